What follows belongs to an exercise in optimizing a design on an open flow for small area; a production flow would make more cautious choices. The RTL was checked by simulation tests, not by an equivalence proof against the original design. Order is by start time. A run may have started before the one above it ended, and the first run may already hold edits. Not every run is shown, and edits may drop behaviour that the tests do not exercise.

File: design/flow/config.mk
export PLATFORM = sky130hd
export DESIGN_NAME = cpu
export DESIGN_NICKNAME = cpu
export VERILOG_FILES = /design/flow/design.v
export SDC_FILE = /design/flow/constraint.sdc
export NUM_CORES = 4
export LEC_CHECK = 0
export CAP_MARGIN = 20
export CORE_MARGIN = 2
export CORE_UTILIZATION = 40
export SLEW_MARGIN = 20
File: design/flow/constraint.sdc
create_clock -name core_clock -period 12.0 [get_ports {clk}]
set_input_delay 2.4000 -clock core_clock [delete_from_list [all_inputs] [get_ports {clk}]]
set_output_delay 2.4000 -clock core_clock [all_outputs]
set_load 0.01 [all_outputs]
File: design/flow/design.v
module uart_tx (
    input  wire        clk,             
    input  wire        resetn,          
    output wire        uart_txd,        
    output wire        uart_tx_busy,    
    input  wire        uart_tx_en,      
    input  wire [ 7:0] uart_tx_data,    
    input  wire [15:0] CYCLES_PER_BIT
);
  parameter STOP_BITS = 1;
  localparam COUNT_REG_LEN = 16;
  reg txd_reg;
  reg [7:0] data_to_send;
  reg [COUNT_REG_LEN-1:0] cycle_counter;
  reg [3:0] bit_counter;
  reg [2:0] fsm_state;
  reg [2:0] n_fsm_state;
  localparam FSM_IDLE = 0;
  localparam FSM_START = 1;
  localparam FSM_SEND = 2;
  localparam FSM_STOP = 3;
  assign uart_tx_busy = fsm_state != FSM_IDLE;
  assign uart_txd     = txd_reg;
  wire next_bit = cycle_counter == CYCLES_PER_BIT;
  wire payload_done = bit_counter == 8;
  wire stop_done = bit_counter == STOP_BITS && fsm_state == FSM_STOP;
  always @(*) begin : p_n_fsm_state
    case (fsm_state)
      FSM_IDLE:  n_fsm_state = uart_tx_en ? FSM_START : FSM_IDLE;
      FSM_START: n_fsm_state = next_bit ? FSM_SEND : FSM_START;
      FSM_SEND:  n_fsm_state = payload_done ? FSM_STOP : FSM_SEND;
      FSM_STOP:  n_fsm_state = stop_done ? FSM_IDLE : FSM_STOP;
      default:   n_fsm_state = FSM_IDLE;
    endcase
  end
  integer i;
  always @(posedge clk) begin : p_data_to_send
    if (!resetn) begin
      data_to_send <= 8'b0;
      i <= 0;
    end else if (fsm_state == FSM_IDLE && uart_tx_en) begin
      data_to_send <= uart_tx_data;
    end else if (fsm_state == FSM_SEND && next_bit) begin
      data_to_send[0] <= data_to_send[1];
      data_to_send[1] <= data_to_send[2];
      data_to_send[2] <= data_to_send[3];
      data_to_send[3] <= data_to_send[4];
      data_to_send[4] <= data_to_send[5];
      data_to_send[5] <= data_to_send[6];
      data_to_send[6] <= data_to_send[7];
    end
  end
  /*verilator lint_off WIDTHTRUNC*/
  always @(posedge clk) begin : p_bit_counter
    if (!resetn) begin
      bit_counter <= 4'b0;
    end else if (fsm_state != FSM_SEND && fsm_state != FSM_STOP) begin
      bit_counter <= {COUNT_REG_LEN{1'b0}};
    end else if (fsm_state == FSM_SEND && n_fsm_state == FSM_STOP) begin
      bit_counter <= {COUNT_REG_LEN{1'b0}};
    end else if (fsm_state == FSM_STOP && next_bit) begin
      bit_counter <= bit_counter + 1'b1;
    end else if (fsm_state == FSM_SEND && next_bit) begin
      bit_counter <= bit_counter + 1'b1;
    end
  end
  /*verilator lint_on WIDTHTRUNC*/
  always @(posedge clk) begin : p_cycle_counter
    if (!resetn) begin
      cycle_counter <= {COUNT_REG_LEN{1'b0}};
    end else if (next_bit) begin
      cycle_counter <= {COUNT_REG_LEN{1'b0}};
    end else if (fsm_state == FSM_START || fsm_state == FSM_SEND || fsm_state == FSM_STOP) begin
      cycle_counter <= cycle_counter + 1'b1;
    end
  end
  always @(posedge clk) begin : p_fsm_state
    if (!resetn) begin
      fsm_state <= FSM_IDLE;
    end else begin
      fsm_state <= n_fsm_state;
    end
  end
  always @(posedge clk) begin : p_txd_reg
    if (!resetn) begin
      txd_reg <= 1'b1;
    end else if (fsm_state == FSM_IDLE) begin
      txd_reg <= 1'b1;
    end else if (fsm_state == FSM_START) begin
      txd_reg <= 1'b0;
    end else if (fsm_state == FSM_SEND) begin
      txd_reg <= data_to_send[0];
    end else if (fsm_state == FSM_STOP) begin
      txd_reg <= 1'b1;
    end
  end
endmodule
module uart_rx (
    input  wire        clk,             
    input  wire        resetn,          
    input  wire        uart_rxd,        
    input  wire        uart_rx_en,      
    output wire        uart_rx_break,   
    output wire        uart_rx_valid,   
    output reg  [ 7:0] uart_rx_data,    
    input  wire [15:0] CYCLES_PER_BIT
);
  localparam COUNT_REG_LEN = 16;
  reg rxd_reg;
  reg rxd_reg_0;
  reg [7:0] recieved_data;
  reg [COUNT_REG_LEN-1:0] cycle_counter;
  reg [3:0] bit_counter;
  reg bit_sample;
  reg [2:0] fsm_state;
  reg [2:0] n_fsm_state;
  localparam FSM_IDLE = 0;
  localparam FSM_START = 1;
  localparam FSM_RECV = 2;
  localparam FSM_STOP = 3;
  assign uart_rx_break = uart_rx_valid && ~|recieved_data;
  assign uart_rx_valid = fsm_state == FSM_STOP && n_fsm_state == FSM_IDLE;
  always @(posedge clk) begin
    if (!resetn) begin
      uart_rx_data <= 8'b0;
    end else if (fsm_state == FSM_STOP) begin
      uart_rx_data <= recieved_data;
    end
  end
  wire next_bit     = cycle_counter == CYCLES_PER_BIT ||
                        fsm_state       == FSM_STOP &&
                        cycle_counter   == {1'b0, CYCLES_PER_BIT[14:0]};
  wire payload_done = bit_counter == 8;
  always @(*) begin : p_n_fsm_state
    case (fsm_state)
      FSM_IDLE:  n_fsm_state = rxd_reg ? FSM_IDLE : FSM_START;
      FSM_START: n_fsm_state = next_bit ? FSM_RECV : FSM_START;
      FSM_RECV:  n_fsm_state = payload_done ? FSM_STOP : FSM_RECV;
      FSM_STOP:  n_fsm_state = next_bit ? FSM_IDLE : FSM_STOP;
      default:   n_fsm_state = FSM_IDLE;
    endcase
  end
  always @(posedge clk) begin : p_recieved_data
    if (!resetn) begin
      recieved_data <= 8'b0;
    end else if (fsm_state == FSM_IDLE) begin
      recieved_data <= 8'b0;
    end else if (fsm_state == FSM_RECV && next_bit) begin
      recieved_data[7] <= bit_sample;
      recieved_data[0] <= recieved_data[1];
      recieved_data[1] <= recieved_data[2];
      recieved_data[2] <= recieved_data[3];
      recieved_data[3] <= recieved_data[4];
      recieved_data[4] <= recieved_data[5];
      recieved_data[5] <= recieved_data[6];
      recieved_data[6] <= recieved_data[7];
    end
  end
  /*verilator lint_off WIDTHTRUNC*/
  always @(posedge clk) begin : p_bit_counter
    if (!resetn) begin
      bit_counter <= 4'b0;
    end else if (fsm_state != FSM_RECV) begin
      bit_counter <= {COUNT_REG_LEN{1'b0}};
    end else if (fsm_state == FSM_RECV && next_bit) begin
      bit_counter <= bit_counter + 1'b1;
    end
  end
  /*verilator lint_on WIDTHTRUNC*/
  always @(posedge clk) begin : p_bit_sample
    if (!resetn) begin
      bit_sample <= 1'b0;
    end else if (cycle_counter == {1'b0, CYCLES_PER_BIT[14:0]}) begin
      bit_sample <= rxd_reg;
    end
  end
  always @(posedge clk) begin : p_cycle_counter
    if (!resetn) begin
      cycle_counter <= {COUNT_REG_LEN{1'b0}};
    end else if (next_bit) begin
      cycle_counter <= {COUNT_REG_LEN{1'b0}};
    end else if (fsm_state == FSM_START || fsm_state == FSM_RECV || fsm_state == FSM_STOP) begin
      cycle_counter <= cycle_counter + 1'b1;
    end
  end
  always @(posedge clk) begin : p_fsm_state
    if (!resetn) begin
      fsm_state <= FSM_IDLE;
    end else begin
      fsm_state <= n_fsm_state;
    end
  end
  always @(posedge clk) begin : p_rxd_reg
    if (!resetn) begin
      rxd_reg   <= 1'b1;
      rxd_reg_0 <= 1'b1;
    end else if (uart_rx_en) begin
      rxd_reg   <= rxd_reg_0;
      rxd_reg_0 <= uart_rxd;
    end
  end
endmodule
module i2c_master (
    input logic clk,
    input logic reset,
    input logic req,
    input logic [15:0] scl_ratio,
    input  logic sda_i,
    output logic sda_o,
    output logic sda_oe,
    output logic scl,
    input  logic [ 3:0] mask,
    input  logic [ 6:0] device_addr,
    input  logic [31:0] data_in,
    output logic [31:0] data_out,
    input logic write,
    output logic busy,
    output logic valid,
    output logic [4:0] acks
);
  typedef enum {
    RESET,
    START,
    SEND_ADDR,
    SEND_CMD,
    RECV_CMD_ACK,
    RECV_FRAME,
    SEND_FRAME_ACK,
    SEND_FRAME,
    RECV_FRAME_ACK,
    STOP,
    END
  } states_t;
  states_t        state;
  logic           scl_reg;
  logic           scl_trigger;
  logic           data_trigger;
  logic           command_trigger;
  logic    [15:0] scl_counter;
  logic    [ 1:0] frame_index;
  logic    [ 1:0] next_frame_index;
  logic           has_next_index;
  logic    [ 7:0] frame;
  logic           sda_i_sync0;
  logic           sda_i_sync1;
  logic    [ 2:0] index;
  always_ff @(posedge clk) begin : scl_trigger_gen
    sda_i_sync0 <= sda_i;
    sda_i_sync1 <= sda_i_sync0;
    if (scl_trigger) begin
      scl_counter <= 0;
    end else scl_counter <= scl_counter + 1;
    if (reset == 0 || req == 1) begin
      scl_counter <= 0;
    end
  end
  logic is_sending;
  assign is_sending = (state == START || state == SEND_ADDR || state == SEND_CMD || state == RECV_CMD_ACK || state == RECV_FRAME
                        || state == SEND_FRAME_ACK || state == SEND_FRAME || state == RECV_FRAME_ACK);
  assign scl = scl_reg;
  assign scl_trigger = (scl_counter == scl_ratio);
  assign data_trigger = (is_sending && scl_counter == {1'b0, scl_ratio[15:1]} && scl_reg == 0);
  assign command_trigger = (scl_counter == {1'b0, scl_ratio[15:1]} && scl_reg == 1);
  always_ff @(posedge clk) begin
    if (scl_trigger) begin
      scl_reg <= ~scl_reg;
    end
    if (command_trigger) begin
      case (state)
        RESET: state <= START;
        RECV_FRAME: data_out[frame_index*8+index] <= sda_i_sync1;
        STOP: state <= END;
        END: state <= END;
      endcase
    end
    if (data_trigger) begin
      case (state)
        START: begin
          state <= SEND_ADDR;
          index <= 6;
          data_out <= 32'b0;
        end
        SEND_ADDR: begin
          if (index == 0) begin
            state <= SEND_CMD;
            index <= 7;
            if (mask[3] == 1) frame_index <= 3;
            else if (mask[2] == 1) frame_index <= 2;
            else if (mask[1] == 1) frame_index <= 1;
            else frame_index <= 0;
          end else index <= index - 1;
        end
        SEND_CMD: state <= RECV_CMD_ACK;
        RECV_CMD_ACK: begin
          if (write) state <= SEND_FRAME;
          else state <= RECV_FRAME;
        end
        RECV_FRAME: begin
          if (index == 0) begin
            state <= SEND_FRAME_ACK;
            index <= 7;
          end else index <= index - 1;
        end
        SEND_FRAME_ACK: begin
          state <= STOP;
          if (has_next_index) begin
            frame_index <= next_frame_index;
            state <= RECV_FRAME;
          end
        end
        SEND_FRAME: begin
          if (index == 0) begin
            state <= RECV_FRAME_ACK;
            index <= 7;
          end else index <= index - 1;
        end
        RECV_FRAME_ACK: begin
          state <= STOP;
          if (has_next_index) begin
            frame_index <= next_frame_index;
            state <= SEND_FRAME;
          end
        end
      endcase
    end
    if (reset == 0) begin
      state <= RESET;
      scl_reg <= 1;
      frame_index <= 3;
      index <= 6;
      data_out <= 32'b0;
    end else if (req == 1) begin
      state   <= RESET;
      scl_reg <= 1;
      index   <= 6;
    end
  end
  logic cmd_ack;
  logic [3:0] frame_acks;
  always_ff @(posedge clk) begin
    if (command_trigger) begin
      case (state)
        START: begin
          frame_acks <= 4'b1111;
          cmd_ack <= 1'b1;
        end
        RECV_CMD_ACK:   cmd_ack <= sda_i_sync1;
        RECV_FRAME_ACK: frame_acks[frame_index] <= sda_i_sync1;
      endcase
    end
    if (reset == 0) begin
      frame_acks <= 4'b1111;
      cmd_ack <= 1;
    end
  end
  assign acks = {cmd_ack, frame_acks};
  always_comb begin
    has_next_index   = 0;
    next_frame_index = 3;
    case (frame_index)
      3: begin
        if (mask[2] == 1) begin
          next_frame_index = 2;
          has_next_index   = 1;
        end else if (mask[1] == 1) begin
          next_frame_index = 1;
          has_next_index   = 1;
        end else if (mask[0] == 1) begin
          next_frame_index = 0;
          has_next_index   = 1;
        end
      end
      2: begin
        if (mask[1] == 1) begin
          next_frame_index = 1;
          has_next_index   = 1;
        end else if (mask[0] == 1) begin
          next_frame_index = 0;
          has_next_index   = 1;
        end
      end
      1: begin
        if (mask[0] == 1) begin
          next_frame_index = 0;
          has_next_index   = 1;
        end
      end
    endcase
  end
  always_comb begin
    sda_oe = 1;
    sda_o  = 1;
    busy   = 1;
    valid  = 0;
    frame  = data_in[frame_index*8+:8];
    case (state)
      START: begin
        sda_o = 0;
      end
      SEND_ADDR: sda_o = device_addr[index];
      SEND_CMD:  sda_o = ~write;   
      RECV_CMD_ACK: begin
        sda_oe = 0;
      end
      RECV_FRAME: begin
        sda_oe = 0;
      end
      SEND_FRAME_ACK: sda_o = 0;
      SEND_FRAME: sda_o = frame[index];
      RECV_FRAME_ACK: begin
        sda_oe = 0;
      end
      STOP: begin
        sda_o = 0;
      end
      RESET, END: begin
        busy = 0;
      end
    endcase
  end
endmodule
module spi_master (
    input logic clk,
    input logic reset,      
    input logic req,
    input logic slow_mode,  
    input  logic so,
    output logic si,
    output logic sclk,   
    output logic ce,     
    input  logic [22:0] addr,        
    input  logic [31:0] data_in,     
    input  logic [ 1:0] byte_mask,   
    output logic [31:0] data_out,    
    input  logic write,
    output logic busy,
    output logic valid
);
  typedef enum logic [2:0] {
    RESET,
    SEND_COMMAND,
    SEND_ADDR,
    WAITING,
    RECV_DATA,
    SEND_DATA,
    VALID
  } states_t;
  states_t state;
  logic       write_reg;
  logic [4:0] index;
  logic [4:0] end_index;
  logic [1:0] clk_counter;
  logic posedge_trigger;
  logic negedge_trigger;
  logic [31:0] data_sw;
  assign data_sw = {data_in[7:0], data_in[15:8], data_in[23:16], data_in[31:24]};
  always_ff @(posedge clk) begin : clock_generator
    clk_counter <= clk_counter + 1;
    posedge_trigger <= 1'b0;
    negedge_trigger <= 1'b0;
    if (slow_mode) begin
      if (clk_counter == 0) posedge_trigger <= 1;
      else if (clk_counter == 2) negedge_trigger <= 1;
    end else begin
      if (clk_counter[0] == 0) posedge_trigger <= 1;
      else negedge_trigger <= 1;
    end
    if (reset == 0) begin
      clk_counter <= 0;
    end
  end
  always_ff @(posedge clk) begin
    if (posedge_trigger) begin
      sclk <= 1;
      case (state)
        SEND_COMMAND: begin
          if (index == 0) begin
            state <= SEND_ADDR;
            index <= 23;
          end else index <= index - 1;
        end
        SEND_ADDR: begin
          if (index == 0) begin
            if (write_reg == 1'b1) state <= SEND_DATA;
            else state <= WAITING;
            index <= 31;
          end else index <= index - 1;
        end
        WAITING: state <= RECV_DATA;
        RECV_DATA, SEND_DATA: begin
          if (index == end_index) begin
            state <= VALID;
          end else index <= index - 1;
        end
        VALID: ;
        default: state <= RESET;
      endcase
    end else if (negedge_trigger) begin
      sclk <= 0;
      case (state)
        RESET: begin
          write_reg <= write;
          state <= SEND_COMMAND;
          index <= 7;
          ce <= 1'b1;
        end
        SEND_COMMAND: si <= (index[2:1] == 2'b00) && (index[0] || ~write_reg);
        RECV_DATA: data_out <= {data_out[30:0], so};
        SEND_ADDR: si <= (index == 5'd23) ? 1'b0 : addr[index];
        SEND_DATA: si <= data_sw[index];
        VALID: ce <= 1'b0;
        default: ;
      endcase
    end
    if (req == 1) begin   
      state <= RESET;
      ce <= 1'b0;
      si <= 1'b0;
    end
    if (reset == 0) begin
      write_reg <= 0;
      state <= RESET;
      ce <= 1'b0;
      index <= 7;
    end
  end
  always_comb begin
    busy  = (state != RESET) && (state != VALID);
    valid = (state == VALID);
    case (byte_mask)
      2'b00: end_index = 24;
      2'b01: end_index = 16;
      default: end_index = 0;
    endcase
  end
endmodule   
`default_nettype none
module dsmod (
	input  wire			i_rst_n,
	input  wire			i_clk,
	input  wire			i_ena_mod,
	input  wire			i_load_pre,		 
	input  wire [29:0]	i_data,
	input  wire			i_mode,			 
	input  wire [1:0]	i_osr,			 
	output wire			o_ds
);
	reg  [29:0] data_pre_r;
	reg  [37:0] data_interp_r;
	reg  [41:0] accu2_r;
	reg  [41:0] accu3_r;
	assign o_ds = i_mode ? ~accu3_r[41] : ~accu2_r[39];
	wire [29:0] diff_w = i_data - data_pre_r;
	reg  [37:0] data_step_w;
	always @(*) begin
		case (i_osr)
			2'd0:    data_step_w = {{5{diff_w[29]}}, diff_w, 3'b0};
			2'd1:    data_step_w = {{6{diff_w[29]}}, diff_w, 2'b0};
			2'd2:    data_step_w = {{7{diff_w[29]}}, diff_w, 1'b0};
			default: data_step_w = {{8{diff_w[29]}}, diff_w};
		endcase
	end
	wire [41:0] fb_w        = {o_ds ? 5'b11111 : 5'b00001, 37'b0};
	wire [41:0] accu2_nxt_w = accu2_r + {{4{data_interp_r[37]}}, data_interp_r} + fb_w;
	wire [41:0] accu3_nxt_w = accu3_r + accu2_nxt_w + fb_w;
	always @(posedge i_clk) begin
		if (!i_rst_n) begin
			accu2_r <= 42'b0;
			accu3_r <= 42'b0;
			data_pre_r <= 30'b0;
			data_interp_r <= 38'b0;
		end else if (i_ena_mod) begin
			accu2_r <= accu2_nxt_w;
			accu3_r <= accu3_nxt_w;
			if (i_load_pre) data_pre_r <= i_data;
			data_interp_r <= data_interp_r + data_step_w;
		end
	end
endmodule  
`default_nettype wire
module cordic_iterative (
    input  wire        clk_i,
    input  wire        rstn_i,
    input  wire        strb_data_valid_i,
    input  wire [29:0] Z_i,
    output wire [29:0] X_o,
    output wire [29:0] Y_o,
    output wire        strb_data_valid_o
);
  localparam [29:0] K_INIT = 30'b010011011011101001011110001101;
  reg  [29:0] x_r, y_r, z_r;
  reg  [ 4:0] shift_value;
  reg  [29:0] angle;
  always @(*) begin
    case (shift_value)
      5'd0:  angle = 30'b001000000000000000000000000000;
      5'd1:  angle = 30'b000100101110010000000101000111;
      5'd2:  angle = 30'b000010011111101100111000010111;
      5'd3:  angle = 30'b000001010001000100010001110101;
      5'd4:  angle = 30'b000000101000101100001101010001;
      5'd5:  angle = 30'b000000010100010111010111111000;
      5'd6:  angle = 30'b000000001010001011110110001000;
      5'd7:  angle = 30'b000000000101000101111100010101;
      5'd8:  angle = 30'b000000000010100010111110010101;
      5'd9:  angle = 30'b000000000001010001011111001100;
      5'd10: angle = 30'b000000000000101000101111100110;
      5'd11: angle = 30'b000000000000010100010111110011;
      5'd12: angle = 30'b000000000000001010001011111010;
      5'd13: angle = 30'b000000000000000101000101111101;
      5'd14: angle = 30'b000000000000000010100010111110;
      5'd15: angle = 30'b000000000000000001010001011111;
      5'd16: angle = 30'b000000000000000000101000110000;
      5'd17: angle = 30'b000000000000000000010100011000;
      5'd18: angle = 30'b000000000000000000001010001100;
      5'd19: angle = 30'b000000000000000000000101000110;
      5'd20: angle = 30'b000000000000000000000010100011;
      5'd21: angle = 30'b000000000000000000000001010001;
      5'd22: angle = 30'b000000000000000000000000101001;
      5'd23: angle = 30'b000000000000000000000000010100;
      5'd24: angle = 30'b000000000000000000000000001010;
      5'd25: angle = 30'b000000000000000000000000000101;
      5'd26: angle = 30'b000000000000000000000000000011;
      5'd27: angle = 30'b000000000000000000000000000001;
      5'd28: angle = 30'b000000000000000000000000000001;
      default: angle = 30'b0;
    endcase
  end
  wire        dir_up = ~z_r[29];
  wire [29:0] y_shr = $signed(y_r) >>> shift_value;
  wire [29:0] x_shr = $signed(x_r) >>> shift_value;
  wire [30:0] sum_x = {x_r[29], x_r} + {y_shr[29] ^ dir_up, y_shr ^ {30{dir_up}}} + {30'b0, dir_up};
  wire [30:0] sum_y = {y_r[29], y_r} + {x_shr[29] ^ ~dir_up, x_shr ^ {30{~dir_up}}} + {30'b0, ~dir_up};
  wire [29:0] dx = (sum_x[30] ^ sum_x[29]) ? {sum_x[30], {29{~sum_x[30]}}} : sum_x[29:0];
  wire [29:0] dy = (sum_y[30] ^ sum_y[29]) ? {sum_y[30], {29{~sum_y[30]}}} : sum_y[29:0];
  wire [29:0] dz = z_r + ((angle ^ {30{dir_up}}) + {29'b0, dir_up});
  wire z_hi = (Z_i[29:28] == 2'b01) && (Z_i[27:0] != 28'd0);   
  wire z_lo = (Z_i[29:28] == 2'b10);                            
  always @(posedge clk_i) begin
    if (!rstn_i) begin
      x_r <= 30'd0;
      y_r <= 30'd0;
      z_r <= 30'd0;
    end else if (strb_data_valid_i) begin
      x_r <= (z_hi || z_lo) ? 30'd0 : K_INIT;
      y_r <= z_hi ? K_INIT : (z_lo ? -K_INIT : 30'd0);
      z_r <= {z_hi ? 2'b00 : (z_lo ? 2'b11 : Z_i[29:28]), Z_i[27:0]};
    end else begin
      x_r <= dx;
      y_r <= dy;
      z_r <= dz;
    end
  end
  always @(posedge clk_i) begin
    if (!rstn_i || strb_data_valid_i) shift_value <= 5'd0;
    else if (shift_value != 5'd31) shift_value <= shift_value + 5'd1;
  end
  assign strb_data_valid_o = (shift_value == 5'd30);
  assign X_o = x_r;
  assign Y_o = y_r;
endmodule
`default_nettype none
module lo_gen (
	input				i_rst_n,		 
	input				i_clk,
	input				i_enable,		 
	input 		[2:0]	i_div_sel,		 
	output reg			o_lo_i,
	output reg			o_lo_q,
	output reg			o_lo_ix,
	output reg			o_lo_qx
);
	reg					lo_i_r, lo_q_r;
	reg			[3:0]	lo_ctr_r;
	wire				lo1_i_w, lo1_q_w, lo1_ix_w, lo1_qx_w;	
	localparam	[2:0]	DIV1  = 3'b000;  
	localparam	[2:0]	DIV2  = 3'b001;  
	localparam	[2:0]	DIV4  = 3'b010;  
	localparam	[2:0]	DIV8  = 3'b011;  
	localparam	[2:0]	DBG1  = 3'b100;  
	localparam	[2:0]	DBG2  = 3'b101;  
	localparam	[2:0]	DBG3  = 3'b110;  
	localparam	[2:0]	DBG4  = 3'b111;  
	always @(*) begin
		case (i_div_sel)
			DIV1: begin
				o_lo_i  = lo1_i_w;
				o_lo_q  = lo1_q_w;
				o_lo_ix = lo1_ix_w;
				o_lo_qx = lo1_qx_w;
			end
			DIV2: begin
				o_lo_i  = lo_ctr_r[1:0] == 2'b00;
				o_lo_q  = lo_ctr_r[1:0] == 2'b01; 
				o_lo_ix = lo_ctr_r[1:0] == 2'b10;
				o_lo_qx = lo_ctr_r[1:0] == 2'b11; 
			end
			DIV4: begin
				o_lo_i  = lo_ctr_r[2:1] == 2'b00;
				o_lo_q  = lo_ctr_r[2:1] == 2'b01; 
				o_lo_ix = lo_ctr_r[2:1] == 2'b10;
				o_lo_qx = lo_ctr_r[2:1] == 2'b11; 
			end
			DIV8: begin
				o_lo_i  = lo_ctr_r[3:2] == 2'b00;
				o_lo_q  = lo_ctr_r[3:2] == 2'b01; 
				o_lo_ix = lo_ctr_r[3:2] == 2'b10;
				o_lo_qx = lo_ctr_r[3:2] == 2'b11; 
			end
			DBG1: begin
				o_lo_i  = 1'b1;
				o_lo_q  = 1'b0;
				o_lo_ix = 1'b0;
				o_lo_qx = 1'b0;
			end	
			DBG2: begin
				o_lo_i  = 1'b0;
				o_lo_q  = 1'b1;
				o_lo_ix = 1'b0;
				o_lo_qx = 1'b0;
			end	
			DBG3: begin
				o_lo_i  = 1'b0;
				o_lo_q  = 1'b0;
				o_lo_ix = 1'b1;
				o_lo_qx = 1'b0;
			end	
			DBG4: begin
				o_lo_i  = 1'b0;
				o_lo_q  = 1'b0;
				o_lo_ix = 1'b0;
				o_lo_qx = 1'b1;
			end	
			default: begin
				o_lo_i  = 1'b0;
				o_lo_q  = 1'b0;
				o_lo_ix = 1'b0; 
				o_lo_qx = 1'b0;
			end
		endcase
	end
  	always @(posedge i_clk) begin
		if (!i_rst_n) begin
			lo_i_r <= 1'b0;
			lo_ctr_r <= 4'b0;
		end else begin
			if (i_enable) begin
				lo_i_r <= ~lo_i_r;
				lo_ctr_r <= lo_ctr_r + 1'b1;
			end
		end	
	end
	always @(negedge i_clk) begin
		if (!i_rst_n) begin
			lo_q_r <= 1'b0;
		end else begin
			if (i_enable) begin
				lo_q_r <= lo_i_r;
			end
		end	
	end	
  	assign lo1_i_w  =  lo_i_r & ~lo_q_r;
	assign lo1_q_w  =  lo_i_r &  lo_q_r;
	assign lo1_ix_w = ~lo_i_r &  lo_q_r;
	assign lo1_qx_w = ~lo_i_r & ~lo_q_r;
endmodule  
`default_nettype wire
module freq_generator (
    input logic        clk,
    input logic        reset_n,
    input logic [29:0] f_c,
    input logic [ 1:0] osr_level,    
    input logic [ 2:0] lo_div_sel,
    input logic        ds_mode,
    input logic        ds_invert,
    input logic start,
    output logic active,
    output logic cos_ds,
    output logic cos_ds_n,
    output logic sin_ds,
    output logic sin_ds_n,
    output logic lo_i,
    output logic lo_q,
    output logic lo_ix,
    output logic lo_qx
);
  localparam logic [7:0] CORDIC_START = 31;
  logic [ 7:0] OSR;
  logic [29:0] theta;
  logic [29:0] cosine;
  logic [29:0] sine;
  logic [29:0] X_o;
  logic [29:0] Y_o;
  logic        cordic_strb_i;
  logic        cordic_strb_o;
  logic        transmission_reset_n;
  cordic_iterative cordic (
      .clk_i(clk),
      .rstn_i(transmission_reset_n),
      .strb_data_valid_i(cordic_strb_i),
      .Z_i(theta),
      .X_o(X_o),
      .Y_o(Y_o),
      .strb_data_valid_o(cordic_strb_o)
  );
  logic       mod_ena;
  logic [7:0] fetch_ctr;
  always_ff @(posedge clk) begin
    if (!transmission_reset_n) fetch_ctr <= 8'd0;
    else if (mod_ena) fetch_ctr <= (fetch_ctr == 8'd0) ? OSR : fetch_ctr - 8'd1;
  end
  logic load_pre;
  assign load_pre = (fetch_ctr == 8'd1);
  logic cos_o_ds;
  dsmod dsmod_cos (
      .i_rst_n(transmission_reset_n),
      .i_clk(clk),
      .i_ena_mod(mod_ena),
      .i_load_pre(load_pre),
      .i_data(cosine),
      .i_mode(ds_mode),
      .i_osr(osr_level),
      .o_ds(cos_o_ds)
  );
  assign cos_ds   = cos_o_ds ^ ds_invert;
  assign cos_ds_n = ~cos_ds;
  logic sin_o_ds;
  dsmod dsmod_sin (
      .i_rst_n(transmission_reset_n),
      .i_clk(clk),
      .i_ena_mod(mod_ena),
      .i_load_pre(load_pre),
      .i_data(sine),
      .i_mode(ds_mode),
      .i_osr(osr_level),
      .o_ds(sin_o_ds)
  );
  assign sin_ds   = sin_o_ds ^ ds_invert;
  assign sin_ds_n = ~sin_ds;
  lo_gen lo_gen (
      .i_rst_n(transmission_reset_n),
      .i_clk(clk),
      .i_enable(mod_ena),
      .i_div_sel(lo_div_sel),
      .o_lo_i(lo_i),
      .o_lo_q(lo_q),
      .o_lo_ix(lo_ix),
      .o_lo_qx(lo_qx)
  );
  typedef enum logic [1:0] {
    IDLE,
    CORDIC_ONLY,   
    DSMOD_ONLY,    
    DSMOD_CORDIC   
  } transmit_state_t;
  transmit_state_t transmit_state;
  logic [7:0] transmit_counter;
  always_ff @(posedge clk) begin
    transmission_reset_n <= 1;
    if (cordic_strb_o) begin
      theta  <= theta + f_c;
      cosine <= X_o;
      sine   <= Y_o;
    end
    case (transmit_state)
      IDLE: begin
        if (start) begin
          transmit_state <= CORDIC_ONLY;
          cordic_strb_i <= 1;
          theta <= 0;
        end
      end
      CORDIC_ONLY: begin
        cordic_strb_i <= 0;
        if (cordic_strb_o) begin
          transmit_state <= DSMOD_ONLY;
          transmit_counter <= OSR;
          mod_ena <= 1;
        end
      end
      DSMOD_ONLY: begin
        transmit_counter <= transmit_counter - 1;
        if (transmit_counter <= CORDIC_START) begin
          transmit_state <= DSMOD_CORDIC;
          cordic_strb_i  <= 1;
        end
      end
      DSMOD_CORDIC: begin
        cordic_strb_i <= 0;
        if (transmit_counter == 0) begin
          transmit_counter <= OSR;
          transmit_state   <= DSMOD_ONLY;
        end else transmit_counter <= transmit_counter - 1;
      end
    endcase
    if (reset_n == 0) begin
      transmission_reset_n <= 0;
      cordic_strb_i <= 0;
      theta <= 0;
      mod_ena <= 0;
      cosine <= 30'd0;
      sine <= 30'd0;
      transmit_counter <= 255;
      transmit_state <= IDLE;
    end
  end
  always_comb begin
    case (osr_level)
      2'b00: OSR = 8'd31;
      2'b01: OSR = 8'd63;
      2'b10: OSR = 8'd127;
      default: OSR = 8'd255;
    endcase
  end
  assign active = (transmit_state == IDLE) ? 0 : 1;
endmodule
module memory #(
    parameter int CLK_FREQ,
    parameter int BAUD
) (
    input logic clk,
    input logic reset,
    input logic ce,      
    input logic spi_slow_mode,
    input logic [ 2:0] funct3,
    input logic [31:0] addr,
    input logic [31:0] datain,
    input logic        memwrite,
    output logic [31:0] dataout,
    output logic        busy,
    output logic        valid,
    input  logic so,
    output logic si,
    output logic sclk,
    output logic sram_ce,
    output logic scl,
    input  logic sda_i,
    output logic sda_o,
    output logic sda_oe,
    input  logic rx,
    output logic tx,
    output logic uart_rx_valid,
    input  logic [2:0] gpio_in,
    output logic [3:0] gpio_out,
    output logic cos_ds,
    output logic cos_ds_n,
    output logic sin_ds,
    output logic sin_ds_n,
    output logic lo_i,
    output logic lo_q,
    output logic lo_ix,
    output logic lo_qx,
    output logic intr_timer,
    output logic load_access_fault
);
localparam logic [6:0] OP_RTYPE = 7'b0110011;
localparam logic [6:0] OP_ITYPE = 7'b0010011;
localparam logic [6:0] OP_LUI = 7'b0110111;
localparam logic [6:0] OP_AUIPC = 7'b0010111;
localparam logic [6:0] OP_LW = 7'b0000011;
localparam logic [6:0] OP_SW = 7'b0100011;
localparam logic [6:0] OP_JALR = 7'b1100111;
localparam logic [6:0] OP_JAL = 7'b1101111;
localparam logic [6:0] OP_BRANCH = 7'b1100011;
localparam logic [6:0] OP_MRET = 7'b1110011;
localparam logic [6:0] OP_CSR = 7'b1110011;
localparam logic [6:0] FUNCT7_ADD = 7'b0000000;
localparam logic [2:0] FUNCT3_ADD = 3'b000;
localparam logic [6:0] FUNCT7_SUB = 7'b0100000;
localparam logic [2:0] FUNCT3_SUB = 3'b000;
localparam logic [6:0] FUNCT7_AND = 7'b0000000;
localparam logic [2:0] FUNCT3_AND = 3'b111;
localparam logic [6:0] FUNCT7_OR = 7'b0000000;
localparam logic [2:0] FUNCT3_OR = 3'b110;
localparam logic [6:0] FUNCT7_XOR = 7'b0000000;
localparam logic [2:0] FUNCT3_XOR = 3'b100;
localparam logic [6:0] FUNCT7_SLT = 7'b0000000;
localparam logic [2:0] FUNCT3_SLT = 3'b010;
localparam logic [6:0] FUNCT7_SLTU = 7'b0000000;
localparam logic [2:0] FUNCT3_SLTU = 3'b011;
localparam logic [6:0] FUNCT7_SRA = 7'b0100000;
localparam logic [2:0] FUNCT3_SRA = 3'b101;
localparam logic [6:0] FUNCT7_SRL = 7'b0000000;
localparam logic [2:0] FUNCT3_SRL = 3'b101;
localparam logic [6:0] FUNCT7_SLL = 7'b0000000;
localparam logic [2:0] FUNCT3_SLL = 3'b001;
localparam logic [2:0] FUNCT3_ADDI = 3'b000;
localparam logic [2:0] FUNCT3_ANDI = 3'b111;
localparam logic [2:0] FUNCT3_ORI = 3'b110;
localparam logic [2:0] FUNCT3_XORI = 3'b100;
localparam logic [2:0] FUNCT3_SLTI = 3'b010;
localparam logic [2:0] FUNCT3_SLTIU = 3'b011;
localparam logic [6:0] FUNCT7_SRAI = 7'b0100000;
localparam logic [2:0] FUNCT3_SRAI = 3'b101;
localparam logic [6:0] FUNCT7_SRLI = 7'b0000000;
localparam logic [2:0] FUNCT3_SRLI = 3'b101;
localparam logic [6:0] FUNCT7_SLLI = 7'b0000000;
localparam logic [2:0] FUNCT3_SLLI = 3'b001;
localparam logic [2:0] FUNCT3_MEM_B = 3'b000;
localparam logic [2:0] FUNCT3_MEM_H = 3'b001;
localparam logic [2:0] FUNCT3_MEM_W = 3'b010;
localparam logic [2:0] FUNCT3_LBU = 3'b100;
localparam logic [2:0] FUNCT3_LHU = 3'b101;
localparam logic [2:0] FUNCT3_BEQ = 3'b000;
localparam logic [2:0] FUNCT3_BNE = 3'b001;
localparam logic [2:0] FUNCT3_BLT = 3'b100;
localparam logic [2:0] FUNCT3_BGE = 3'b101;
localparam logic [2:0] FUNCT3_BLTU = 3'b110;
localparam logic [2:0] FUNCT3_BGEU = 3'b111;
localparam logic [6:0] FUNCT7_MRET = 7'b0011000;
localparam logic [2:0] FUNCT3_MRET = 3'b000;
localparam logic [2:0] FUNCT3_CSRW = 3'b001;
localparam logic [2:0] FUNCT3_CSRR = 3'b010;
  localparam logic [5:0] I2C_DEVICE_LO   = 6'h03;
  localparam logic [5:0] I2C_MASK_LO     = 6'h05;
  localparam logic [5:0] I2C_ACK_LO      = 6'h06;
  localparam logic [5:0] MTIME_LO        = 6'h08;
  localparam logic [5:0] MTIMEH_LO       = 6'h0C;
  localparam logic [5:0] MTIMECMP_LO     = 6'h10;
  localparam logic [5:0] MTIMECMPH_LO    = 6'h14;
  localparam logic [5:0] FREQ_STATUS_LO  = 6'h18;
  localparam logic [5:0] FREQ_OSR_FC_LO  = 6'h1C;
  localparam logic [5:0] FREQ_LO_DIV_LO  = 6'h20;
  localparam logic [5:0] UART_RX_STATUS_LO = 6'h21;
  localparam logic [5:0] UART_RX_DATA_LO = 6'h22;
  localparam logic [5:0] UART_RX_CPB_LO  = 6'h24;
  localparam logic [5:0] UART_TX_CPB_LO  = 6'h28;
  localparam logic [5:0] SCL_RATIO_LO    = 6'h2C;
  typedef enum logic [2:0] {
    IDLE,
    WRITING,
    READING,
    GPIO_WAIT,
    CONTROL_REG,
    VALID,
    FINISH,
    FAULT
  } states_t;
  states_t        state;
  logic    [63:0] mtime;
  logic    [63:0] mtimecmp;
  logic master_busy;
  logic sram_busy, sram_valid;
  logic i2c_req, i2c_busy, i2c_valid;
  logic [6:0] i2c_addr;
  logic [3:0] i2c_mask;
  logic [31:0] sram_dataout, i2c_dataout;
  logic [2:0] gpio_in_sync;
  logic sclk_flag;
  logic is_sram, is_periph, is_gpio_out, is_gpio_in, is_uart_tx, is_i2c_dev, is_i2c_data, is_ctrl;
  assign is_sram     = (addr[31:23] == 9'd0);
  assign is_periph   = (addr[31:6] == 26'h0020000);   
  assign is_gpio_out = is_periph && addr[5:0] == 6'h00;
  assign is_gpio_in  = is_periph && addr[5:0] == 6'h01;
  assign is_uart_tx  = is_periph && addr[5:0] == 6'h02;
  assign is_i2c_dev  = is_periph && addr[5:0] == 6'h03;
  assign is_i2c_data = is_periph && addr[5:0] == 6'h04;
  assign is_ctrl     = is_periph && addr[5:0] >= 6'h05 && addr[5:0] <= 6'h2C;
  logic tgt_sram, tgt_i2c, tgt_uart;
  assign tgt_sram = is_sram;
  assign tgt_i2c  = is_i2c_data;
  assign tgt_uart = is_uart_tx;
  logic sram_req;
  spi_master sram_master (
      .clk(clk),
      .reset(reset),
      .req(sram_req),
      .slow_mode(spi_slow_mode),
      .si(si),
      .so(so),
      .sclk(sclk),
      .ce(sram_ce),
      .addr(addr[22:0]),
      .byte_mask(funct3[1:0]),
      .data_in(datain),
      .data_out(sram_dataout),
      .write(memwrite),
      .busy(sram_busy),
      .valid(sram_valid)
  );
  logic [4:0] i2c_acks;
  localparam TARGET = 100_000;   
  localparam SCL_RATIO_DEFAULT = (CLK_FREQ / TARGET) / 2;
  logic [15:0] scl_ratio;
  i2c_master i2c_master (
      .clk(clk),
      .reset(reset),
      .req(i2c_req),
      .scl_ratio(scl_ratio),
      .sda_i(sda_i),
      .sda_o(sda_o),
      .sda_oe(sda_oe),
      .scl(scl),
      .device_addr(i2c_addr),
      .mask(i2c_mask),
      .data_in(datain),
      .data_out(i2c_dataout),
      .write(memwrite),
      .busy(i2c_busy),
      .valid(i2c_valid),
      .acks(i2c_acks)
  );
  localparam BIT_P = 1_000_000_000 * 1 / BAUD;   
  localparam CLK_P = 1_000_000_000 * 1 / CLK_FREQ;   
  localparam [15:0] CYCLES_PER_BIT_DEFAULT = 16'(BIT_P / CLK_P);
  logic uart_tx_busy;
  logic uart_tx_en;
  logic [15:0] uart_tx_cpb;
  uart_tx uart_transmitter (
      .clk(clk),
      .resetn(reset),
      .uart_txd(tx),
      .uart_tx_busy(uart_tx_busy),
      .uart_tx_en(uart_tx_en),
      .uart_tx_data(datain[7:0]),
      .CYCLES_PER_BIT(uart_tx_cpb)
  );
  logic [ 2:0] uart_rx_status;
  logic [ 7:0] uart_rx_data;
  logic [15:0] uart_rx_cpb;
  assign uart_rx_valid = uart_rx_status[2];
  uart_rx uart_receiver (
      .clk(clk),
      .resetn(reset),
      .uart_rxd(rx),
      .uart_rx_en(uart_rx_status[0]),
      .uart_rx_break(uart_rx_status[1]),
      .uart_rx_valid(uart_rx_status[2]),
      .uart_rx_data(uart_rx_data),
      .CYCLES_PER_BIT(uart_rx_cpb)
  );
  logic [ 2:0] freq_status;
  logic [31:0] osr_fc_reg;
  logic [ 4:0] ds_lo_conf;
  freq_generator freq_inst (
      .clk(clk),
      .reset_n(freq_status[0]),
      .f_c(osr_fc_reg[29:0]),
      .osr_level(osr_fc_reg[31:30]),
      .lo_div_sel(ds_lo_conf[2:0]),
      .ds_mode(ds_lo_conf[3]),
      .ds_invert(ds_lo_conf[4]),
      .start(freq_status[1]),
      .active(freq_status[2]),
      .cos_ds(cos_ds),
      .cos_ds_n(cos_ds_n),
      .sin_ds(sin_ds),
      .sin_ds_n(sin_ds_n),
      .lo_i(lo_i),
      .lo_q(lo_q),
      .lo_ix(lo_ix),
      .lo_qx(lo_qx)
  );
  always_ff @(posedge clk) begin
    mtime <= mtime + 1;
    gpio_in_sync <= gpio_in;
    if (reset == 0) begin
      state <= IDLE;
      uart_tx_en <= 0;
      mtime <= 0;
      mtimecmp <= 0;
      freq_status[1:0] <= 2'b00;
      gpio_out <= 4'd0;
      gpio_in_sync <= 3'd0;
      uart_rx_status[0] <= 1'b0;
      osr_fc_reg <= {2'b11, 30'b000001100111110101011101010101};
      uart_tx_cpb <= CYCLES_PER_BIT_DEFAULT;
      uart_rx_cpb <= CYCLES_PER_BIT_DEFAULT;
      scl_ratio <= SCL_RATIO_DEFAULT[15:0];
      sclk_flag <= 0;
      i2c_mask <= 4'b1111;
      i2c_addr <= 7'b0;
      ds_lo_conf <= 5'b00100;
    end else if (ce) begin
      state <= IDLE;
      uart_tx_en <= 0;
    end else begin
      case (state)
        IDLE: begin
          sclk_flag <= 0;
          if (is_sram) begin
            state <= memwrite ? WRITING : READING;
          end else if (is_gpio_out) begin
            if (memwrite) begin
              gpio_out <= datain[3:0];
              state <= GPIO_WAIT;
            end else begin
              dataout <= 0;
              state   <= FAULT;
            end
          end else if (is_gpio_in) begin
            if (~memwrite) begin
              dataout <= {29'b0, gpio_in_sync};
              state <= GPIO_WAIT;
            end else state <= FAULT;
          end else if (is_uart_tx) begin
            if (memwrite) begin
              uart_tx_en <= 1;
              state <= WRITING;
            end else state <= FAULT;
          end else if (is_i2c_dev || is_ctrl) begin
            state <= CONTROL_REG;
          end else if (is_i2c_data) begin
            state <= memwrite ? WRITING : READING;
          end else state <= FAULT;
        end
        READING: begin
          if (master_busy) sclk_flag <= 1;
          if (sclk_flag && ~master_busy) begin
            state <= VALID;
            if (tgt_sram) begin
              case (funct3)
                FUNCT3_MEM_B: dataout <= {24'b0, sram_dataout[7:0]};
                FUNCT3_LBU:   dataout <= {{24{sram_dataout[7]}}, sram_dataout[7:0]};
                FUNCT3_MEM_H: dataout <= {16'b0, sram_dataout[7:0], sram_dataout[15:8]};
                FUNCT3_LHU:   dataout <= {{16{sram_dataout[7]}}, sram_dataout[7:0], sram_dataout[15:8]};
                default:
                dataout <= {sram_dataout[7:0], sram_dataout[15:8], sram_dataout[23:16], sram_dataout[31:24]};
              endcase
            end else dataout <= i2c_dataout;
          end
        end
        WRITING: begin
          if (master_busy) begin
            sclk_flag <= 1;
            if (tgt_uart) uart_tx_en <= 0;
          end
          if (sclk_flag && ~master_busy) state <= FINISH;
        end
        GPIO_WAIT: state <= FINISH;
        CONTROL_REG: begin
          state <= FINISH;
          if (memwrite) begin
            case (addr[5:0])
              I2C_DEVICE_LO:     i2c_addr <= datain[6:0];
              I2C_MASK_LO:       i2c_mask <= datain[3:0];
              MTIME_LO:          mtime[31:0] <= datain;
              MTIMEH_LO:         mtime[63:32] <= datain;
              MTIMECMP_LO:       mtimecmp[31:0] <= datain;
              MTIMECMPH_LO:      mtimecmp[63:32] <= datain;
              FREQ_STATUS_LO:    freq_status[1:0] <= datain[1:0];
              FREQ_OSR_FC_LO:    osr_fc_reg <= datain;
              FREQ_LO_DIV_LO:    ds_lo_conf <= datain[4:0];
              UART_RX_STATUS_LO: uart_rx_status[0] <= datain[0];
              UART_RX_CPB_LO:    uart_rx_cpb <= datain[15:0];
              UART_TX_CPB_LO:    uart_tx_cpb <= datain[15:0];
              SCL_RATIO_LO:      scl_ratio <= datain[15:0];
              default: ;
            endcase
          end else begin
            case (addr[5:0])
              I2C_DEVICE_LO:     dataout <= {25'b0, i2c_addr};
              I2C_MASK_LO:       dataout <= {28'b0, i2c_mask};
              I2C_ACK_LO:        dataout <= {27'b0, i2c_acks};
              MTIME_LO:          dataout <= mtime[31:0];
              MTIMEH_LO:         dataout <= mtime[63:32];
              MTIMECMP_LO:       dataout <= mtimecmp[31:0];
              MTIMECMPH_LO:      dataout <= mtimecmp[63:32];
              FREQ_STATUS_LO:    dataout <= {29'b0, freq_status};
              FREQ_OSR_FC_LO:    dataout <= osr_fc_reg;
              FREQ_LO_DIV_LO:    dataout <= {27'b0, ds_lo_conf};
              UART_RX_STATUS_LO: dataout <= {29'b0, uart_rx_status};
              UART_RX_DATA_LO:   dataout <= {24'b0, uart_rx_data};
              UART_RX_CPB_LO:    dataout <= {16'b0, uart_rx_cpb};
              UART_TX_CPB_LO:    dataout <= {16'b0, uart_tx_cpb};
              SCL_RATIO_LO:      dataout <= {16'b0, scl_ratio};
              default: ;
            endcase
          end
        end
        default: ;   
      endcase
    end
  end
  logic reading_or_writing;
  assign reading_or_writing = (state == READING || state == WRITING);
  always_comb begin
    master_busy = sram_busy;
    if (tgt_i2c) master_busy = i2c_busy;
    else if (tgt_uart) master_busy = uart_tx_busy;
  end
  assign busy = (state == READING || state == WRITING || state == GPIO_WAIT || state == CONTROL_REG) ? 1'b1 : 1'b0;
  assign valid = (state == VALID) ? 1'b1 : 1'b0;
  assign i2c_req  = ~(tgt_i2c && reading_or_writing);
  assign sram_req = ~(tgt_sram && reading_or_writing);
  assign intr_timer = ($unsigned(mtime) >= $unsigned(mtimecmp)) ? 1 : 0;
  assign load_access_fault = (state == FAULT) ? 1 : 0;
endmodule   
module regs (
    input logic clk,
    input logic reset,
    input logic regwrite,
    input  logic [3:0] radr,
    input  logic [3:0] rdadr,
    input  logic [31:0] rd,
    output logic [31:0] rdata
);
  logic [31:0] registers[1:15];
  always_ff @(posedge clk) begin
    if (reset && regwrite && rdadr != 0) registers[rdadr] <= rd;
  end
  assign rdata = (radr == 4'd0) ? 32'd0 : registers[radr];
endmodule   
module alu (
    input  logic [31:0] a,                
    input  logic [31:0] b,                
    input  logic [16:0] instruction,      
    input  logic        force_add,        
    output logic [31:0] sum,
    output logic [31:0] rd,
    output logic        illegal_instruction
);
localparam logic [6:0] OP_RTYPE = 7'b0110011;
localparam logic [6:0] OP_ITYPE = 7'b0010011;
localparam logic [6:0] OP_LUI = 7'b0110111;
localparam logic [6:0] OP_AUIPC = 7'b0010111;
localparam logic [6:0] OP_LW = 7'b0000011;
localparam logic [6:0] OP_SW = 7'b0100011;
localparam logic [6:0] OP_JALR = 7'b1100111;
localparam logic [6:0] OP_JAL = 7'b1101111;
localparam logic [6:0] OP_BRANCH = 7'b1100011;
localparam logic [6:0] OP_MRET = 7'b1110011;
localparam logic [6:0] OP_CSR = 7'b1110011;
localparam logic [6:0] FUNCT7_ADD = 7'b0000000;
localparam logic [2:0] FUNCT3_ADD = 3'b000;
localparam logic [6:0] FUNCT7_SUB = 7'b0100000;
localparam logic [2:0] FUNCT3_SUB = 3'b000;
localparam logic [6:0] FUNCT7_AND = 7'b0000000;
localparam logic [2:0] FUNCT3_AND = 3'b111;
localparam logic [6:0] FUNCT7_OR = 7'b0000000;
localparam logic [2:0] FUNCT3_OR = 3'b110;
localparam logic [6:0] FUNCT7_XOR = 7'b0000000;
localparam logic [2:0] FUNCT3_XOR = 3'b100;
localparam logic [6:0] FUNCT7_SLT = 7'b0000000;
localparam logic [2:0] FUNCT3_SLT = 3'b010;
localparam logic [6:0] FUNCT7_SLTU = 7'b0000000;
localparam logic [2:0] FUNCT3_SLTU = 3'b011;
localparam logic [6:0] FUNCT7_SRA = 7'b0100000;
localparam logic [2:0] FUNCT3_SRA = 3'b101;
localparam logic [6:0] FUNCT7_SRL = 7'b0000000;
localparam logic [2:0] FUNCT3_SRL = 3'b101;
localparam logic [6:0] FUNCT7_SLL = 7'b0000000;
localparam logic [2:0] FUNCT3_SLL = 3'b001;
localparam logic [2:0] FUNCT3_ADDI = 3'b000;
localparam logic [2:0] FUNCT3_ANDI = 3'b111;
localparam logic [2:0] FUNCT3_ORI = 3'b110;
localparam logic [2:0] FUNCT3_XORI = 3'b100;
localparam logic [2:0] FUNCT3_SLTI = 3'b010;
localparam logic [2:0] FUNCT3_SLTIU = 3'b011;
localparam logic [6:0] FUNCT7_SRAI = 7'b0100000;
localparam logic [2:0] FUNCT3_SRAI = 3'b101;
localparam logic [6:0] FUNCT7_SRLI = 7'b0000000;
localparam logic [2:0] FUNCT3_SRLI = 3'b101;
localparam logic [6:0] FUNCT7_SLLI = 7'b0000000;
localparam logic [2:0] FUNCT3_SLLI = 3'b001;
localparam logic [2:0] FUNCT3_MEM_B = 3'b000;
localparam logic [2:0] FUNCT3_MEM_H = 3'b001;
localparam logic [2:0] FUNCT3_MEM_W = 3'b010;
localparam logic [2:0] FUNCT3_LBU = 3'b100;
localparam logic [2:0] FUNCT3_LHU = 3'b101;
localparam logic [2:0] FUNCT3_BEQ = 3'b000;
localparam logic [2:0] FUNCT3_BNE = 3'b001;
localparam logic [2:0] FUNCT3_BLT = 3'b100;
localparam logic [2:0] FUNCT3_BGE = 3'b101;
localparam logic [2:0] FUNCT3_BLTU = 3'b110;
localparam logic [2:0] FUNCT3_BGEU = 3'b111;
localparam logic [6:0] FUNCT7_MRET = 7'b0011000;
localparam logic [2:0] FUNCT3_MRET = 3'b000;
localparam logic [2:0] FUNCT3_CSRW = 3'b001;
localparam logic [2:0] FUNCT3_CSRR = 3'b010;
  logic [6:0] opcode;
  logic [6:0] funct7;
  logic [2:0] funct3;
  assign opcode = instruction[6:0];
  assign funct7 = instruction[16:10];
  assign funct3 = instruction[9:7];
  logic is_op, is_opi, is_branch, is_lwsw, is_sys;
  assign is_op     = (opcode == OP_RTYPE);
  assign is_opi    = (opcode == OP_ITYPE);
  assign is_branch = (opcode == OP_BRANCH);
  assign is_lwsw   = (opcode == OP_LW) || (opcode == OP_SW);
  assign is_sys    = (opcode == OP_CSR);
  logic f7_zero, f7_alt;
  assign f7_zero = (funct7 == 7'b0000000);
  assign f7_alt  = (funct7 == 7'b0100000);
  logic op_ok, opi_ok;
  assign op_ok  = f7_zero || (f7_alt && (funct3 == 3'b000 || funct3 == 3'b101));
  assign opi_ok = (funct3 == 3'b001) ? f7_zero : (funct3 == 3'b101) ? (f7_zero || f7_alt) : 1'b1;
  always_comb begin
    illegal_instruction = 1'b1;
    case (opcode)
      OP_RTYPE:  illegal_instruction = ~op_ok;
      OP_ITYPE:  illegal_instruction = ~opi_ok;
      OP_CSR:
      illegal_instruction = ~((funct3 == FUNCT3_CSRR) || (funct3 == FUNCT3_CSRW) ||
                              (funct3 == 3'b000 && funct7 == FUNCT7_MRET));
      OP_BRANCH: illegal_instruction = (funct3[2:1] == 2'b01);
      OP_JAL, OP_JALR, OP_LUI, OP_AUIPC, OP_LW, OP_SW: illegal_instruction = 1'b0;
      default:   illegal_instruction = 1'b1;
    endcase
  end
  logic is_sub;
  assign is_sub = ~force_add & (is_branch |
                  ((is_op | is_opi) & (funct3[2:1] == 2'b01)) |
                  (is_op & (funct3 == 3'b000) & funct7[5]));
  logic [32:0] sum33;
  assign sum33 = {1'b0, a} + {1'b0, b ^ {32{is_sub}}} + {32'b0, is_sub};
  assign sum   = sum33[31:0];
  logic lt_u, lt_s, eq;
  assign lt_u = ~sum33[32];
  assign lt_s = (a[31] ^ b[31]) ? a[31] : sum33[31];
  assign eq   = (sum33[31:0] == 32'd0);   
  logic is_sll;
  assign is_sll = (funct3 == 3'b001);
  logic [31:0] sh_in, sh_out, sh_r;
  always_comb begin
    for (int i = 0; i < 32; i++) sh_in[i] = is_sll ? a[31-i] : a[i];
  end
  assign sh_r = $signed({funct7[5] & ~is_sll & a[31], sh_in}) >>> b[4:0];
  always_comb begin
    for (int i = 0; i < 32; i++) sh_out[i] = is_sll ? sh_r[31-i] : sh_r[i];
  end
  logic br_taken;
  always_comb begin
    case (funct3)
      3'b000:  br_taken = eq;
      3'b001:  br_taken = ~eq;
      3'b100:  br_taken = lt_s;
      3'b101:  br_taken = ~lt_s;
      3'b110:  br_taken = lt_u;
      default: br_taken = ~lt_u;
    endcase
  end
  always_comb begin
    rd = 32'b0;
    case (opcode)
      OP_RTYPE, OP_ITYPE: begin
        if (is_op ? op_ok : opi_ok) begin
          case (funct3)
            3'b000:  rd = sum;
            3'b001:  rd = sh_out;
            3'b010:  rd = {31'b0, lt_s};
            3'b011:  rd = {31'b0, lt_u};
            3'b100:  rd = a ^ b;
            3'b101:  rd = sh_out;
            3'b110:  rd = a | b;
            default: rd = a & b;
          endcase
        end
      end
      OP_LUI:   rd = b;
      OP_AUIPC: rd = sum;
      OP_LW, OP_SW: begin
        if (funct3 == 3'b000 || funct3 == 3'b001 || funct3 == 3'b010 || funct3 == 3'b100 ||
            funct3 == 3'b101)
          rd = sum;
      end
      OP_JALR: rd = {7'b0, 2'b01, sum[22:1], 1'b0};
      OP_BRANCH: rd = {7'b0, ~br_taken, 24'b0};
      default: rd = 32'b0;
    endcase
  end
endmodule
module control (
    input logic        clk,
    input logic        reset,
    input logic [31:0] iword,
    input logic        mem_busy,
    input logic        mem_valid,
    output logic [31:0] immediate,
    output logic [ 5:0] control_flags,
    output logic        wbflag,
    output logic        memflag,
    output logic        pcflag,
    output logic        fetchflag,
    output logic        mem_ce,
    output logic        read_rs2,    
    output logic        exec,        
    input logic interrupt_pending,
    input logic [2:0] exceptions,
    output logic jump_to_isr,
    output logic mret,
    output logic csr_write
);
localparam logic [6:0] OP_RTYPE = 7'b0110011;
localparam logic [6:0] OP_ITYPE = 7'b0010011;
localparam logic [6:0] OP_LUI = 7'b0110111;
localparam logic [6:0] OP_AUIPC = 7'b0010111;
localparam logic [6:0] OP_LW = 7'b0000011;
localparam logic [6:0] OP_SW = 7'b0100011;
localparam logic [6:0] OP_JALR = 7'b1100111;
localparam logic [6:0] OP_JAL = 7'b1101111;
localparam logic [6:0] OP_BRANCH = 7'b1100011;
localparam logic [6:0] OP_MRET = 7'b1110011;
localparam logic [6:0] OP_CSR = 7'b1110011;
localparam logic [6:0] FUNCT7_ADD = 7'b0000000;
localparam logic [2:0] FUNCT3_ADD = 3'b000;
localparam logic [6:0] FUNCT7_SUB = 7'b0100000;
localparam logic [2:0] FUNCT3_SUB = 3'b000;
localparam logic [6:0] FUNCT7_AND = 7'b0000000;
localparam logic [2:0] FUNCT3_AND = 3'b111;
localparam logic [6:0] FUNCT7_OR = 7'b0000000;
localparam logic [2:0] FUNCT3_OR = 3'b110;
localparam logic [6:0] FUNCT7_XOR = 7'b0000000;
localparam logic [2:0] FUNCT3_XOR = 3'b100;
localparam logic [6:0] FUNCT7_SLT = 7'b0000000;
localparam logic [2:0] FUNCT3_SLT = 3'b010;
localparam logic [6:0] FUNCT7_SLTU = 7'b0000000;
localparam logic [2:0] FUNCT3_SLTU = 3'b011;
localparam logic [6:0] FUNCT7_SRA = 7'b0100000;
localparam logic [2:0] FUNCT3_SRA = 3'b101;
localparam logic [6:0] FUNCT7_SRL = 7'b0000000;
localparam logic [2:0] FUNCT3_SRL = 3'b101;
localparam logic [6:0] FUNCT7_SLL = 7'b0000000;
localparam logic [2:0] FUNCT3_SLL = 3'b001;
localparam logic [2:0] FUNCT3_ADDI = 3'b000;
localparam logic [2:0] FUNCT3_ANDI = 3'b111;
localparam logic [2:0] FUNCT3_ORI = 3'b110;
localparam logic [2:0] FUNCT3_XORI = 3'b100;
localparam logic [2:0] FUNCT3_SLTI = 3'b010;
localparam logic [2:0] FUNCT3_SLTIU = 3'b011;
localparam logic [6:0] FUNCT7_SRAI = 7'b0100000;
localparam logic [2:0] FUNCT3_SRAI = 3'b101;
localparam logic [6:0] FUNCT7_SRLI = 7'b0000000;
localparam logic [2:0] FUNCT3_SRLI = 3'b101;
localparam logic [6:0] FUNCT7_SLLI = 7'b0000000;
localparam logic [2:0] FUNCT3_SLLI = 3'b001;
localparam logic [2:0] FUNCT3_MEM_B = 3'b000;
localparam logic [2:0] FUNCT3_MEM_H = 3'b001;
localparam logic [2:0] FUNCT3_MEM_W = 3'b010;
localparam logic [2:0] FUNCT3_LBU = 3'b100;
localparam logic [2:0] FUNCT3_LHU = 3'b101;
localparam logic [2:0] FUNCT3_BEQ = 3'b000;
localparam logic [2:0] FUNCT3_BNE = 3'b001;
localparam logic [2:0] FUNCT3_BLT = 3'b100;
localparam logic [2:0] FUNCT3_BGE = 3'b101;
localparam logic [2:0] FUNCT3_BLTU = 3'b110;
localparam logic [2:0] FUNCT3_BGEU = 3'b111;
localparam logic [6:0] FUNCT7_MRET = 7'b0011000;
localparam logic [2:0] FUNCT3_MRET = 3'b000;
localparam logic [2:0] FUNCT3_CSRW = 3'b001;
localparam logic [2:0] FUNCT3_CSRR = 3'b010;
  logic       mem_phase;
  logic       mem_write;
  logic       reg_write;
  logic       AUIPC;
  logic       imm_as_b;
  logic       jump;
  logic [6:0] opcode;
  logic [2:0] funct3;
  logic [6:0] funct7;
  logic       pc_misaligned;
  logic       illegal_instruction;
  logic       load_access_fault;
  assign pc_misaligned       = exceptions[0];
  assign illegal_instruction = exceptions[1];
  assign load_access_fault   = exceptions[2];
  assign opcode              = iword[6:0];
  assign funct3              = iword[14:12];
  assign funct7              = iword[31:25];
  assign control_flags[0]    = mem_phase;
  assign control_flags[1]    = mem_write;
  assign control_flags[2]    = reg_write;
  assign control_flags[3]    = AUIPC;
  assign control_flags[4]    = imm_as_b;
  assign control_flags[5]    = jump;
  typedef enum logic [3:0] {
    rst,
    fetch_await,
    fetch,
    decode,
    execute,
    memory_await,
    memory,
    writeback,
    interrupt
  } states_t;
  states_t state_d, state_q;
  always_ff @(posedge clk) begin
    if (reset == 0) state_q <= rst;
    else state_q <= state_d;
  end
  always_comb begin : Delta
    state_d = state_q;
    case (state_q)
      rst: state_d = fetch_await;
      fetch_await: begin
        if (pc_misaligned) state_d = interrupt;
        else if (load_access_fault) state_d = interrupt;
        else if (mem_busy) state_d = fetch;
      end
      fetch: if (~mem_busy) state_d = decode;
      decode: state_d = execute;
      execute: begin
        if (illegal_instruction) state_d = interrupt;
        else if (mem_phase == 1) state_d = memory_await;
        else state_d = writeback;
      end
      memory_await: begin
        if (load_access_fault) state_d = interrupt;
        else if (mem_busy) state_d = memory;
      end
      memory: if (~mem_busy) state_d = writeback;
      writeback: begin
        if (interrupt_pending) state_d = interrupt;
        else state_d = fetch_await;
      end
      interrupt: state_d = fetch_await;
      default: state_d = state_q;
    endcase
  end
  imm_gen imm_gen_i (
      .iword(iword),
      .immediate(immediate)
  );
  always_comb begin
    pcflag = 0;
    memflag = 0;
    mem_ce = 1;
    wbflag = 0;
    fetchflag = 0;
    jump_to_isr = 0;
    mret = 0;
    csr_write = 0;
    read_rs2 = 0;
    exec = 0;
    case (state_q)
      fetch: begin
        mem_ce = 0;
        if (mem_valid) fetchflag = 1;
      end
      fetch_await: mem_ce = 0;
      execute: begin
        read_rs2 = 1;
        exec = 1;
      end
      memory, memory_await: begin
        memflag = 1;
        mem_ce = 0;
        read_rs2 = 1;
      end
      writeback: begin
        pcflag = 1;
        if (reg_write) wbflag = 1;
        if ({funct7, funct3, opcode} == {FUNCT7_MRET, FUNCT3_MRET, OP_MRET}) mret = 1;
        if ({funct3, opcode} == {FUNCT3_CSRW, OP_CSR}) csr_write = 1;
      end
      interrupt: jump_to_isr = 1;
      default: ;
    endcase
  end
  always_comb begin
    mem_phase = (opcode == OP_LW || opcode == OP_SW);
    mem_write = (opcode == OP_SW);
    reg_write = 1;
    AUIPC = (opcode == OP_AUIPC);
    imm_as_b = (opcode == OP_ITYPE || opcode == OP_LUI || opcode == OP_AUIPC || opcode == OP_LW ||
                opcode == OP_SW || opcode == OP_JAL || opcode == OP_JALR);
    jump = (opcode == OP_BRANCH || opcode == OP_JAL || opcode == OP_JALR);
    if (opcode == OP_BRANCH || opcode == OP_SW) reg_write = 0;
    if (opcode == OP_CSR && funct3 == FUNCT3_CSRW) reg_write = 0;
    if (opcode == OP_MRET && funct3 == FUNCT3_MRET && funct7 == FUNCT7_MRET) reg_write = 0;
  end
endmodule
module instructioncounter (
    input logic clk,
    input logic reset,
    input logic        pcflag,
    input logic        interrupt,
    input logic [ 1:0] jump,
    input logic [22:0] imm,
    input logic [22:0] pc_plus_imm,
    input logic [22:0] pc_plus4,
    input logic [22:0] isr_target,
    input logic [22:0] isr_return,
    output logic [22:0] pc_new,
    output logic pc_misaligned
);
  logic [22:0] pc_reg;
  always_ff @(posedge clk) begin
    if (interrupt) begin
      pc_reg <= isr_target;
    end else if (pcflag) begin
      case (jump)
        2'b00: pc_reg <= pc_plus_imm;   
        2'b01: pc_reg <= imm;   
        2'b10: pc_reg <= pc_plus4;   
        default: pc_reg <= isr_return;   
      endcase
    end
    if (reset == 0) pc_reg <= 0;
  end
  assign pc_new = pc_reg;
  assign pc_misaligned = (pc_reg[1:0] != 2'b00);
endmodule   
module csr (
    input logic clk,
    input logic reset,
    input  logic       intr_timer,
    input  logic       intr_ext,
    input  logic       uart_rx_valid,
    input  logic [2:0] exceptions,
    input  logic       mret,
    input  logic       enter_isr,
    output logic       interrupt_pending,
    input  logic [31:0] data_in,
    input  logic [11:0] addr,
    input  logic        write_en,
    output logic [31:0] data_out,
    input  logic [22:0] pc,
    output logic [22:0] isr_return,
    output logic [22:0] isr_target
);
  logic intr_ext_sync;
  logic timer_interrupt;
  logic external_interrupt;
  logic uart_interrupt;
  localparam [4:0] TIMER = 7;
  localparam [4:0] EXTERNAL = 11;
  localparam [4:0] UART = 16;
  logic [31:0] mstatus;   
  logic [31:0] mie;   
  logic [31:0] mtvec;   
  logic [31:0] mepc;   
  logic [31:0] mcause;   
  logic [31:0] mip;   
  logic sel_mstatus, sel_mie, sel_mtvec, sel_mepc, sel_mcause, sel_mip;
  assign sel_mstatus = (addr == 12'h300);
  assign sel_mie     = (addr == 12'h304);
  assign sel_mtvec   = (addr == 12'h305);
  assign sel_mepc    = (addr == 12'h341);
  assign sel_mcause  = (addr == 12'h342);
  assign sel_mip     = (addr == 12'h344);
  assign timer_interrupt = mstatus[3] && mie[TIMER] && mip[TIMER];
  assign external_interrupt = mstatus[3] && mie[EXTERNAL] && mip[EXTERNAL];
  assign uart_interrupt = mstatus[3] && mie[UART] && mip[UART];
  assign interrupt_pending = timer_interrupt || external_interrupt || uart_interrupt;
  assign isr_return = mepc[22:0];
  always_ff @(posedge clk) begin
    intr_ext_sync <= intr_ext;
    mip[TIMER] <= intr_timer;
    if (intr_ext_sync) mip[EXTERNAL] <= 1;
    if (uart_rx_valid) mip[UART] <= 1;
    if (enter_isr) begin
      mepc <= {9'b0, pc};
      mstatus[3] <= 0;
      if (mcause == {1'b1, 31'd11}) mip[EXTERNAL] <= 0;
    end
    if (mret) begin
      mstatus[3] <= 1;
    end
    if (write_en) begin
      if (sel_mstatus) mstatus <= data_in;
      if (sel_mie) mie <= data_in;
      if (sel_mtvec) mtvec <= data_in;
      if (sel_mepc) mepc <= data_in;
      if (sel_mcause) mcause <= data_in;
      if (sel_mip) mip <= data_in;
    end
    if (external_interrupt) mcause <= {1'b1, 31'd11};
    else if (uart_interrupt) mcause <= {1'b1, 31'd16};
    else if (timer_interrupt) mcause <= {1'b1, 31'd7};
    else if (exceptions[1]) mcause <= {1'b0, 31'd2};   
    else if (exceptions[0]) mcause <= {1'b0, 31'd0};   
    else if (exceptions[2]) mcause <= {1'b0, 31'd5};   
    if (reset == 0) begin
      mstatus <= 32'd0;   
      mie <= 32'd0;
      mtvec <= {30'b0, 2'd1};
      mepc <= 32'd0;
      mcause <= 32'd0;
      mip <= 32'd0;
      intr_ext_sync <= 0;
    end
  end
  always_comb begin
    isr_target = {mtvec[22:2] + (mcause[31] ? mcause[20:0] : 21'd0), 2'b00};
    data_out = ({32{sel_mstatus}} & mstatus) | ({32{sel_mie}} & mie) |
               ({32{sel_mtvec}} & mtvec) | ({32{sel_mepc}} & mepc) |
               ({32{sel_mcause}} & mcause) | ({32{sel_mip}} & mip);
  end
endmodule
module imm_gen (
    input  logic [31:0] iword,
    output logic [31:0] immediate
);
  always_comb begin
    case (iword[6:0])
      7'b0000011, 7'b0010011, 7'b1100111, 7'b1110011:
      immediate = {{21{iword[31]}}, iword[30:20]};   
      7'b0100011: immediate = {{21{iword[31]}}, iword[30:25], iword[11:7]};   
      7'b1100011:
      immediate = {{20{iword[31]}}, iword[7], iword[30:25], iword[11:8], 1'b0};   
      7'b0010111, 7'b0110111: immediate = {iword[31:12], 12'b0};   
      7'b1101111:
      immediate = {{12{iword[31]}}, iword[19:12], iword[20], iword[30:21], 1'b0};   
      default: immediate = 32'b0;
    endcase
  end
endmodule
module cpu #(
    parameter int CLK_FREQ = 12_000_000,
    parameter int BAUD = 115_200
) (
    input logic clk,
    input logic reset,  
    input  logic so,
    output logic si,
    output logic sclk,
    output logic sram_ce,
    input  logic sda_i,
    output logic sda_o,
    output logic sda_oe,
    output logic scl,
    input  logic rx,
    output logic tx,
    input  logic [3:0] gpio_in,   
    output logic [3:0] gpio_out,
    output logic cos_ds,
    output logic cos_ds_n,
    output logic sin_ds,
    output logic sin_ds_n,
    output logic lo_i,
    output logic lo_q,
    output logic lo_ix,
    output logic lo_qx
);
localparam logic [6:0] OP_RTYPE = 7'b0110011;
localparam logic [6:0] OP_ITYPE = 7'b0010011;
localparam logic [6:0] OP_LUI = 7'b0110111;
localparam logic [6:0] OP_AUIPC = 7'b0010111;
localparam logic [6:0] OP_LW = 7'b0000011;
localparam logic [6:0] OP_SW = 7'b0100011;
localparam logic [6:0] OP_JALR = 7'b1100111;
localparam logic [6:0] OP_JAL = 7'b1101111;
localparam logic [6:0] OP_BRANCH = 7'b1100011;
localparam logic [6:0] OP_MRET = 7'b1110011;
localparam logic [6:0] OP_CSR = 7'b1110011;
localparam logic [6:0] FUNCT7_ADD = 7'b0000000;
localparam logic [2:0] FUNCT3_ADD = 3'b000;
localparam logic [6:0] FUNCT7_SUB = 7'b0100000;
localparam logic [2:0] FUNCT3_SUB = 3'b000;
localparam logic [6:0] FUNCT7_AND = 7'b0000000;
localparam logic [2:0] FUNCT3_AND = 3'b111;
localparam logic [6:0] FUNCT7_OR = 7'b0000000;
localparam logic [2:0] FUNCT3_OR = 3'b110;
localparam logic [6:0] FUNCT7_XOR = 7'b0000000;
localparam logic [2:0] FUNCT3_XOR = 3'b100;
localparam logic [6:0] FUNCT7_SLT = 7'b0000000;
localparam logic [2:0] FUNCT3_SLT = 3'b010;
localparam logic [6:0] FUNCT7_SLTU = 7'b0000000;
localparam logic [2:0] FUNCT3_SLTU = 3'b011;
localparam logic [6:0] FUNCT7_SRA = 7'b0100000;
localparam logic [2:0] FUNCT3_SRA = 3'b101;
localparam logic [6:0] FUNCT7_SRL = 7'b0000000;
localparam logic [2:0] FUNCT3_SRL = 3'b101;
localparam logic [6:0] FUNCT7_SLL = 7'b0000000;
localparam logic [2:0] FUNCT3_SLL = 3'b001;
localparam logic [2:0] FUNCT3_ADDI = 3'b000;
localparam logic [2:0] FUNCT3_ANDI = 3'b111;
localparam logic [2:0] FUNCT3_ORI = 3'b110;
localparam logic [2:0] FUNCT3_XORI = 3'b100;
localparam logic [2:0] FUNCT3_SLTI = 3'b010;
localparam logic [2:0] FUNCT3_SLTIU = 3'b011;
localparam logic [6:0] FUNCT7_SRAI = 7'b0100000;
localparam logic [2:0] FUNCT3_SRAI = 3'b101;
localparam logic [6:0] FUNCT7_SRLI = 7'b0000000;
localparam logic [2:0] FUNCT3_SRLI = 3'b101;
localparam logic [6:0] FUNCT7_SLLI = 7'b0000000;
localparam logic [2:0] FUNCT3_SLLI = 3'b001;
localparam logic [2:0] FUNCT3_MEM_B = 3'b000;
localparam logic [2:0] FUNCT3_MEM_H = 3'b001;
localparam logic [2:0] FUNCT3_MEM_W = 3'b010;
localparam logic [2:0] FUNCT3_LBU = 3'b100;
localparam logic [2:0] FUNCT3_LHU = 3'b101;
localparam logic [2:0] FUNCT3_BEQ = 3'b000;
localparam logic [2:0] FUNCT3_BNE = 3'b001;
localparam logic [2:0] FUNCT3_BLT = 3'b100;
localparam logic [2:0] FUNCT3_BGE = 3'b101;
localparam logic [2:0] FUNCT3_BLTU = 3'b110;
localparam logic [2:0] FUNCT3_BGEU = 3'b111;
localparam logic [6:0] FUNCT7_MRET = 7'b0011000;
localparam logic [2:0] FUNCT3_MRET = 3'b000;
localparam logic [2:0] FUNCT3_CSRW = 3'b001;
localparam logic [2:0] FUNCT3_CSRR = 3'b010;
  logic mem_ce, memwrite, mem_busy, mem_valid;
  logic [31:0] mem_addr;
  logic [31:0] mem_dataout;
  logic [31:0] iword, immediate;
  logic wbflag, memflag, pcflag, fetchflag, read_rs2, exec;
  logic [5:0] control_flags;
  logic [1:0] jump;
  logic [22:0] imm;
  logic [31:0] a, b, rd;
  logic [16:0] instruction;
  logic [31:0] rd_alu, alu_comb, alu_sum;
  logic [31:0] rport, rs1_q;
  logic [22:0] pc_new;
  logic [23:0] pc_plus4;
  always_ff @(posedge clk) begin
    if (exec) rd_alu <= alu_comb;
    if (fetchflag) iword <= mem_dataout;
    if (reset == 0) iword <= 0;
  end
  always_ff @(posedge clk) rs1_q <= rport;
  logic       intr_timer;
  logic       load_access_fault;
  logic [2:0] funct3;
  logic       uart_rx_valid;
  memory #(
      .CLK_FREQ(CLK_FREQ),
      .BAUD(BAUD)
  ) memory_i (
      .clk(clk),
      .reset(reset),
      .ce(mem_ce),
      .spi_slow_mode(gpio_in[3]),
      .funct3(funct3),
      .addr(mem_addr),
      .datain(rport),
      .memwrite(memwrite),
      .dataout(mem_dataout),
      .busy(mem_busy),
      .valid(mem_valid),
      .so(so),
      .si(si),
      .rx(rx),
      .tx(tx),
      .uart_rx_valid(uart_rx_valid),
      .sclk(sclk),
      .sram_ce(sram_ce),
      .scl(scl),
      .sda_i(sda_i),
      .sda_o(sda_o),
      .sda_oe(sda_oe),
      .gpio_in(gpio_in[2:0]),
      .gpio_out(gpio_out),
      .cos_ds(cos_ds),
      .cos_ds_n(cos_ds_n),
      .sin_ds(sin_ds),
      .sin_ds_n(sin_ds_n),
      .lo_i(lo_i),
      .lo_q(lo_q),
      .lo_ix(lo_ix),
      .lo_qx(lo_qx),
      .intr_timer(intr_timer),
      .load_access_fault(load_access_fault)
  );
  assign memwrite = (memflag) ? control_flags[1] : 1'b0;
  assign mem_addr = (memflag) ? rd_alu : {9'b0, pc_new};
  assign funct3   = (memflag) ? iword[14:12] : FUNCT3_MEM_W;
  logic       jump_to_isr;
  logic       mret;
  logic       interrupt_pending;
  logic       csr_write;
  logic [2:0] exceptions;
  control control_i (
      .clk(clk),
      .reset(reset),
      .iword(iword),
      .mem_busy(mem_busy),
      .mem_valid(mem_valid),
      .immediate(immediate),
      .control_flags(control_flags),
      .wbflag(wbflag),
      .memflag(memflag),
      .pcflag(pcflag),
      .fetchflag(fetchflag),
      .mem_ce(mem_ce),
      .read_rs2(read_rs2),
      .exec(exec),
      .interrupt_pending(interrupt_pending),
      .exceptions(exceptions),
      .jump_to_isr(jump_to_isr),
      .mret(mret),
      .csr_write(csr_write)
  );
  logic [22:0] isr_return;
  logic [22:0] isr_target;
  logic [31:0] csr_dataout;
  csr csr_i (
      .clk(clk),
      .reset(reset),
      .intr_timer(intr_timer),
      .intr_ext(gpio_in[0]),
      .uart_rx_valid(uart_rx_valid),
      .exceptions(exceptions),
      .mret(mret),
      .enter_isr(jump_to_isr),
      .data_in(rport),
      .addr(iword[31:20]),
      .write_en(csr_write),
      .data_out(csr_dataout),
      .pc(pc_new),
      .isr_return(isr_return),
      .isr_target(isr_target),
      .interrupt_pending(interrupt_pending)
  );
  assign pc_plus4 = {1'b0, pc_new[22:2] + 21'd1, pc_new[1:0]};
  logic pc_misaligned;
  instructioncounter inst_i (
      .clk(clk),
      .reset(reset),
      .pcflag(pcflag),
      .interrupt(jump_to_isr),
      .jump(jump),
      .imm(imm),
      .pc_plus_imm(alu_sum[22:0]),
      .pc_plus4(pc_plus4[22:0]),
      .isr_target(isr_target),
      .isr_return(isr_return),
      .pc_new(pc_new),
      .pc_misaligned(pc_misaligned)
  );
  assign imm = rd_alu[22:0];   
  always_comb begin
    jump[0] = (control_flags[5]) ? rd_alu[23] : 1'b0;
    jump[1] = (control_flags[5]) ? rd_alu[24] : 1'b1;
    if (mret) begin
      jump = 2'b11;
    end
  end
  logic illegal_instruction;
  alu alu_i (
      .a(a),
      .b(b),
      .instruction(instruction),
      .force_add(pcflag),
      .sum(alu_sum),
      .rd(alu_comb),
      .illegal_instruction(illegal_instruction)
  );
  assign exceptions = {load_access_fault, illegal_instruction, pc_misaligned};
  assign instruction = {iword[31:25], iword[14:12], iword[6:0]};
  assign a = (control_flags[3] | pcflag) ? {9'b0, pc_new} : rs1_q;
  assign b = (control_flags[4] | pcflag) ? immediate : rport;
  always_comb begin
    rd = rd_alu;
    if (iword[6:0] == OP_JALR || iword[6:0] == OP_JAL) rd = {8'b0, pc_plus4};
    else if (iword[6:0] == OP_CSR && iword[14:12] == FUNCT3_CSRR) rd = csr_dataout;
    else if (control_flags[0]) rd = mem_dataout;
  end
  regs regs (
      .clk(clk),
      .reset(reset),
      .regwrite(wbflag),
      .radr(read_rs2 ? iword[23:20] : iword[18:15]),
      .rdadr(iword[10:7]),
      .rd(rd),
      .rdata(rport)
  );
endmodule   
localparam logic [6:0] OP_RTYPE = 7'b0110011;
localparam logic [6:0] OP_ITYPE = 7'b0010011;
localparam logic [6:0] OP_LUI = 7'b0110111;
localparam logic [6:0] OP_AUIPC = 7'b0010111;
localparam logic [6:0] OP_LW = 7'b0000011;
localparam logic [6:0] OP_SW = 7'b0100011;
localparam logic [6:0] OP_JALR = 7'b1100111;
localparam logic [6:0] OP_JAL = 7'b1101111;
localparam logic [6:0] OP_BRANCH = 7'b1100011;
localparam logic [6:0] OP_MRET = 7'b1110011;
localparam logic [6:0] OP_CSR = 7'b1110011;
localparam logic [6:0] FUNCT7_ADD = 7'b0000000;
localparam logic [2:0] FUNCT3_ADD = 3'b000;
localparam logic [6:0] FUNCT7_SUB = 7'b0100000;
localparam logic [2:0] FUNCT3_SUB = 3'b000;
localparam logic [6:0] FUNCT7_AND = 7'b0000000;
localparam logic [2:0] FUNCT3_AND = 3'b111;
localparam logic [6:0] FUNCT7_OR = 7'b0000000;
localparam logic [2:0] FUNCT3_OR = 3'b110;
localparam logic [6:0] FUNCT7_XOR = 7'b0000000;
localparam logic [2:0] FUNCT3_XOR = 3'b100;
localparam logic [6:0] FUNCT7_SLT = 7'b0000000;
localparam logic [2:0] FUNCT3_SLT = 3'b010;
localparam logic [6:0] FUNCT7_SLTU = 7'b0000000;
localparam logic [2:0] FUNCT3_SLTU = 3'b011;
localparam logic [6:0] FUNCT7_SRA = 7'b0100000;
localparam logic [2:0] FUNCT3_SRA = 3'b101;
localparam logic [6:0] FUNCT7_SRL = 7'b0000000;
localparam logic [2:0] FUNCT3_SRL = 3'b101;
localparam logic [6:0] FUNCT7_SLL = 7'b0000000;
localparam logic [2:0] FUNCT3_SLL = 3'b001;
localparam logic [2:0] FUNCT3_ADDI = 3'b000;
localparam logic [2:0] FUNCT3_ANDI = 3'b111;
localparam logic [2:0] FUNCT3_ORI = 3'b110;
localparam logic [2:0] FUNCT3_XORI = 3'b100;
localparam logic [2:0] FUNCT3_SLTI = 3'b010;
localparam logic [2:0] FUNCT3_SLTIU = 3'b011;
localparam logic [6:0] FUNCT7_SRAI = 7'b0100000;
localparam logic [2:0] FUNCT3_SRAI = 3'b101;
localparam logic [6:0] FUNCT7_SRLI = 7'b0000000;
localparam logic [2:0] FUNCT3_SRLI = 3'b101;
localparam logic [6:0] FUNCT7_SLLI = 7'b0000000;
localparam logic [2:0] FUNCT3_SLLI = 3'b001;
localparam logic [2:0] FUNCT3_MEM_B = 3'b000;
localparam logic [2:0] FUNCT3_MEM_H = 3'b001;
localparam logic [2:0] FUNCT3_MEM_W = 3'b010;
localparam logic [2:0] FUNCT3_LBU = 3'b100;
localparam logic [2:0] FUNCT3_LHU = 3'b101;
localparam logic [2:0] FUNCT3_BEQ = 3'b000;
localparam logic [2:0] FUNCT3_BNE = 3'b001;
localparam logic [2:0] FUNCT3_BLT = 3'b100;
localparam logic [2:0] FUNCT3_BGE = 3'b101;
localparam logic [2:0] FUNCT3_BLTU = 3'b110;
localparam logic [2:0] FUNCT3_BGEU = 3'b111;
localparam logic [6:0] FUNCT7_MRET = 7'b0011000;
localparam logic [2:0] FUNCT3_MRET = 3'b000;
localparam logic [2:0] FUNCT3_CSRW = 3'b001;
localparam logic [2:0] FUNCT3_CSRR = 3'b010;
File: design/flow/run.sh
#!/bin/bash
# synth_recipe.tcl (not shown) runs the flow's synth.tcl, then flattens the netlist and writes it again
# the make line also repeats each setting of config.mk as NAME=value (left out here)
make -C /OpenROAD-flow-scripts/flow DESIGN_CONFIG=/design/flow/config.mk WORK_HOME=/design/flow/orfs CLKGATE_MAP_FILE= SYNTH_SCRIPT=/design/flow/synth_recipe.tcl finish
==> impl_results.md, run 1 <==
* Status: complete, no violations
* H-tree depth at 4
* Clock sinks at roughly 1.8k
* Final setup fails at 0
* Async S/R FF share, synth at 0
* Worst rel slew slack at 0.147
* Synth Register Bits at roughly 1.8k
* Final HPWL DP at approximately 260 mm
* Die width at ~530 µm
* First-pass iteration count of the detailed router at 7
* Reg2reg end: rd_alu[24]$_DFFE_PP_
* CP Data Required Time at approximately 9.6 ns
* Setup crit end: lo_ix
* Number of max-cap violations at 0
* Crit path launch: memory_i.freq_inst.lo_gen.lo_q_r$_SDFFE_NN0P_
* Crit. End Element: output pin
* XOR/XNOR Fraction of Synth Area at 0.0575
* Mux cell area share after synthesis at 0.0670
* Vias at ~100k
* Port buffer count at 27
* Top FF cell, synth: dfxtp_1
* Hold_buf cts at 0
* Final Max Tran Viols at 0
* Share of cells above drive strength 1 at 0.0696
* Post-synthesis adder-cell area fraction at 0.0925
* Largest net degree at the start of global routing at 183
* Clk Latency, worst-skew pair at around 0.92 ns
* Worst slew pin tran at ~1.3 ns
* FP Rows at between 150 and 200
* Grt total ovfl at 0
* Clock skew at 0.0874 ns
* Top Registers: regs.registers x480, memory_i.mtime x64, memory_i.mtimecmp x64
* Syn Inst Count at 13.3k
* Die area at roughly 290000 µm²
* Number of flops mapped to enable cells by yosys at 576
* Root Driver: clkbuf_16
* Total GRT Usage at 0.255
* Residual DRC at 0
* Reg2reg setup slack at 2.25 ns
* Worst hold slack at 0.326 ns
* Post-route antenna net violation count at 0
* Syn Nets at approximately 14k
* Syn. warnings at 16
* Post-synthesis cell area at between 100000 and 150000 µm²
* Number of CTS-inserted buffers at 210
* Final Util at 0.444
* Die height at ~530 µm
* Total setup buffers inserted after CTS at 0
* Commonest non-fill, non-tap cell in the layout: nand2_1
* Crit path DAT at about 8.3 ns
* HP Class: flip-flop to flip-flop
* Core area at approximately 280000 µm²
* CTS tree: done
* Sequential share of the synthesized area at 0.375
* Post-synthesis compound-gate area fraction at 0.182
* Drt total wl at 378 mm
* Vias in the first global route at 89.7k
* Vias/cell at between 5 and 6
* Gates resized, CTS repair at 0
* Clock Pin Slew Worst Setup and Hold Paths at approximately 0.060 ns
* Post-synth cell types at between 100 and 150
* Simple-gate share of the synthesized area at 0.182
* DRT iter0 DRCs at about 11k
* Setup TNS at 0 ns
* Top reg by flops: regs.registers
* Final net count at between 10k and 15k
* Worst-path fanout max at 4
* Commonest non-fill, non-tap cells in the layout: nand2_1, a21oi_1, dfxtp_1, nor2_1, ha_1
* Clock Path Buffers at 4
* Mean routed wirelength per cell at around 22 µm
* Largest register FFs at 480
* FF-to-FF Start: control_i.state_q[2]$_SDFFE_PN0P_
* Worst reg-to-reg path cell count at 26
* Setup crit start kind: flip-flop
* RSZ-0062 raised after global routing: false
* First-pass GRT wire length at 568 mm
* Io pins at 28
* Area Growth Syn to Fin at 10.3%
* Syn Area/Cell at ~8.5 µm²
* Initial Util at 0.403
* Final GP Congestion at about 1.0
* Critical path class: flip-flop to output pin
* Pre-CTS WS at 2.15 ns
* Hold Fails Final Rpt at 0
* Main combinational cell family by area after synthesis: simple AND/OR/NAND/NOR gates
* Initial antenna violation count at 27
* Setup ws final at around 1.3 ns
-- cell families after synthesis --
| group | Yosys count |
|---|---|
| simple gates | 4718 |
| mux | 648 |
| flops | 1823 |
| buf+inv | 1245 |
| xor+xnor | 738 |
| compound gates | 3300 |
| fa+ha+maj | 817 |
-- area by class of cell --
class | instances | area [µm²]
clock inverters | 99 | 1080
flip-flops and latches | 1823 | 42300
fillers | 27600 | 155000
inverters | 461 | 1750
well taps | 3724 | 4660
diodes | 11 | 27.5
clock buffers | 283 | 5930
repair buffers | 262 | 2060
multi-input cells | 10200 | 66400
-- Yosys cell counts (39+ instances only) --
library cell  instances  area (µm²)
nand4_1             101         632
a211oi_1            234        1760
o21a_1               57         428
a222oi_1             40         400
xnor2_1             491        4300
nand2_1            2239        8400
a22oi_1             127         953
o22ai_1              66         413
edfxtp_1            576       17300
a311oi_1             67         587
and3_1               94         588
nor2_1             1121        4210
xor2_1              246        2150
buf_1                93         349
nor2b_1              76         475
mux4_2               77        1730
o21ai_0             522        2610
a221oi_1             56         490
nand3_1             487        2440
nor3_1              140         701
or3_1                61         382
inv_1               449        1690
ha_1                791        9900
and2_1               93         582
a21oi_1            1319        6600
a21o_1              212        1590
mux2i_1             511        5110
clkbuf_1            631        2370
or2_2                39         244
dfxtp_1            1247       25000
o21ai_1              68         340
nor4_1               58         363
a31oi_1              84         526
nand2b_1            114         713
buf_2                45         225
o211ai_1             85         638
o21bai_1             74         556
mux2_2               51         574
-- layer usage --
layer  part of all wire  wire length, µm  global-route usage
met1               0.45           168000               0.364
met2               0.41           156000               0.375
met3              0.093            35200              0.0498
met4              0.047            17600               0.107
met5            0.00027              102                   0
-- critical path, stage by stage (launching register included) --
cell,delay [ns]
dfxtp_1,0.36
inv_1,0.07
nor4_1,0.22
a21oi_1,0.07
o32ai_1,0.15
clkdlybuf4s50_1,0.58
-- worst min-delay path by stage --
stage / startpoint / end / slack (ns) / depth (start not counted)
2_1_floorplan: memory_i.i2c_master.sda_i_sync0$_DFF_P_ / memory_i.i2c_master.sda_i_sync1$_DFF_P_ / 0.31 / 0
3_3_place_gp: memory_i.i2c_master.sda_i_sync0$_DFF_P_ / memory_i.i2c_master.sda_i_sync1$_DFF_P_ / 0.31 / 0
3_5_place_dp: memory_i.i2c_master.sda_i_sync0$_DFF_P_ / memory_i.i2c_master.sda_i_sync1$_DFF_P_ / 0.32 / 0
4_1_cts: memory_i.i2c_master.sda_i_sync0$_DFF_P_ / memory_i.i2c_master.sda_i_sync1$_DFF_P_ / 0.33 / 0
5_1_grt: memory_i.i2c_master.sda_i_sync0$_DFF_P_ / memory_i.i2c_master.sda_i_sync1$_DFF_P_ / 0.33 / 0
6_report: memory_i.i2c_master.sda_i_sync0$_DFF_P_ / memory_i.i2c_master.sda_i_sync1$_DFF_P_ / 0.33 / 0
-- per-stage QoR --
| stage | area (µm²) | std cells |
|---|---|---|
| 4_1_cts | 124000 | 16900 |
| 3_5_place_dp | 117000 | 16500 |
| 2_1_floorplan | 113000 | 13300 |
| 6_report | 124000 | 16900 |
| 3_3_place_gp | 117000 | 16500 |
| 5_1_grt | 124000 | 16900 |
Power of run 1 is not shown: the default activity estimate is doubtful for this run.
==> inputs of run 2 (changes only) <==
--- a/design/flow/design.v
+++ b/design/flow/design.v
@@ -14,2 +14,4 @@
   reg [COUNT_REG_LEN-1:0] cycle_counter;
+  wire [COUNT_REG_LEN-1:0] cycle_counter_inc;
+  rc_inc #(.W(COUNT_REG_LEN)) u_cc_inc (.a(cycle_counter), .ci(1'b1), .s(cycle_counter_inc), .co());
   reg [3:0] bit_counter;
@@ -73,3 +75,3 @@
     end else if (fsm_state == FSM_START || fsm_state == FSM_SEND || fsm_state == FSM_STOP) begin
-      cycle_counter <= cycle_counter + 1'b1;
+      cycle_counter <= cycle_counter_inc;
     end
@@ -112,2 +114,4 @@
   reg [COUNT_REG_LEN-1:0] cycle_counter;
+  wire [COUNT_REG_LEN-1:0] cycle_counter_inc;
+  rc_inc #(.W(COUNT_REG_LEN)) u_cc_inc (.a(cycle_counter), .ci(1'b1), .s(cycle_counter_inc), .co());
   reg [3:0] bit_counter;
@@ -182,3 +186,3 @@
     end else if (fsm_state == FSM_START || fsm_state == FSM_RECV || fsm_state == FSM_STOP) begin
-      cycle_counter <= cycle_counter + 1'b1;
+      cycle_counter <= cycle_counter_inc;
     end
@@ -220,3 +224,3 @@
 );
-  typedef enum {
+  typedef enum logic [3:0] {
     RESET,
@@ -238,3 +242,4 @@
   logic           command_trigger;
-  logic    [15:0] scl_counter;
+  logic    [15:0] scl_counter, scl_counter_inc;
+  rc_inc #(.W(16)) u_scl_inc (.a(scl_counter), .ci(1'b1), .s(scl_counter_inc), .co());
   logic    [ 1:0] frame_index;
@@ -251,3 +256,3 @@
       scl_counter <= 0;
-    end else scl_counter <= scl_counter + 1;
+    end else scl_counter <= scl_counter_inc;
     if (reset == 0 || req == 1) begin
@@ -325,12 +330,5 @@
     end
-    if (reset == 0) begin
-      state <= RESET;
-      scl_reg <= 1;
-      frame_index <= 3;
-      index <= 6;
-      data_out <= 32'b0;
-    end else if (req == 1) begin
+    if (reset == 0 || req == 1) begin
       state   <= RESET;
       scl_reg <= 1;
-      index   <= 6;
     end
@@ -520,6 +518,4 @@
     if (reset == 0) begin
-      write_reg <= 0;
       state <= RESET;
       ce <= 1'b0;
-      index <= 7;
     end
@@ -538,3 +534,2 @@
 module dsmod (
-	input  wire			i_rst_n,
 	input  wire			i_clk,
@@ -543,2 +538,3 @@
 	input  wire [29:0]	i_data,
+	input  wire [29:0]	i_data_nxt,		 
 	input  wire			i_mode,			 
@@ -548,2 +544,3 @@
 	reg  [29:0] data_pre_r;
+	reg  [29:0] diff_r;				 
 	reg  [37:0] data_interp_r;
@@ -552,3 +549,5 @@
 	assign o_ds = i_mode ? ~accu3_r[41] : ~accu2_r[39];
-	wire [29:0] diff_w = i_data - data_pre_r;
+	wire [29:0] pre_nxt_w = !i_ena_mod ? 30'b0 : (i_load_pre ? i_data : data_pre_r);
+	wire [29:0] diff_nxt_w;
+	csi_add #(.W(30), .U(9)) u_diff (.a(i_data_nxt), .b(~pre_nxt_w), .ci(1'b1), .s(diff_nxt_w), .co(), .c_msb());
 	reg  [37:0] data_step_w;
@@ -556,22 +555,39 @@
 		case (i_osr)
-			2'd0:    data_step_w = {{5{diff_w[29]}}, diff_w, 3'b0};
-			2'd1:    data_step_w = {{6{diff_w[29]}}, diff_w, 2'b0};
-			2'd2:    data_step_w = {{7{diff_w[29]}}, diff_w, 1'b0};
-			default: data_step_w = {{8{diff_w[29]}}, diff_w};
+			2'd0:    data_step_w = {{5{diff_r[29]}}, diff_r, 3'b0};
+			2'd1:    data_step_w = {{6{diff_r[29]}}, diff_r, 2'b0};
+			2'd2:    data_step_w = {{7{diff_r[29]}}, diff_r, 1'b0};
+			default: data_step_w = {{8{diff_r[29]}}, diff_r};
 		endcase
 	end
-	wire [41:0] fb_w        = {o_ds ? 5'b11111 : 5'b00001, 37'b0};
-	wire [41:0] accu2_nxt_w = accu2_r + {{4{data_interp_r[37]}}, data_interp_r} + fb_w;
-	wire [41:0] accu3_nxt_w = accu3_r + accu2_nxt_w + fb_w;
+	wire [37:0] interp_nxt_w;
+	csi_add #(.W(38), .U(14)) u_interp (.a(data_interp_r), .b(data_step_w), .ci(1'b0), .s(interp_nxt_w), .co(), .c_msb());
+	wire [41:0] in_ext_w = {{4{data_interp_r[37]}}, data_interp_r};
+	wire [4:0] a2_hi_w;
+	rc_add #(.W(5)) u_acc2_fb (.a(accu2_r[41:37]), .b({{4{o_ds}}, 1'b1}), .ci(1'b0), .s(a2_hi_w), .co(), .c_msb());
+	wire [41:0] accu2_nxt_w;
+	csi_add #(.W(42), .U(17)) u_acc2 (.a({a2_hi_w, accu2_r[36:0]}), .b(in_ext_w), .ci(1'b0), .s(accu2_nxt_w), .co(), .c_msb());
+	wire [3:0] a3_hi_w;
+	rc_add #(.W(4)) u_acc3_fb (.a(accu3_r[41:38]), .b({{3{o_ds}}, 1'b1}), .ci(1'b0), .s(a3_hi_w), .co(), .c_msb());
+	wire [41:0] a3_w = {a3_hi_w, accu3_r[37:0]};
+	wire [41:0] cs_s_w, cs_c_w;
+	genvar i;
+	generate
+		for (i = 0; i < 42; i = i + 1) begin : g_csa
+			assign cs_s_w[i] = a3_w[i] ^ accu2_r[i] ^ in_ext_w[i];
+			assign cs_c_w[i] = (a3_w[i] & accu2_r[i]) | (in_ext_w[i] & (a3_w[i] ^ accu2_r[i]));
+		end
+	endgenerate
+	wire [41:0] accu3_nxt_w;
+	csi_add #(.W(42), .U(17)) u_acc3 (.a(cs_s_w), .b({cs_c_w[40:0], 1'b0}), .ci(1'b0), .s(accu3_nxt_w), .co(), .c_msb());
 	always @(posedge i_clk) begin
-		if (!i_rst_n) begin
+		data_pre_r <= pre_nxt_w;
+		diff_r <= diff_nxt_w;
+		if (!i_ena_mod) begin
 			accu2_r <= 42'b0;
 			accu3_r <= 42'b0;
-			data_pre_r <= 30'b0;
 			data_interp_r <= 38'b0;
-		end else if (i_ena_mod) begin
+		end else begin
 			accu2_r <= accu2_nxt_w;
 			accu3_r <= accu3_nxt_w;
-			if (i_load_pre) data_pre_r <= i_data;
-			data_interp_r <= data_interp_r + data_step_w;
+			data_interp_r <= interp_nxt_w;
 		end
@@ -580,2 +596,106 @@
 `default_nettype wire
+module rc_add #(
+    parameter integer W = 8
+) (
+    input  wire [W-1:0] a,
+    input  wire [W-1:0] b,
+    input  wire         ci,
+    output wire [W-1:0] s,
+    output wire         co,
+    output wire         c_msb    
+);
+  wire [W:0] c;
+  assign c[0] = ci;
+  genvar i;
+  generate
+    for (i = 0; i < W; i = i + 1) begin : g_bit
+      wire p = a[i] ^ b[i];
+      assign s[i] = p ^ c[i];
+      assign c[i+1] = (a[i] & b[i]) | (p & c[i]);
+    end
+  endgenerate
+  assign co = c[W];
+  assign c_msb = c[W-1];
+endmodule
+module rc_inc #(
+    parameter integer W = 8
+) (
+    input  wire [W-1:0] a,
+    input  wire         ci,
+    output wire [W-1:0] s,
+    output wire         co
+);
+  wire [W:0] c;
+  assign c[0] = ci;
+  genvar i;
+  generate
+    for (i = 0; i < W; i = i + 1) begin : g_bit
+      assign s[i] = a[i] ^ c[i];
+      assign c[i+1] = a[i] & c[i];
+    end
+  endgenerate
+  assign co = c[W];
+endmodule
+module rc_dec #(
+    parameter integer W = 8
+) (
+    input  wire [W-1:0] a,
+    output wire [W-1:0] s
+);
+  wire [W:0] b;
+  assign b[0] = 1'b1;
+  genvar i;
+  generate
+    for (i = 0; i < W; i = i + 1) begin : g_bit
+      assign s[i] = a[i] ^ b[i];
+      assign b[i+1] = ~a[i] & b[i];
+    end
+  endgenerate
+endmodule
+module rc_geu #(
+    parameter integer W = 8
+) (
+    input  wire [W-1:0] a,
+    input  wire [W-1:0] b,
+    output wire         ge
+);
+  wire [W:0] c;
+  assign c[0] = 1'b1;
+  genvar i;
+  generate
+    for (i = 0; i < W; i = i + 1) begin : g_bit
+      assign c[i+1] = (a[i] & ~b[i]) | ((a[i] | ~b[i]) & c[i]);
+    end
+  endgenerate
+  assign ge = c[W];
+endmodule
+module csi_add #(
+    parameter integer W = 16,
+    parameter integer U = 8
+) (
+    input  wire [W-1:0] a,
+    input  wire [W-1:0] b,
+    input  wire         ci,
+    output wire [W-1:0] s,
+    output wire         co,
+    output wire         c_msb
+);
+  localparam integer K = W - U;
+  wire          cl, cml_unused;
+  wire [U-1:0]  s0;
+  wire          co0, cm0;
+  rc_add #(.W(K)) u_lo (.a(a[K-1:0]), .b(b[K-1:0]), .ci(ci), .s(s[K-1:0]), .co(cl), .c_msb(cml_unused));
+  rc_add #(.W(U)) u_hi (.a(a[W-1:K]), .b(b[W-1:K]), .ci(1'b0), .s(s0), .co(co0), .c_msb(cm0));
+  wire [U:0] all_ones;
+  assign all_ones[0] = 1'b1;
+  genvar i;
+  generate
+    for (i = 0; i < U; i = i + 1) begin : g_inc
+      assign all_ones[i+1] = all_ones[i] & s0[i];
+      assign s[K+i] = s0[i] ^ (cl & all_ones[i]);
+    end
+  endgenerate
+  assign co    = co0 | (cl & all_ones[U]);
+  assign c_msb = cm0 | (cl & all_ones[U-1]);
+endmodule
 module cordic_iterative (
@@ -630,7 +750,10 @@
   wire [29:0] x_shr = $signed(x_r) >>> shift_value;
-  wire [30:0] sum_x = {x_r[29], x_r} + {y_shr[29] ^ dir_up, y_shr ^ {30{dir_up}}} + {30'b0, dir_up};
-  wire [30:0] sum_y = {y_r[29], y_r} + {x_shr[29] ^ ~dir_up, x_shr ^ {30{~dir_up}}} + {30'b0, ~dir_up};
-  wire [29:0] dx = (sum_x[30] ^ sum_x[29]) ? {sum_x[30], {29{~sum_x[30]}}} : sum_x[29:0];
-  wire [29:0] dy = (sum_y[30] ^ sum_y[29]) ? {sum_y[30], {29{~sum_y[30]}}} : sum_y[29:0];
-  wire [29:0] dz = z_r + ((angle ^ {30{dir_up}}) + {29'b0, dir_up});
+  wire [29:0] sx, sy;
+  wire        cox, cmx, coy, cmy;
+  csi_add #(.W(30), .U(12)) u_x (.a(x_r), .b(y_shr ^ {30{dir_up}}), .ci(dir_up), .s(sx), .co(cox), .c_msb(cmx));
+  csi_add #(.W(30), .U(12)) u_y (.a(y_r), .b(x_shr ^ {30{~dir_up}}), .ci(~dir_up), .s(sy), .co(coy), .c_msb(cmy));
+  wire [29:0] dx = (cox ^ cmx) ? {x_r[29], {29{~x_r[29]}}} : sx;
+  wire [29:0] dy = (coy ^ cmy) ? {y_r[29], {29{~y_r[29]}}} : sy;
+  wire [29:0] dz;
+  csi_add #(.W(30), .U(7)) u_z (.a(z_r), .b(angle ^ {30{dir_up}}), .ci(dir_up), .s(dz), .co(), .c_msb());
   wire z_hi = (Z_i[29:28] == 2'b01) && (Z_i[27:0] != 28'd0);   
@@ -638,2 +761,4 @@
   always @(posedge clk_i) begin
+    if (strb_data_valid_i) z_r <= {z_hi ? 2'b00 : (z_lo ? 2'b11 : Z_i[29:28]), Z_i[27:0]};
+    else z_r <= dz;
     if (!rstn_i) begin
@@ -641,3 +766,2 @@
       y_r <= 30'd0;
-      z_r <= 30'd0;
     end else if (strb_data_valid_i) begin
@@ -645,3 +769,2 @@
       y_r <= z_hi ? K_INIT : (z_lo ? -K_INIT : 30'd0);
-      z_r <= {z_hi ? 2'b00 : (z_lo ? 2'b11 : Z_i[29:28]), Z_i[27:0]};
     end else begin
@@ -649,3 +772,2 @@
       y_r <= dy;
-      z_r <= dz;
     end
@@ -662,3 +784,2 @@
 module lo_gen (
-	input				i_rst_n,		 
 	input				i_clk,
@@ -671,3 +792,4 @@
 );
-	reg					lo_i_r, lo_q_r;
+	reg					lo_q_r;
+	wire				lo_i_r;
 	reg			[3:0]	lo_ctr_r;
@@ -741,20 +863,15 @@
   	always @(posedge i_clk) begin
-		if (!i_rst_n) begin
-			lo_i_r <= 1'b0;
+		if (!i_enable) begin
 			lo_ctr_r <= 4'b0;
 		end else begin
-			if (i_enable) begin
-				lo_i_r <= ~lo_i_r;
-				lo_ctr_r <= lo_ctr_r + 1'b1;
-			end
-		end	
+			lo_ctr_r <= lo_ctr_r + 1'b1;
+		end
 	end
+	assign lo_i_r = lo_ctr_r[0];
 	always @(negedge i_clk) begin
-		if (!i_rst_n) begin
+		if (!i_enable) begin
 			lo_q_r <= 1'b0;
 		end else begin
-			if (i_enable) begin
-				lo_q_r <= lo_i_r;
-			end
-		end	
+			lo_q_r <= lo_i_r;
+		end
 	end	
@@ -788,4 +905,4 @@
   logic [29:0] theta;
-  logic [29:0] cosine;
-  logic [29:0] sine;
+  logic [29:0] cosine, cosine_nxt;
+  logic [29:0] sine, sine_nxt;
   logic [29:0] X_o;
@@ -805,6 +922,7 @@
   logic       mod_ena;
-  logic [7:0] fetch_ctr;
+  logic [7:0] fetch_ctr, fetch_ctr_dec;
+  rc_dec #(.W(8)) u_fetch_dec (.a(fetch_ctr), .s(fetch_ctr_dec));
   always_ff @(posedge clk) begin
-    if (!transmission_reset_n) fetch_ctr <= 8'd0;
-    else if (mod_ena) fetch_ctr <= (fetch_ctr == 8'd0) ? OSR : fetch_ctr - 8'd1;
+    if (!mod_ena) fetch_ctr <= 8'd0;
+    else fetch_ctr <= (fetch_ctr == 8'd0) ? OSR : fetch_ctr_dec;
   end
@@ -814,3 +932,2 @@
   dsmod dsmod_cos (
-      .i_rst_n(transmission_reset_n),
       .i_clk(clk),
@@ -819,2 +936,3 @@
       .i_data(cosine),
+      .i_data_nxt(cosine_nxt),
       .i_mode(ds_mode),
@@ -827,3 +945,2 @@
   dsmod dsmod_sin (
-      .i_rst_n(transmission_reset_n),
       .i_clk(clk),
@@ -832,2 +949,3 @@
       .i_data(sine),
+      .i_data_nxt(sine_nxt),
       .i_mode(ds_mode),
@@ -839,3 +957,2 @@
   lo_gen lo_gen (
-      .i_rst_n(transmission_reset_n),
       .i_clk(clk),
@@ -855,10 +972,13 @@
   transmit_state_t transmit_state;
-  logic [7:0] transmit_counter;
+  logic [7:0] transmit_counter, transmit_counter_dec;
+  rc_dec #(.W(8)) u_tc_dec (.a(transmit_counter), .s(transmit_counter_dec));
+  logic [29:0] theta_nxt;
+  csi_add #(.W(30), .U(5)) u_theta (.a(theta), .b(f_c), .ci(1'b0), .s(theta_nxt), .co(), .c_msb());
+  assign cosine_nxt = cordic_strb_o ? X_o : cosine;
+  assign sine_nxt   = cordic_strb_o ? Y_o : sine;
   always_ff @(posedge clk) begin
     transmission_reset_n <= 1;
-    if (cordic_strb_o) begin
-      theta  <= theta + f_c;
-      cosine <= X_o;
-      sine   <= Y_o;
-    end
+    cosine <= cosine_nxt;
+    sine   <= sine_nxt;
+    if (cordic_strb_o) theta <= theta_nxt;
     case (transmit_state)
@@ -880,4 +1000,4 @@
       DSMOD_ONLY: begin
-        transmit_counter <= transmit_counter - 1;
-        if (transmit_counter <= CORDIC_START) begin
+        transmit_counter <= transmit_counter_dec;
+        if (transmit_counter[7:5] == 3'b000) begin   
           transmit_state <= DSMOD_CORDIC;
@@ -891,3 +1011,3 @@
           transmit_state   <= DSMOD_ONLY;
-        end else transmit_counter <= transmit_counter - 1;
+        end else transmit_counter <= transmit_counter_dec;
       end
@@ -899,5 +1019,2 @@
       mod_ena <= 0;
-      cosine <= 30'd0;
-      sine <= 30'd0;
-      transmit_counter <= 255;
       transmit_state <= IDLE;
@@ -1152,4 +1269,10 @@
   );
+  logic [63:0] mtime_inc;
+  logic [3:0] mtime_blk_ci;
+  assign mtime_blk_ci = {&mtime[47:0], &mtime[31:0], &mtime[15:0], 1'b1};
+  for (genvar g = 0; g < 4; g++) begin : g_mtime_inc
+    rc_inc #(.W(16)) u_inc (.a(mtime[16*g+15:16*g]), .ci(mtime_blk_ci[g]), .s(mtime_inc[16*g+15:16*g]), .co());
+  end
   always_ff @(posedge clk) begin
-    mtime <= mtime + 1;
+    mtime <= mtime_inc;
     gpio_in_sync <= gpio_in;
@@ -1168,3 +1291,2 @@
       scl_ratio <= SCL_RATIO_DEFAULT[15:0];
-      sclk_flag <= 0;
       i2c_mask <= 4'b1111;
@@ -1284,3 +1406,3 @@
   assign sram_req = ~(tgt_sram && reading_or_writing);
-  assign intr_timer = ($unsigned(mtime) >= $unsigned(mtimecmp)) ? 1 : 0;
+  assign intr_timer = (mtime >= mtimecmp);
   assign load_access_fault = (state == FAULT) ? 1 : 0;
@@ -1300,4 +1422,7 @@
   end
-  assign rdata = (radr == 4'd0) ? 32'd0 : registers[radr];
-endmodule   
+  always_comb begin
+    rdata = 32'd0;
+    for (int i = 1; i < 16; i++) rdata = rdata | ({32{radr == 4'(i)}} & registers[i]);
+  end
+endmodule
 module alu (
@@ -1404,9 +1529,8 @@
                   (is_op & (funct3 == 3'b000) & funct7[5]));
-  logic [32:0] sum33;
-  assign sum33 = {1'b0, a} + {1'b0, b ^ {32{is_sub}}} + {32'b0, is_sub};
-  assign sum   = sum33[31:0];
+  logic carry;
+  csi_add #(.W(32), .U(13)) u_add (.a(a), .b(b ^ {32{is_sub}}), .ci(is_sub), .s(sum), .co(carry), .c_msb());
   logic lt_u, lt_s, eq;
-  assign lt_u = ~sum33[32];
-  assign lt_s = (a[31] ^ b[31]) ? a[31] : sum33[31];
-  assign eq   = (sum33[31:0] == 32'd0);   
+  assign lt_u = ~carry;
+  assign lt_s = (a[31] ^ b[31]) ? a[31] : sum[31];
+  assign eq   = (sum == 32'd0);   
   logic is_sll;
@@ -1737,2 +1861,6 @@
   assign isr_return = mepc[22:0];
+  logic [20:0] isr_sum;
+  rc_add #(.W(21)) u_isr (.a(mtvec[22:2]), .b(mcause[31] ? mcause[20:0] : 21'd0), .ci(1'b0),
+                          .s(isr_sum), .co(), .c_msb());
+  assign isr_target = {isr_sum, 2'b00};
   always_ff @(posedge clk) begin
@@ -1775,3 +1903,2 @@
   always_comb begin
-    isr_target = {mtvec[22:2] + (mcause[31] ? mcause[20:0] : 21'd0), 2'b00};
     data_out = ({32{sel_mstatus}} & mstatus) | ({32{sel_mie}} & mie) |
@@ -1997,3 +2124,6 @@
   );
-  assign pc_plus4 = {1'b0, pc_new[22:2] + 21'd1, pc_new[1:0]};
+  logic [20:0] pc_inc;
+  logic        pc_inc_co;
+  rc_inc #(.W(21)) u_pc_inc (.a(pc_new[22:2]), .ci(1'b1), .s(pc_inc), .co(pc_inc_co));
+  assign pc_plus4 = {pc_inc_co, pc_inc, pc_new[1:0]};
   logic pc_misaligned;
--- a/design/flow/config.mk
+++ b/design/flow/config.mk
@@ -7,2 +7,3 @@
 export LEC_CHECK = 0
+export ABC_AREA = 1
 export CAP_MARGIN = 20
@@ -10,2 +11,4 @@
 export CORE_UTILIZATION = 40
+export CTS_CLUSTER_DIAMETER = 100
+export CTS_CLUSTER_SIZE = 20
 export SLEW_MARGIN = 20
==> run 2 against run 1 <==
Via count decreased by 12%. Non-clock buffer count rose by 134. Global-route usage is 2.1 points higher. Critical path depth rose by 40. Sequential share of layout area rose by 5.1 points. Still clean. Critical path type is now flip-flop to flip-flop. Hold slack gained 0.12 ns. Register-to-register slack got worse by 1.9 ns. Routed wire length fell by 3.1%. Critical endpoint is now rd_alu[24]$_DFFE_PP_. Core utilization is 0.59 points lower. Cell count fell by 9.7%.
==> impl_results.md, run 2 <==
* Commonest non-fill, non-tap cells in the layout: nand2_1, inv_1, dfxtp_1, o21ai_0, nor2_1
* FP Rows at 184 (-5.2%)
* Synth Register Bits at 1854 (+1.7%)
* Routing usage on met3 at 0.0593 (+0.00947)
* Final setup fails at 0 (unchanged)
* Top reg by flops: regs.registers
* Hold Fails Final Rpt at 0 (unchanged)
* Port buffer count at 27 (unchanged)
* Number of flops mapped to enable cells by yosys at 596 (+3.5%)
* Crit path DAT at 12.16 ns (+3.82 ns)
* CP Data Required Time at 12.56 ns (+2.96 ns)
* Die height at 507 µm (-5.1%)
* CTS tree: done
* Crit. End Element: flip-flop
* Max Fclk at ~0.086 GHz
* Clock Path Buffers at 3 (-1)
* Grt total ovfl at 0 (unchanged)
* Pre-CTS WS at -0.496 ns (-2.65 ns)
* Post-route antenna net violation count at 0 (unchanged)
* Status: complete, no violations
* Slowest cell delay on critical path at 0.43 ns (-0.15 ns)
* H-tree depth at 3 (-1)
* Clock skew at 0.0782 ns (-0.00921 ns)
* Final GP Congestion at 1.02 (-0.66%)
* Cell mode on critical path: fa_1
* First-pass GRT wire length at 537 mm (-5.4%)
* Final worst-path cycle share at 0.967
* HP Class: flip-flop to flip-flop
* Largest register FFs at 480 (unchanged)
* Setup ws final at 0.400 ns (-0.859 ns)
* Most Used Layer, Global Route: met2
* Worst hold slack at 0.449 ns (+0.123 ns)
* Setup crit start kind: flip-flop
* Most frequent cell after synthesis: nand2_1
* Hold_buf cts at 0 (unchanged)
* Initial Util at 0.403 (about the same)
* Syn Area/Cell at 8.48 µm² (+0.12%)
* Final Max Tran Viols at 0 (unchanged)
* Top FF cell, synth: dfxtp_1
* Final HPWL DP at 266 mm (+0.86%)
* Die width at 507 µm (-5.1%)
* FF-to-FF Start: control_i.state_q[3]$_SDFFE_PN0P_
* Total GRT Usage at 0.277 (+0.0212)
* Min Tclk post-route at ~12 ns
* Mean routed wirelength per cell at 24.0 µm (+7.3%)
* Synth top area share at 0.249 (+0.0271)
* Worst slew pin tran at 1.23 ns (-0.0486 ns)
* Sequential share of the synthesized area at 0.426 (+0.0502)
* Die area at 257000 µm² (-10%)
* Slowest stage cell, crit path: fa_1
* Residual DRC at 0 (unchanged)
* Initial antenna violation count at 25 (-7.4%)
* Met2 Resource Use GR at 0.424 (+0.0497)
* Worst rel slew slack at 0.179 (+0.0315)
* Clock sinks at 1854 (+1.7%)
* Crit path launch: control_i.state_q[3]$_SDFFE_PN0P_
* Number of CTS-inserted buffers at 109 (-48%)
* Worst-path fanout max at 9 (+5)
* Drt total wl at 366 mm (-3.1%)
* # fillers at 24.8k (-10%)
* Post-synth cell types at 73 (-38%)
* Critical path class: flip-flop to flip-flop
* Async S/R FF share, synth at 0 (unchanged)
* First-pass iteration count of the detailed router at 6 (-1)
* Clk Latency, worst-skew pair at 0.81 ns (-0.11 ns)
* Syn Inst Count at 11.9k (-10%)
* Syn. warnings at 16 (unchanged)
* Area after DPL at 106000 µm² (-9.3%)
* Largest net degree at the start of global routing at 143 (-22%)
* Root Driver: clkbuf_16
* Syn Nets at 12.8k (-9.2%)
* DRT iter0 DRCs at 10.7k (-4.6%)
* Commonest non-fill, non-tap cell in the layout: nand2_1
* Vias at 86.3k (-12%)
* Design area at 110000 µm² (-11%)
* Met1 usage at 0.374 (+0.0104)
* Core area at 251000 µm² (-10%)
* Vias in the first global route at 82.2k (-8.4%)
* Hold path start: memory_i.sram_master.data_out[21]$_DFFE_PP_
* Post-synth top cells: nand2_1, inv_1, dfxtp_1
* Share of cells above drive strength 1 at 0.0721 (+0.00250)
* Final net count at 12.7k (-8.0%)
* Top post-synthesis cells by area: dfxtp_1, edfxtp_1, fa_1, nand2_1, o21ai_0
* Final Util at 0.438 (-0.00590)
* Number of max-cap violations at 0 (unchanged)
* Clock Pin Slew Worst Setup and Hold Paths at 0.09 ns (+0.03 ns)
* Area Growth Syn to Fin at 8.87%
* Vias/cell at 5.66 (-2.6%)
* Post-synthesis cell area at 101000 µm² (-10%)
* Synth area leader: dfxtp_1
* Io pins at 28 (unchanged)
* Top Registers: regs.registers x480, memory_i.mtime x64, memory_i.mtimecmp x64
==> run 2: worst max-delay path: cells and delay by family (launching register included) <==
kind / cells / cell delay [ns]
DFF: 1 / 0.40
AOI/OAI and AO/OA: 3 / 0.53
buffers and inverters: 5 / 0.64
xor gates and xnor gates: 1 / 0.16
and+or+nand+nor: 17 / 2.13
adders and majority gates: 19 / 7.47
==> run 2: layout make-up <==
| cell class | instances | area (µm²) | share of cell area |
|---|---|---|---|
| repair inverters | 1 | 7.51 | 0.0000681 |
| flip-flops and latches | 1854 | 43100 | 0.391 |
| well taps | 3348 | 4190 | 0.0380 |
| clock buffers | 143 | 2940 | 0.0266 |
| diodes | 17 | 42.5 | 0.000386 |
| clock inverters | 27 | 313 | 0.00284 |
| multi-input cells | 7954 | 50700 | 0.460 |
| inverters | 1513 | 5700 | 0.0517 |
| repair buffers | 396 | 3250 | 0.0295 |
==> run 2: cell families (layout without fill, tap and decap cells) <==
logic type / Yosys count / after routing / synth area share
and+or+nand+nor: 4057 / 4057 / 0.166
buffers and inverters: 2126 / 2080 / 0.0817
muxes: 39 / 39 / 0.00386
other: 0 / 17 / 0
adders and majority gates: 867 / 867 / 0.146
DFF: 1854 / 1854 / 0.426
xor gates and xnor gates: 243 / 243 / 0.0210
AOI/OAI and AO/OA: 2748 / 2748 / 0.155
==> run 2: through the flow <==
stage / TNS [ns] / cells
after floorplan: 0 / 11900
after global placement: -6.42 / 15000
after detailed placement: -6.05 / 15000
after CTS: 0 / 15200
after global routing: -0.119 / 15200
final: 0 / 15300
==> run 2: routing by layer <==
layer,vias up,share of wire
met5,-,0.00022
met1,41800,0.42
met3,777,0.098
li1,39400,-
met4,6,0.052
met2,4241,0.43
==> run 2: repair_timing <==
| action | 4_1_cts | 5_1_grt |
|---|---|---|
| setup endpoints to repair | 26 | 112 |
| pin swaps | 0 | 30 |
| resized for setup | 33 | 147 |
| gates cloned | 0 | 4 |
| endpoints found under the hold margin | 0 | 0 |
| setup buffers | 0 | 13 |
==> run 2: final timing paths <==
path | end | slack (ns) | cells past startpoint
setup / recovery | rd_alu[24]$_DFFE_PP_ | 0.40 | 45
setup reg to reg | rd_alu[24]$_DFFE_PP_ | 0.40 | 45
hold / removal | memory_i.sram_master.data_out[22]$_DFFE_PP_ | 0.45 | 0
hold reg to reg | memory_i.sram_master.data_out[22]$_DFFE_PP_ | 0.45 | 0
Power of run 2 is not shown: the default activity estimate is doubtful for this run.
==> inputs of run 3 (changes only) <==
--- a/design/flow/design.v
+++ b/design/flow/design.v
@@ -218,3 +218,6 @@
     input  logic [31:0] data_in,
-    output logic [31:0] data_out,
+    output logic        rx_we,       
+    output logic [ 4:0] rx_pos,      
+    output logic        rx_clr,      
+    output logic        rx_bit,
     input logic write,
@@ -275,3 +278,2 @@
         RESET: state <= START;
-        RECV_FRAME: data_out[frame_index*8+index] <= sda_i_sync1;
         STOP: state <= END;
@@ -285,3 +287,2 @@
           index <= 6;
-          data_out <= 32'b0;
         end
@@ -335,2 +336,6 @@
   end
+  assign rx_we  = command_trigger && (state == RECV_FRAME);
+  assign rx_pos = {frame_index, index};
+  assign rx_clr = data_trigger && (state == START);
+  assign rx_bit = sda_i_sync1;
   logic cmd_ack;
@@ -431,3 +436,4 @@
     input  logic [ 1:0] byte_mask,   
-    output logic [31:0] data_out,    
+    output logic        rx_we,       
+    output logic [ 4:0] rx_index,    
     input  logic write,
@@ -505,3 +511,2 @@
         SEND_COMMAND: si <= (index[2:1] == 2'b00) && (index[0] || ~write_reg);
-        RECV_DATA: data_out <= {data_out[30:0], so};
         SEND_ADDR: si <= (index == 5'd23) ? 1'b0 : addr[index];
@@ -522,2 +527,4 @@
   end
+  assign rx_we    = negedge_trigger && !posedge_trigger && (state == RECV_DATA);
+  assign rx_index = index;
   always_comb begin
@@ -551,3 +558,3 @@
 	wire [29:0] diff_nxt_w;
-	csi_add #(.W(30), .U(9)) u_diff (.a(i_data_nxt), .b(~pre_nxt_w), .ci(1'b1), .s(diff_nxt_w), .co(), .c_msb());
+	csi_add #(.W(30), .U(11)) u_diff (.a(i_data_nxt), .b(~pre_nxt_w), .ci(1'b1), .s(diff_nxt_w), .co(), .c_msb());
 	reg  [37:0] data_step_w;
@@ -562,3 +569,3 @@
 	wire [37:0] interp_nxt_w;
-	csi_add #(.W(38), .U(14)) u_interp (.a(data_interp_r), .b(data_step_w), .ci(1'b0), .s(interp_nxt_w), .co(), .c_msb());
+	csi_add #(.W(38), .U(16)) u_interp (.a(data_interp_r), .b(data_step_w), .ci(1'b0), .s(interp_nxt_w), .co(), .c_msb());
 	wire [41:0] in_ext_w = {{4{data_interp_r[37]}}, data_interp_r};
@@ -567,3 +574,3 @@
 	wire [41:0] accu2_nxt_w;
-	csi_add #(.W(42), .U(17)) u_acc2 (.a({a2_hi_w, accu2_r[36:0]}), .b(in_ext_w), .ci(1'b0), .s(accu2_nxt_w), .co(), .c_msb());
+	csi_add #(.W(42), .U(19)) u_acc2 (.a({a2_hi_w, accu2_r[36:0]}), .b(in_ext_w), .ci(1'b0), .s(accu2_nxt_w), .co(), .c_msb());
 	wire [3:0] a3_hi_w;
@@ -580,3 +587,3 @@
 	wire [41:0] accu3_nxt_w;
-	csi_add #(.W(42), .U(17)) u_acc3 (.a(cs_s_w), .b({cs_c_w[40:0], 1'b0}), .ci(1'b0), .s(accu3_nxt_w), .co(), .c_msb());
+	csi_add #(.W(42), .U(18)) u_acc3 (.a(cs_s_w), .b({cs_c_w[40:0], 1'b0}), .ci(1'b0), .s(accu3_nxt_w), .co(), .c_msb());
 	always @(posedge i_clk) begin
@@ -975,3 +982,3 @@
   logic [29:0] theta_nxt;
-  csi_add #(.W(30), .U(5)) u_theta (.a(theta), .b(f_c), .ci(1'b0), .s(theta_nxt), .co(), .c_msb());
+  csi_add #(.W(30), .U(7)) u_theta (.a(theta), .b(f_c), .ci(1'b0), .s(theta_nxt), .co(), .c_msb());
   assign cosine_nxt = cordic_strb_o ? X_o : cosine;
@@ -1162,3 +1169,4 @@
   logic [3:0] i2c_mask;
-  logic [31:0] sram_dataout, i2c_dataout;
+  logic       sram_rx_we, i2c_rx_we, i2c_rx_clr, i2c_rx_bit;
+  logic [4:0] sram_rx_index, i2c_rx_pos;
   logic [2:0] gpio_in_sync;
@@ -1191,3 +1199,4 @@
       .data_in(datain),
-      .data_out(sram_dataout),
+      .rx_we(sram_rx_we),
+      .rx_index(sram_rx_index),
       .write(memwrite),
@@ -1212,3 +1221,6 @@
       .data_in(datain),
-      .data_out(i2c_dataout),
+      .rx_we(i2c_rx_we),
+      .rx_pos(i2c_rx_pos),
+      .rx_clr(i2c_rx_clr),
+      .rx_bit(i2c_rx_bit),
       .write(memwrite),
@@ -1329,2 +1341,5 @@
           if (master_busy) sclk_flag <= 1;
+          if (tgt_sram && sram_rx_we) dataout[{~sram_rx_index[4:3], sram_rx_index[2:0]}] <= so;
+          if (tgt_i2c && i2c_rx_clr) dataout <= 32'b0;
+          if (tgt_i2c && i2c_rx_we) dataout[i2c_rx_pos] <= i2c_rx_bit;
           if (sclk_flag && ~master_busy) begin
@@ -1333,10 +1348,9 @@
               case (funct3)
-                FUNCT3_MEM_B: dataout <= {24'b0, sram_dataout[7:0]};
-                FUNCT3_LBU:   dataout <= {{24{sram_dataout[7]}}, sram_dataout[7:0]};
-                FUNCT3_MEM_H: dataout <= {16'b0, sram_dataout[7:0], sram_dataout[15:8]};
-                FUNCT3_LHU:   dataout <= {{16{sram_dataout[7]}}, sram_dataout[7:0], sram_dataout[15:8]};
-                default:
-                dataout <= {sram_dataout[7:0], sram_dataout[15:8], sram_dataout[23:16], sram_dataout[31:24]};
+                FUNCT3_MEM_B: dataout[31:8] <= 24'b0;
+                FUNCT3_LBU:   dataout[31:8] <= {24{dataout[7]}};
+                FUNCT3_MEM_H: dataout[31:16] <= 16'b0;
+                FUNCT3_LHU:   dataout[31:16] <= {16{dataout[15]}};
+                default: ;
               endcase
-            end else dataout <= i2c_dataout;
+            end
           end
==> run 3 against run 2 <==
Clock skew shrank 0.0061 ns. Largest cell class unchanged. Maximum frequency grew 0.60%. Critical path type unchanged. Sequential cell count shrank 64. Via count grew 0.60%. Synthesized area shrank 0.47%. Critical path depth grew 6. Still clean on timing, DRC and antenna. Global-route usage grew 0.47 points. Routed wire length grew 1.1%.
==> impl_results.md, run 3 <==
* Final GP Congestion at 1.02 (+0.14%)
* Number of max-cap violations at 0 (unchanged)
* Residual DRC at 0 (unchanged)
* Synth Register Bits at 1790 (-3.5%)
* Clock skew at 0.0721 ns (-0.00605 ns)
* Commonest non-fill, non-tap cell in the layout: nand2_1
* Die height at 506 µm (-0.23%)
* Hold_buf cts at 0 (unchanged)
* Syn Inst Count at 12.1k (+1.5%)
* Most frequent cell after synthesis: nand2_1
* Setup ws final at 0.469 ns (+0.0693 ns)
* Clock Pin Slew Worst Setup and Hold Paths at 0.09 ns (about the same)
* Post-route antenna net violation count at 0 (unchanged)
* Crit path DAT at 12.10 ns (-0.06 ns)
* Worst-path fanout max at 11 (+2)
* Slowest cell delay on critical path at 0.41 ns (-0.02 ns)
* Pre-CTS WS at -0.437 ns (+0.0588 ns)
* Initial Util at 0.401 (-0.00115)
* # fillers at 24.7k (-0.54%)
* Status: complete, no violations
* Vias/cell at 5.62 (-0.66%)
* Worst rel slew slack at 0.217 (+0.0384)
* Top post-synthesis cells by area: dfxtp_1, edfxtp_1, fa_1, nand2_1, o21ai_0
* Die width at 506 µm (-0.23%)
* Register area at 41500 µm² (-3.7%)
* Setup crit start kind: flip-flop
* Post-synth top cells: nand2_1, inv_1, dfxtp_1
* Post-synth cell types at 78 (+6.8%)
* Syn. warnings at 16 (unchanged)
* Multi-input logic area at 51400 µm² (+1.5%)
* Total GRT Usage at 0.281 (+0.00467)
* DRT iter0 DRCs at 10.2k (-4.6%)
* Slowest stage cell, crit path: fa_2
* CTS tree: done
* FP Rows at 184 (unchanged)
* Final net count at 12.9k (+1.5%)
* Clock Path Buffers at 3 (unchanged)
* Top FF cell, synth: dfxtp_1
* Synth top area share at 0.244 (-0.00519)
* Hold Fails Final Rpt at 0 (unchanged)
* Vias at 86.8k (+0.60%)
* Worst slew pin tran at 1.17 ns (-0.0652 ns)
* Root Driver: clkbuf_16
* Top Registers: regs.registers x480, memory_i.mtime x64, memory_i.mtimecmp x64
* Number of CTS-inserted buffers at 108 (-0.92%)
* First-pass iteration count of the detailed router at 9 (+3)
* Vias in the first global route at 82.2k (-0.0073%)
* Final setup fails at 0 (unchanged)
* Syn Nets at 13.0k (+1.4%)
* Reg2reg setup slack at 0.47 ns (+0.07 ns)
* Die area at 256000 µm² (-0.46%)
* Drt total wl at 370 mm (+1.1%)
* Largest net degree at the start of global routing at 99 (-31%)
* Largest register FFs at 480 (unchanged)
* Initial antenna violation count at 31 (+24%)
* Crit. End Element: flip-flop
* Clk Latency, worst-skew pair at 0.82 ns (about the same)
* Core area at 251000 µm² (-0.18%)
* Sequential share of the synthesized area at 0.412 (-0.0139)
* Post-synthesis cell area at 101000 µm² (-0.47%)
* Cell mode on critical path: fa_2
* Area Growth Syn to Fin at 8.94% (about the same)
* Grt total ovfl at 0 (unchanged)
* Io pins at 28 (unchanged)
* Number of flops mapped to enable cells by yosys at 564 (-5.4%)
* Mean routed wirelength per cell at 24.0 µm (-0.19%)
* Commonest non-fill, non-tap cells in the layout: nand2_1, inv_1, dfxtp_1, o21ai_0, nor2_1
* Clock sinks at 1790 (-3.5%)
* Final worst-path cycle share at 0.961 (-0.00577)
* Port buffer count at 27 (unchanged)
* First-pass GRT wire length at 543 mm (+1.1%)
* Min Tclk post-route at 11.53 ns (-0.0693 ns)
* Synth area leader: dfxtp_1
* Top reg by flops: regs.registers
* Syn Area/Cell at 8.32 µm² (-1.9%)
* HP Class: flip-flop to flip-flop
* H-tree depth at 3 (unchanged)
* CP Data Required Time at 12.57 ns (about the same)
* Critical path class: flip-flop to flip-flop
* Async S/R FF share, synth at 0 (unchanged)
* Final Max Tran Viols at 0 (unchanged)
* Max Fclk at 0.0867 GHz (+0.60%)
* Share of cells above drive strength 1 at 0.0697 (-0.00240)
* Final HPWL DP at 274 mm (+3.0%)
run 3: cell types whose count changed in the layout (fill, tap and decap cells not counted), sizes merged, moves of 23 or more:
cell    before   now
nand2     2245  2332
nand3      602   676
inv       1511  1580
a21oi      813   758
nor3        99   144
a221oi     122    86
o211ai      81   116
dfxtp     1258  1226
edfxtp     596   564
a211oi      93   117
a22o        24    47
o21ai     1219  1196
run 3: repair_timing:
action	in CTS	in global routing
pin swaps	1	7
resized for setup	17	118
setup buffers	3	5
endpoints found under the setup margin	16	111
endpoints found under the hold margin	0	0
cloned	0	1
run 3: routing by layer:
metal | track usage | wire length, µm | up-vias
met5 | 0 | 115 | -
met4 | 0.120 | 18000 | 18
met3 | 0.0651 | 39300 | 745
met2 | 0.410 | 154000 | 4224
met1 | 0.398 | 159000 | 41800
li1 | - | - | 40000
run 3: area by class of cell:
cell class / count / share of cell area
tap: 3348 / 0.0382
clock inverter: 29 / 0.00397
antenna: 17 / 0.000388
multi-input combinational: 8113 / 0.468
inverter: 1598 / 0.0548
timing repair buffer: 407 / 0.0302
clock buffer: 145 / 0.0260
sequential: 1790 / 0.378
run 3: metrics by stage:
step                      TNS [ns]  hold slack [ns]  instance area, µm²  std cells   util
after CTS                        0            0.339              109000      15400  0.435
final                            0            0.334              110000      15400  0.437
after floorplan                  0            0.310              101000      12100      -
after global placement       -4.99            0.312              106000      15200  0.422
after global routing       -0.0770            0.348              110000      15400  0.437
after detailed placement     -3.53            0.320              106000      15200  0.422
run 3: logic make-up (layout without fill, tap and decap cells):
family	after synthesis	after routing	share of synthesized area
xor gates and xnor gates	243	243	0.0211
buffers and inverters	2211	2179	0.0852
AOI/OAI and AO/OA	2668	2668	0.152
DFF	1790	1790	0.412
and+or+nand+nor	4297	4297	0.179
adders and majority gates	866	866	0.147
other	0	17	0
muxes	39	39	0.00387
run 3: worst max-delay path, delay by kind of cell, from the launching register on:
family                     cells  cell delay [ns]
DFF                            1             0.36
buffers and inverters          7             0.93
adders and majority gates     19             7.11
and+or+nand+nor               22             2.49
AOI/OAI and AO/OA              3             0.37
run 3: final timing paths:
| check | start | end | cells past startpoint |
|---|---|---|---|
| min reg2reg | memory_i.i2c_master.sda_i_sync0$_DFF_P_ | memory_i.i2c_master.sda_i_sync1$_DFF_P_ | 0 |
| min | memory_i.i2c_master.sda_i_sync0$_DFF_P_ | memory_i.i2c_master.sda_i_sync1$_DFF_P_ | 0 |
| max reg2reg | control_i.state_q[2]$_SDFFE_PN0P_ | rd_alu[24]$_DFFE_PP_ | 51 |
| max | control_i.state_q[2]$_SDFFE_PN0P_ | rd_alu[24]$_DFFE_PP_ | 51 |
Power of run 3 is not shown: the default activity estimate is doubtful for this run.
==> inputs of run 4 (changes only) <==
--- a/design/flow/design.v
+++ b/design/flow/design.v
@@ -558,3 +558,3 @@
 	wire [29:0] diff_nxt_w;
-	csi_add #(.W(30), .U(11)) u_diff (.a(i_data_nxt), .b(~pre_nxt_w), .ci(1'b1), .s(diff_nxt_w), .co(), .c_msb());
+	csi_add #(.W(30), .U(14)) u_diff (.a(i_data_nxt), .b(~pre_nxt_w), .ci(1'b1), .s(diff_nxt_w), .co(), .c_msb());
 	reg  [37:0] data_step_w;
@@ -569,3 +569,3 @@
 	wire [37:0] interp_nxt_w;
-	csi_add #(.W(38), .U(16)) u_interp (.a(data_interp_r), .b(data_step_w), .ci(1'b0), .s(interp_nxt_w), .co(), .c_msb());
+	csi_add #(.W(38), .U(19)) u_interp (.a(data_interp_r), .b(data_step_w), .ci(1'b0), .s(interp_nxt_w), .co(), .c_msb());
 	wire [41:0] in_ext_w = {{4{data_interp_r[37]}}, data_interp_r};
@@ -574,3 +574,3 @@
 	wire [41:0] accu2_nxt_w;
-	csi_add #(.W(42), .U(19)) u_acc2 (.a({a2_hi_w, accu2_r[36:0]}), .b(in_ext_w), .ci(1'b0), .s(accu2_nxt_w), .co(), .c_msb());
+	csi_add #(.W(42), .U(22)) u_acc2 (.a({a2_hi_w, accu2_r[36:0]}), .b(in_ext_w), .ci(1'b0), .s(accu2_nxt_w), .co(), .c_msb());
 	wire [3:0] a3_hi_w;
@@ -587,3 +587,3 @@
 	wire [41:0] accu3_nxt_w;
-	csi_add #(.W(42), .U(18)) u_acc3 (.a(cs_s_w), .b({cs_c_w[40:0], 1'b0}), .ci(1'b0), .s(accu3_nxt_w), .co(), .c_msb());
+	csi_add #(.W(42), .U(21)) u_acc3 (.a(cs_s_w), .b({cs_c_w[40:0], 1'b0}), .ci(1'b0), .s(accu3_nxt_w), .co(), .c_msb());
 	always @(posedge i_clk) begin
@@ -719,37 +719,34 @@
   reg  [ 4:0] shift_value;
-  reg  [29:0] angle;
-  always @(*) begin
-    case (shift_value)
-      5'd0:  angle = 30'b001000000000000000000000000000;
-      5'd1:  angle = 30'b000100101110010000000101000111;
-      5'd2:  angle = 30'b000010011111101100111000010111;
-      5'd3:  angle = 30'b000001010001000100010001110101;
-      5'd4:  angle = 30'b000000101000101100001101010001;
-      5'd5:  angle = 30'b000000010100010111010111111000;
-      5'd6:  angle = 30'b000000001010001011110110001000;
-      5'd7:  angle = 30'b000000000101000101111100010101;
-      5'd8:  angle = 30'b000000000010100010111110010101;
-      5'd9:  angle = 30'b000000000001010001011111001100;
-      5'd10: angle = 30'b000000000000101000101111100110;
-      5'd11: angle = 30'b000000000000010100010111110011;
-      5'd12: angle = 30'b000000000000001010001011111010;
-      5'd13: angle = 30'b000000000000000101000101111101;
-      5'd14: angle = 30'b000000000000000010100010111110;
-      5'd15: angle = 30'b000000000000000001010001011111;
-      5'd16: angle = 30'b000000000000000000101000110000;
-      5'd17: angle = 30'b000000000000000000010100011000;
-      5'd18: angle = 30'b000000000000000000001010001100;
-      5'd19: angle = 30'b000000000000000000000101000110;
-      5'd20: angle = 30'b000000000000000000000010100011;
-      5'd21: angle = 30'b000000000000000000000001010001;
-      5'd22: angle = 30'b000000000000000000000000101001;
-      5'd23: angle = 30'b000000000000000000000000010100;
-      5'd24: angle = 30'b000000000000000000000000001010;
-      5'd25: angle = 30'b000000000000000000000000000101;
-      5'd26: angle = 30'b000000000000000000000000000011;
-      5'd27: angle = 30'b000000000000000000000000000001;
-      5'd28: angle = 30'b000000000000000000000000000001;
-      default: angle = 30'b0;
-    endcase
-  end
+  localparam [899:0] ATAN_TABLE = {
+    30'b000000000000000000000000000000,
+    30'b000000000000000000000000000001,
+    30'b000000000000000000000000000001,
+    30'b000000000000000000000000000011,
+    30'b000000000000000000000000000101,
+    30'b000000000000000000000000001010,
+    30'b000000000000000000000000010100,
+    30'b000000000000000000000000101001,
+    30'b000000000000000000000001010001,
+    30'b000000000000000000000010100011,
+    30'b000000000000000000000101000110,
+    30'b000000000000000000001010001100,
+    30'b000000000000000000010100011000,
+    30'b000000000000000000101000110000,
+    30'b000000000000000001010001011111,
+    30'b000000000000000010100010111110,
+    30'b000000000000000101000101111101,
+    30'b000000000000001010001011111010,
+    30'b000000000000010100010111110011,
+    30'b000000000000101000101111100110,
+    30'b000000000001010001011111001100,
+    30'b000000000010100010111110010101,
+    30'b000000000101000101111100010101,
+    30'b000000001010001011110110001000,
+    30'b000000010100010111010111111000,
+    30'b000000101000101100001101010001,
+    30'b000001010001000100010001110101,
+    30'b000010011111101100111000010111,
+    30'b000100101110010000000101000111,
+    30'b001000000000000000000000000000};
+  wire [29:0] angle = (shift_value < 5'd30) ? ATAN_TABLE[shift_value*30 +: 30] : 30'd0;
   wire        dir_up = ~z_r[29];
@@ -759,4 +756,4 @@
   wire        cox, cmx, coy, cmy;
-  csi_add #(.W(30), .U(12)) u_x (.a(x_r), .b(y_shr ^ {30{dir_up}}), .ci(dir_up), .s(sx), .co(cox), .c_msb(cmx));
-  csi_add #(.W(30), .U(12)) u_y (.a(y_r), .b(x_shr ^ {30{~dir_up}}), .ci(~dir_up), .s(sy), .co(coy), .c_msb(cmy));
+  csi_add #(.W(30), .U(15)) u_x (.a(x_r), .b(y_shr ^ {30{dir_up}}), .ci(dir_up), .s(sx), .co(cox), .c_msb(cmx));
+  csi_add #(.W(30), .U(15)) u_y (.a(y_r), .b(x_shr ^ {30{~dir_up}}), .ci(~dir_up), .s(sy), .co(coy), .c_msb(cmy));
   wire [29:0] dx = (cox ^ cmx) ? {x_r[29], {29{~x_r[29]}}} : sx;
@@ -764,3 +761,3 @@
   wire [29:0] dz;
-  csi_add #(.W(30), .U(7)) u_z (.a(z_r), .b(angle ^ {30{dir_up}}), .ci(dir_up), .s(dz), .co(), .c_msb());
+  csi_add #(.W(30), .U(13)) u_z (.a(z_r), .b(angle ^ {30{dir_up}}), .ci(dir_up), .s(dz), .co(), .c_msb());
   wire z_hi = (Z_i[29:28] == 2'b01) && (Z_i[27:0] != 28'd0);   
@@ -982,3 +979,3 @@
   logic [29:0] theta_nxt;
-  csi_add #(.W(30), .U(7)) u_theta (.a(theta), .b(f_c), .ci(1'b0), .s(theta_nxt), .co(), .c_msb());
+  csi_add #(.W(30), .U(9)) u_theta (.a(theta), .b(f_c), .ci(1'b0), .s(theta_nxt), .co(), .c_msb());
   assign cosine_nxt = cordic_strb_o ? X_o : cosine;
@@ -1544,3 +1541,3 @@
   logic carry;
-  csi_add #(.W(32), .U(13)) u_add (.a(a), .b(b ^ {32{is_sub}}), .ci(is_sub), .s(sum), .co(carry), .c_msb());
+  csi_add #(.W(32), .U(15)) u_add (.a(a), .b(b ^ {32{is_sub}}), .ci(is_sub), .s(sum), .co(carry), .c_msb());
   logic lt_u, lt_s, eq;
@@ -1615,2 +1612,3 @@
     output logic        exec,        
+    output logic        dec,         
     input logic interrupt_pending,
@@ -1763,2 +1761,3 @@
     exec = 0;
+    dec = 0;
     case (state_q)
@@ -1769,2 +1768,3 @@
       fetch_await: mem_ce = 0;
+      decode: dec = 1;
       execute: begin
@@ -1879,37 +1879,41 @@
   assign isr_target = {isr_sum, 2'b00};
+  logic [31:0] din_r;
+  assign din_r = reset ? data_in : 32'd0;
+  logic we_mstatus, we_mie, we_mtvec, we_mepc, we_mcause, we_mip;
+  assign we_mstatus = ~reset | (write_en & sel_mstatus);
+  assign we_mie     = ~reset | (write_en & sel_mie);
+  assign we_mtvec   = ~reset | (write_en & sel_mtvec);
+  assign we_mepc    = ~reset | (write_en & sel_mepc);
+  assign we_mcause  = ~reset | (write_en & sel_mcause);
+  assign we_mip     = ~reset | (write_en & sel_mip);
+  logic mcause_set;
+  logic [31:0] mcause_val;
+  always_comb begin
+    mcause_set = 1'b1;
+    mcause_val = 32'd0;
+    if (external_interrupt) mcause_val = {1'b1, 31'd11};
+    else if (uart_interrupt) mcause_val = {1'b1, 31'd16};
+    else if (timer_interrupt) mcause_val = {1'b1, 31'd7};
+    else if (exceptions[1]) mcause_val = {1'b0, 31'd2};   
+    else if (exceptions[0]) mcause_val = {1'b0, 31'd0};   
+    else if (exceptions[2]) mcause_val = {1'b0, 31'd5};   
+    else mcause_set = 1'b0;
+  end
   always_ff @(posedge clk) begin
-    intr_ext_sync <= intr_ext;
-    mip[TIMER] <= intr_timer;
-    if (intr_ext_sync) mip[EXTERNAL] <= 1;
-    if (uart_rx_valid) mip[UART] <= 1;
-    if (enter_isr) begin
-      mepc <= {9'b0, pc};
-      mstatus[3] <= 0;
-      if (mcause == {1'b1, 31'd11}) mip[EXTERNAL] <= 0;
-    end
-    if (mret) begin
-      mstatus[3] <= 1;
-    end
-    if (write_en) begin
-      if (sel_mstatus) mstatus <= data_in;
-      if (sel_mie) mie <= data_in;
-      if (sel_mtvec) mtvec <= data_in;
-      if (sel_mepc) mepc <= data_in;
-      if (sel_mcause) mcause <= data_in;
-      if (sel_mip) mip <= data_in;
-    end
-    if (external_interrupt) mcause <= {1'b1, 31'd11};
-    else if (uart_interrupt) mcause <= {1'b1, 31'd16};
-    else if (timer_interrupt) mcause <= {1'b1, 31'd7};
-    else if (exceptions[1]) mcause <= {1'b0, 31'd2};   
-    else if (exceptions[0]) mcause <= {1'b0, 31'd0};   
-    else if (exceptions[2]) mcause <= {1'b0, 31'd5};   
-    if (reset == 0) begin
-      mstatus <= 32'd0;   
-      mie <= 32'd0;
-      mtvec <= {30'b0, 2'd1};
-      mepc <= 32'd0;
-      mcause <= 32'd0;
-      mip <= 32'd0;
-      intr_ext_sync <= 0;
+    intr_ext_sync <= reset & intr_ext;
+    if (we_mstatus) mstatus <= din_r;
+    else if (mret) mstatus[3] <= 1'b1;
+    else if (enter_isr) mstatus[3] <= 1'b0;
+    if (we_mie) mie <= din_r;
+    if (we_mtvec) mtvec <= {din_r[31:1], din_r[0] | ~reset};
+    if (we_mepc) mepc <= din_r;
+    else if (enter_isr) mepc <= {9'b0, pc};
+    if (reset && mcause_set) mcause <= mcause_val;
+    else if (we_mcause) mcause <= din_r;
+    if (we_mip) mip <= din_r;
+    else begin
+      mip[TIMER] <= intr_timer;
+      if (enter_isr && mcause == {1'b1, 31'd11}) mip[EXTERNAL] <= 1'b0;
+      else if (intr_ext_sync) mip[EXTERNAL] <= 1'b1;
+      if (uart_rx_valid) mip[UART] <= 1'b1;
     end
@@ -2029,3 +2033,3 @@
   logic [31:0] iword, immediate;
-  logic wbflag, memflag, pcflag, fetchflag, read_rs2, exec;
+  logic wbflag, memflag, pcflag, fetchflag, read_rs2, exec, dec;
   logic [5:0] control_flags;
@@ -2036,3 +2040,3 @@
   logic [31:0] rd_alu, alu_comb, alu_sum;
-  logic [31:0] rport, rs1_q;
+  logic [31:0] rport;
   logic [22:0] pc_new;
@@ -2041,2 +2045,3 @@
     if (exec) rd_alu <= alu_comb;
+    else if (dec) rd_alu <= rport;
     if (fetchflag) iword <= mem_dataout;
@@ -2044,3 +2049,2 @@
   end
-  always_ff @(posedge clk) rs1_q <= rport;
   logic       intr_timer;
@@ -2111,2 +2115,3 @@
       .exec(exec),
+      .dec(dec),
       .interrupt_pending(interrupt_pending),
@@ -2177,3 +2182,3 @@
   assign instruction = {iword[31:25], iword[14:12], iword[6:0]};
-  assign a = (control_flags[3] | pcflag) ? {9'b0, pc_new} : rs1_q;
+  assign a = (control_flags[3] | pcflag) ? {9'b0, pc_new} : rd_alu;
   assign b = (control_flags[4] | pcflag) ? immediate : rport;
==> run 4 against run 3 <==
Count of clock-buffer cells in the layout rose by 14. Setup slack improved by 0.078 ns. Non-clock buffer count fell by 70.
==> impl_results.md, run 4 <==
* Status: complete, no violations
* Clock Pin Slew Worst Setup and Hold Paths at 0.11 ns (+0.02 ns)
* Post-synthesis cell area at 101000 µm² (-0.14%)
* Top post-synthesis cells by area: edfxtp_1, dfxtp_1, fa_1, nand2_1, inv_1
* Final setup fails at 0 (unchanged)
* Clk Latency, worst-skew pair at 0.88 ns (+0.06 ns)
* Post-synth top cells: nand2_1, inv_1, o21ai_0
* CTS tree: done
* Vias/cell at 5.61 (-0.22%)
* Commonest non-fill, non-tap cell in the layout: nand2_1
* Residual DRC at 0 (unchanged)
* Final Max Tran Viols at 0 (unchanged)
* Post-route antenna net violation count at 0 (unchanged)
* Io pins at 28 (unchanged)
* Setup TNS at 0 ns (unchanged)
* Worst slew pin tran at 1.22 ns (+0.0522 ns)
* Share of cells above drive strength 1 at 0.0652 (-0.00450)
* Synth top area share at 0.225 (-0.0183)
* Worst-path fanout max at 11 (unchanged)
* Drt total wl at 382 mm (+3.3%)
* Slowest cell delay on critical path at 0.45 ns (+0.04 ns)
* Final worst-path cycle share at 0.954 (-0.00651)
* Vias in the first global route at 82.7k (+0.61%)
* Clock sinks at 1731 (-3.3%)
* Die width at 506 µm (about the same)
* Max Fclk at 0.0873 GHz (+0.68%)
* RSZ-0062 raised after global routing: false
* Finished Layout Cells at 15.2k (-1.9%)
* Die area at 256000 µm² (-0.14%)
* Number of flops mapped to enable cells by yosys at 755 (+34%)
* Core area at 251000 µm² (about the same)
* Commonest non-fill, non-tap cells in the layout: nand2_1, inv_1, o21ai_0, dfxtp_1, nor2_1
* H-tree depth at 3 (unchanged)
* Port buffer count at 27 (unchanged)
* Crit. End Element: flip-flop
* Area after DPL at 105000 µm² (-0.40%)
* Cell mode on critical path: fa_1
* Final GP Congestion at 1.03 (+1.5%)
* Top FF cell, synth: dfxtp_1
* Syn Area/Cell at 8.51 µm² (+2.3%)
* CP Data Required Time at 12.62 ns (+0.05 ns)
* Mean routed wirelength per cell at 25.2 µm (+5.3%)
* Final net count at 12.6k (-2.3%)
* Grt total ovfl at 0 (unchanged)
* Synth area leader: edfxtp_1
* # fillers at 24.9k (+0.79%)
* Top reg by flops: regs.registers
* Largest net degree at the start of global routing at 96 (-3.0%)
* Vias at 84.9k (-2.1%)
* Die height at 506 µm (about the same)
* Syn. warnings at 16 (unchanged)
* Area Growth Syn to Fin at 8.15%
* Setup crit start kind: flip-flop
* Final HPWL DP at 283 mm (+3.3%)
* Min Tclk post-route at 11.45 ns (-0.0782 ns)
* Placed Cells at 15.0k (-1.9%)
* Synth Register Bits at 1731 (-3.3%)
* Hold Fails Final Rpt at 0 (unchanged)
* Async S/R FF share, synth at 0 (unchanged)
* Top Registers: regs.registers x480, memory_i.mtime x64, memory_i.mtimecmp x64
* Number of max-cap violations at 0 (unchanged)
* Initial Util at 0.401 (about the same)
* Hold_buf cts at 0 (unchanged)
* Root Driver: clkbuf_16
* Most frequent cell after synthesis: nand2_1
* Syn Nets at 12.7k (-2.2%)
* Total GRT Usage at 0.292 (+0.0112)
* Clock Path Buffers at 3 (unchanged)
* First-pass iteration count of the detailed router at 8 (-1)
* Initial antenna violation count at 22 (-29%)
* Critical path class: flip-flop to flip-flop
* Syn Inst Count at 11.8k (-2.4%)
* Largest register FFs at 480 (unchanged)
* Number of CTS-inserted buffers at 103 (-4.6%)
* Design area at 109000 µm² (-0.87%)
* Worst rel slew slack at 0.178 (-0.0395)
* Sequential share of the synthesized area at 0.420 (+0.00783)
* FP Rows at 184 (unchanged)
* HP Class: flip-flop to flip-flop
* Post-synth cell types at 79 (+1.3%)
* Crit path DAT at 12.07 ns (-0.03 ns)
* Slowest stage cell, crit path: dfxtp_1
* Clock skew at 0.108 ns (+0.0357 ns)
* First-pass GRT wire length at 556 mm (+2.5%)
* DRT iter0 DRCs at 8897 (-13%)
run 4: final timing paths:
check / to / startpoint / slack [ns] / depth (start not counted)
max: rd_alu[24]$_DFFE_PP_ / control_i.state_q[0]$_SDFFE_PN0P_ / 0.55 / 52
min: memory_i.i2c_master.sda_i_sync1$_DFF_P_ / memory_i.i2c_master.sda_i_sync0$_DFF_P_ / 0.33 / 0
max reg2reg: rd_alu[24]$_DFFE_PP_ / control_i.state_q[0]$_SDFFE_PN0P_ / 0.55 / 52
min reg2reg: memory_i.i2c_master.sda_i_sync1$_DFF_P_ / memory_i.i2c_master.sda_i_sync0$_DFF_P_ / 0.33 / 0
run 4: cell type report:
class | count | area (µm²) | area share
Clock inverter | 21 | 397 | 0.00365
Antenna cell | 10 | 25.0 | 0.000230
Clock buffer | 159 | 2840 | 0.0261
Timing Repair Buffer | 337 | 2640 | 0.0242
Sequential cell | 1731 | 42200 | 0.388
Multi-Input combinational cell | 7839 | 50100 | 0.460
Inverter | 1710 | 6430 | 0.0591
Tap cell | 3348 | 4190 | 0.0385
run 4: cells by family after synthesis:
logic type / Yosys count / synth area share
buffers and inverters: 2258 / 0.0869
adders and majority gates: 863 / 0.147
xor gates and xnor gates: 241 / 0.0210
and+or+nand+nor: 4281 / 0.180
muxes: 24 / 0.00239
AOI/OAI and AO/OA: 2430 / 0.143
DFF: 1731 / 0.420
run 4: worst max-delay path, delay by kind of cell, from the launching register on:
family                     cells  cell delay, ns
adders and majority gates     16            6.39
and+or+nand+nor               32            3.89
DFF                            1            0.45
buffers and inverters          2            0.22
AOI/OAI and AO/OA              1            0.13
xor gates and xnor gates       1            0.10
run 4: what timing repair did:
item	in CTS	in global routing
buffers inserted	0	4
setup endpoints to repair	0	25
endpoints found under the hold margin	0	0
resized for setup	0	28
run 4: stage by stage:
stage,utilization,hold WS (ns),worst slack (ns)
after CTS,0.433,0.340,0.308
after global routing,0.434,0.345,0.0178
final,0.434,0.335,0.547
after global placement,0.420,0.315,0.262
after floorplan,-,0.310,0.761
after detailed placement,0.420,0.318,0.377
run 4: layer usage:
metal | global-route usage | wire [µm] | up-vias
met5 | 0 | 51 | -
met4 | 0.171 | 26500 | 8
met3 | 0.0379 | 27300 | 851
met2 | 0.485 | 179000 | 3587
met1 | 0.365 | 150000 | 41600
li1 | - | - | 38900
Power of run 4 is not shown: the default activity estimate is doubtful for this run.
==> inputs of run 5 (changes only) <==
--- a/design/flow/design.v
+++ b/design/flow/design.v
@@ -558,3 +558,3 @@
 	wire [29:0] diff_nxt_w;
-	csi_add #(.W(30), .U(14)) u_diff (.a(i_data_nxt), .b(~pre_nxt_w), .ci(1'b1), .s(diff_nxt_w), .co(), .c_msb());
+	csi_add #(.W(30), .U(11)) u_diff (.a(i_data_nxt), .b(~pre_nxt_w), .ci(1'b1), .s(diff_nxt_w), .co(), .c_msb());
 	reg  [37:0] data_step_w;
@@ -569,3 +569,3 @@
 	wire [37:0] interp_nxt_w;
-	csi_add #(.W(38), .U(19)) u_interp (.a(data_interp_r), .b(data_step_w), .ci(1'b0), .s(interp_nxt_w), .co(), .c_msb());
+	csi_add #(.W(38), .U(16)) u_interp (.a(data_interp_r), .b(data_step_w), .ci(1'b0), .s(interp_nxt_w), .co(), .c_msb());
 	wire [41:0] in_ext_w = {{4{data_interp_r[37]}}, data_interp_r};
@@ -574,3 +574,3 @@
 	wire [41:0] accu2_nxt_w;
-	csi_add #(.W(42), .U(22)) u_acc2 (.a({a2_hi_w, accu2_r[36:0]}), .b(in_ext_w), .ci(1'b0), .s(accu2_nxt_w), .co(), .c_msb());
+	csi_add #(.W(42), .U(19)) u_acc2 (.a({a2_hi_w, accu2_r[36:0]}), .b(in_ext_w), .ci(1'b0), .s(accu2_nxt_w), .co(), .c_msb());
 	wire [3:0] a3_hi_w;
@@ -587,3 +587,3 @@
 	wire [41:0] accu3_nxt_w;
-	csi_add #(.W(42), .U(21)) u_acc3 (.a(cs_s_w), .b({cs_c_w[40:0], 1'b0}), .ci(1'b0), .s(accu3_nxt_w), .co(), .c_msb());
+	csi_add #(.W(42), .U(18)) u_acc3 (.a(cs_s_w), .b({cs_c_w[40:0], 1'b0}), .ci(1'b0), .s(accu3_nxt_w), .co(), .c_msb());
 	always @(posedge i_clk) begin
@@ -756,4 +756,4 @@
   wire        cox, cmx, coy, cmy;
-  csi_add #(.W(30), .U(15)) u_x (.a(x_r), .b(y_shr ^ {30{dir_up}}), .ci(dir_up), .s(sx), .co(cox), .c_msb(cmx));
-  csi_add #(.W(30), .U(15)) u_y (.a(y_r), .b(x_shr ^ {30{~dir_up}}), .ci(~dir_up), .s(sy), .co(coy), .c_msb(cmy));
+  csi_add #(.W(30), .U(12)) u_x (.a(x_r), .b(y_shr ^ {30{dir_up}}), .ci(dir_up), .s(sx), .co(cox), .c_msb(cmx));
+  csi_add #(.W(30), .U(12)) u_y (.a(y_r), .b(x_shr ^ {30{~dir_up}}), .ci(~dir_up), .s(sy), .co(coy), .c_msb(cmy));
   wire [29:0] dx = (cox ^ cmx) ? {x_r[29], {29{~x_r[29]}}} : sx;
@@ -761,3 +761,3 @@
   wire [29:0] dz;
-  csi_add #(.W(30), .U(13)) u_z (.a(z_r), .b(angle ^ {30{dir_up}}), .ci(dir_up), .s(dz), .co(), .c_msb());
+  csi_add #(.W(30), .U(11)) u_z (.a(z_r), .b(angle ^ {30{dir_up}}), .ci(dir_up), .s(dz), .co(), .c_msb());
   wire z_hi = (Z_i[29:28] == 2'b01) && (Z_i[27:0] != 28'd0);   
@@ -979,3 +979,3 @@
   logic [29:0] theta_nxt;
-  csi_add #(.W(30), .U(9)) u_theta (.a(theta), .b(f_c), .ci(1'b0), .s(theta_nxt), .co(), .c_msb());
+  csi_add #(.W(30), .U(7)) u_theta (.a(theta), .b(f_c), .ci(1'b0), .s(theta_nxt), .co(), .c_msb());
   assign cosine_nxt = cordic_strb_o ? X_o : cosine;
@@ -1541,3 +1541,3 @@
   logic carry;
-  csi_add #(.W(32), .U(15)) u_add (.a(a), .b(b ^ {32{is_sub}}), .ci(is_sub), .s(sum), .co(carry), .c_msb());
+  csi_add #(.W(32), .U(13)) u_add (.a(a), .b(b ^ {32{is_sub}}), .ci(is_sub), .s(sum), .co(carry), .c_msb());
   logic lt_u, lt_s, eq;
==> run 5 against run 4 <==
Still clean. Global-route usage decreased by 0.59 points. Register-to-register slack got worse by 0.09 ns. Sequential share of layout area is 0.25 points lower. Setup slack got worse by 0.089 ns. Clock skew shrank 0.029 ns. Die area decreased by 0.87%. Maximum frequency down 0.77%. Cell count fell by 0.32%. Critical path depth unchanged. Critical path type unchanged. Largest cell class unchanged.
==> impl_results.md, run 5 <==
* Status: complete, no violations
* Critical path class: flip-flop to flip-flop
* Most frequent cell after synthesis: nand2_1
* Async S/R FF share, synth at 0 (unchanged)
* Sequential share of the synthesized area at 0.423 (+0.00373)
* Final net count at 12.6k (-0.17%)
* Post-synth top cells: nand2_1, inv_1, o21ai_0
* Number of max-cap violations at 0 (unchanged)
* Crit. End Element: flip-flop
* Worst-path fanout max at 8 (-3)
* Number of CTS-inserted buffers at 105 (+1.9%)
* Synth top area share at 0.227 (+0.00200)
* Initial Util at 0.402 (+0.000480)
* Root Driver: clkbuf_16
* Final HPWL DP at 269 mm (-5.1%)
* CTS tree: done
* Final GP Congestion at 1.05 (+1.8%)
* Clock Path Buffers at 3 (unchanged)
* CP Data Required Time at 12.58 ns (-0.04 ns)
* Post-synth cell types at 83 (+5.1%)
* Hold path start: memory_i.i2c_master.sda_i_sync0$_DFF_P_
* Crit path DAT at 12.12 ns (+0.05 ns)
* Hold Fails Final Rpt at 0 (unchanged)
* Top Registers: regs.registers x480, memory_i.mtime x64, memory_i.mtimecmp x64
* Commonest non-fill, non-tap cell in the layout: nand2_1
* Design area at 110000 µm² (+0.69%)
* Number of flops mapped to enable cells by yosys at 755 (unchanged)
* Final worst-path cycle share at 0.962 (+0.00742)
* Io pins at 28 (unchanged)
* Largest net degree at the start of global routing at 107 (+11%)
* Die height at 503 µm (-0.44%)
* FF-to-FF Start: control_i.state_q[3]$_SDFFE_PN0P_
* Slowest cell delay on critical path at 0.40 ns (-0.05 ns)
* Max Fclk at 0.0866 GHz (-0.77%)
* Largest register FFs at 480 (unchanged)
* Grt total ovfl at 0 (unchanged)
* Vias/cell at 5.62 (+0.23%)
* Syn. warnings at 16 (unchanged)
* Cell mode on critical path: fa_2
* Synth Register Bits at 1731 (unchanged)
* Crit path launch: control_i.state_q[3]$_SDFFE_PN0P_
* First-pass GRT wire length at 543 mm (-2.4%)
* Drt total wl at 369 mm (-3.3%)
* Hold-critical path depth at 0 (unchanged)
* Top reg by flops: regs.registers
* Top post-synthesis cells by area: edfxtp_1, dfxtp_1, fa_1, nand2_1, inv_1
* Commonest non-fill, non-tap cells in the layout: nand2_1, inv_1, o21ai_0, dfxtp_1, nor2_1
* Min Tclk post-route at 11.54 ns (+0.0890 ns)
* Post-synthesis cell area at 99700 µm² (-0.88%)
* H-tree depth at 3 (unchanged)
* Reg2reg end: rd_alu[24]$_DFFE_PP_
* Synth area leader: edfxtp_1
* Port buffer count at 27 (unchanged)
* Vias at 84.9k (-0.089%)
* Slowest stage cell, crit path: fa_1
* Total GRT Usage at 0.286 (-0.00588)
* Reg2reg setup slack at 0.46 ns (-0.09 ns)
* Syn Area/Cell at 8.54 µm² (+0.45%)
* Area Growth Syn to Fin at 9.86%
* Final Max Tran Viols at 0 (unchanged)
* Syn Nets at 12.5k (-1.2%)
* Final setup fails at 0 (unchanged)
* Mean routed wirelength per cell at 24.5 µm (-3.0%)
* Die area at 253000 µm² (-0.87%)
* Worst reg-to-reg path cell count at 52 (unchanged)
* Residual DRC at 0 (unchanged)
* Vias in the first global route at 81.6k (-1.3%)
* Setup crit start kind: flip-flop
* FP Rows at 183 (-0.54%)
* Worst slew pin tran at 1.15 ns (-0.0720 ns)
* Area after DPL at 106000 µm² (about the same)
* Clock skew at 0.0789 ns (-0.0289 ns)
* Die width at 503 µm (-0.44%)
* Worst hold path endpoint: memory_i.i2c_master.sda_i_sync1$_DFF_P_
* DRT iter0 DRCs at 9626 (+8.2%)
* Initial antenna violation count at 22 (unchanged)
* Top FF cell, synth: dfxtp_1
* Syn Inst Count at 11.7k (-1.3%)
* Hold_buf cts at 0 (unchanged)
* Clock sinks at 1731 (unchanged)
* Post-route antenna net violation count at 0 (unchanged)
* First-pass iteration count of the detailed router at 8 (unchanged)
* Worst rel slew slack at 0.235 (+0.0578)
* Core area at 248000 µm² (-1.0%)
* Clock Pin Slew Worst Setup and Hold Paths at 0.09 ns (-0.02 ns)
* Share of cells above drive strength 1 at 0.0828 (+0.0176)
* # fillers at 24.3k (-2.3%)
* HP Class: flip-flop to flip-flop
* Clk Latency, worst-skew pair at 0.83 ns (-0.05 ns)
## run 5: cell count changes in the layout (fill, tap and decap cells not counted), sizes merged, moves of 30 or more
| cell | change |
|---|---|
| buf | +121 |
| a211oi | -33 |
| o221ai | +31 |
| nand2 | -134 |
| nor3 | -30 |
| o21ai | +54 |
## run 5: cells by family (layout without fill, tap and decap cells)
kind of cell,Yosys count,count (layout),share of synthesized area
AOI/OAI and AO/OA,2480,2480,0.146
xor gates and xnor gates,226,226,0.0198
adders and majority gates,863,863,0.148
buffers and inverters,2221,2317,0.0862
DFF,1731,1731,0.423
muxes,27,27,0.00272
other,0,9,0
and+or+nand+nor,4123,4123,0.174
## run 5: what timing repair did
action                     in CTS  in global routing
setup endpoints to repair      26                113
gates resized for setup        35                164
setup buffers                   1                 11
pin swaps                       4                 18
cloned                          0                  7
## run 5: routing by layer
| metal | vias up | global-route usage | share of wire | routed length [µm] |
|---|---|---|---|---|
| li1 | 38800 | - | - | - |
| met1 | 41400 | 0.374 | 0.40 | 149000 |
| met2 | 3818 | 0.454 | 0.45 | 165000 |
| met3 | 859 | 0.0484 | 0.084 | 31200 |
| met4 | 20 | 0.153 | 0.064 | 23800 |
| met5 | - | 0 | 0.00034 | 127 |
## run 5: worst max-delay path, delay by kind of cell (launching register included)
family          cells  cell delay (ns)
fa+ha+maj          18             6.74
simple gates       26             3.18
flops               1             0.36
compound gates      2             0.25
buf+inv             6             0.76
## run 5: final cells by class
cell class              count  area, µm²  area share
well taps                3330       4170      0.0380
clock buffers             147       2870      0.0262
repair buffers            466       3840      0.0351
inverters                1678       6310      0.0576
multi-input cells        7719      49800       0.454
flip-flops and latches   1731      42200       0.386
clock inverters            26        345     0.00315
diodes                      9       22.5    0.000206
## run 5: worst max-delay path by stage
stage	to	slack, ns
floorplan	memory_i.freq_inst.dsmod_cos.accu2_r[41]$_SDFF_PN0_	0.09
global placement	memory_i.freq_inst.dsmod_cos.accu2_r[41]$_SDFF_PN0_	-0.65
detailed placement	memory_i.freq_inst.dsmod_cos.accu2_r[41]$_SDFF_PN0_	-0.65
CTS	rd_alu[24]$_DFFE_PP_	0.01
global route	memory_i.freq_inst.dsmod_sin.data_interp_r[37]$_SDFF_PN0_	-0.05
finish	rd_alu[24]$_DFFE_PP_	0.46
## run 5: stage by stage
stage / util / cells / TNS [ns] / setup WS [ns] / hold slack (ns)
2_1_floorplan: - / 11700 / 0 / 0.0939 / 0.310
4_1_cts: 0.438 / 15100 / 0 / 0.0111 / 0.356
6_report: 0.441 / 15100 / 0 / 0.458 / 0.357
5_1_grt: 0.441 / 15100 / -0.266 / -0.0498 / 0.363
3_5_place_dp: 0.425 / 14900 / -6.49 / -0.649 / 0.321
3_3_place_gp: 0.425 / 14900 / -6.31 / -0.653 / 0.319
Power of run 5 is not shown: the default activity estimate is doubtful for this run.
==> inputs of run 6 (changes only) <==
--- a/design/flow/design.v
+++ b/design/flow/design.v
@@ -1291,14 +1291,3 @@
       mtime <= 0;
-      mtimecmp <= 0;
-      freq_status[1:0] <= 2'b00;
-      gpio_out <= 4'd0;
       gpio_in_sync <= 3'd0;
-      uart_rx_status[0] <= 1'b0;
-      osr_fc_reg <= {2'b11, 30'b000001100111110101011101010101};
-      uart_tx_cpb <= CYCLES_PER_BIT_DEFAULT;
-      uart_rx_cpb <= CYCLES_PER_BIT_DEFAULT;
-      scl_ratio <= SCL_RATIO_DEFAULT[15:0];
-      i2c_mask <= 4'b1111;
-      i2c_addr <= 7'b0;
-      ds_lo_conf <= 5'b00100;
     end else if (ce) begin
@@ -1314,3 +1303,2 @@
             if (memwrite) begin
-              gpio_out <= datain[3:0];
               state <= GPIO_WAIT;
@@ -1366,15 +1354,4 @@
             case (addr[5:0])
-              I2C_DEVICE_LO:     i2c_addr <= datain[6:0];
-              I2C_MASK_LO:       i2c_mask <= datain[3:0];
               MTIME_LO:          mtime[31:0] <= datain;
               MTIMEH_LO:         mtime[63:32] <= datain;
-              MTIMECMP_LO:       mtimecmp[31:0] <= datain;
-              MTIMECMPH_LO:      mtimecmp[63:32] <= datain;
-              FREQ_STATUS_LO:    freq_status[1:0] <= datain[1:0];
-              FREQ_OSR_FC_LO:    osr_fc_reg <= datain;
-              FREQ_LO_DIV_LO:    ds_lo_conf <= datain[4:0];
-              UART_RX_STATUS_LO: uart_rx_status[0] <= datain[0];
-              UART_RX_CPB_LO:    uart_rx_cpb <= datain[15:0];
-              UART_TX_CPB_LO:    uart_tx_cpb <= datain[15:0];
-              SCL_RATIO_LO:      scl_ratio <= datain[15:0];
               default: ;
@@ -1406,2 +1383,21 @@
   end
+  localparam logic [31:0] OSR_FC_DEFAULT = {2'b11, 30'b000001100111110101011101010101};
+  logic        ctl_wr;
+  logic [31:0] d_rst;
+  assign ctl_wr = reset && !ce && (state == CONTROL_REG) && memwrite;
+  assign d_rst  = reset ? datain : 32'd0;
+  always_ff @(posedge clk) begin
+    if (!reset || (ctl_wr && addr[5:0] == I2C_DEVICE_LO)) i2c_addr <= d_rst[6:0];
+    if (!reset || (ctl_wr && addr[5:0] == I2C_MASK_LO)) i2c_mask <= reset ? datain[3:0] : 4'b1111;
+    if (!reset || (ctl_wr && addr[5:0] == MTIMECMP_LO)) mtimecmp[31:0] <= d_rst;
+    if (!reset || (ctl_wr && addr[5:0] == MTIMECMPH_LO)) mtimecmp[63:32] <= d_rst;
+    if (!reset || (ctl_wr && addr[5:0] == FREQ_STATUS_LO)) freq_status[1:0] <= d_rst[1:0];
+    if (!reset || (ctl_wr && addr[5:0] == FREQ_OSR_FC_LO)) osr_fc_reg <= reset ? datain : OSR_FC_DEFAULT;
+    if (!reset || (ctl_wr && addr[5:0] == FREQ_LO_DIV_LO)) ds_lo_conf <= reset ? datain[4:0] : 5'b00100;
+    if (!reset || (ctl_wr && addr[5:0] == UART_RX_STATUS_LO)) uart_rx_status[0] <= d_rst[0];
+    if (!reset || (ctl_wr && addr[5:0] == UART_RX_CPB_LO)) uart_rx_cpb <= reset ? datain[15:0] : CYCLES_PER_BIT_DEFAULT;
+    if (!reset || (ctl_wr && addr[5:0] == UART_TX_CPB_LO)) uart_tx_cpb <= reset ? datain[15:0] : CYCLES_PER_BIT_DEFAULT;
+    if (!reset || (ctl_wr && addr[5:0] == SCL_RATIO_LO)) scl_ratio <= reset ? datain[15:0] : SCL_RATIO_DEFAULT[15:0];
+    if (!reset || (!ce && state == IDLE && is_gpio_out && memwrite)) gpio_out <= d_rst[3:0];
+  end
   logic reading_or_writing;
==> run 6 against run 5 <==
Still clean on timing, DRC and antenna. Sequential share of layout area grew 1.7 points. Setup slack lost 0.0060 ns. Die area shrank 0.62%. Global-route usage shrank 1.1 points. Count of clock-buffer cells in the layout grew 10.
==> impl_results.md, run 6 <==
* Hold path start: memory_i.i2c_master.sda_i_sync0$_DFF_P_
* Synth top area share at 0.279 (+0.0520)
* Clock sinks at 1731 (unchanged)
* FF-to-FF Start: control_i.state_q[2]$_SDFFE_PN0P_
* Most frequent cell after synthesis: nand2_1
* Die area at 252000 µm² (-0.62%)
* First-pass iteration count of the detailed router at 7 (-1)
* Syn Nets at 12.1k (-3.3%)
* Top FF cell, synth: edfxtp_1
* Worst reg-to-reg path cell count at 56 (+7.7%)
* Top reg by flops: regs.registers
* Synth Register Bits at 1731 (unchanged)
* Syn Area/Cell at 8.80 µm² (+3.1%)
* Top post-synthesis cells by area: edfxtp_1, dfxtp_1, fa_1, nand2_1, inv_1
* Vias in the first global route at 78.9k (-3.3%)
* FP Rows at 182 (-0.55%)
* Final worst-path cycle share at 0.962 (about the same)
* CP Data Required Time at 12.52 ns (-0.06 ns)
* Total GRT Usage at 0.275 (-0.0110)
* Initial Util at 0.403 (+0.000818)
* Register area at 43900 µm² (+3.9%)
* HP Class: flip-flop to flip-flop
* Largest net degree at the start of global routing at 196 (+83%)
* Syn Inst Count at 11.3k (-3.6%)
* First-pass GRT wire length at 519 mm (-4.4%)
* Die height at 502 µm (-0.31%)
* Number of flops mapped to enable cells by yosys at 922 (+22%)
* Reg2reg end: rd_alu[0]$_DFFE_PP_
* Die width at 502 µm (-0.31%)
* Largest register FFs at 480 (unchanged)
* Residual DRC at 0 (unchanged)
* Family with the most delay on the worst path: adder cells
* Sequential share of the synthesized area at 0.443 (+0.0195)
* DRT iter0 DRCs at 9103 (-5.4%)
* Clock Path Buffers at 3 (unchanged)
* Reg2reg setup slack at 0.45 ns (about the same)
* Multi-input logic area at 48100 µm² (-3.4%)
* Final HPWL DP at 262 mm (-2.5%)
* Crit path DAT at 12.06 ns (-0.06 ns)
* Worst-path fanout max at 8 (unchanged)
* # fillers at 23.9k (-1.9%)
* Grt total ovfl at 0 (unchanged)
* Area Growth Syn to Fin at 10.2%
* Syn. warnings at 16 (unchanged)
* Final net count at 12.2k (-2.9%)
* Post-synthesis cell area at 99100 µm² (-0.62%)
* H-tree depth at 3 (unchanged)
* Final setup fails at 0 (unchanged)
* Commonest non-fill, non-tap cell in the layout: nand2_1
* Slowest stage cell, crit path: fa_1
* Number of max-cap violations at 0 (unchanged)
* Worst Path Buf+Inv at 8 (+2)
* Commonest non-fill, non-tap cells in the layout: nand2_1, inv_1, edfxtp_1, o21ai_0, nor2_1
* Status: complete, no violations
* Root Driver: clkbuf_16
* Top Registers: regs.registers x480, memory_i.mtime x64, memory_i.mtimecmp x64
* Min Tclk post-route at 11.55 ns (+0.00598 ns)
* Clk Latency, worst-skew pair at 0.87 ns (+0.04 ns)
* Crit. End Element: flip-flop
* Initial antenna violation count at 14 (-36%)
* Post-route antenna net violation count at 0 (unchanged)
* Worst slew pin tran at 1.26 ns (+0.118 ns)
* CTS tree: done
* Critical path class: flip-flop to flip-flop
* Number of CTS-inserted buffers at 104 (-0.95%)
* Setup crit start kind: flip-flop
* Io pins at 28 (unchanged)
* Max Fclk at 0.0866 GHz (about the same)
* Worst rel slew slack at 0.149 (-0.0869)
* Final GP Congestion at 1.06 (+0.58%)
* Synth area leader: edfxtp_1
* Mean routed wirelength per cell at 24.0 µm (-1.9%)
* Vias/cell at 5.57 (-0.88%)
* Drt total wl at 354 mm (-4.3%)
* Vias at 82.1k (-3.3%)
* Cell mode on critical path: fa_1
* Worst hold slack at 0.340 ns (-0.0165 ns)
* Final Max Tran Viols at 0 (unchanged)
* Hold-critical path depth at 0 (unchanged)
* Clock Pin Slew Worst Setup and Hold Paths at 0.10 ns (about the same)
* Post-synth cell types at 78 (-6.0%)
* Async S/R FF share, synth at 0 (unchanged)
* Clock skew at 0.114 ns (+0.0352 ns)
* Port buffer count at 27 (unchanged)
* Post-synth top cells: nand2_1, inv_1, o21ai_0
* Hold Fails Final Rpt at 0 (unchanged)
* Share of cells above drive strength 1 at 0.0795 (-0.00331)
* Core area at 246000 µm² (-0.82%)
* Slowest cell delay on critical path at 0.41 ns (about the same)
* Worst hold path endpoint: memory_i.i2c_master.sda_i_sync1$_DFF_P_
[run 6: changes by cell type in the layout (fill, tap and decap cells not counted), moves of 79 or more]
cell | before | now
a21oi_1 | 633 | 440
dfxtp_1 | 964 | 802
edfxtp_1 | 755 | 922
inv_1 | 1604 | 1525
nand2_1 | 2141 | 2255
o21ai_0 | 1016 | 908
[run 6: what timing repair did]
item | in CTS | in global routing
resized for setup | 38 | 159
setup buffers | 1 | 4
endpoints found under the setup margin | 21 | 113
hold buffers | 0 | 0
cloned | 1 | 1
pin swaps | 4 | 14
[run 6: metrics by stage]
step	worst slack (ns)	instances	utilization	instance area (µm²)	TNS [ns]
after floorplan	0.0148	11300	-	99100	0
after global placement	-0.799	14500	0.428	105000	-7.08
after detailed placement	-0.698	14500	0.428	105000	-6.67
after CTS	0.0183	14700	0.441	109000	0
after global routing	-0.0446	14700	0.443	109000	-0.0978
final	0.452	14700	0.444	109000	0
[run 6: worst max-delay path by stage]
stage                                                                      from                                             endpoint  slack [ns]  cells past startpoint
final                                         control_i.state_q[2]$_SDFFE_PN0P_                                  rd_alu[0]$_DFFE_PP_        0.45                     56
after detailed placement     memory_i.freq_inst.dsmod_cos.accu2_r[0]$_SDFF_PN0_  memory_i.freq_inst.dsmod_cos.accu2_r[41]$_SDFF_PN0_       -0.70                     51
after CTS                    memory_i.freq_inst.dsmod_cos.accu2_r[0]$_SDFF_PN0_  memory_i.freq_inst.dsmod_cos.accu2_r[41]$_SDFF_PN0_        0.02                     51
after floorplan           memory_i.freq_inst.cordic.shift_value[0]$_SDFFE_PP0P_      memory_i.freq_inst.dsmod_cos.diff_r[29]$_DFF_P_        0.01                     46
after global placement       memory_i.freq_inst.dsmod_cos.accu2_r[0]$_SDFF_PN0_  memory_i.freq_inst.dsmod_cos.accu2_r[41]$_SDFF_PN0_       -0.80                     51
after global routing                          control_i.state_q[2]$_SDFFE_PN0P_                                  rd_alu[0]$_DFFE_PP_       -0.04                     54
[run 6: metal layers]
metal | up-vias | GRT usage | share of wire
met3 | 686 | 0.0535 | 0.090
met1 | 40000 | 0.372 | 0.42
met5 | - | 0 | 0.00020
met4 | 12 | 0.130 | 0.055
met2 | 3823 | 0.425 | 0.44
li1 | 37600 | - | -
[run 6: cells by family (layout without fill, tap and decap cells)]
family | Yosys count | in the layout | synth area share
compound gates | 2091 | 2091 | 0.125
xor+xnor | 246 | 246 | 0.0217
fa+ha+maj | 864 | 864 | 0.149
buf+inv | 2080 | 2238 | 0.0803
flops | 1731 | 1731 | 0.443
mux | 32 | 32 | 0.00323
other cells | 0 | 8 | 0
simple gates | 4211 | 4212 | 0.177
[run 6: layout make-up]
type / count / share of cell area
flip-flops and latches: 1731 / 0.402
inverters: 1584 / 0.0545
diodes: 8 / 0.000183
clock buffers: 157 / 0.0262
multi-input cells: 7445 / 0.440
clock inverters: 25 / 0.00367
repair buffers: 472 / 0.0350
well taps: 3312 / 0.0380
Power of run 6 is not shown: the default activity estimate is doubtful for this run.
==> inputs of run 7 (changes only) <==
--- a/design/flow/design.v
+++ b/design/flow/design.v
@@ -558,3 +558,3 @@
 	wire [29:0] diff_nxt_w;
-	csi_add #(.W(30), .U(11)) u_diff (.a(i_data_nxt), .b(~pre_nxt_w), .ci(1'b1), .s(diff_nxt_w), .co(), .c_msb());
+	csi_add #(.W(30), .U(14)) u_diff (.a(i_data_nxt), .b(~pre_nxt_w), .ci(1'b1), .s(diff_nxt_w), .co(), .c_msb());
 	reg  [37:0] data_step_w;
@@ -569,3 +569,3 @@
 	wire [37:0] interp_nxt_w;
-	csi_add #(.W(38), .U(16)) u_interp (.a(data_interp_r), .b(data_step_w), .ci(1'b0), .s(interp_nxt_w), .co(), .c_msb());
+	csi_add #(.W(38), .U(19)) u_interp (.a(data_interp_r), .b(data_step_w), .ci(1'b0), .s(interp_nxt_w), .co(), .c_msb());
 	wire [41:0] in_ext_w = {{4{data_interp_r[37]}}, data_interp_r};
@@ -574,3 +574,3 @@
 	wire [41:0] accu2_nxt_w;
-	csi_add #(.W(42), .U(19)) u_acc2 (.a({a2_hi_w, accu2_r[36:0]}), .b(in_ext_w), .ci(1'b0), .s(accu2_nxt_w), .co(), .c_msb());
+	csi_add #(.W(42), .U(22)) u_acc2 (.a({a2_hi_w, accu2_r[36:0]}), .b(in_ext_w), .ci(1'b0), .s(accu2_nxt_w), .co(), .c_msb());
 	wire [3:0] a3_hi_w;
@@ -587,3 +587,3 @@
 	wire [41:0] accu3_nxt_w;
-	csi_add #(.W(42), .U(18)) u_acc3 (.a(cs_s_w), .b({cs_c_w[40:0], 1'b0}), .ci(1'b0), .s(accu3_nxt_w), .co(), .c_msb());
+	csi_add #(.W(42), .U(21)) u_acc3 (.a(cs_s_w), .b({cs_c_w[40:0], 1'b0}), .ci(1'b0), .s(accu3_nxt_w), .co(), .c_msb());
 	always @(posedge i_clk) begin
@@ -756,4 +756,4 @@
   wire        cox, cmx, coy, cmy;
-  csi_add #(.W(30), .U(12)) u_x (.a(x_r), .b(y_shr ^ {30{dir_up}}), .ci(dir_up), .s(sx), .co(cox), .c_msb(cmx));
-  csi_add #(.W(30), .U(12)) u_y (.a(y_r), .b(x_shr ^ {30{~dir_up}}), .ci(~dir_up), .s(sy), .co(coy), .c_msb(cmy));
+  csi_add #(.W(30), .U(15)) u_x (.a(x_r), .b(y_shr ^ {30{dir_up}}), .ci(dir_up), .s(sx), .co(cox), .c_msb(cmx));
+  csi_add #(.W(30), .U(15)) u_y (.a(y_r), .b(x_shr ^ {30{~dir_up}}), .ci(~dir_up), .s(sy), .co(coy), .c_msb(cmy));
   wire [29:0] dx = (cox ^ cmx) ? {x_r[29], {29{~x_r[29]}}} : sx;
@@ -761,3 +761,3 @@
   wire [29:0] dz;
-  csi_add #(.W(30), .U(11)) u_z (.a(z_r), .b(angle ^ {30{dir_up}}), .ci(dir_up), .s(dz), .co(), .c_msb());
+  csi_add #(.W(30), .U(13)) u_z (.a(z_r), .b(angle ^ {30{dir_up}}), .ci(dir_up), .s(dz), .co(), .c_msb());
   wire z_hi = (Z_i[29:28] == 2'b01) && (Z_i[27:0] != 28'd0);   
@@ -979,3 +979,3 @@
   logic [29:0] theta_nxt;
-  csi_add #(.W(30), .U(7)) u_theta (.a(theta), .b(f_c), .ci(1'b0), .s(theta_nxt), .co(), .c_msb());
+  csi_add #(.W(30), .U(9)) u_theta (.a(theta), .b(f_c), .ci(1'b0), .s(theta_nxt), .co(), .c_msb());
   assign cosine_nxt = cordic_strb_o ? X_o : cosine;
@@ -1537,3 +1537,3 @@
   logic carry;
-  csi_add #(.W(32), .U(13)) u_add (.a(a), .b(b ^ {32{is_sub}}), .ci(is_sub), .s(sum), .co(carry), .c_msb());
+  csi_add #(.W(32), .U(15)) u_add (.a(a), .b(b ^ {32{is_sub}}), .ci(is_sub), .s(sum), .co(carry), .c_msb());
   logic lt_u, lt_s, eq;
==> run 7 against run 6 <==
Via count grew 0.61%. Critical path depth shrank 5. Non-clock buffer count shrank 121. Still clean. Register-to-register slack gained 0.04 ns. Synthesized cell count grew 1.0%. Cell count is essentially flat. First-iteration DRC count grew 1.9%.
==> impl_results.md, run 7 <==
* Final Max Tran Viols at 0 (unchanged)
* Worst slew pin tran at 1.25 ns (-0.0184 ns)
* Mean routed wirelength per cell at 25.2 µm (+4.9%)
* Family with the most delay on the worst path: adder cells
* Number of CTS-inserted buffers at 106 (+1.9%)
* Met1 usage at 0.382 (+0.00954)
* Final net count at 12.2k (-0.082%)
* Io pins at 28 (unchanged)
* # fillers at 24.3k (+1.6%)
* Finished Layout Cells at 14.7k (-0.020%)
* Clk Latency, worst-skew pair at 0.88 ns (about the same)
* Residual DRC at 0 (unchanged)
* Sequential share of the synthesized area at 0.440 (-0.00319)
* Setup TNS at 0 ns (unchanged)
* Top Registers: regs.registers x480, memory_i.mtime x64, memory_i.mtimecmp x64
* Clock Pin Slew Worst Setup and Hold Paths at 0.10 ns (about the same)
* Final HPWL DP at 275 mm (+5.0%)
* Commonest non-fill, non-tap cells in the layout: nand2_1, inv_1, o21ai_0, edfxtp_1, nor2_1
* Slowest cell delay on critical path at 0.44 ns (+0.03 ns)
* Hold Fails Final Rpt at 0 (unchanged)
* Syn Nets at 12.2k (+0.95%)
* Met2 Resource Use GR at 0.454 (+0.0299)
* Vias in the first global route at 80.0k (+1.4%)
* Most frequent cell after synthesis: nand2_1
* Post-synthesis cell area at 99800 µm² (+0.72%)
* Register area at 43900 µm² (about the same)
* Top FF cell, synth: edfxtp_1
* Design area at 108000 µm² (-0.65%)
* Largest register FFs at 480 (unchanged)
* Die height at 504 µm (+0.36%)
* Top reg by flops: regs.registers
* Min Tclk post-route at 11.50 ns (-0.0446 ns)
* Post-synth cell types at 75 (-3.8%)
* Area after DPL at 105000 µm² (-0.30%)
* Die width at 504 µm (+0.36%)
* Clock sinks at 1731 (unchanged)
* Number of max-cap violations at 0 (unchanged)
* Syn Area/Cell at 8.78 µm² (-0.29%)
* Die area at 254000 µm² (+0.72%)
* RSZ-0062 raised after global routing: false
* CTS tree: done
* First-pass iteration count of the detailed router at 6 (-1)
* Root Driver: clkbuf_16
* Worst Path Buf+Inv at 5 (-3)
* Initial antenna violation count at 14 (unchanged)
* Initial Util at 0.402 (-0.000785)
* Routing usage on met3 at 0.0565 (+0.00299)
* Grt total ovfl at 0 (unchanged)
* Slowest stage cell, crit path: fa_1
* Total GRT Usage at 0.288 (+0.0125)
* DRT iter0 DRCs at 9275 (+1.9%)
* Post-synth top cells: nand2_1, inv_1, o21ai_0
* Post-route antenna net violation count at 0 (unchanged)
* Placed Cells at 14.5k (+0.062%)
* Clock Path Buffers at 3 (unchanged)
* Vias at 82.6k (+0.61%)
* Vias/cell at 5.60 (+0.63%)
* Synth area leader: edfxtp_1
* First-pass GRT wire length at 540 mm (+3.9%)
* Synth top area share at 0.277 (-0.00201)
* Commonest non-fill, non-tap cell in the layout: nand2_1
* Syn Inst Count at 11.4k (+1.0%)
* CP Data Required Time at 12.51 ns (about the same)
* Area Growth Syn to Fin at 8.66%
* Core area at 248000 µm² (+0.92%)
* Clock skew at 0.133 ns (+0.0191 ns)
* Syn. warnings at 16 (unchanged)
* Max Fclk at 0.0869 GHz (+0.39%)
* Status: complete, no violations
* Share of cells above drive strength 1 at 0.0624 (-0.0171)
* Port buffer count at 27 (unchanged)
* Worst-path fanout max at 11 (+3)
* FP Rows at 183 (+0.55%)
* Final setup fails at 0 (unchanged)
* Number of flops mapped to enable cells by yosys at 922 (unchanged)
* Critical path class: flip-flop to flip-flop
* Drt total wl at 371 mm (+4.9%)
* Cell mode on critical path: fa_1
* H-tree depth at 3 (unchanged)
* Final worst-path cycle share at 0.959 (-0.00372)
* Top post-synthesis cells by area: edfxtp_1, dfxtp_1, fa_1, nand2_1, inv_1
* Async S/R FF share, synth at 0 (unchanged)
* Most Used Layer, Global Route: met2
* Worst rel slew slack at 0.162 (+0.0135)
* Largest net degree at the start of global routing at 130 (-34%)
* Synth Register Bits at 1731 (unchanged)
* Crit path DAT at 12.01 ns (-0.05 ns)
* Hold_buf cts at 0 (unchanged)
* Multi-input logic area at 48400 µm² (+0.65%)
* Crit. End Element: flip-flop
* HP Class: flip-flop to flip-flop
* Setup crit start kind: flip-flop
* Final GP Congestion at 1.00 (-5.0%)
[run 7: changes by cell type in the layout (fill, tap and decap cells not counted), sizes merged, moves of 10 or more]
cell | previous run | this run
buf | 445 | 325
nand2 | 2283 | 2347
a21oi | 443 | 490
a221oi | 115 | 76
nand3 | 616 | 653
o221ai | 50 | 79
nor2 | 943 | 915
nand4 | 146 | 120
clkbuf | 158 | 144
a22o | 70 | 83
nor3 | 112 | 125
or2 | 36 | 49
a211oi | 84 | 73
o2111ai | 23 | 33
[run 7: cell type report]
cell class,instances,share of cell area
inverter,1570,0.0545
sequential,1731,0.405
clock inverter,28,0.00460
multi-input combinational,7568,0.446
antenna,9,0.000208
timing repair buffer,351,0.0255
tap,3330,0.0384
clock buffer,144,0.0260
[run 7: layer usage]
layer,up-vias,part of all wire
met1,40500,0.41
met4,4,0.052
met2,3611,0.45
li1,37700,-
met3,697,0.085
met5,-,0.000062
[run 7: path summary, 6_finish.rpt]
| check | cells after the start | slack (ns) | to | start |
|---|---|---|---|---|
| setup reg to reg | 51 | 0.50 | rd_alu[24]$_DFFE_PP_ | control_i.state_q[1]$_SDFFE_PN0P_ |
| hold reg to reg | 0 | 0.35 | memory_i.i2c_master.sda_i_sync1$_DFF_P_ | memory_i.i2c_master.sda_i_sync0$_DFF_P_ |
| setup / recovery | 51 | 0.50 | rd_alu[24]$_DFFE_PP_ | control_i.state_q[1]$_SDFFE_PN0P_ |
| hold / removal | 0 | 0.35 | memory_i.i2c_master.sda_i_sync1$_DFF_P_ | memory_i.i2c_master.sda_i_sync0$_DFF_P_ |
[run 7: cells by family after synthesis]
| kind of cell | after synthesis | synth area share |
|---|---|---|
| xor gates and xnor gates | 244 | 0.0214 |
| AOI/OAI and AO/OA | 2141 | 0.127 |
| buffers and inverters | 2071 | 0.0800 |
| DFF | 1731 | 0.440 |
| and+or+nand+nor | 4293 | 0.181 |
| adders and majority gates | 864 | 0.148 |
| muxes | 26 | 0.00262 |
[run 7: timing repair]
action,in CTS,in global routing
resized for setup,0,26
setup endpoints to repair,0,66
setup buffers,0,6
[run 7: stage by stage]
| step | setup WS, ns | hold WS (ns) | util |
|---|---|---|---|
| after global placement | 0.322 | 0.322 | 0.422 |
| after detailed placement | 0.509 | 0.318 | 0.423 |
| after CTS | 0.351 | 0.349 | 0.436 |
| final | 0.497 | 0.347 | 0.437 |
| after global routing | 0.00566 | 0.360 | 0.437 |
| after floorplan | 0.946 | 0.310 | - |
Power of run 7 is not shown: the default activity estimate is doubtful for this run.
==> inputs of run 8 (changes only) <==
--- a/design/flow/config.mk
+++ b/design/flow/config.mk
@@ -10,3 +10,3 @@
 export CORE_MARGIN = 2
-export CORE_UTILIZATION = 40
+export CORE_UTILIZATION = 50
 export CTS_CLUSTER_DIAMETER = 100
==> run 8 against run 7 <==
Clock skew is 0.072 ns lower. Final area decreased by 0.59%. Synthesized area unchanged. Still clean. Critical endpoint unchanged. Largest cell class unchanged.
==> impl_results.md, run 8 <==
* Vias at 82.9k (+0.39%)
* Port buffer count at 27 (unchanged)
* Min Tclk post-route at 11.38 ns (-0.127 ns)
* Worst rel slew slack at 0.219 (+0.0572)
* Initial Util at 0.501 (+0.0997)
* Clk Latency, worst-skew pair at 0.83 ns (-0.05 ns)
* DRT iter0 DRCs at 10.1k (+9.0%)
* Worst Path Buf+Inv at 7 (+2)
* Synth top area share at 0.277 (unchanged)
* HP Class: flip-flop to flip-flop
* Clock skew at 0.0616 ns (-0.0717 ns)
* First-pass iteration count of the detailed router at 7 (+1)
* Async S/R FF share, synth at 0 (unchanged)
* Largest register FFs at 480 (unchanged)
* Post-synth top cells: nand2_1, inv_1, o21ai_0
* Die height at 451 µm (-10%)
* CTS tree: done
* Sequential share of the synthesized area at 0.440 (unchanged)
* Commonest non-fill, non-tap cell in the layout: nand2_1
* Max Fclk at 0.0879 GHz (+1.1%)
* Vias/cell at 5.89 (+5.1%)
* Critical path class: flip-flop to flip-flop
* Syn Inst Count at 11.4k (unchanged)
* Grt total ovfl at 0 (unchanged)
* Share of cells above drive strength 1 at 0.0650 (+0.00263)
* Hold Fails Final Rpt at 0 (unchanged)
* FP Rows at 164 (-10%)
* Placed Cells at 13.9k (-4.6%)
* Final worst-path cycle share at 0.948 (-0.0106)
* Crit. End Element: flip-flop
* Final setup fails at 0 (unchanged)
* Post-route antenna net violation count at 0 (unchanged)
* Slowest stage cell, crit path: fa_1
* Crit path DAT at 11.91 ns (-0.10 ns)
* Initial antenna violation count at 14 (unchanged)
* H-tree depth at 3 (unchanged)
* Total GRT Usage at 0.355 (+0.0673)
* First-pass GRT wire length at 537 mm (-0.58%)
* Multi-input logic area at 48500 µm² (+0.23%)
* Drt total wl at 367 mm (-1.1%)
* Number of flops mapped to enable cells by yosys at 922 (unchanged)
* Commonest non-fill, non-tap cells in the layout: nand2_1, inv_1, o21ai_0, edfxtp_1, nor2_1
* Most frequent cell after synthesis: nand2_1
* Top Registers: regs.registers x480, memory_i.mtime x64, memory_i.mtimecmp x64
* Setup crit start kind: flip-flop
* Largest net degree at the start of global routing at 121 (-6.9%)
* Post-synthesis cell area at 99800 µm² (unchanged)
* Root Driver: clkbuf_16
* Synth Register Bits at 1731 (unchanged)
* Syn Nets at 12.2k (unchanged)
* Hold_buf cts at 0 (unchanged)
* # fillers at 18.3k (-24%)
* Synth area leader: edfxtp_1
* Top post-synthesis cells by area: edfxtp_1, dfxtp_1, fa_1, nand2_1, inv_1
* Post-synth cell types at 75 (unchanged)
* Worst-path fanout max at 11 (unchanged)
* Core area at 199000 µm² (-20%)
* Clock Pin Slew Worst Setup and Hold Paths at 0.09 ns (about the same)
* Io pins at 28 (unchanged)
* Mean routed wirelength per cell at 26.1 µm (+3.5%)
* Register area at 43900 µm² (about the same)
* Final HPWL DP at 275 mm (-0.12%)
* Cell mode on critical path: fa_1
* Syn. warnings at 16 (unchanged)
* Family with the most delay on the worst path: adder cells
* Top reg by flops: regs.registers
* Vias in the first global route at 80.2k (+0.18%)
* Die width at 451 µm (-10%)
* Residual DRC at 0 (unchanged)
* Finished Layout Cells at 14.1k (-4.5%)
* Slowest cell delay on critical path at 0.42 ns (-0.02 ns)
* Die area at 203000 µm² (-20%)
* Clock sinks at 1731 (unchanged)
* RSZ-0062 raised after global routing: true
* Final Max Tran Viols at 0 (unchanged)
* Clock Path Buffers at 3 (unchanged)
* Final GP Congestion at 1.07 (+6.5%)
* Number of CTS-inserted buffers at 105 (-0.94%)
* CP Data Required Time at 12.53 ns (+0.02 ns)
* Syn Area/Cell at 8.78 µm² (unchanged)
* Area Growth Syn to Fin at 8.02%
* Top FF cell, synth: edfxtp_1
* Worst slew pin tran at 1.16 ns (-0.0865 ns)
* Final net count at 12.2k (+0.11%)
* Status: complete, no violations
* Number of max-cap violations at 0 (unchanged)
## run 8: stage by stage
step	hold WS [ns]	setup TNS (ns)	setup slack (ns)	cell area, µm²	utilization
after global routing	0.342	-0.0509	-0.0292	108000	0.542
after floorplan	0.310	0	0.946	99800	-
after detailed placement	0.319	0	0.203	104000	0.524
final	0.335	0	0.624	108000	0.542
after global placement	0.313	0	0.223	104000	0.523
after CTS	0.336	0	0.0740	107000	0.540
## run 8: final timing paths
check | from | end | slack, ns | cells after the start
min reg2reg | memory_i.i2c_master.sda_i_sync0$_DFF_P_ | memory_i.i2c_master.sda_i_sync1$_DFF_P_ | 0.33 | 0
max reg2reg | control_i.state_q[2]$_SDFFE_PN0P_ | rd_alu[24]$_DFFE_PP_ | 0.62 | 53
min | memory_i.i2c_master.sda_i_sync0$_DFF_P_ | memory_i.i2c_master.sda_i_sync1$_DFF_P_ | 0.33 | 0
max | control_i.state_q[2]$_SDFFE_PN0P_ | rd_alu[24]$_DFFE_PP_ | 0.62 | 53
## run 8: cell type report
class	count	area share
Multi-Input combinational cell	7568	0.450
Sequential cell	1731	0.407
Inverter	1570	0.0548
Tap cell	2656	0.0308
Timing Repair Buffer	365	0.0271
Clock buffer	145	0.0261
Clock inverter	28	0.00401
Antenna cell	10	0.000232
Timing Repair inverter	1	0.0000696
## run 8: cell families (layout without fill, tap and decap cells)
| logic type | after synthesis | in the layout | synth area share |
|---|---|---|---|
| DFF | 1731 | 1731 | 0.440 |
| AOI/OAI and AO/OA | 2141 | 2141 | 0.127 |
| adders and majority gates | 864 | 864 | 0.148 |
| muxes | 26 | 26 | 0.00262 |
| other | 0 | 10 | 0 |
| buffers and inverters | 2071 | 2109 | 0.0800 |
| and+or+nand+nor | 4293 | 4293 | 0.181 |
| xor gates and xnor gates | 244 | 244 | 0.0214 |
## run 8: repair_timing
| action | CTS | global route |
|---|---|---|
| endpoints found under the setup margin | 0 | 73 |
| setup buffers | 0 | 21 |
| gates resized for setup | 0 | 55 |
## run 8: metal layers
metal / vias up / routed length [µm] / global-route usage
li1: 37700 / - / -
met1: 40400 / 146000 / 0.473
met2: 3967 / 165000 / 0.560
met3: 794 / 34200 / 0.0669
met4: 12 / 20700 / 0.168
met5: - / 86 / 0
## run 8: worst register-to-register path, delay by kind of cell (launching register included)
| family | cells | cell delay (ns) |
|---|---|---|
| flops | 1 | 0.40 |
| compound gates | 4 | 0.53 |
| fa+ha+maj | 16 | 6.38 |
| buf+inv | 7 | 0.75 |
| simple gates | 26 | 3.03 |
Power of run 8 is not shown: the default activity estimate is doubtful for this run.
